Context: an optimization exercise on an open-source flow, tuned for small area. The choices shown serve that exercise and are no tape-out recipe. Where RTL was checked, it was by simulation tests only, not by an equivalence proof against the original. Runs are listed by start time; runs that overlapped did not see each other's results, and the first one shown may already differ from the original design. The series may have gaps, and a smaller design here may also do less where the tests do not look. For runs 2 to 7 and 9, only the layout was checked, not whether the RTL still works. The clock cells of runs 16 to 20 come from the design's own scripts or RTL, not from TritonCTS. No driver is modelled on the clock port, so clock power and skew are understated where the tree is cut down; a real chip needs a root buffer or a tree.

==> design.v <==
module sdram_master(
input						clk,
input						waitrequest,
input						readdatavalid,
input 		[15:0]	readdata,
input						reset_n,
input 					ready,
output reg				chipselect,				 
output reg 	[1:0]		byteenable,				 
output reg 				done,						 
output reg 				read_n,					 
output reg				write_n,					 
output reg 	[31:0]	address,			 
output reg	[15:0]	writedata,				 
output 		[31:0]	toHexLed					 
);
localparam WAIT_ST = 0;	
localparam READY_ST = 1;	
localparam READ_ST = 2;
localparam MAX_ST = 3; 		
localparam MIN_ST = 4;		
localparam RESET_ST = 5;	
localparam IDLE_ST = 6;	
localparam BASE_ADDR 	 = 32'h0;		
localparam BASE_ADDR_MAX = 32'h14;		
localparam BASE_ADDR_MIN = 32'h16;
localparam MAX_READ_COUNT = 'h9;
localparam MAX_TIMER = 17'd100_000;
reg [2:0] 	State;
reg [2:0]	State_next;
reg [3:0] 	Read_count;
reg [16:0] 	Timer;
reg [15:0]	Maxnum; 
reg [15:0]	Minnum; 
reg [31:0]	address_next; 
assign toHexLed = {Maxnum,Minnum};
always @ (posedge clk) begin
		chipselect 	<= 1'b1;
		byteenable 	<= 2'b11;
end 
always @ (posedge clk) begin
		if (reset_n == 0 || State == RESET_ST) begin
			done 		<= 0;
			read_n	    <= 1'b1;
			write_n 	<= 1'b1;	
		end	
		else begin
			done 		<= (Read_count > MAX_READ_COUNT)	? 1 : 0;
			read_n 	    <= (State == READ_ST)	? 0 : 1'b1;
			write_n 	<= (State == MAX_ST || State == MIN_ST)	? 0 : 1'b1;
		end
end 
always @ (posedge clk) begin
		if (reset_n == 0 || State == RESET_ST) begin
			State 		<= READY_ST;
			Read_count	<= 0;
			Timer 		<= 0;
            Maxnum      <= 0;
            Minnum      <= 16'hFFFF;
			address		<= BASE_ADDR;
			writedata	<= 0;
		end	
		else begin
			State 		<= State_next;
            Timer 		<= (State == WAIT_ST) ? Timer + 17'h1 : 0;
			Read_count	<= (State == READ_ST && readdatavalid) ? Read_count + 4'h1 : Read_count;
            Maxnum      <= (State == READ_ST && readdatavalid && Read_count < 4'hA && readdata > Maxnum) ? readdata : Maxnum;
            Minnum      <= (State == READ_ST && readdatavalid && Read_count < 4'hA && readdata < Minnum) ? readdata : Minnum;
			writedata	<= (State == MAX_ST) ? Maxnum : Minnum;
            address		<= address_next;
		end
end 
always @ (*) begin
	case (State)
	WAIT_ST:	begin   State_next = (Timer > MAX_TIMER) ? READY_ST : WAIT_ST;	end 
    READY_ST: 	begin	State_next = (ready) ? READ_ST : WAIT_ST;	end
	READ_ST:	begin	State_next = (Read_count > MAX_READ_COUNT) ? MAX_ST : READ_ST; end 
	MAX_ST:		begin   State_next = (waitrequest == 0) ? MIN_ST : MAX_ST;		end
	MIN_ST:		begin   State_next = (waitrequest == 0) ? IDLE_ST : MIN_ST;	    end
	IDLE_ST: 	begin	State_next = IDLE_ST;	end
	RESET_ST: 	begin	State_next = WAIT_ST;	end
	default: 	begin	State_next = RESET_ST;	end
	endcase
end 
always @ (*) begin
	case (State)
	READ_ST: 	begin address_next = (waitrequest == 0) ? address + 32'h2 : address; end
	MAX_ST:		begin address_next = BASE_ADDR_MAX; end
	MIN_ST:		begin address_next = BASE_ADDR_MIN; end
	RESET_ST: 	begin address_next = BASE_ADDR; end
	default: 	begin address_next = address; end
	endcase
end 
endmodule
==> run.sh <==
#!/bin/bash
# synth_recipe.tcl (not shown) runs the flow's synth.tcl, then flattens the netlist and writes it again
# the make line also repeats each setting of config.mk as NAME=value (left out here)
make -C /OpenROAD-flow-scripts/flow DESIGN_CONFIG=/design/flow/config.mk WORK_HOME=/design/flow/orfs CLKGATE_MAP_FILE= SYNTH_SCRIPT=/design/flow/synth_recipe.tcl finish
==> config.mk <==
export PLATFORM = sky130hd
export DESIGN_NAME = sdram_master
export DESIGN_NICKNAME = sdram_master
export VERILOG_FILES = /design/flow/design.v
export SDC_FILE = /design/flow/constraint.sdc
export NUM_CORES = 4
export LEC_CHECK = 0
export CAP_MARGIN = 20
export CORE_MARGIN = 2
export CORE_UTILIZATION = 40
export SLEW_MARGIN = 20
==> constraint.sdc <==
create_clock -name core_clock -period 10.0 [get_ports {clk}]
set_input_delay 2.0000 -clock core_clock [delete_from_list [all_inputs] [get_ports {clk}]]
set_output_delay 2.0000 -clock core_clock [all_outputs]
set_load 0.01 [all_outputs]
==> notes.md, run 1 <==
period utilization=0.459; count of final hold-check violations=0; Post-synth EDFFs=0; fin util=0.524; TritonCTS buffer count=9; DRC marker count from the first detailed-route iteration=between 300 and 400; IO Pins=107; sequential-to-total area share from yosys stat=0.384; Primary FF master, synth=dfxtp_1; Max Fclk=between 0.2 and 0.25 GHz; critical path fanouts, max=17; min cycle time layout=4.59 ns; CP Buf/Inv Count=1; placed inst area=6660 sq um; die height=121 microns; Post-Synthesis Cells=687; fin. max-slew vios=0; Port Buffers=102; Max stage delay on crit path=0.70 ns; commonest cells after routing, fill and taps aside=106 x dfxtp_1, 102 x clkdlybuf4s50_1, 68 x nand2_1; startpoint types=input pin; Synth async-reset ratio=0; commonest non-fill, non-tap cell in the layout=dfxtp_1; first-pass GRT wire length=24,100 microns; Hold Crit Class=reg2reg; routed vias/inst=5.42; Final Cell Area=around 7000 sq um; Distinct cells, synth=51; crit path DAT=4.80 ns; antenna viol nets, final=0; chip width=121 microns; Final setup viols=0; Crit path max-delay family=compound AO/OA/AOI/OAI gates; Hold Buf Count CTS=0; clk sinks=106; total of max-cap violations=0; skew final=0.00722 ns; DP Wirelength=roughly 11,000 microns; final estimated routing congestion in global placement=0.819; Layout area overhead=26.6%; Slowest-stage cell, CP=a311o_1; Avg Synthesized Cell Area=between 8 and 9 sq um; synth warn=1; nature of the critical path endpoint=flop; DR WL/cell=15.9 microns; total global-route track usage=0.208; global route overflow=0; CTS tree=yes; Worst-Margin Slew=1.09 ns; initial antenna violation count=0; FF+latch count, synth=about 110; largest net degree at the start of global routing=28; crit path kind=in2reg; length of the first detailed-routing pass in iterations=5; Critical Path, Cell by Cell=clkdlybuf4s50_1, ha_1, nand4_1, nor4_1, a21o_1, a311o_1, o211ai_1; vias after detailed routing=5,164; CTS clk-pin slew, worst paths=about 0.060 ns; Mapped Area=5520 sq um; H-tree levels=3; run status=finished clean; post_cts resized=0; Routed WL=15,100 microns; die area=14,800 sq um; Skew-Pair Late Insertion Delay=0.36 ns; slew margin rel.=0.272; ANT cells=0; clk buf depth=2; final net count=829; initial core utilization=0.414; vias in the first global route=4,795; setup repair bufs after CTS=0; DRC Markers=0; Rows=42; CTS Root Cell=clkbuf_16; Core Region=13,300 sq um; Req. time, crit path=10.21 ns; share of layout cells above drive strength 1=0.0361; Fin Setup TNS=0 ns; RSZ-0062 raised after global routing=no
## tightest hold or removal path, cell delays in order, from the launching register on
cell	delay (ns)
dfxtp_1	0.32
nand2_1	0.06
a21oi_1	0.05
## sequential cells by signal, summed over array words and instances, names as in the netlist
register / count
Timer: 17
Minnum: 16
address: 31
writedata: 16
done: 1
Maxnum: 16
write_n: 1
Read_count: 4
State: 3
read_n: 1
## final timing paths
path | slack, ns | start | depth (start not counted) | to
setup / recovery | 5.41 | readdata[14] | 7 | Maxnum[9]$_SDFFE_PP0P_
hold / removal | 0.48 | Minnum[8]$_SDFFE_PP1P_ | 2 | writedata[8]$_SDFF_PP0_
setup reg to reg | 6.78 | State[2]$_SDFF_PP0_ | 5 | address[28]$_SDFFE_PP0P_
hold reg to reg | 0.48 | Minnum[8]$_SDFFE_PP1P_ | 2 | writedata[8]$_SDFF_PP0_
## through the flow
step           hold slack [ns]  setup slack, ns  cells
2_1_floorplan            0.449             6.12    689
5_1_grt                  0.504             5.21    952
4_1_cts                  0.480             5.44    952
3_3_place_gp             0.464             5.16    936
3_5_place_dp             0.471             5.09    936
6_report                 0.478             5.41    952
## cell usage after synthesis (4+ instances only)
cell type / instances / share of area
a211o_1: 11 / 0.017
nand3_1: 39 / 0.035
and4_1: 5 / 0.0079
xnor2_1: 13 / 0.021
nand2_1: 68 / 0.046
nand3b_1: 7 / 0.0095
dfxtp_1: 106 / 0.38
and3_1: 16 / 0.018
o211ai_1: 17 / 0.023
o21ai_0: 19 / 0.017
or3_1: 11 / 0.012
ha_1: 37 / 0.084
clkbuf_1: 27 / 0.018
o31ai_1: 6 / 0.0082
nor2_1: 54 / 0.037
buf_4: 4 / 0.0054
a21oi_1: 51 / 0.046
nor4_1: 10 / 0.011
nand4_1: 33 / 0.037
nor3_1: 22 / 0.020
or4_1: 8 / 0.011
inv_1: 58 / 0.039
nand2b_1: 5 / 0.0057
xor2_1: 19 / 0.030
## cell families after synthesis
logic type	count (synthesis)	share of synthesized area
buffers and inverters	96	0.0700
other	2	0.00136
DFF	106	0.384
xor gates and xnor gates	32	0.0508
adders and majority gates	37	0.0838
AOI/OAI and AO/OA	122	0.137
muxes	1	0.00181
and+or+nand+nor	291	0.271
## cell type report
cell class | count | area, sq um
Fill cell | 1340 | 6360
Multi-Input combinational cell | 487 | 3030
Sequential cell | 106 | 2120
Timing Repair Buffer | 109 | 1070
Clock buffer | 12 | 256
Tap cell | 176 | 220
Inverter | 58 | 218
Clock inverter | 4 | 73.8
## metal layers
layer,up-vias,track usage,part of all wire
met5,-,0,0
met4,0,0.0884,0.016
met3,15,0.0315,0.045
met2,117,0.312,0.45
met1,2451,0.295,0.49
li1,2581,-,-
Power of run 1 is not shown: the default activity estimate is doubtful for this run.
==> run 2: changes to the inputs <==
==> design.v (replaced) <==
module sdram_master(
input                       clk,
input                       waitrequest,
input                       readdatavalid,
input       [15:0]          readdata,
input                       reset_n,
input                       ready,
output                      chipselect,
output      [1:0]           byteenable,
output reg                  done,
output reg                  read_n,
output reg                  write_n,
output      [31:0]          address,
output reg  [15:0]          writedata,
output      [31:0]          toHexLed
);
reg [1:0]   st;
reg [3:0]   cnt;         
reg [16:0]  tq;          
reg [15:0]  maxnum;
reg [15:0]  minnum;
reg [31:1]  addr;
assign chipselect = 1'b1;
assign byteenable = 2'b11;
assign address    = {addr, 1'b0};
assign toHexLed   = {maxnum, minnum};
wire s_ready = ~done & ~st[1] & ~st[0];
wire s_wait  = ~done & st[0];
wire s_read  = ~done & st[1];
wire s_max   =  done & ~st[1] & ~st[0];
wire s_wr    =  done & ~st[1];             
localparam [16:0] INV  = 17'h0aaaa;        
localparam [16:0] TERM = 17'h151ae;
wire [16:0] t     = tq ^ INV;
wire        fb    = ~(t[16] ^ t[13]);
wire        tdone = (t == TERM);
always @(posedge clk)
    tq <= (s_wait ? {t[15:0], fb} : 17'd0) ^ INV;
wire full = cnt[3] & cnt[1];               
wire take = s_read & readdatavalid & ~full;
wire [4:0] cc;
assign cc[0] = readdatavalid;
genvar i;
generate for (i = 0; i < 4; i = i + 1) begin : g_cnt
    assign cc[i+1] = cc[i] & cnt[i];
end endgenerate
always @(posedge clk)
    cnt <= s_read ? (cnt ^ cc[3:0]) : 4'd0;
always @(posedge clk) begin
    if (!reset_n) begin
        done    <= 1'b0;
        st      <= 2'b00;
        read_n  <= 1'b1;
        write_n <= 1'b1;
    end else begin
        read_n  <= ~s_read;
        write_n <= ~s_wr;
        case ({done, st})
        3'b000:  begin done <= 1'b0; st <= ready ? 2'b10 : 2'b01; end
        3'b001:  begin done <= 1'b0; st <= tdone ? 2'b00 : 2'b01; end
        3'b010:  begin done <= full; st <= full ? 2'b00 : 2'b10; end
        3'b100:  begin done <= 1'b1; st <= waitrequest ? 2'b00 : 2'b01; end
        3'b101:  begin done <= 1'b1; st <= waitrequest ? 2'b01 : 2'b10; end
        default: begin done <= 1'b1; st <= 2'b10; end
        endcase
    end
end
wire [16:0] gmax, lmin;
assign gmax[0] = 1'b0;
assign lmin[0] = 1'b0;
generate for (i = 0; i < 16; i = i + 1) begin : g_cmp
    assign gmax[i+1] = (readdata[i] & ~maxnum[i]) | (readdata[i] & gmax[i]) | (~maxnum[i] & gmax[i]);
    assign lmin[i+1] = (minnum[i] & ~readdata[i]) | (minnum[i] & lmin[i]) | (~readdata[i] & lmin[i]);
end endgenerate
wire upd_max = take & gmax[16];            
wire upd_min = take & lmin[16];            
always @(posedge clk) begin
    if (!reset_n) begin
        maxnum    <= 16'h0000;
        minnum    <= 16'hFFFF;
        writedata <= 16'h0000;
    end else begin
        if (upd_max) maxnum <= readdata;
        if (upd_min) minnum <= readdata;
        writedata <= s_max ? maxnum : minnum;
    end
end
wire [32:1] ac;
assign ac[1] = s_read & ~waitrequest;
generate for (i = 1; i < 32; i = i + 1) begin : g_addr
    assign ac[i+1] = ac[i] & addr[i];
end endgenerate
wire [31:1] ainc = addr ^ ac[31:1];
always @(posedge clk) begin
    if (!reset_n)
        addr <= 31'd0;
    else if (done)
        addr <= {27'd0, 3'b101, ~s_max};
    else
        addr <= ainc;
end
endmodule
==> flow/run.sh (new file) <==
#!/bin/bash
# Standard ORFS layout with: an area-oriented ABC script in synthesis, the smallest
# buffer cell for the port buffers, and a clock tree without dummy loads.
set -euo pipefail
here=$(pwd)
export MY_ABC_SCRIPT=$here/flow/abc.script
export FLOW_SYNTH=$here/synth_recipe.tcl
bash standard.sh \
  SYNTH_SCRIPT=$here/flow/synth.tcl \
  BUFFER_PORTS_ARGS="-buffer_cell sky130_fd_sc_hd__buf_1" \
  CTS_ARGS="-sink_clustering_enable -repair_clock_nets -dont_use_dummy_load -buf_list {sky130_fd_sc_hd__clkbuf_4 sky130_fd_sc_hd__clkbuf_8}" \
  finish > flow.log 2>&1
==> flow/abc.script (new file) <==
strash
ifraig
dc2
strash
dch -f
amap
topo
==> flow/synth.tcl (new file) <==
# The standard flow's synthesis script, with ABC's mapping script replaced by flow/abc.script
# (area-oriented; only the combinational logic is remapped, registers are untouched).
proc abc {args} {
  set i [lsearch $args -script]
  lset args [expr {$i + 1}] $::env(MY_ABC_SCRIPT)
  set j [lsearch $args -D]
  if {$j >= 0} { set args [lreplace $args $j [expr {$j + 1}]] }
  yosys abc {*}$args
}
source $::env(FLOW_SYNTH)
==> standard.sh (new file) <==
#!/bin/bash
# synth_recipe.tcl (not shown) runs the flow's synth.tcl, then flattens the netlist and writes it again
# the make line also repeats each setting of config.mk as NAME=value (left out here)
make -C /OpenROAD-flow-scripts/flow DESIGN_CONFIG=/design/flow/config.mk WORK_HOME=/design/flow/orfs CLKGATE_MAP_FILE= SYNTH_SCRIPT=/design/flow/synth_recipe.tcl "${@:-finish}"
--- a/config.mk
+++ b/config.mk
@@ -7,5 +7,5 @@
 export LEC_CHECK = 0
 export CAP_MARGIN = 20
 export CORE_MARGIN = 2
-export CORE_UTILIZATION = 40
+export CORE_UTILIZATION = 70
 export SLEW_MARGIN = 20
removed: run.sh
==> notes.md, run 2 <==
run status=finished clean; Max Fclk=0.128 GHz (-41%); Distinct cells, synth=30 (-41%); CP Buf/Inv Count=1 (unchanged); chip width=79.1 microns (-35%); DR WL/cell=15.3 microns (-3.4%); Biggest register=addr; initial core utilization=0.722 (+0.308); crit path DAT=8.05 ns (+3.25 ns); FF-to-FF Start=done$_SDFF_PN0_; count of final hold-check violations=0 (unchanged); Hold Buf Count CTS=0 (unchanged); clk buf depth=2 (unchanged); total global-route track usage=0.293 (+0.0855); Worst Setup EP=addr[31]$_SDFF_PP0_; nature of the critical path endpoint=flop; Post-synth EDFFs=0 (unchanged); Skew-Pair Late Insertion Delay=0.36 ns (about the same); DRC marker count from the first detailed-route iteration=296 (-2.3%); vias in the first global route=3,201 (-33%); final estimated routing congestion in global placement=0.845 (+3.2%); Core Region=5470 sq um (-59%); ANT cells=0 (unchanged); final net count=568 (-31%); Mapped Area=3950 sq um (-28%); worst-case reg-to-reg path depth=32 (+27); total of max-cap violations=0 (unchanged); skew final=0.0258 ns (+0.0186 ns); Req. time, crit path=10.23 ns (+0.02 ns); CP Launch Point=waitrequest; largest net degree at the start of global routing=48 (+71%); Slowest-stage cell, CP=a2111oi_0; CP Depth=33 (+26); routed vias/inst=5.96 (+9.9%); Hold Crit Class=reg2reg; Worst-Margin Slew=0.650 ns (-0.438 ns); Avg Synthesized Cell Area=9.93 sq um (+24%); Layout area overhead=16.0%; vias after detailed routing=3,483 (-33%); period utilization=0.782 (+0.322); crit path kind=in2reg; commonest non-fill, non-tap cell in the layout=dfxtp_1; post-synth top area share=0.532 (+0.148); Routed WL=8960 microns (-41%); share of layout cells above drive strength 1=0.0273 (-0.00874); first-pass GRT wire length=14,400 microns (-40%); Post-Synthesis Cells=398 (-42%); commonest cells in the netlist=105 x dfxtp_1, 42 x nor2_1, 40 x clkinv_1, 33 x ha_1, 30 x and3_1; most area-consuming cells after synthesis=dfxtp_1 53%, ha_1 10%, and3_1 4.7%; startpoint types=input pin; met2 usage=0.481 (+0.169); FF+latch count, synth=105 (-0.94%); slew margin rel.=0.564 (+0.291); Max stage delay on crit path=0.33 ns (-0.37 ns); RSZ-0062 raised after global routing=no; commonest cells after routing, fill and taps aside=105 x dfxtp_1, 102 x buf_1, 42 x nor2_1; sequential-to-total area share from yosys stat=0.532 (+0.148); Synth async-reset ratio=0 (unchanged); biggest regs=addr: 31 flops, tq: 17 flops; global routing usage on met3=0.0489 (+0.0174); Crit path max-delay family=adder cells; IO Pins=107 (unchanged); CTS tree=yes; CTS clk-pin slew, worst paths=0.08 ns (+0.02 ns); most used cell, CP=ha_1; Fin Setup TNS=0 ns (unchanged); TritonCTS buffer count=9 (unchanged); antenna viol nets, final=0 (unchanged); post-synth top area cell=dfxtp_1; clk sinks=105 (-0.94%); Port Buffers=102 (unchanged); die height=79.1 microns (-35%); fin cells=584 (-39%); Rows=27 (-36%); fill cell count=362 (-73%); Most Crowded Layer GR=met2; hold_sp=tq[4]$_SDFF_PN0_; die area=6260 sq um (-58%); Final WS setup=2.18 ns (-3.22 ns); max reg flops=31 (unchanged); r2r setup slk=3.29 ns (-3.49 ns); fin. max-slew vios=0 (unchanged); length of the first detailed-routing pass in iterations=4 (-1); Primary FF master, synth=dfxtp_1; placed insts=574 (-39%); post_cts resized=0 (unchanged); CTS Root Cell=clkbuf_8; post-place setup slack=1.77 ns (-3.32 ns); most frequent cell after synthesis=dfxtp_1; Final setup viols=0 (unchanged); synth warn=1 (unchanged); FF-to-FF End=addr[31]$_SDFF_PP0_; DRC Markers=0 (unchanged); met1 GRT Util=0.371 (+0.0756); setup repair bufs after CTS=0 (unchanged); H-tree levels=3 (unchanged); DP Wirelength=6180 microns (-41%); min cycle time layout=7.82 ns (+3.22 ns); initial antenna violation count=0 (unchanged); global route overflow=0 (unchanged); critical path fanouts, max=4 (-13)
[run 2: area by class of cell]
cell class | instances | area, sq um | share of cell area
clock buffer | 9 | 124 | 0.0270
multi-input combinational | 251 | 1680 | 0.366
inverter | 40 | 150 | 0.0328
sequential | 105 | 2100 | 0.459
timing repair buffer | 107 | 440 | 0.0961
tap | 72 | 90.1 | 0.0197
[run 2: how the worst min path moves through the flow]
stage / to / slack (ns) / cells after the start
CTS: tq[5]$_DFF_P_ / 0.39 / 1
floorplan: tq[11]$_DFF_P_ / 0.35 / 1
detailed placement: tq[1]$_DFF_P_ / 0.37 / 1
global placement: tq[7]$_DFF_P_ / 0.36 / 1
finish: tq[5]$_DFF_P_ / 0.38 / 1
global route: tq[5]$_DFF_P_ / 0.40 / 1
[run 2: routing by layer]
layer  routed length, microns  vias up
li1                         -     1679
met1                     3810     1628
met2                     4270      152
met3                      590       24
met4                      283        0
met5                        0        -
[run 2: kinds of logic after synthesis]
kind of cell             Yosys count  share of synthesized area
AO/OA/AOI/OAI                    107                      0.189
AND/OR/NAND/NOR                  107                      0.127
flip-flops                       105                      0.532
buffers and inverters             44                     0.0456
adder cells (fa/ha/maj)           33                      0.104
other                              2                    0.00190
[run 2: metrics by stage]
stage                     hold WS, ns  cell area, sq um   util
after CTS                       0.389              4560  0.832
final                           0.384              4580  0.837
after detailed placement        0.368              4430  0.810
after global routing            0.402              4580  0.837
after floorplan                 0.353              3960      -
after global placement          0.361              4430  0.810
Power of run 2 is not shown: the default activity estimate is doubtful for this run.
==> run 3: changes to the inputs <==
--- a/flow/run.sh
+++ b/flow/run.sh
@@ -8,5 +8,5 @@
 bash standard.sh \
   SYNTH_SCRIPT=$here/flow/synth.tcl \
   BUFFER_PORTS_ARGS="-buffer_cell sky130_fd_sc_hd__buf_1" \
-  CTS_ARGS="-sink_clustering_enable -repair_clock_nets -dont_use_dummy_load -buf_list {sky130_fd_sc_hd__clkbuf_4 sky130_fd_sc_hd__clkbuf_8}" \
+  CTS_ARGS="-sink_clustering_enable -repair_clock_nets -dont_use_dummy_load -sink_clustering_size 25 -buf_list {sky130_fd_sc_hd__clkbuf_8 sky130_fd_sc_hd__clkbuf_16}" \
   finish > flow.log 2>&1
--- a/config.mk
+++ b/config.mk
@@ -8,4 +8,5 @@
 export CAP_MARGIN = 20
 export CORE_MARGIN = 2
 export CORE_UTILIZATION = 70
+export PLACE_DENSITY = 0.8
 export SLEW_MARGIN = 20
==> notes.md, run 3 <==
Req. time, crit path=10.23 ns (about the same); CTS tree=yes; largest net degree at the start of global routing=48 (unchanged); clk sinks=105 (unchanged); initial core utilization=0.722 (unchanged); die height=79.1 microns (unchanged); Distinct cells, synth=30 (unchanged); fraction of synthesized cell area in xor and xnor cells=0 (unchanged); die area=6260 sq um (unchanged); Max Fclk=0.128 GHz (unchanged); H-tree levels=3 (unchanged); simple-gate share of the synthesized area=0.127 (unchanged); skew final=0.0258 ns (unchanged); Synth Area in Adders=0.104 (unchanged); Hold Buf Count CTS=0 (unchanged); Slowest-stage cell, CP=a2111oi_0; length of the first detailed-routing pass in iterations=4 (unchanged); most frequent cell after synthesis=dfxtp_1; period utilization=0.782 (unchanged); clk buf depth=2 (unchanged); crit path kind=in2reg; IO Pins=107 (unchanged); Biggest register=addr; first-pass GRT wire length=14,400 microns (unchanged); final net count=568 (unchanged); post-synth top area cell=dfxtp_1; Final setup viols=0 (unchanged); post-synth top area share=0.532 (unchanged); Skew-Pair Late Insertion Delay=0.36 ns (about the same); most area-consuming cells after synthesis=dfxtp_1 53%, ha_1 10%, and3_1 4.7%; min cycle time layout=7.82 ns (unchanged); worst-case reg-to-reg path depth=32 (unchanged); CTS Root Cell=clkbuf_8; commonest cells in the netlist=105 x dfxtp_1, 42 x nor2_1, 40 x clkinv_1, 33 x ha_1, 30 x and3_1; count of final hold-check violations=0 (unchanged); Compound-Gate Fraction of Synth Area=0.189 (unchanged); share of layout cells above drive strength 1=0.0273 (unchanged); Crit path max-delay family=adder cells; fin cells=584 (unchanged); CTS clk-pin slew, worst paths=0.08 ns (about the same); r2r setup slk=3.29 ns (about the same); post_cts resized=0 (unchanged); critical path fanouts, max=4 (unchanged); DRC marker count from the first detailed-route iteration=296 (unchanged); initial antenna violation count=0 (unchanged); commonest non-fill, non-tap cell in the layout=dfxtp_1; vias after detailed routing=3,483 (unchanged); CP Buf/Inv Count=1 (unchanged); routed vias/inst=5.96 (unchanged); main combinational cell family by area after synthesis=compound AO/OA/AOI/OAI gates; Post-synth EDFFs=0 (unchanged); DR WL/cell=15.3 microns (unchanged); fin. max-slew vios=0 (unchanged); Port Buffers=102 (unchanged); Layout area overhead=16.0% (unchanged); hold endpoint=tq[5]$_DFF_P_; hold path depth=1 (unchanged); vias in the first global route=3,201 (unchanged); total of max-cap violations=0 (unchanged); Fin Setup TNS=0 ns (unchanged); RSZ-0062 raised after global routing=no; slew margin rel.=0.564 (unchanged); Primary FF master, synth=dfxtp_1; Final WS setup=2.18 ns (unchanged); DRC Markers=0 (unchanged); Synth async-reset ratio=0 (unchanged); FF-to-FF Start=done$_SDFF_PN0_; setup repair bufs after CTS=0 (unchanged); synth warn=1 (unchanged); biggest regs=addr: 31 flops, tq: 17 flops; chip width=79.1 microns (unchanged); ANT cells=0 (unchanged); sequential-to-total area share from yosys stat=0.532 (unchanged); Core Region=5470 sq um (unchanged); crit path DAT=8.05 ns (about the same); Max stage delay on crit path=0.33 ns (about the same); Worst-Margin Slew=0.650 ns (unchanged); most used cell, CP=ha_1; Mapped Area=3950 sq um (unchanged); commonest cells after routing, fill and taps aside=105 x dfxtp_1, 102 x buf_1, 42 x nor2_1; Avg Synthesized Cell Area=9.93 sq um (unchanged); DP Wirelength=6180 microns (unchanged); placed insts=574 (unchanged); Routed WL=8960 microns (unchanged); fill cell count=362 (unchanged); Hold Crit Class=reg2reg; total global-route track usage=0.293 (unchanged); Post-Synthesis Cells=398 (unchanged); FF-to-FF End=addr[31]$_SDFF_PP0_; run status=finished clean; global route overflow=0 (unchanged); max reg flops=31 (unchanged); startpoint types=input pin; fraction of synthesized area in multiplexers=0 (unchanged); final estimated routing congestion in global placement=0.845 (unchanged); hold_sp=tq[4]$_SDFF_PN0_; Rows=27 (unchanged); antenna viol nets, final=0 (unchanged); FF+latch count, synth=105 (unchanged); post-place setup slack=1.77 ns (unchanged); TritonCTS buffer count=9 (unchanged); nature of the critical path endpoint=flop
-- run 3: cell counts after synthesis --
No cell type changed its count.
-- run 3: layout make-up --
| class | count | area (sq um) | area share |
|---|---|---|---|
| Tap cell | 72 | 90.1 | 0.0197 |
| Clock buffer | 9 | 124 | 0.0270 |
| Sequential cell | 105 | 2100 | 0.459 |
| Timing Repair Buffer | 107 | 440 | 0.0961 |
| Inverter | 40 | 150 | 0.0328 |
| Multi-Input combinational cell | 251 | 1680 | 0.366 |
-- run 3: how the worst max path moves through the flow --
stage	from	endpoint	slack, ns	depth (start not counted)
floorplan	waitrequest	addr[31]$_SDFF_PP0_	2.39	32
global placement	waitrequest	addr[31]$_SDFF_PP0_	2.04	33
detailed placement	waitrequest	addr[31]$_SDFF_PP0_	1.77	33
CTS	waitrequest	addr[31]$_SDFF_PP0_	2.13	33
global route	waitrequest	addr[31]$_SDFF_PP0_	1.86	33
finish	waitrequest	addr[31]$_SDFF_PP0_	2.18	33
-- run 3: stage by stage --
step	hold slack (ns)	utilization	cell area (sq um)
3_5_place_dp	0.368	0.810	4430
5_1_grt	0.402	0.837	4580
4_1_cts	0.389	0.832	4560
2_1_floorplan	0.353	-	3960
6_report	0.384	0.837	4580
3_3_place_gp	0.361	0.810	4430
-- run 3: per-layer routing --
metal / part of all wire / wire [microns] / global-route usage / vias up
met1: 0.43 / 3810 / 0.371 / 1628
li1: - / - / - / 1679
met4: 0.032 / 283 / 0.155 / 0
met5: 0 / 0 / 0 / -
met2: 0.48 / 4270 / 0.481 / 152
met3: 0.066 / 590 / 0.0489 / 24
-- run 3: logic make-up (layout without fill, tap and decap cells) --
| group | count (synthesis) | after routing |
|---|---|---|
| flip-flops | 105 | 105 |
| other | 2 | 4 |
| AND/OR/NAND/NOR | 107 | 107 |
| adder cells (fa/ha/maj) | 33 | 33 |
| AO/OA/AOI/OAI | 107 | 107 |
| buffers and inverters | 44 | 156 |
Power of run 3 is not shown: the default activity estimate is doubtful for this run.
==> run 4: changes to the inputs <==
==> design.v (replaced) <==
module sdram_master(
input                       clk,
input                       waitrequest,
input                       readdatavalid,
input       [15:0]          readdata,
input                       reset_n,
input                       ready,
output                      chipselect,
output      [1:0]           byteenable,
output                      done,
output reg                  read_n,
output reg                  write_n,
output      [31:0]          address,
output reg  [15:0]          writedata,
output      [31:0]          toHexLed
);
localparam [3:0] RD0 = 4'd0;
localparam [3:0] RD1 = 4'd1;
localparam [3:0] RD2 = 4'd2;
localparam [3:0] RD3 = 4'd3;
localparam [3:0] RD4 = 4'd4;
localparam [3:0] RD5 = 4'd5;
localparam [3:0] RD6 = 4'd6;
localparam [3:0] RD7 = 4'd7;
localparam [3:0] RD8 = 4'd8;
localparam [3:0] RD9 = 4'd9;
localparam [3:0] RD10= 4'd10;
localparam [3:0] RDY = 4'd11;
localparam [3:0] WT  = 4'd12;
localparam [3:0] MX  = 4'd13;
localparam [3:0] MN  = 4'd14;
localparam [3:0] ID  = 4'd15;
reg [3:0]   st;
reg [3:0]   st_n;
reg [15:0]  maxnum;
reg [15:0]  minnum;
reg [31:1]  addr;
wire s_wait = (st == WT);
wire s_read = (st == RD0) | (st == RD1) | (st == RD2) | (st == RD3) | (st == RD4) | (st == RD5) | (st == RD6) | (st == RD7) | (st == RD8) | (st == RD9) | (st == RD10);
wire s_take = (st == RD0) | (st == RD1) | (st == RD2) | (st == RD3) | (st == RD4) | (st == RD5) | (st == RD6) | (st == RD7) | (st == RD8) | (st == RD9);      
wire s_max  = (st == MX);
wire s_wr   = (st == MX) | (st == MN);
assign done = (st == MX) | (st == MN) | (st == ID);
assign chipselect = 1'b1;
assign byteenable = 2'b11;
assign toHexLed   = {maxnum, minnum};
wire tdone = addr[17] & addr[16] & addr[11] & addr[10] & addr[8] & addr[6] & addr[1];
assign address = {addr[31:18], addr[17:1] & {17{~s_wait}}, 1'b0};
always @(*) begin
    case (st)
    RD0: st_n = readdatavalid ? RD1 : RD0;
    RD1: st_n = readdatavalid ? RD2 : RD1;
    RD2: st_n = readdatavalid ? RD3 : RD2;
    RD3: st_n = readdatavalid ? RD4 : RD3;
    RD4: st_n = readdatavalid ? RD5 : RD4;
    RD5: st_n = readdatavalid ? RD6 : RD5;
    RD6: st_n = readdatavalid ? RD7 : RD6;
    RD7: st_n = readdatavalid ? RD8 : RD7;
    RD8: st_n = readdatavalid ? RD9 : RD8;
    RD9: st_n = readdatavalid ? RD10 : RD9;
    RD10: st_n = MX;
    RDY:  st_n = ready ? RD0 : WT;
    WT:   st_n = tdone ? RDY : WT;
    MX:   st_n = waitrequest ? MX : MN;
    MN:   st_n = waitrequest ? MN : ID;
    default: st_n = ID;
    endcase
end
always @(posedge clk) begin
    if (!reset_n) begin
        st      <= RDY;
        read_n  <= 1'b1;
        write_n <= 1'b1;
    end else begin
        st      <= st_n;
        read_n  <= ~s_read;
        write_n <= ~s_wr;
    end
end
genvar i;
wire [16:0] gmax, lmin;
assign gmax[0] = 1'b0;
assign lmin[0] = 1'b0;
generate for (i = 0; i < 16; i = i + 1) begin : g_cmp
    assign gmax[i+1] = (readdata[i] & ~maxnum[i]) | (readdata[i] & gmax[i]) | (~maxnum[i] & gmax[i]);
    assign lmin[i+1] = (minnum[i] & ~readdata[i]) | (minnum[i] & lmin[i]) | (~readdata[i] & lmin[i]);
end endgenerate
wire take    = s_take & readdatavalid;
wire upd_max = take & gmax[16];            
wire upd_min = take & lmin[16];            
always @(posedge clk) begin
    if (!reset_n) begin
        maxnum    <= 16'h0000;
        minnum    <= 16'hFFFF;
        writedata <= 16'h0000;
    end else begin
        if (upd_max) maxnum <= readdata;
        if (upd_min) minnum <= readdata;
        writedata <= s_max ? maxnum : minnum;
    end
end
wire [32:1] ac;
assign ac[1] = (s_read & ~waitrequest) | s_wait;
generate for (i = 1; i < 32; i = i + 1) begin : g_addr
    assign ac[i+1] = ac[i] & addr[i];
end endgenerate
always @(posedge clk) begin
    if (!reset_n || (s_wait && tdone))
        addr <= 31'd0;
    else if (done)
        addr <= {27'd0, 3'b101, ~s_max};
    else
        addr <= addr ^ ac[31:1];
end
endmodule
--- a/flow/run.sh
+++ b/flow/run.sh
@@ -8,5 +8,5 @@
 bash standard.sh \
   SYNTH_SCRIPT=$here/flow/synth.tcl \
   BUFFER_PORTS_ARGS="-buffer_cell sky130_fd_sc_hd__buf_1" \
-  CTS_ARGS="-sink_clustering_enable -repair_clock_nets -dont_use_dummy_load -sink_clustering_size 25 -buf_list {sky130_fd_sc_hd__clkbuf_8 sky130_fd_sc_hd__clkbuf_16}" \
+  CTS_ARGS="-sink_clustering_enable -repair_clock_nets -dont_use_dummy_load -buf_list {sky130_fd_sc_hd__clkbuf_4 sky130_fd_sc_hd__clkbuf_8}" \
   finish > flow.log 2>&1
--- a/config.mk
+++ b/config.mk
@@ -5,8 +5,8 @@
 export SDC_FILE = /design/flow/constraint.sdc
 export NUM_CORES = 4
 export LEC_CHECK = 0
-export CAP_MARGIN = 20
+export CAP_MARGIN = 0
 export CORE_MARGIN = 2
 export CORE_UTILIZATION = 70
-export PLACE_DENSITY = 0.8
-export SLEW_MARGIN = 20
+export GPL_TIMING_DRIVEN = 0
+export SLEW_MARGIN = 0
==> notes.md, run 4 <==
commonest non-fill, non-tap cell in the layout=buf_1; Worst-Margin Slew=1.29 ns (+0.644 ns); Port Buffers=102 (unchanged); clk buf depth=2 (unchanged); nature of the critical path endpoint=flop; Routed WL=8760 microns (-2.2%); post_cts resized=0 (unchanged); total global-route track usage=0.303 (+0.00998); Mapped Area=3700 sq um (-6.2%); Synth async-reset ratio=0 (unchanged); global route overflow=0 (unchanged); die height=76.8 microns (-3.0%); startpoint types=input pin; TritonCTS buffer count=9 (unchanged); vias in the first global route=3,304 (+3.2%); Hold Crit Class=reg2reg; CP Launch Point=waitrequest; final estimated routing congestion in global placement=0.882 (+4.4%); IO Pins=107 (unchanged); total of max-cap violations=0 (unchanged); RSZ-0062 raised after global routing=no; die area=5890 sq um (-5.9%); Fin Setup TNS=0 ns (unchanged); CTS clk-pin slew, worst paths=0.07 ns (about the same); commonest cells in the netlist=85 x dfxtp_1, 51 x clkinv_1, 41 x nor2b_1, 35 x nor2_1, 30 x ha_1; run status=finished clean; first-pass GRT wire length=14,600 microns (+1.5%); most area-consuming cells after synthesis=dfxtp_1 46%, ha_1 10%, nor2b_1 6.9%; clk sinks=85 (-19%); critical path fanouts, max=3 (-1); Final setup viols=0 (unchanged); commonest cells after routing, fill and taps aside=102 x buf_1, 85 x dfxtp_1, 51 x clkinv_1; Max Fclk=0.128 GHz (+0.27%); H-tree levels=3 (unchanged); Slowest-stage cell, CP=ha_1; most used cell, CP=ha_1; Primary FF master, synth=dfxtp_1; Skew-Pair Late Insertion Delay=0.35 ns (about the same); post-synth top area cell=dfxtp_1; FF-to-FF Start=st[1]$_SDFF_PN1_; antenna viol nets, final=0 (unchanged); Final WS setup=2.21 ns (+0.0208 ns); Avg Synthesized Cell Area=9.33 sq um (-6.0%); routed vias/inst=5.83 (-2.3%); Post-synth EDFFs=0 (unchanged); length of the first detailed-routing pass in iterations=5 (+1); FF+latch count, synth=85 (-19%); synth warn=1 (unchanged); initial antenna violation count=0 (unchanged); Max stage delay on crit path=0.27 ns (-0.06 ns); hold_sp=st[3]$_SDFF_PN1_; Layout area overhead=18.1%; count of final hold-check violations=0 (unchanged); min cycle time layout=7.79 ns (-0.0208 ns); skew final=0.0202 ns (-0.00560 ns); Hold Buf Count CTS=0 (unchanged); Distinct cells, synth=29 (-3.3%); initial core utilization=0.725 (+0.00339); post-place setup slack=1.83 ns (+0.0629 ns); sequential-to-total area share from yosys stat=0.459 (-0.0727); Rows=26 (-3.7%); ANT cells=0 (unchanged); fin. max-slew vios=0 (unchanged); Core Region=5110 sq um (-6.7%); largest net degree at the start of global routing=33 (-31%); DR WL/cell=15.0 microns (-2.3%); final net count=568 (unchanged); DRC marker count from the first detailed-route iteration=209 (-29%); DP Wirelength=6410 microns (+3.8%); Post-Synthesis Cells=397 (-0.25%); DRC Markers=0 (unchanged); CTS Root Cell=clkbuf_8; post-synth top area share=0.459 (-0.0727); CTS tree=yes; Crit path max-delay family=adder cells; slew margin rel.=0.137 (-0.426); CP Buf/Inv Count=1 (unchanged); setup repair bufs after CTS=0 (unchanged); period utilization=0.779 (-0.00208); chip width=76.8 microns (-3.0%); Req. time, crit path=10.23 ns (about the same); crit path kind=in2reg; crit path DAT=8.03 ns (-0.02 ns); max reg flops=31 (unchanged); most frequent cell after synthesis=dfxtp_1; share of layout cells above drive strength 1=0.0680 (+0.0406); Biggest register=addr; vias after detailed routing=3,408 (-2.2%)
## run 4: worst reg2reg max path: cells and delay by family (launching register included)
kind	cells	cell delay [ns]
adders and majority gates	30	5.64
AOI/OAI and AO/OA	3	0.57
DFF	1	0.42
buffers and inverters	1	0.16
and+or+nand+nor	1	0.13
## run 4: cells by family after synthesis
group	after synthesis	synth area share
AOI/OAI and AO/OA	114	0.217
adders and majority gates	30	0.101
buffers and inverters	69	0.0881
DFF	85	0.459
other	2	0.00203
and+or+nand+nor	97	0.132
## run 4: path summary, 6_finish.rpt
check,endpoint,slack (ns),depth (start not counted)
max,addr[30]$_SDFF_PP0_,2.21,33
min,st[3]$_SDFF_PN1_,0.46,1
max reg2reg,addr[30]$_SDFF_PP0_,2.99,35
min reg2reg,st[3]$_SDFF_PN1_,0.46,1
## run 4: layout make-up
type                       count  area [sq um]
fill                         300           733
buffer                        18           135
timing repair buffer         107           435
clock buffer                   9           124
sequential                    85          1700
tap                           70          87.6
multi-input combinational    245          1700
inverter                      51           191
## run 4: per-layer routing
layer  wire length, microns  track usage  vias up  part of all wire
met4                    281        0.142        0             0.032
met3                    736       0.0612       27             0.084
met2                   4360        0.542      181              0.50
li1                       -            -     1644                 -
met5                      0            0        -                 0
met1                   3380        0.345     1556              0.39
## run 4: per-stage QoR
step / cells / instance area [sq um] / utilization / hold WS, ns
finish: 585 / 4370 / 0.856 / 0.457
global route: 585 / 4370 / 0.856 / 0.481
CTS: 585 / 4370 / 0.856 / 0.462
detailed placement: 576 / 4250 / 0.832 / 0.452
global placement: 571 / 4180 / 0.819 / 0.442
floorplan: 399 / 3710 / - / 0.428
Power of run 4 is not shown: the default activity estimate is doubtful for this run.
==> run 5: changes to the inputs <==
--- a/flow/run.sh
+++ b/flow/run.sh
@@ -8,5 +8,5 @@
 bash standard.sh \
   SYNTH_SCRIPT=$here/flow/synth.tcl \
   BUFFER_PORTS_ARGS="-buffer_cell sky130_fd_sc_hd__buf_1" \
-  CTS_ARGS="-sink_clustering_enable -repair_clock_nets -dont_use_dummy_load -buf_list {sky130_fd_sc_hd__clkbuf_4 sky130_fd_sc_hd__clkbuf_8}" \
+  CTS_ARGS="-sink_clustering_enable -repair_clock_nets -dont_use_dummy_load -sink_clustering_max_diameter 200 -sink_clustering_size 40 -buf_list {sky130_fd_sc_hd__clkbuf_16}" \
   finish > flow.log 2>&1
--- a/config.mk
+++ b/config.mk
@@ -7,6 +7,6 @@
 export LEC_CHECK = 0
 export CAP_MARGIN = 0
 export CORE_MARGIN = 2
-export CORE_UTILIZATION = 70
+export CORE_UTILIZATION = 80
 export GPL_TIMING_DRIVEN = 0
 export SLEW_MARGIN = 0
==> notes.md, run 5 <==
run status=stopped before the end; Exit stage=global placement (3_3_place_gp); First Err=[ERROR GPL-0301] Utilization 101.194 % exceeds 100%.; chip width=72.1 microns (-6.1%); Avg Synthesized Cell Area=9.33 sq um (unchanged); post-synth top area share=0.459 (unchanged); Rows=24 (-7.7%); post-synth top area cell=dfxtp_1; most frequent cell after synthesis=dfxtp_1; Port Buffers=102 (unchanged); FF+latch count, synth=85 (unchanged); Distinct cells, synth=29 (unchanged); Mapped Area=3700 sq um (unchanged); synth warn=1 (unchanged); commonest cells in the netlist=85 x dfxtp_1, 51 x clkinv_1, 41 x nor2b_1, 35 x nor2_1, 30 x ha_1; Primary FF master, synth=dfxtp_1; most area-consuming cells after synthesis=dfxtp_1 46%, ha_1 10%, nor2b_1 6.9%; initial core utilization=0.839 (+0.114); IO Pins=107 (unchanged); Post-synth EDFFs=0 (unchanged); Synth async-reset ratio=0 (unchanged); sequential-to-total area share from yosys stat=0.459 (unchanged); die height=72.1 microns (-6.1%); Post-Synthesis Cells=397 (unchanged)
-- run 5: cell counts after synthesis --
No cell type changed its count.
-- run 5: kinds of logic after synthesis --
group | after synthesis | synth area share
compound gates | 114 | 0.217
other cells | 2 | 0.00203
fa+ha+maj | 30 | 0.101
simple gates | 97 | 0.132
buf+inv | 69 | 0.0881
flops | 85 | 0.459
==> run 6: changes to the inputs <==
==> flow/run.sh (replaced) <==
#!/bin/bash
# Standard ORFS layout with: an area-oriented ABC script in synthesis, the smallest
# buffer cell for the port buffers, and a clock tree without dummy loads.
set -euo pipefail
here=$(pwd)
export MY_ABC_SCRIPT=$here/flow/abc.script
export FLOW_SYNTH=$here/synth_recipe.tcl
bash standard.sh \
  SYNTH_SCRIPT=$here/flow/synth.tcl REMOVE_ABC_BUFFERS=1 \
  BUFFER_PORTS_ARGS="-buffer_cell sky130_fd_sc_hd__buf_1" \
  CTS_ARGS="-sink_clustering_enable -repair_clock_nets -dont_use_dummy_load -buf_list {sky130_fd_sc_hd__clkbuf_4 sky130_fd_sc_hd__clkbuf_8}" \
  finish > flow.log 2>&1
--- a/config.mk
+++ b/config.mk
@@ -7,6 +7,6 @@
 export LEC_CHECK = 0
 export CAP_MARGIN = 0
 export CORE_MARGIN = 2
-export CORE_UTILIZATION = 80
+export CORE_UTILIZATION = 70
 export GPL_TIMING_DRIVEN = 0
 export SLEW_MARGIN = 0
==> notes.md, run 6 <==
min cycle time layout=around 8 ns; final estimated routing congestion in global placement=0.948; post_cts resized=0; area of the multi-input gates=approximately 1700 sq um; Synth async-reset ratio=0 (unchanged); Core Region=between 5000 and 6000 sq um; clk sinks=85; Port Buffers=102 (unchanged); skew final=between 0.02 and 0.025 ns; setup repair bufs after CTS=0; Skew-Pair Late Insertion Delay=~0.36 ns; commonest cells in the netlist=85 x dfxtp_1, 51 x clkinv_1, 41 x nor2b_1, 35 x nor2_1, 30 x ha_1; total of max-cap violations=0; Primary FF master, synth=dfxtp_1; share of layout cells above drive strength 1=0.0303; FF+latch count, synth=85 (unchanged); simple-gate share of the synthesized area=0.132 (unchanged); fill cell count=around 360; largest net degree at the start of global routing=33; length of the first detailed-routing pass in iterations=5; post-synth top area share=0.459 (unchanged); Routed WL=8370 microns; slew margin rel.=0.141; Max Fclk=0.128 GHz; run status=finished clean; chip width=76.8 microns (+6.5%); post-place setup slack=between 1.5 and 2 ns; total global-route track usage=0.280; Layout area overhead=13.8%; Fin Setup TNS=0 ns; most frequent cell after synthesis=dfxtp_1; Hold Buf Count CTS=0; clk buf depth=2; Synth Area in Adders=0.101 (unchanged); Compound-Gate Fraction of Synth Area=0.217 (unchanged); global route overflow=0; CTS tree=yes; main combinational cell family by area after synthesis=compound AO/OA/AOI/OAI gates; count of final hold-check violations=0; fin. max-slew vios=0; vias after detailed routing=3,309; Worst-Margin Slew=approximately 1.3 ns; DR WL/cell=14.8 microns; Req. time, crit path=between 10 and 15 ns; Max stage delay on crit path=0.27 ns; DRC Markers=0; crit path kind=in2reg; Rows=26 (+8.3%); RSZ-0062 raised after global routing=no; commonest non-fill, non-tap cell in the layout=buf_1; crit path DAT=8.02 ns; critical path fanouts, max=3; routed vias/inst=about 5.9; Post-synth EDFFs=0 (unchanged); most used cell, CP=ha_1; Hold Crit Class=reg2reg; die area=5890 sq um; TritonCTS buffer count=9; period utilization=0.780; ANT cells=0; Biggest register=addr; Final WS setup=between 2 and 2.5 ns; post-synth top area cell=dfxtp_1; fraction of synthesized area in multiplexers=0 (unchanged); initial antenna violation count=0; Distinct cells, synth=29 (unchanged); Post-Synthesis Cells=397 (unchanged); commonest cells after routing, fill and taps aside=102 x buf_1, 85 x dfxtp_1, 51 x clkinv_1; nature of the critical path endpoint=flop; CTS Root Cell=clkbuf_8; CTS clk-pin slew, worst paths=0.08 ns; H-tree levels=3; fraction of synthesized cell area in xor and xnor cells=0 (unchanged); most area-consuming cells after synthesis=dfxtp_1 46%, ha_1 10%, nor2b_1 6.9%; sequential-to-total area share from yosys stat=0.459 (unchanged); synth warn=1 (unchanged); first-pass GRT wire length=~13,000 microns; DP Wirelength=5990 microns; max reg flops=31; DRC marker count from the first detailed-route iteration=roughly 220; hold slack=~0.48 ns; vias in the first global route=3,018; Mapped Area=3700 sq um (unchanged); Avg Synthesized Cell Area=9.33 sq um (unchanged); IO Pins=107 (unchanged); antenna viol nets, final=0; Slowest-stage cell, CP=ha_1; initial core utilization=0.725 (-0.114); final net count=548; FF/Latch Area=between 1500 and 2000 sq um; Final setup viols=0; die height=76.8 microns (+6.5%); startpoint types=input pin
run 6: cell counts after synthesis:
Identical to the previous run, type by type.
run 6: kinds of logic (layout without fill, tap and decap cells):
kind of cell,after synthesis,in the layout
adders and majority gates,30,30
and+or+nand+nor,97,97
other,2,4
AOI/OAI and AO/OA,114,114
DFF,85,85
buffers and inverters,69,165
run 6: cell type report:
| cell class | instances | area share |
|---|---|---|
| inverter | 51 | 0.0454 |
| multi-input combinational | 245 | 0.403 |
| tap | 70 | 0.0208 |
| timing repair buffer | 105 | 0.0979 |
| clock buffer | 9 | 0.0294 |
| sequential | 85 | 0.404 |
run 6: through the flow:
step                instances  area [sq um]   util
floorplan                 381          3580      -
global placement          553          4050  0.793
detailed placement        556          4090  0.801
CTS                       565          4220  0.826
global route              565          4220  0.826
finish                    565          4220  0.826
run 6: worst paths after layout:
| check | start | to | slack, ns | depth (start not counted) |
|---|---|---|---|---|
| hold / removal | st[3]$_SDFF_PN1_ | st[3]$_SDFF_PN1_ | 0.48 | 1 |
| hold reg to reg | st[3]$_SDFF_PN1_ | st[3]$_SDFF_PN1_ | 0.48 | 1 |
| setup reg to reg | st[1]$_SDFF_PN1_ | addr[30]$_SDFF_PP0_ | 2.94 | 35 |
| setup / recovery | waitrequest | addr[30]$_SDFF_PP0_ | 2.20 | 33 |
run 6: worst max-delay path, delay by kind of cell:
kind	cells	cell delay, ns
adders and majority gates	30	5.66
and+or+nand+nor	1	0.13
AOI/OAI and AO/OA	1	0.11
buffers and inverters	1	0.12
run 6: routing by layer:
metal  GRT usage  part of all wire
met2       0.493              0.49
met5           0                 0
met4      0.0909             0.017
met1       0.329              0.41
met3      0.0765             0.079
Power of run 6 is not shown: the default activity estimate is doubtful for this run.
==> run 7: changes to the inputs <==
--- a/flow/run.sh
+++ b/flow/run.sh
@@ -8,5 +8,5 @@
 bash standard.sh \
   SYNTH_SCRIPT=$here/flow/synth.tcl REMOVE_ABC_BUFFERS=1 \
   BUFFER_PORTS_ARGS="-buffer_cell sky130_fd_sc_hd__buf_1" \
-  CTS_ARGS="-sink_clustering_enable -repair_clock_nets -dont_use_dummy_load -buf_list {sky130_fd_sc_hd__clkbuf_4 sky130_fd_sc_hd__clkbuf_8}" \
+  CTS_ARGS="-sink_clustering_enable -repair_clock_nets -dont_use_dummy_load -sink_clustering_max_diameter 200 -sink_clustering_size 40 -buf_list {sky130_fd_sc_hd__clkbuf_16}" \
   finish > flow.log 2>&1
==> notes.md, run 7 <==
H-tree levels=3 (unchanged); share of layout cells above drive strength 1=0.0303 (unchanged); post_cts resized=0 (unchanged); Max stage delay on crit path=0.27 ns (about the same); Crit path max-delay family=adder cells; crit path DAT=8.04 ns (+0.02 ns); commonest cells after routing, fill and taps aside=102 x buf_1, 85 x dfxtp_1, 51 x clkinv_1; CTS Root Cell=clkbuf_16; Met3 Routed Length=717 microns (+9.0%); Hold Buf Count CTS=0 (unchanged); Avg Synthesized Cell Area=9.33 sq um (unchanged); Hold Crit Class=reg2reg; critical path fanouts, max=3 (unchanged); Distinct cells, synth=29 (unchanged); Skew-Pair Late Insertion Delay=0.33 ns (-0.03 ns); most area-consuming cells after synthesis=dfxtp_1 46%, ha_1 10%, nor2b_1 6.9%; max reg flops=31 (unchanged); vias after detailed routing=3,366 (+1.7%); skew final=0.0128 ns (-0.00816 ns); Core Region=5110 sq um (unchanged); FF-to-FF End=addr[30]$_SDFF_PP0_; crit path kind=in2reg; Final setup viols=0 (unchanged); TritonCTS buffer count=9 (unchanged); DRC Markers=0 (unchanged); Mapped Area=3700 sq um (unchanged); fraction of synthesized cell area in xor and xnor cells=0 (unchanged); IO Pins=107 (unchanged); hold_sp=st[3]$_SDFF_PN1_; CTS tree=yes; Biggest register=addr; fraction of synthesized area in multiplexers=0 (unchanged); hold path depth=1 (unchanged); r2r setup slk=2.93 ns (about the same); chip width=76.8 microns (unchanged); ANT cells=0 (unchanged); sequential-to-total area share from yosys stat=0.459 (unchanged); FF-to-FF Start=st[1]$_SDFF_PN1_; DR WL/cell=15.3 microns (+3.2%); clk buf depth=2 (unchanged); synth warn=1 (unchanged); initial antenna violation count=0 (unchanged); simple-gate share of the synthesized area=0.132 (unchanged); fill cell count=339 (-6.1%); wire length on met2=4310 microns (+4.3%); startpoint types=input pin; main combinational cell family by area after synthesis=compound AO/OA/AOI/OAI gates; commonest non-fill, non-tap cell in the layout=buf_1; final estimated routing congestion in global placement=0.948 (unchanged); total global-route track usage=0.288 (+0.00846); largest net degree at the start of global routing=33 (unchanged); Routed WL=8630 microns (+3.2%); run status=finished clean; die height=76.8 microns (unchanged); Post-synth EDFFs=0 (unchanged); CP Buf/Inv Count=1 (unchanged); Slowest-stage cell, CP=ha_1; worst-case reg-to-reg path depth=35 (unchanged); clk sinks=85 (unchanged); CTS clk-pin slew, worst paths=0.06 ns (-0.02 ns); Metal-1 WL=3470 microns (+1.2%); DR top layer=met4; FF+latch count, synth=85 (unchanged); length of the first detailed-routing pass in iterations=5 (unchanged); nature of the critical path endpoint=flop; Post-Synthesis Cells=397 (unchanged); Synth Area in Adders=0.101 (unchanged); vias in the first global route=3,041 (+0.76%); initial core utilization=0.725 (unchanged); global route overflow=0 (unchanged); post-synth top area share=0.459 (unchanged); Max Fclk=0.127 GHz (-0.75%); Layout area overhead=16.5%; antenna viol nets, final=0 (unchanged); Rows=26 (unchanged); total of max-cap violations=0 (unchanged); slew margin rel.=0.143 (+0.00129); post-synth top area cell=dfxtp_1; fin. max-slew vios=0 (unchanged); routed vias/inst=5.96 (+1.7%); Fin Setup TNS=0 ns (unchanged); Worst-Margin Slew=1.29 ns (-0.00193 ns); hold endpoint=st[3]$_SDFF_PN1_; period utilization=0.786 (+0.00586); final net count=548 (unchanged); DP Wirelength=5990 microns (unchanged); RSZ-0062 raised after global routing=no; setup repair bufs after CTS=0 (unchanged); most frequent cell after synthesis=dfxtp_1; Req. time, crit path=10.18 ns (-0.04 ns); first-pass GRT wire length=13,800 microns (+2.5%); Compound-Gate Fraction of Synth Area=0.217 (unchanged); Primary FF master, synth=dfxtp_1; DRC marker count from the first detailed-route iteration=273 (+22%); Synth async-reset ratio=0 (unchanged); count of final hold-check violations=0 (unchanged); Port Buffers=102 (unchanged); min cycle time layout=7.86 ns (+0.0586 ns); die area=5890 sq um (unchanged); commonest cells in the netlist=85 x dfxtp_1, 51 x clkinv_1, 41 x nor2b_1, 35 x nor2_1, 30 x ha_1; most used cell, CP=ha_1
## run 7: worst max-delay path by stage
stage / from / end / slack (ns) / cells past startpoint
global placement: waitrequest / addr[30]$_SDFF_PP0_ / 1.97 / 33
floorplan: waitrequest / addr[30]$_SDFF_PP0_ / 2.43 / 32
finish: waitrequest / addr[30]$_SDFF_PP0_ / 2.14 / 33
global route: waitrequest / addr[30]$_SDFF_PP0_ / 1.96 / 33
detailed placement: waitrequest / addr[30]$_SDFF_PP0_ / 1.81 / 33
CTS: waitrequest / addr[30]$_SDFF_PP0_ / 2.13 / 33
## run 7: cell families after synthesis
group,after synthesis
other,2
and+or+nand+nor,97
AOI/OAI and AO/OA,114
adders and majority gates,30
DFF,85
buffers and inverters,69
## run 7: routing by layer
metal | vias to the layer above | global-route usage
met3 | 17 | 0.0729
met4 | 0 | 0.0927
li1 | 1609 | -
met5 | - | 0
met1 | 1568 | 0.344
met2 | 172 | 0.507
## run 7: per-stage QoR
step | utilization | cell area, sq um | hold slack (ns) | setup WS [ns] | std cells
finish | 0.845 | 4320 | 0.469 | 2.14 | 565
global route | 0.845 | 4320 | 0.493 | 1.96 | 565
CTS | 0.845 | 4320 | 0.463 | 2.13 | 565
detailed placement | 0.801 | 4090 | 0.455 | 1.81 | 556
global placement | 0.793 | 4050 | 0.446 | 1.97 | 553
floorplan | - | 3580 | 0.428 | 2.43 | 381
## run 7: area by class of cell
type                            count  area (sq um)  share of cell area
Tap cell                           70          87.6              0.0203
Inverter                           51           191              0.0443
Multi-Input combinational cell    245          1700               0.394
Clock buffer                        9           225              0.0522
Timing Repair Buffer              105           413              0.0956
Sequential cell                    85          1700               0.394
## run 7: worst reg2reg max path: cells and delay by family, from the launching register on
family	cells	cell delay, ns
flip-flops	1	0.42
adder cells (fa/ha/maj)	30	5.72
AO/OA/AOI/OAI	3	0.55
buffers and inverters	1	0.15
AND/OR/NAND/NOR	1	0.13
Power of run 7 is not shown: the default activity estimate is doubtful for this run.
==> run 8: changes to the inputs <==
--- a/design.v
+++ b/design.v
@@ -34,7 +34,9 @@
 reg [3:0]   st_n;
 reg [15:0]  maxnum;
 reg [15:0]  minnum;
-reg [31:1]  addr;
+reg [31:18] addr_hi;
+reg [17:1]  addr_ln;     
+wire [31:1] addr = {addr_hi, ~addr_ln};
 wire s_wait = (st == WT);
 wire s_read = (st == RD0) | (st == RD1) | (st == RD2) | (st == RD3) | (st == RD4) | (st == RD5) | (st == RD6) | (st == RD7) | (st == RD8) | (st == RD9) | (st == RD10);
 wire s_take = (st == RD0) | (st == RD1) | (st == RD2) | (st == RD3) | (st == RD4) | (st == RD5) | (st == RD6) | (st == RD7) | (st == RD8) | (st == RD9);      
@@ -45,7 +47,7 @@
 assign byteenable = 2'b11;
 assign toHexLed   = {maxnum, minnum};
 wire tdone = addr[17] & addr[16] & addr[11] & addr[10] & addr[8] & addr[6] & addr[1];
-assign address = {addr[31:18], addr[17:1] & {17{~s_wait}}, 1'b0};
+assign address = {addr_hi, ~(addr_ln | {17{s_wait}}), 1'b0};
 always @(*) begin
     case (st)
     RD0: st_n = readdatavalid ? RD1 : RD0;
@@ -88,28 +90,33 @@
 wire take    = s_take & readdatavalid;
 wire upd_max = take & gmax[16];            
 wire upd_min = take & lmin[16];            
+wire mx_new  = upd_max & reset_n;
+wire mx_old  = ~upd_max & reset_n;
+wire mn_new  = ~upd_min | ~reset_n;        
+wire mn_old  = upd_min | ~reset_n;
+wire wd_max  = s_max & reset_n;
+wire wd_min  = ~s_max & reset_n;
 always @(posedge clk) begin
-    if (!reset_n) begin
-        maxnum    <= 16'h0000;
-        minnum    <= 16'hFFFF;
-        writedata <= 16'h0000;
-    end else begin
-        if (upd_max) maxnum <= readdata;
-        if (upd_min) minnum <= readdata;
-        writedata <= s_max ? maxnum : minnum;
-    end
+    maxnum    <= ({16{mx_new}} & readdata) | ({16{mx_old}} & maxnum);
+    minnum    <= ({16{mn_new}} | readdata) & ({16{mn_old}} | minnum);
+    writedata <= ({16{wd_max}} & maxnum) | ({16{wd_min}} & minnum);
 end
 wire [32:1] ac;
 assign ac[1] = (s_read & ~waitrequest) | s_wait;
 generate for (i = 1; i < 32; i = i + 1) begin : g_addr
     assign ac[i+1] = ac[i] & addr[i];
 end endgenerate
+reg [31:1] addr_n;
+always @(*) begin
+    if (!reset_n || (s_wait && tdone))
+        addr_n = 31'd0;
+    else if (done)
+        addr_n = {27'd0, 3'b101, ~s_max};
+    else
+        addr_n = addr ^ ac[31:1];
+end
 always @(posedge clk) begin
-    if (!reset_n || (s_wait && tdone))
-        addr <= 31'd0;
-    else if (done)
-        addr <= {27'd0, 3'b101, ~s_max};
-    else
-        addr <= addr ^ ac[31:1];
+    addr_hi <= addr_n[31:18];
+    addr_ln <= ~addr_n[17:1];
 end
 endmodule
--- a/flow/run.sh
+++ b/flow/run.sh
@@ -8,5 +8,5 @@
 bash standard.sh \
   SYNTH_SCRIPT=$here/flow/synth.tcl REMOVE_ABC_BUFFERS=1 \
   BUFFER_PORTS_ARGS="-buffer_cell sky130_fd_sc_hd__buf_1" \
-  CTS_ARGS="-sink_clustering_enable -repair_clock_nets -dont_use_dummy_load -sink_clustering_max_diameter 200 -sink_clustering_size 40 -buf_list {sky130_fd_sc_hd__clkbuf_16}" \
+  CTS_ARGS="-sink_clustering_enable -repair_clock_nets -dont_use_dummy_load -buf_list {sky130_fd_sc_hd__clkbuf_4 sky130_fd_sc_hd__clkbuf_8}" \
   finish > flow.log 2>&1
==> flow/abc.script (replaced) <==
strash
&get -n
&deepsyn -T 60
&put
strash
dch -f
amap
topo
==> notes.md, run 8 <==
Mapped Area=3460 sq um (-6.7%); FF+latch count, synth=85 (unchanged); RSZ-0062 raised after global routing=no; Port Buffers=102 (unchanged); Routed WL=8070 microns (-6.6%); Final setup viols=0 (unchanged); initial core utilization=0.727 (+0.00146); antenna viol nets, final=0 (unchanged); Biggest register=addr_ln; Synth async-reset ratio=0 (unchanged); post-synth top area cell=dfxtp_1; total global-route track usage=0.298 (+0.00925); Slowest-stage cell, CP=ha_1; nature of the critical path endpoint=flop; Layout area overhead=16.8%; crit path DAT=7.90 ns (-0.14 ns); Core Region=4750 sq um (-6.9%); Post-synth EDFFs=0 (unchanged); max reg flops=17 (-45%); vias in the first global route=2,893 (-4.9%); commonest cells after routing, fill and taps aside=102 x buf_1, 85 x dfxtp_1, 63 x clkinv_1; Max stage delay on crit path=0.26 ns (about the same); CTS clk-pin slew, worst paths=0.08 ns (+0.02 ns); Primary FF master, synth=dfxtp_1; fill cell count=314 (-7.4%); CTS tree=yes; commonest non-fill, non-tap cell in the layout=buf_1; final estimated routing congestion in global placement=0.803 (-15%); Hold Buf Count CTS=0 (unchanged); synth warn=1 (unchanged); most area-consuming cells after synthesis=dfxtp_1 49%, ha_1 11%, clkinv_1 6.8%; fin. max-slew vios=0 (unchanged); ANT cells=0 (unchanged); DRC marker count from the first detailed-route iteration=130 (-52%); H-tree levels=3 (unchanged); FF/Latch Area=1700 sq um (unchanged); first-pass GRT wire length=12,500 microns (-9.3%); DRC Markers=0 (unchanged); count of final hold-check violations=0 (unchanged); length of the first detailed-routing pass in iterations=5 (unchanged); Post-Synthesis Cells=381 (-4.0%); Req. time, crit path=10.23 ns (+0.05 ns); Distinct cells, synth=28 (-3.4%); sequential-to-total area share from yosys stat=0.492 (+0.0331); routed vias/inst=5.62 (-5.6%); Fin Setup TNS=0 ns (unchanged); min cycle time layout=7.67 ns (-0.189 ns); Avg Synthesized Cell Area=9.07 sq um (-2.8%); initial antenna violation count=0 (unchanged); final net count=544 (-0.73%); most frequent cell after synthesis=dfxtp_1; run status=finished clean; TritonCTS buffer count=9 (unchanged); skew final=0.0230 ns (+0.0102 ns); setup repair bufs after CTS=0 (unchanged); critical path fanouts, max=2 (-1); vias after detailed routing=3,138 (-6.8%); DR WL/cell=14.5 microns (-5.4%); hold slack=0.494 ns (+0.0253 ns); startpoint types=input pin; CTS Root Cell=clkbuf_8; total of max-cap violations=0 (unchanged); Hold Crit Class=reg2reg; die height=74.3 microns (-3.2%); crit path kind=in2reg; most used cell, CP=ha_1; post-synth top area share=0.492 (+0.0331); DP Wirelength=5730 microns (-4.4%); clk sinks=85 (unchanged); IO Pins=107 (unchanged); chip width=74.3 microns (-3.2%); slew margin rel.=0.297 (+0.154); fin util=0.849 (+0.00379); post_cts resized=0 (unchanged); Skew-Pair Late Insertion Delay=0.35 ns (+0.02 ns); share of layout cells above drive strength 1=0.0224 (-0.00790); clk buf depth=2 (unchanged); Rows=25 (-3.8%); area of the multi-input gates=1500 sq um (-12%); Worst-Margin Slew=1.05 ns (-0.231 ns); die area=5510 sq um (-6.4%); Max Fclk=0.130 GHz (+2.5%); commonest cells in the netlist=85 x dfxtp_1, 63 x clkinv_1, 36 x nor2_1, 30 x ha_1, 27 x o21ai_0; largest net degree at the start of global routing=29 (-12%); period utilization=0.767 (-0.0189); global route overflow=0 (unchanged)
[run 8: cell count changes after synthesis, moves of 5 or more]
cell	delta
nor2b_1	-28
o221ai_1	-20
a22oi_1	-15
o22a_1	+15
o22ai_1	+15
buf_4	-14
nand2_1	+13
clkinv_1	+12
a221oi_1	-9
nand3_1	+9
o21ai_0	+7
a21oi_1	-5
[run 8: kinds of logic (layout without fill, tap and decap cells)]
| logic type | count (synthesis) | in the layout | share of synthesized area |
|---|---|---|---|
| adders and majority gates | 30 | 30 | 0.109 |
| buffers and inverters | 67 | 175 | 0.0771 |
| DFF | 85 | 85 | 0.492 |
| AOI/OAI and AO/OA | 104 | 104 | 0.199 |
| other | 2 | 4 | 0.00217 |
| and+or+nand+nor | 93 | 93 | 0.121 |
[run 8: layer usage]
layer,vias to the layer above,wire (microns),track usage,part of all wire
met4,0,167,0.143,0.021
met2,128,4220,0.541,0.52
met3,18,572,0.0827,0.071
li1,1549,-,-,-
met1,1443,3110,0.318,0.38
met5,-,0,0,0
[run 8: worst paths after layout]
kind,cells after the start,to,start,slack (ns)
max,33,addr_hi[30]$_SDFF_PP0_,waitrequest,2.33
min,1,addr_hi[31]$_SDFF_PP0_,addr_hi[31]$_SDFF_PP0_,0.49
max reg2reg,36,addr_hi[30]$_SDFF_PP0_,st[0]$_SDFF_PN1_,3.05
min reg2reg,1,addr_hi[31]$_SDFF_PP0_,addr_hi[31]$_SDFF_PP0_,0.49
[run 8: through the flow]
step / worst slack [ns] / area, sq um / cells
3_5_place_dp: 1.97 / 3910 / 549
3_3_place_gp: 2.10 / 3900 / 548
2_1_floorplan: 2.46 / 3430 / 379
6_report: 2.33 / 4040 / 558
5_1_grt: 2.06 / 4040 / 558
4_1_cts: 2.29 / 4040 / 558
[run 8: cell type report]
class / instances / share of cell area
clock buffer: 9 / 0.0307
inverter: 63 / 0.0586
tap: 67 / 0.0208
timing repair buffer: 103 / 0.0967
multi-input combinational: 231 / 0.372
sequential: 85 / 0.421
[run 8: worst max-delay path: cells and delay by family]
family | cells | cell delay, ns
adder cells (fa/ha/maj) | 30 | 5.58
AO/OA/AOI/OAI | 1 | 0.10
buffers and inverters | 1 | 0.08
AND/OR/NAND/NOR | 1 | 0.13
Power of run 8 is not shown: the default activity estimate is doubtful for this run.
==> run 9: changes to the inputs <==
--- a/design.v
+++ b/design.v
@@ -80,15 +80,16 @@
     end
 end
 genvar i;
-wire [16:0] gmax, lmin;
-assign gmax[0] = 1'b0;
-assign lmin[0] = 1'b0;
+wire [15:0] nrd = ~readdata;
+wire [16:0] gemax, lmin;
+assign gemax[0] = 1'b1;                    
+assign lmin[0]  = 1'b0;                    
 generate for (i = 0; i < 16; i = i + 1) begin : g_cmp
-    assign gmax[i+1] = (readdata[i] & ~maxnum[i]) | (readdata[i] & gmax[i]) | (~maxnum[i] & gmax[i]);
-    assign lmin[i+1] = (minnum[i] & ~readdata[i]) | (minnum[i] & lmin[i]) | (~readdata[i] & lmin[i]);
+    assign gemax[i+1] = (maxnum[i] & nrd[i]) | (maxnum[i] & gemax[i]) | (nrd[i] & gemax[i]);
+    assign lmin[i+1]  = (minnum[i] & nrd[i]) | (minnum[i] & lmin[i])  | (nrd[i] & lmin[i]);
 end endgenerate
 wire take    = s_take & readdatavalid;
-wire upd_max = take & gmax[16];            
+wire upd_max = take & ~gemax[16];          
 wire upd_min = take & lmin[16];            
 wire mx_new  = upd_max & reset_n;
 wire mx_old  = ~upd_max & reset_n;
==> flow/run.sh (replaced) <==
#!/bin/bash
# Standard ORFS layout with: an area-oriented ABC script in synthesis (flow/synth.tcl,
# flow/abc.script), the smallest buffer cell for the port buffers, the buffers that
# Yosys/ABC left removed at floorplan, and a clock tree of small buffers where only the
# leaf buffers that need it are upsized (flow/post_cts_size.tcl).
set -euo pipefail
here=$(pwd)
export MY_ABC_SCRIPT=$here/flow/abc.script
export FLOW_SYNTH=$here/synth_recipe.tcl
bash standard.sh \
  SYNTH_SCRIPT=$here/flow/synth.tcl \
  REMOVE_ABC_BUFFERS=1 \
  BUFFER_PORTS_ARGS="-buffer_cell sky130_fd_sc_hd__buf_1" \
  CTS_ARGS="-sink_clustering_enable -repair_clock_nets -dont_use_dummy_load -buf_list {sky130_fd_sc_hd__clkbuf_4}" \
  POST_CTS_TCL=$here/flow/post_cts_size.tcl \
  finish > flow.log 2>&1
==> flow/abc.script (replaced) <==
strash
&get -n
&deepsyn -T 60
&put
strash
dch -f
map -a
topo
==> flow/post_cts_size.tcl (new file) <==
# POST_CTS hook: clock_tree_synthesis runs with small clock buffers only; here any clock
# buffer whose output slew (placement estimate) is above CLK_SLEW_UP ns is swapped for the
# next larger clock buffer, until none is or all are at the largest size allowed.
set cs_sizes {sky130_fd_sc_hd__clkbuf_2 sky130_fd_sc_hd__clkbuf_4 sky130_fd_sc_hd__clkbuf_8 sky130_fd_sc_hd__clkbuf_16}
set cs_limit 0.110
if {[info exists ::env(CLK_SLEW_UP)]} { set cs_limit $::env(CLK_SLEW_UP) }
for {set pass 0} {$pass < 4} {incr pass} {
  estimate_parasitics -placement
  set changed 0
  foreach inst [get_cells *] {
    set ref [get_property $inst ref_name]
    set i [lsearch $cs_sizes $ref]
    if {$i < 0 || $i == [llength $cs_sizes] - 1} { continue }
    # only buffers that drive flip-flops: the limit is on flip-flop clock pins
    set leaf 0
    foreach p [get_pins -of_objects [get_nets -of_objects [get_pins [get_name $inst]/X]]] {
      if {[get_property $p direction] eq "input" && [string match "*/CLK" [get_full_name $p]]} { set leaf 1 }
    }
    if {!$leaf} { continue }
    set s [get_property [get_pins [get_name $inst]/X] slew_max]
    if {$s > $cs_limit} {
      puts "cs: [get_name $inst] $ref slew $s -> [lindex $cs_sizes [expr {$i + 1}]]"
      replace_cell $inst [lindex $cs_sizes [expr {$i + 1}]]
      incr changed
    }
  }
  if {$changed == 0} { break }
  detailed_placement
}
estimate_parasitics -placement
set cs_worst 0
foreach p [get_pins -hierarchical */CLK] {
  set s [get_property $p slew_max]
  if {$s > $cs_worst} { set cs_worst $s }
}
puts "cs: worst flip-flop clock slew (placement estimate) $cs_worst"
==> notes.md, run 9 <==
Biggest register=addr_ln; Final setup viols=0 (unchanged); commonest cells after routing, fill and taps aside=102 x buf_1, 91 x clkinv_1, 85 x dfxtp_1; first-pass GRT wire length=12,000 microns (-4.3%); DRC marker count from the first detailed-route iteration=248 (+91%); fraction of synthesized area in multiplexers=0 (unchanged); fin. max-slew vios=0 (unchanged); most used cell, CP=ha_1; total global-route track usage=0.278 (-0.0194); hold slack=0.484 ns (-0.00945 ns); ANT cells=0 (unchanged); nature of the critical path endpoint=flop; slew margin rel.=0.178 (-0.119); fill cell count=326 (+3.8%); Slowest-stage cell, CP=ha_1; commonest non-fill, non-tap cell in the layout=buf_1; skew final=0.0259 ns (+0.00290 ns); routed vias/inst=5.51 (-2.1%); FF/Latch Area=1700 sq um (unchanged); share of layout cells above drive strength 1=0.0234 (+0.00103); Hold Crit Class=reg2reg; Synth async-reset ratio=0 (unchanged); crit path kind=in2reg; critical path fanouts, max=2 (unchanged); RSZ-0062 raised after global routing=no; FF+latch count, synth=85 (unchanged); most frequent cell after synthesis=clkinv_1; vias in the first global route=2,807 (-3.0%); Fin Setup TNS=0 ns (unchanged); simple-gate share of the synthesized area=0.100 (-0.0209); post-synth top area cell=dfxtp_1; Worst-Margin Slew=1.23 ns (+0.174 ns); chip width=74.2 microns (about the same); most area-consuming cells after synthesis=dfxtp_1 49%, ha_1 11%, clkinv_1 9.9%; total of max-cap violations=0 (unchanged); final net count=565 (+3.9%); Max Fclk=0.130 GHz (about the same); period utilization=0.767 (about the same); IO Pins=107 (unchanged); Req. time, crit path=10.28 ns (+0.05 ns); synth warn=1 (unchanged); DP Wirelength=5460 microns (-4.7%); run status=finished clean; global route overflow=0 (unchanged); die area=5510 sq um (about the same); initial core utilization=0.726 (-0.000789); post-synth top area share=0.493 (+0.000535); Rows=25 (unchanged); Core Region=4750 sq um (unchanged); min cycle time layout=7.67 ns (+0.00311 ns); DR WL/cell=13.1 microns (-9.6%); commonest cells in the netlist=91 x clkinv_1, 85 x dfxtp_1, 48 x o22ai_1, 43 x nor2_1, 33 x nand2_1; Compound-Gate Fraction of Synth Area=0.186 (-0.0128); count of final hold-check violations=0 (unchanged); Post-synth EDFFs=0 (unchanged); crit path DAT=7.95 ns (+0.05 ns); fraction of synthesized cell area in xor and xnor cells=0.00254 (+0.00254); placed inst area=3910 sq um (about the same); Final Cell Area=4000 sq um (-0.96%); Port Buffers=102 (unchanged); vias after detailed routing=3,189 (+1.6%); initial antenna violation count=0 (unchanged); Routed WL=7570 microns (-6.2%); area of the multi-input gates=1390 sq um (-7.3%); final estimated routing congestion in global placement=0.862 (+7.3%); Post-Synthesis Cells=402 (+5.5%); DRC Markers=0 (unchanged); Layout area overhead=15.8%; max reg flops=17 (unchanged); Synth Area in Adders=0.109 (+0.000118); antenna viol nets, final=0 (unchanged); Avg Synthesized Cell Area=8.59 sq um (-5.3%); Skew-Pair Late Insertion Delay=0.41 ns (+0.06 ns); clk sinks=85 (unchanged); largest net degree at the start of global routing=19 (-34%); Distinct cells, synth=21 (-25%); CTS clk-pin slew, worst paths=0.08 ns (about the same); die height=74.2 microns (about the same); sequential-to-total area share from yosys stat=0.493 (+0.000535); length of the first detailed-routing pass in iterations=5 (unchanged); main combinational cell family by area after synthesis=compound AO/OA/AOI/OAI gates; CTS tree=yes; Primary FF master, synth=dfxtp_1; fin util=0.841 (-0.00816); Max stage delay on crit path=0.19 ns (-0.07 ns); startpoint types=input pin; Mapped Area=3450 sq um (-0.11%)
run 9: kinds of logic (layout without fill, tap and decap cells):
family / Yosys count / count (layout)
fa+ha+maj: 30 / 30
flops: 85 / 85
compound gates: 102 / 102
other cells: 2 / 4
simple gates: 87 / 87
xor+xnor: 1 / 1
buf+inv: 95 / 203
run 9: stage by stage:
stage / setup WS, ns / cells
6_report: 2.33 / 579
5_1_grt: 1.94 / 579
3_5_place_dp: 1.88 / 570
3_3_place_gp: 1.98 / 569
2_1_floorplan: 2.38 / 400
run 9: routing by layer:
| metal | track usage | part of all wire |
|---|---|---|
| met5 | 0 | 0 |
| met4 | 0.109 | 0.013 |
| met3 | 0.0637 | 0.085 |
| met2 | 0.474 | 0.48 |
| met1 | 0.344 | 0.42 |
run 9: worst paths after layout:
path	cells past startpoint	slack, ns	endpoint	start
setup / recovery	36	2.33	addr_hi[31]$_SDFF_PP0_	waitrequest
hold / removal	2	0.48	minnum[0]$_DFF_P_	minnum[0]$_DFF_P_
setup reg to reg	37	3.13	addr_hi[31]$_SDFF_PP0_	st[0]$_SDFF_PN1_
hold reg to reg	2	0.48	minnum[0]$_DFF_P_	minnum[0]$_DFF_P_
run 9: layout make-up:
| class | count | area share |
|---|---|---|
| Tap cell | 67 | 0.0210 |
| Multi-Input combinational cell | 224 | 0.348 |
| Timing Repair Buffer | 103 | 0.0986 |
| Inverter | 91 | 0.0854 |
| Sequential cell | 85 | 0.426 |
| Clock buffer | 9 | 0.0216 |
run 9: worst max-delay path, delay by kind of cell:
family | cells | cell delay [ns]
AOI/OAI and AO/OA | 1 | 0.08
xor gates and xnor gates | 1 | 0.17
adders and majority gates | 30 | 5.41
buffers and inverters | 2 | 0.16
and+or+nand+nor | 2 | 0.13
Power of run 9 is not shown: the default activity estimate is doubtful for this run.
==> run 10: changes to the inputs <==
--- a/design.v
+++ b/design.v
@@ -80,16 +80,15 @@
     end
 end
 genvar i;
-wire [15:0] nrd = ~readdata;
-wire [16:0] gemax, lmin;
-assign gemax[0] = 1'b1;                    
-assign lmin[0]  = 1'b0;                    
+wire [16:0] gmax, lmin;
+assign gmax[0] = 1'b0;
+assign lmin[0] = 1'b0;
 generate for (i = 0; i < 16; i = i + 1) begin : g_cmp
-    assign gemax[i+1] = (maxnum[i] & nrd[i]) | (maxnum[i] & gemax[i]) | (nrd[i] & gemax[i]);
-    assign lmin[i+1]  = (minnum[i] & nrd[i]) | (minnum[i] & lmin[i])  | (nrd[i] & lmin[i]);
+    assign gmax[i+1] = (readdata[i] & ~maxnum[i]) | (readdata[i] & gmax[i]) | (~maxnum[i] & gmax[i]);
+    assign lmin[i+1] = (minnum[i] & ~readdata[i]) | (minnum[i] & lmin[i]) | (~readdata[i] & lmin[i]);
 end endgenerate
 wire take    = s_take & readdatavalid;
-wire upd_max = take & ~gemax[16];          
+wire upd_max = take & gmax[16];            
 wire upd_min = take & lmin[16];            
 wire mx_new  = upd_max & reset_n;
 wire mx_old  = ~upd_max & reset_n;
==> notes.md, run 10 <==
Fin Setup TNS=0 ns (unchanged); Worst Setup EP=addr_hi[31]$_SDFF_PP0_; hold slack=0.480 ns (-0.00442 ns); Rows=25 (unchanged); wire length on met2=3860 microns (+5.9%); simple-gate share of the synthesized area=0.0975 (-0.00255); initial antenna violation count=0 (unchanged); post-synth top area share=0.495 (+0.00179); DP Wirelength=5740 microns (+5.1%); startpoint types=input pin; fraction of synthesized area in multiplexers=0 (unchanged); FF+latch count, synth=85 (unchanged); placed insts=566 (-0.70%); hold_sp=minnum[0]$_DFF_P_; final estimated routing congestion in global placement=0.891 (+3.3%); FF/Latch Area=1700 sq um (unchanged); die area=5490 sq um (-0.35%); main combinational cell family by area after synthesis=compound AO/OA/AOI/OAI gates; DR top layer=met4; Skew-Pair Late Insertion Delay=0.41 ns (about the same); DRC marker count from the first detailed-route iteration=198 (-20%); CTS tree=yes; r2r setup slk=3.17 ns (+0.04 ns); FF-to-FF Start=st[0]$_SDFF_PN1_; Worst-Margin Slew=1.29 ns (+0.0630 ns); crit path DAT=7.93 ns (-0.02 ns); Synth async-reset ratio=0 (unchanged); chip width=74.1 microns (-0.18%); Layout area overhead=15.6%; total of max-cap violations=0 (unchanged); period utilization=0.763 (-0.00432); commonest cells in the netlist=92 x clkinv_1, 85 x dfxtp_1, 45 x nor2_1, 44 x o22ai_1, 31 x nand2_1; skew final=0.0309 ns (+0.00499 ns); critical path fanouts, max=2 (unchanged); crit path kind=in2reg; Final setup viols=0 (unchanged); clk sinks=85 (unchanged); nature of the critical path endpoint=flop; Post-synth EDFFs=0 (unchanged); vias after detailed routing=3,191 (+0.063%); length of the first detailed-routing pass in iterations=4 (-1); fraction of synthesized cell area in xor and xnor cells=0.00255 (+0.00000923); global route overflow=0 (unchanged); worst-case reg-to-reg path depth=37 (unchanged); most area-consuming cells after synthesis=dfxtp_1 49%, ha_1 11%, clkinv_1 10%; area of the multi-input gates=1370 sq um (-1.5%); sequential-to-total area share from yosys stat=0.495 (+0.00179); Compound-Gate Fraction of Synth Area=0.185 (-0.00114); DR WL/cell=13.8 microns (+5.4%); post-place setup slack=1.94 ns (+0.0588 ns); commonest cells after routing, fill and taps aside=102 x buf_1, 92 x clkinv_1, 85 x dfxtp_1; vias in the first global route=2,935 (+4.6%); Core Region=4720 sq um (-0.66%); total global-route track usage=0.292 (+0.0139); count of final hold-check violations=0 (unchanged); most used cell, CP=ha_1; initial core utilization=0.728 (+0.00216); Post-Synthesis Cells=399 (-0.75%); final net count=561 (-0.71%); ANT cells=0 (unchanged); largest net degree at the start of global routing=19 (unchanged); Port Buffers=102 (unchanged); slew margin rel.=0.139 (-0.0390); FF-to-FF End=addr_hi[31]$_SDFF_PP0_; fin cells=575 (-0.69%); commonest non-fill, non-tap cell in the layout=buf_1; Req. time, crit path=10.30 ns (+0.02 ns); fill cell count=310 (-4.9%); share of layout cells above drive strength 1=0.0217 (-0.00178); CTS clk-pin slew, worst paths=0.10 ns (+0.02 ns); DRC Markers=0 (unchanged); run status=finished clean; Primary FF master, synth=dfxtp_1; post-synth top area cell=dfxtp_1; most frequent cell after synthesis=clkinv_1; Mapped Area=3440 sq um (-0.36%); max reg flops=17 (unchanged); Biggest register=addr_ln; Slowest-stage cell, CP=ha_1; CP Launch Point=waitrequest; Synth Area in Adders=0.109 (+0.000396); Hold Crit Class=reg2reg; Final WS setup=2.37 ns (+0.0432 ns); min cycle time layout=7.63 ns (-0.0432 ns); antenna viol nets, final=0 (unchanged); fin. max-slew vios=0 (unchanged); RSZ-0062 raised after global routing=no; synth warn=1 (unchanged); Metal-1 WL=3310 microns (+4.1%); Routed WL=7920 microns (+4.6%); Distinct cells, synth=21 (unchanged); IO Pins=107 (unchanged); Max Fclk=0.131 GHz (+0.57%); first-pass GRT wire length=12,300 microns (+3.2%); die height=74.1 microns (-0.18%); Avg Synthesized Cell Area=8.62 sq um (+0.39%); Max stage delay on crit path=0.20 ns (about the same); Met3 Routed Length=544 microns (-16%); routed vias/inst=5.55 (+0.76%)
## run 10: cell count changes after synthesis, moves of 2 or more
cell / before / now
nor2_1: 43 / 45
nand2_1: 33 / 31
o22ai_1: 48 / 44
a211oi_1: 3 / 0
a22oi_1: 22 / 18
o221ai_1: 1 / 6
a21oi_1: 11 / 15
## run 10: per-stage QoR
stage / util / instance area, sq um
final: 0.842 / 3980
after detailed placement: 0.822 / 3880
after global routing: 0.842 / 3980
after global placement: 0.822 / 3880
after floorplan: - / 3420
## run 10: critical path, delay by kind of cell
kind | cells | cell delay, ns
simple gates | 1 | 0.06
xor+xnor | 1 | 0.16
fa+ha+maj | 30 | 5.47
compound gates | 1 | 0.11
buf+inv | 1 | 0.10
## run 10: worst min-delay path by stage
stage	to	slack (ns)	cells after the start
3_5_place_dp	writedata[0]$_DFF_P_	0.47	2
3_3_place_gp	maxnum[0]$_DFF_P_	0.46	2
2_1_floorplan	minnum[15]$_DFF_P_	0.49	2
5_1_grt	writedata[8]$_DFF_P_	0.50	2
6_report	minnum[0]$_DFF_P_	0.48	2
## run 10: layer usage
layer  up-vias  global-route usage
met3        24              0.0637
met4         0               0.170
li1       1559                   -
met2       150               0.505
met5         -                   0
met1      1458               0.332
## run 10: area by class of cell
| class | count | area share |
|---|---|---|
| flip-flops and latches | 85 | 0.428 |
| multi-input cells | 220 | 0.345 |
| repair buffers | 102 | 0.0963 |
| inverters | 92 | 0.0868 |
| clock buffers | 9 | 0.0233 |
| well taps | 67 | 0.0211 |
## run 10: kinds of logic (layout without fill, tap and decap cells)
family	after synthesis	after routing
flip-flops	85	85
AND/OR/NAND/NOR	85	85
buffers and inverters	96	203
AO/OA/AOI/OAI	100	100
XOR/XNOR	1	1
adder cells (fa/ha/maj)	30	30
other	2	4
Power of run 10 is not shown: the default activity estimate is doubtful for this run.
==> run 11: changes to the inputs <==
==> flow/run.sh (replaced) <==
#!/bin/bash
# Standard ORFS layout with: an area-oriented ABC script in synthesis and no separate
# half/full-adder extraction before it (flow/synth.tcl,
# flow/abc.script), the smallest buffer cell for the port buffers, the buffers that
# Yosys/ABC left removed at floorplan, and a clock tree of small buffers where only the
# leaf buffers that need it are upsized (flow/post_cts_size.tcl).
set -euo pipefail
here=$(pwd)
export MY_ABC_SCRIPT=$here/flow/abc.script
export FLOW_SYNTH=$here/synth_recipe.tcl
bash standard.sh \
  SYNTH_SCRIPT=$here/flow/synth.tcl \
  REMOVE_ABC_BUFFERS=1 ADDER_MAP_FILE= \
  BUFFER_PORTS_ARGS="-buffer_cell sky130_fd_sc_hd__buf_1" \
  CTS_ARGS="-sink_clustering_enable -repair_clock_nets -dont_use_dummy_load -buf_list {sky130_fd_sc_hd__clkbuf_4}" \
  POST_CTS_TCL=$here/flow/post_cts_size.tcl \
  finish > flow.log 2>&1
==> flow/abc.script (replaced) <==
strash
&get -n
&deepsyn -T 60
&put
strash
dch -f
amap
topo
==> notes.md, run 11 <==
skew final=0.0355 ns (+0.00455 ns); Layout area overhead=16.0%; CTS clk-pin slew, worst paths=0.08 ns (-0.02 ns); nature of the critical path endpoint=flop; final net count=523 (-6.8%); initial core utilization=0.715 (-0.0131); vias in the first global route=2,938 (+0.10%); share of layout cells above drive strength 1=0.0220 (+0.000346); ANT cells=0 (unchanged); Core Region=4630 sq um (-2.0%); CTS tree=yes; vias after detailed routing=3,216 (+0.78%); total global-route track usage=0.303 (+0.0106); Primary FF master, synth=dfxtp_1; DP Wirelength=5600 microns (-2.4%); Final setup viols=0 (unchanged); commonest cells after routing, fill and taps aside=102 x buf_1, 85 x dfxtp_1, 61 x clkinv_1; length of the first detailed-routing pass in iterations=5 (+1); DR WL/cell=13.8 microns (+0.28%); min cycle time layout=6.62 ns (-1.01 ns); count of final hold-check violations=0 (unchanged); IO Pins=107 (unchanged); crit path DAT=6.90 ns (-1.03 ns); FF+latch count, synth=85 (unchanged); Mapped Area=3310 sq um (-3.7%); Biggest register=addr_ln; initial antenna violation count=0 (unchanged); most frequent cell after synthesis=dfxtp_1; DRC Markers=0 (unchanged); post-place setup slack=3.03 ns (+1.09 ns); Final WS setup=3.38 ns (+1.01 ns); die area=5300 sq um (-3.5%); final estimated routing congestion in global placement=0.904 (+1.5%); clk sinks=85 (unchanged); FF/Latch Area=1700 sq um (unchanged); FF-to-FF Start=st[2]$_SDFF_PN0_; period utilization=0.662 (-0.101); Post-Synthesis Cells=390 (-2.3%); Post-synth EDFFs=0 (unchanged); Req. time, crit path=10.28 ns (-0.02 ns); Routed WL=7650 microns (-3.4%); fill cell count=298 (-3.9%); synth warn=1 (unchanged); Worst-Margin Slew=1.01 ns (-0.282 ns); most area-consuming cells after synthesis=dfxtp_1 51%, clkinv_1 6.9%, nor2_1 6.5%; RSZ-0062 raised after global routing=no; total of max-cap violations=0 (unchanged); fin. max-slew vios=0 (unchanged); largest net degree at the start of global routing=23 (+4); post-synth top area cell=dfxtp_1; Synth async-reset ratio=0 (unchanged); commonest cells in the netlist=85 x dfxtp_1, 61 x clkinv_1, 57 x nor2_1, 28 x o22ai_1, 24 x o21ai_0; area of the multi-input gates=1360 sq um (-0.55%); Distinct cells, synth=29 (+38%); Port Buffers=102 (unchanged); Max Fclk=0.151 GHz (+15%); global route overflow=0 (unchanged); startpoint types=input pin; sequential-to-total area share from yosys stat=0.514 (+0.0193); Fin Setup TNS=0 ns (unchanged); critical path fanouts, max=4 (+2); routed vias/inst=5.81 (+4.6%); CP Launch Point=waitrequest; commonest non-fill, non-tap cell in the layout=buf_1; hold_sp=maxnum[0]$_DFF_P_; post-synth top area share=0.514 (+0.0193); DRC marker count from the first detailed-route iteration=240 (+21%); Skew-Pair Late Insertion Delay=0.43 ns (+0.02 ns); slew margin rel.=0.327 (+0.188); chip width=72.8 microns (-1.8%); die height=72.8 microns (-1.8%); run status=finished clean; Hold Crit Class=reg2reg; Avg Synthesized Cell Area=8.49 sq um (-1.5%); first-pass GRT wire length=12,500 microns (+1.3%); r2r setup slk=4.21 ns (+1.04 ns); max reg flops=17 (unchanged); crit path kind=in2reg; Rows=25 (unchanged); antenna viol nets, final=0 (unchanged)
[run 11: final timing paths]
path	end	depth (start not counted)
max	addr_hi[31]$_SDFF_PP0_	28
min	writedata[0]$_DFF_P_	2
max reg2reg	addr_hi[31]$_SDFF_PP0_	30
min reg2reg	writedata[0]$_DFF_P_	2
[run 11: routing by layer]
metal | share of wire | global-route usage | routed length, microns
met2 | 0.50 | 0.528 | 3840
met3 | 0.071 | 0.0704 | 540
met5 | 0 | 0 | 0
met4 | 0.022 | 0.150 | 168
met1 | 0.41 | 0.346 | 3100
[run 11: final cells by class]
cell class                 count  share of cell area
inverter                      61              0.0596
clock buffer                   9              0.0225
timing repair buffer         103               0.103
sequential                    85               0.443
tap                           54              0.0176
multi-input combinational    242               0.355
[run 11: per-stage QoR]
| step | hold WS, ns | instance area, sq um | util | cells |
|---|---|---|---|---|
| detailed placement | 0.473 | 3750 | 0.811 | 545 |
| finish | 0.483 | 3840 | 0.830 | 554 |
| global route | 0.512 | 3840 | 0.830 | 554 |
| global placement | 0.445 | 3740 | 0.808 | 544 |
| floorplan | 0.454 | 3290 | - | 388 |
[run 11: logic make-up after synthesis]
family,share of synthesized area
other,0.00227
DFF,0.514
AOI/OAI and AO/OA,0.239
and+or+nand+nor,0.166
buffers and inverters,0.0782
[run 11: critical path: stages]
cell and delay [ns]:
buf_1 0.09, a21oi_1 0.18, nand2_1 0.12, nor2_1 0.15, clkinv_1 0.12, nor2_1 0.17, nand2_1 0.12, nor2_1 0.19
nand2_1 0.11, nor2_1 0.17, nand2_1 0.12, nor2_1 0.19, nand2_1 0.13, nor2_1 0.18, nand2_1 0.13, nor2_1 0.17
nand2_1 0.11, or2_0 0.27, nor3_1 0.35, and2_0 0.24, and3_1 0.21, and3_1 0.20, and3_1 0.20, and3_1 0.21
and3_1 0.23, and3_1 0.22, nor2_1 0.06, a211oi_1 0.26
Power of run 11 is not shown: the default activity estimate is doubtful for this run.
==> run 12: changes to the inputs <==
--- a/flow/run.sh
+++ b/flow/run.sh
@@ -10,7 +10,7 @@
 export FLOW_SYNTH=$here/synth_recipe.tcl
 bash standard.sh \
   SYNTH_SCRIPT=$here/flow/synth.tcl \
-  REMOVE_ABC_BUFFERS=1 ADDER_MAP_FILE= \
+  REMOVE_ABC_BUFFERS=1 ADDER_MAP_FILE= SKIP_REPAIR_TIE_FANOUT=1 \
   BUFFER_PORTS_ARGS="-buffer_cell sky130_fd_sc_hd__buf_1" \
   CTS_ARGS="-sink_clustering_enable -repair_clock_nets -dont_use_dummy_load -buf_list {sky130_fd_sc_hd__clkbuf_4}" \
   POST_CTS_TCL=$here/flow/post_cts_size.tcl \
==> notes.md, run 12 <==
worst-case reg-to-reg path depth=30 (unchanged); IO Pins=107 (unchanged); crit path kind=in2reg; initial antenna violation count=0 (unchanged); RSZ-0062 raised after global routing=no; Slowest-stage cell, CP=nor3_1; die area=5300 sq um (unchanged); post-synth top area cell=dfxtp_1; Layout area overhead=15.8%; Biggest register=addr_ln; Core Region=4630 sq um (unchanged); Synth async-reset ratio=0 (unchanged); synth warn=1 (unchanged); final estimated routing congestion in global placement=0.929 (+2.8%); final net count=521 (-0.38%); startpoint types=input pin; CTS tree=yes; fin. max-slew vios=0 (unchanged); Post-synth EDFFs=0 (unchanged); Avg Synthesized Cell Area=8.49 sq um (unchanged); skew final=0.0338 ns (-0.00161 ns); initial core utilization=0.715 (unchanged); Req. time, crit path=10.31 ns (+0.03 ns); commonest cells in the netlist=85 x dfxtp_1, 61 x clkinv_1, 57 x nor2_1, 28 x o22ai_1, 24 x o21ai_0; DR WL/cell=14.2 microns (+2.8%); global route overflow=0 (unchanged); vias after detailed routing=3,218 (+0.062%); Fin Setup TNS=0 ns (unchanged); DP Wirelength=5590 microns (-0.24%); routed vias/inst=5.83 (+0.42%); CP Depth=28 (unchanged); fin util=0.828 (-0.00162); chip width=72.8 microns (unchanged); Final setup viols=0 (unchanged); Hold Crit Class=reg2reg; sequential-to-total area share from yosys stat=0.514 (unchanged); crit path DAT=6.89 ns (about the same); share of layout cells above drive strength 1=0.0221 (+0.0000884); DRC marker count from the first detailed-route iteration=191 (-20%); ANT cells=0 (unchanged); Worst-Margin Slew=1.02 ns (+0.00561 ns); largest net degree at the start of global routing=23 (unchanged); FF-to-FF Start=st[2]$_SDFF_PN0_; area of the multi-input gates=1360 sq um (-0.55%); Rows=25 (unchanged); first-pass GRT wire length=12,400 microns (-0.38%); antenna viol nets, final=0 (unchanged); slew margin rel.=0.323 (-0.00374); total of max-cap violations=0 (unchanged); count of final hold-check violations=0 (unchanged); CP Launch Point=waitrequest; Post-Synthesis Cells=390 (unchanged); fill cell count=313 (+5.0%); Max stage delay on crit path=0.31 ns (-0.04 ns); DRC Markers=0 (unchanged); commonest non-fill, non-tap cell in the layout=buf_1; CTS clk-pin slew, worst paths=0.09 ns (about the same); Crit path max-delay family=simple AND/OR/NAND/NOR gates; run status=finished clean; die height=72.8 microns (unchanged); Mapped Area=3310 sq um (unchanged); period utilization=0.658 (-0.00320); most frequent cell after synthesis=dfxtp_1; max reg flops=17 (unchanged); hold_sp=maxnum[0]$_DFF_P_; Final Cell Area=3830 sq um (-0.20%); clk sinks=85 (unchanged); placed inst area=3750 sq um (-0.20%); Distinct cells, synth=29 (unchanged); length of the first detailed-routing pass in iterations=5 (unchanged); Routed WL=7840 microns (+2.5%); total global-route track usage=0.299 (-0.00338); nature of the critical path endpoint=flop; CP Buf/Inv Count=2 (unchanged); FF/Latch Area=1700 sq um (unchanged); Primary FF master, synth=dfxtp_1; min cycle time layout=6.58 ns (-0.0320 ns); Port Buffers=102 (unchanged); most used cell, CP=nor2_1; vias in the first global route=2,895 (-1.5%); most area-consuming cells after synthesis=dfxtp_1 51%, clkinv_1 6.9%, nor2_1 6.5%; critical path fanouts, max=4 (unchanged); hold path depth=2 (unchanged); post-synth top area share=0.514 (unchanged); Max Fclk=0.152 GHz (+0.49%); FF+latch count, synth=85 (unchanged); Skew-Pair Late Insertion Delay=0.43 ns (about the same); commonest cells after routing, fill and taps aside=102 x buf_1, 85 x dfxtp_1, 61 x clkinv_1
run 12: cell families after synthesis:
group	count (synthesis)	share of synthesized area
other cells	2	0.00227
simple gates	124	0.166
flops	85	0.514
buf+inv	65	0.0782
compound gates	114	0.239
run 12: per-stage QoR:
stage | instances | hold slack, ns | worst slack, ns
3_3_place_gp | 542 | 0.446 | 3.32
6_report | 552 | 0.479 | 3.42
3_5_place_dp | 543 | 0.465 | 3.09
2_1_floorplan | 386 | 0.454 | 3.96
5_1_grt | 552 | 0.496 | 2.87
run 12: metal layers:
layer | global-route usage | vias to the layer above | part of all wire
met1 | 0.341 | 1495 | 0.40
met3 | 0.0746 | 21 | 0.071
met4 | 0.132 | 0 | 0.024
met5 | 0 | - | 0
met2 | 0.528 | 124 | 0.50
li1 | - | 1578 | -
run 12: worst paths after layout:
kind / slack [ns] / to
min reg2reg: 0.48 / writedata[0]$_DFF_P_
max: 3.42 / addr_hi[31]$_SDFF_PP0_
max reg2reg: 4.19 / addr_hi[31]$_SDFF_PP0_
min: 0.48 / writedata[0]$_DFF_P_
run 12: layout make-up:
cell class	count	area share
Sequential cell	85	0.444
Multi-Input combinational cell	240	0.353
Timing Repair Buffer	103	0.103
Inverter	61	0.0597
Clock buffer	9	0.0225
Tap cell	54	0.0176
run 12: tightest hold or removal path: cells and delay by family, from the launching register on:
| kind | cells | cell delay, ns |
|---|---|---|
| flip-flops | 1 | 0.32 |
| AO/OA/AOI/OAI | 1 | 0.07 |
| buffers and inverters | 1 | 0.05 |
Power of run 12 is not shown: the default activity estimate is doubtful for this run.
==> run 13: changes to the inputs <==
==> flow/run.sh (replaced) <==
#!/bin/bash
# Standard ORFS layout with: area-oriented ABC scripts in synthesis, the smallest result
# kept, and no separate half/full-adder extraction before them (flow/synth.tcl,
# flow/abc_s*.script), the smallest buffer cell for the port buffers, the buffers that
# Yosys/ABC left removed at floorplan, and a clock tree of small buffers where only the
# leaf buffers that need it are upsized (flow/post_cts_size.tcl).
set -euo pipefail
here=$(pwd)
export MY_ABC_SCRIPTS="$(ls $here/flow/abc_s*.script | tr '\n' ' ')"
export FLOW_SYNTH=$here/synth_recipe.tcl
bash standard.sh \
  SYNTH_SCRIPT=$here/flow/synth.tcl \
  REMOVE_ABC_BUFFERS=1 ADDER_MAP_FILE= SKIP_REPAIR_TIE_FANOUT=1 \
  BUFFER_PORTS_ARGS="-buffer_cell sky130_fd_sc_hd__buf_1" \
  CTS_ARGS="-sink_clustering_enable -repair_clock_nets -dont_use_dummy_load -buf_list {sky130_fd_sc_hd__clkbuf_4}" \
  POST_CTS_TCL=$here/flow/post_cts_size.tcl \
  finish > flow.log 2>&1
==> flow/abc_s0.script (new file) <==
strash
&get -n
&deepsyn -T 60 -S 0
&put
strash
dch -f
amap
topo
==> flow/abc_s1.script (new file) <==
strash
&get -n
&deepsyn -T 60 -S 1
&put
strash
dch -f
amap
topo
==> flow/abc_s2.script (new file) <==
strash
&get -n
&deepsyn -T 60 -S 2
&put
strash
dch -f
amap
topo
==> flow/abc_s3.script (new file) <==
strash
&get -n
&deepsyn -T 60 -S 3
&put
strash
dch -f
amap
topo
==> flow/abc_s4.script (new file) <==
strash
&get -n
&deepsyn -T 60 -S 4
&put
strash
dch -f
amap
topo
==> flow/synth.tcl (replaced) <==
# The standard flow's synthesis script, with ABC's mapping step replaced: ABC runs once per script
# listed in MY_ABC_SCRIPTS (area-oriented scripts, differing only in the random seed of
# &deepsyn), and the mapping with the smallest cell area is kept. Only the combinational
# logic is remapped; the registers are untouched.
proc abc {args} {
  set i [lsearch $args -script]
  set j [lsearch $args -D]
  if {$j >= 0} { set args [lreplace $args $j [expr {$j + 1}]] }
  set libargs {}
  foreach lib $::env(LIB_FILES) { lappend libargs -liberty $lib }
  yosys design -save my_pre_abc
  set best ""
  set best_area 1e30
  foreach script $::env(MY_ABC_SCRIPTS) {
    yosys design -load my_pre_abc
    lset args [expr {$i + 1}] $script
    yosys abc {*}$args
    yosys opt_clean
    yosys tee -q -o $::env(OBJECTS_DIR)/my_abc_stat.txt stat {*}$libargs
    set f [open $::env(OBJECTS_DIR)/my_abc_stat.txt r]
    set area 1e30
    foreach line [split [read $f] "\n"] {
      if {[regexp {Chip area for module .*: ([0-9.]+)} $line -> a]} { set area $a }
    }
    close $f
    puts "my_abc: $script area $area"
    if {$area < $best_area} {
      set best_area $area
      set best $script
      yosys design -save my_best_abc
    }
  }
  puts "my_abc: kept $best area $best_area"
  yosys design -load my_best_abc
}
source $::env(FLOW_SYNTH)
removed: flow/abc.script
==> notes.md, run 13 <==
CTS clk-pin slew, worst paths=0.11 ns (+0.02 ns); DRC marker count from the first detailed-route iteration=176 (-7.9%); period utilization=0.675 (+0.0163); most used cell, CP=nor2_1; commonest non-fill, non-tap cell in the layout=buf_1; crit path kind=in2reg; commonest cells in the netlist=85 x dfxtp_1, 61 x clkinv_1, 56 x nor2_1, 29 x o22ai_1, 23 x o21ai_0; startpoint types=input pin; Req. time, crit path=10.32 ns (about the same); DP Wirelength=5450 microns (-2.6%); global route overflow=0 (unchanged); die height=72.7 microns (about the same); FF/Latch Area=1700 sq um (unchanged); post-place setup slack=2.98 ns (-0.109 ns); total global-route track usage=0.287 (-0.0121); post-synth top area share=0.514 (about the same); synth warn=1 (unchanged); clk sinks=85 (unchanged); initial core utilization=0.715 (about the same); Layout area overhead=15.7% (about the same); Final WS setup=3.25 ns (-0.163 ns); Biggest register=addr_ln; first-pass GRT wire length=11,700 microns (-5.8%); FF-to-FF Start=st[1]$_SDFF_PN1_; fin. max-slew vios=0 (unchanged); share of layout cells above drive strength 1=0.0222 (+0.000134); Core Region=4630 sq um (unchanged); CTS tree=yes; Hold Crit Class=reg2reg; Post-synth EDFFs=0 (unchanged); run status=finished clean; total of max-cap violations=0 (unchanged); most frequent cell after synthesis=dfxtp_1; Avg Synthesized Cell Area=8.55 sq um (+0.70%); critical path fanouts, max=4 (unchanged); CP Launch Point=waitrequest; min cycle time layout=6.75 ns (+0.163 ns); max reg flops=17 (unchanged); Skew-Pair Late Insertion Delay=0.41 ns (-0.02 ns); Fin Setup TNS=0 ns (unchanged); antenna viol nets, final=0 (unchanged); vias after detailed routing=3,180 (-1.2%); largest net degree at the start of global routing=24 (+4.3%); die area=5290 sq um (about the same); sequential-to-total area share from yosys stat=0.514 (about the same); initial antenna violation count=0 (unchanged); IO Pins=107 (unchanged); Distinct cells, synth=30 (+3.4%); vias in the first global route=2,731 (-5.7%); Final setup viols=0 (unchanged); Max Fclk=0.148 GHz (-2.4%); routed vias/inst=5.79 (-0.64%); skew final=0.0330 ns (-0.000859 ns); Worst-Margin Slew=0.962 ns (-0.0530 ns); most area-consuming cells after synthesis=dfxtp_1 51%, clkinv_1 6.9%, nor2_1 6.4%; ANT cells=0 (unchanged); DRC Markers=0 (unchanged); area of the multi-input gates=1350 sq um (-0.18%); commonest cells after routing, fill and taps aside=102 x buf_1, 85 x dfxtp_1, 61 x clkinv_1; chip width=72.7 microns (about the same); final net count=518 (-0.58%); RSZ-0062 raised after global routing=no; Primary FF master, synth=dfxtp_1; Mapped Area=3310 sq um (about the same); hold_sp=maxnum[0]$_DFF_P_; Max stage delay on crit path=0.34 ns (+0.03 ns); hold slack=0.475 ns (-0.00378 ns); slew margin rel.=0.358 (+0.0353); final estimated routing congestion in global placement=0.875 (-5.8%); nature of the critical path endpoint=flop; count of final hold-check violations=0 (unchanged); post-synth top area cell=dfxtp_1; length of the first detailed-routing pass in iterations=5 (unchanged); Rows=25 (unchanged); Synth async-reset ratio=0 (unchanged); crit path DAT=7.06 ns (+0.17 ns); FF+latch count, synth=85 (unchanged); Port Buffers=102 (unchanged); fin util=0.827 (-0.00135); fill cell count=315 (+0.64%); Slowest-stage cell, CP=nor3_1; DR WL/cell=13.8 microns (-2.8%); Routed WL=7580 microns (-3.3%); Post-Synthesis Cells=387 (-0.77%)
run 13: path summary, 6_finish.rpt:
check / end / slack, ns / cells after the start
setup / recovery: addr_hi[31]$_SDFF_PP0_ / 3.25 / 28
hold / removal: writedata[0]$_DFF_P_ / 0.48 / 2
setup reg to reg: addr_hi[31]$_SDFF_PP0_ / 4.37 / 29
hold reg to reg: writedata[0]$_DFF_P_ / 0.48 / 2
run 13: per-stage QoR:
step | instances | cell area [sq um]
detailed placement | 540 | 3740
global placement | 539 | 3730
finish | 549 | 3830
global route | 549 | 3830
floorplan | 383 | 3280
run 13: logic make-up after synthesis:
logic type,Yosys count,synth area share
AND/OR/NAND/NOR,119,0.161
other,2,0.00227
buffers and inverters,65,0.0783
flip-flops,85,0.514
AO/OA/AOI/OAI,116,0.244
run 13: metal layers:
layer / GRT usage / vias up / wire, microns
met4: 0.130 / 0 / 136
met5: 0 / - / 0
li1: - / 1593 / -
met1: 0.339 / 1433 / 3210
met3: 0.0663 / 14 / 493
met2: 0.496 / 140 / 3740
run 13: critical path: cells and delay by family:
family                 cells  cell delay (ns)
AOI/OAI and AO/OA          2             0.50
and+or+nand+nor           24             4.35
buffers and inverters      2             0.19
run 13: area by class of cell:
| type | count | share of cell area |
|---|---|---|
| Tap cell | 54 | 0.0177 |
| Sequential cell | 85 | 0.445 |
| Inverter | 61 | 0.0598 |
| Clock buffer | 9 | 0.0226 |
| Multi-Input combinational cell | 237 | 0.353 |
| Timing Repair Buffer | 103 | 0.102 |
Power of run 13 is not shown: the default activity estimate is doubtful for this run.
==> run 14: changes to the inputs <==
--- a/config.mk
+++ b/config.mk
@@ -7,6 +7,6 @@
 export LEC_CHECK = 0
 export CAP_MARGIN = 0
 export CORE_MARGIN = 2
-export CORE_UTILIZATION = 70
+export CORE_UTILIZATION = 78
 export GPL_TIMING_DRIVEN = 0
 export SLEW_MARGIN = 0
removed: flow/abc_s0.script
removed: flow/abc_s2.script
removed: flow/abc_s3.script
removed: flow/abc_s4.script
==> notes.md, run 14 <==
most frequent cell after synthesis=dfxtp_1; IO Pins=107 (unchanged); synth warn=1 (unchanged); post-synth top area share=0.514 (unchanged); Port Buffers=102 (unchanged); Synth async-reset ratio=0 (unchanged); run status=stopped before the end; chip width=69.1 microns (-5.0%); die height=69.1 microns (-5.0%); commonest cells in the netlist=85 x dfxtp_1, 61 x clkinv_1, 56 x nor2_1, 29 x o22ai_1, 23 x o21ai_0; Exit stage=global placement (3_3_place_gp); First Err=[ERROR GPL-0301] Utilization 101.842 % exceeds 100%.; Primary FF master, synth=dfxtp_1; Mapped Area=3310 sq um (unchanged); Avg Synthesized Cell Area=8.55 sq um (unchanged); Distinct cells, synth=30 (unchanged); Post-synth EDFFs=0 (unchanged); post-synth top area cell=dfxtp_1; initial core utilization=0.821 (+0.107); FF+latch count, synth=85 (unchanged); sequential-to-total area share from yosys stat=0.514 (unchanged); Post-Synthesis Cells=387 (unchanged); Rows=23 (-8.0%); most area-consuming cells after synthesis=dfxtp_1 51%, clkinv_1 6.9%, nor2_1 6.4%
-- run 14: cell counts after synthesis --
No cell type changed its count.
-- run 14: cells by family after synthesis --
kind of cell,synth area share
AND/OR/NAND/NOR,0.161
other,0.00227
AO/OA/AOI/OAI,0.244
flip-flops,0.514
buffers and inverters,0.0783
==> run 15: changes to the inputs <==
--- a/config.mk
+++ b/config.mk
@@ -7,6 +7,7 @@
 export LEC_CHECK = 0
 export CAP_MARGIN = 0
 export CORE_MARGIN = 2
-export CORE_UTILIZATION = 78
+export CORE_UTILIZATION = 70
 export GPL_TIMING_DRIVEN = 0
+export PLACE_DENSITY = 0.85
 export SLEW_MARGIN = 0
==> notes.md, run 15 <==
post-synth top area cell=dfxtp_1; DRC Markers=0; initial antenna violation count=0; critical path fanouts, max=4; Final Cell Area=3830 sq um; Routed WL=7860 microns; skew final=0.0340 ns; post-place setup slack=between 3 and 4 ns; Distinct cells, synth=30 (unchanged); Avg Synthesized Cell Area=8.55 sq um (unchanged); startpoint types=input pin; Final setup viols=0; Skew-Pair Late Insertion Delay=0.43 ns; Post-synth EDFFs=0 (unchanged); Fin Setup TNS=0 ns; period utilization=0.667; Synth async-reset ratio=0 (unchanged); Mapped Area=3310 sq um (unchanged); placed inst area=~3700 sq um; Core Region=4630 sq um; commonest cells after routing, fill and taps aside=102 x buf_1, 85 x dfxtp_1, 61 x clkinv_1; Primary FF master, synth=dfxtp_1; Post-Synthesis Cells=387 (unchanged); first-pass GRT wire length=12,300 microns; Max Fclk=~0.15 GHz; Slowest-stage cell, CP=nor3_1; Worst-Margin Slew=0.977 ns; ANT cells=0; commonest cells in the netlist=85 x dfxtp_1, 61 x clkinv_1, 56 x nor2_1, 29 x o22ai_1, 23 x o21ai_0; synth warn=1 (unchanged); total global-route track usage=0.296; Biggest register=addr_ln; crit path DAT=6.97 ns; DRC marker count from the first detailed-route iteration=237; nature of the critical path endpoint=flop; die height=72.7 microns (+5.2%); min cycle time layout=6.67 ns; FF+latch count, synth=85 (unchanged); Req. time, crit path=10.30 ns; DR WL/cell=14.3 microns; vias after detailed routing=approximately 3,200; RSZ-0062 raised after global routing=no; most frequent cell after synthesis=dfxtp_1; post-synth top area share=0.514 (unchanged); largest net degree at the start of global routing=24; slew margin rel.=0.349; Hold Crit Class=reg2reg; Final WS setup=3.33 ns; die area=roughly 5300 sq um; routed vias/inst=5.83; total of max-cap violations=0; global route overflow=0; max reg flops=17; commonest non-fill, non-tap cell in the layout=buf_1; length of the first detailed-routing pass in iterations=6; final net count=518; hold slack=roughly 0.49 ns; fin. max-slew vios=0; CTS clk-pin slew, worst paths=approximately 0.1 ns; Layout area overhead=15.7%; Crit path max-delay family=simple AND/OR/NAND/NOR gates; final estimated routing congestion in global placement=roughly 0.90; clk sinks=85; CTS tree=yes; IO Pins=107 (unchanged); most used cell, CP=nor2_1; run status=finished clean; Max stage delay on crit path=0.35 ns; antenna viol nets, final=0; CP Buf/Inv Count=2; DP Wirelength=between 5000 and 6000 microns; vias in the first global route=2,881; Port Buffers=102 (unchanged); count of final hold-check violations=0; crit path kind=in2reg; sequential-to-total area share from yosys stat=0.514 (unchanged); share of layout cells above drive strength 1=0.0222; chip width=72.7 microns (+5.2%); initial core utilization=0.715 (-0.107); most area-consuming cells after synthesis=dfxtp_1 51%, clkinv_1 6.9%, nor2_1 6.4%; Rows=25 (+8.7%)
[run 15: area by class of cell]
cell class / count / area [sq um]
Multi-Input combinational cell: 237 / 1350
Clock buffer: 9 / 86.3
Sequential cell: 85 / 1700
Timing Repair Buffer: 103 / 390
Tap cell: 54 / 67.6
Inverter: 61 / 229
Fill cell: 316 / 802
[run 15: metrics by stage]
step,std cells,utilization
floorplan,383,-
global placement,539,0.805
detailed placement,540,0.808
global route,549,0.827
finish,549,0.827
[run 15: metal layers]
layer,part of all wire,up-vias,global-route usage
met2,0.49,119,0.505
li1,-,1597,-
met4,0.024,0,0.160
met3,0.065,18,0.0622
met1,0.42,1466,0.348
met5,0,-,0
[run 15: worst register-to-register path, delay by kind of cell (launching register included)]
family / cells / cell delay, ns
compound gates: 2 / 0.46
simple gates: 26 / 4.51
flops: 1 / 0.37
buf+inv: 1 / 0.10
[run 15: final timing paths]
check                                  startpoint                endpoint  slack, ns  depth (start not counted)
worst max-delay path                  waitrequest  addr_hi[31]$_SDFF_PP0_       3.33                         28
worst min-delay path            maxnum[0]$_DFF_P_    writedata[0]$_DFF_P_       0.49                          2
worst max register to register   st[1]$_SDFF_PN1_  addr_hi[31]$_SDFF_PP0_       4.45                         29
worst min register to register  maxnum[0]$_DFF_P_    writedata[0]$_DFF_P_       0.49                          2
[run 15: cells by family (layout without fill, tap and decap cells)]
logic type	count (synthesis)	after routing	share of synthesized area
buffers and inverters	65	173	0.0783
AOI/OAI and AO/OA	116	116	0.244
DFF	85	85	0.514
and+or+nand+nor	119	119	0.161
other	2	2	0.00227
Power of run 15 is not shown: the default activity estimate is doubtful for this run.
==> run 16: changes to the inputs <==
==> flow/run.sh (replaced) <==
#!/bin/bash
# Standard ORFS layout with: area-oriented ABC scripts in synthesis, the smallest result
# kept, and no separate half/full-adder extraction before them (flow/synth.tcl,
# flow/abc_s*.script), the smallest buffer cell for the port buffers, the buffers that
# Yosys/ABC left removed at floorplan, and a balanced two-level clock tree of small
# buffers built after CTS in place of its tree (flow/post_cts_manual.tcl, which upsizes
# only the leaf buffers that need it with flow/post_cts_size.tcl).
set -euo pipefail
here=$(pwd)
export MY_ABC_SCRIPTS="$(ls $here/flow/abc_s*.script | tr '\n' ' ')"
export FLOW_SYNTH=$here/synth_recipe.tcl
bash standard.sh \
  SYNTH_SCRIPT=$here/flow/synth.tcl \
  REMOVE_ABC_BUFFERS=1 ADDER_MAP_FILE= SKIP_REPAIR_TIE_FANOUT=1 \
  BUFFER_PORTS_ARGS="-buffer_cell sky130_fd_sc_hd__buf_1" \
  CTS_ARGS="-sink_clustering_enable -repair_clock_nets -dont_use_dummy_load -buf_list {sky130_fd_sc_hd__clkbuf_4}" \
  POST_CTS_TCL=$here/flow/post_cts_manual.tcl \
  finish > flow.log 2>&1
==> flow/post_cts_manual.tcl (new file) <==
# POST_CTS hook: replace the clock tree that clock_tree_synthesis built by a balanced
# two-level tree: the clock port drives one root buffer, the root drives CLK_NLEAF leaf
# buffers, and each leaf drives one group of flip-flops. The groups come from recursive
# bisection of the flip-flop locations (median cuts across the longer side), so they are
# compact and differ in size by at most one. Each leaf sits at its group's centre; a leaf
# whose output slew (placement estimate) is above CLK_SLEW_UP ns is swapped for a larger
# clock buffer.

proc mt_center {inst} {
  set b [$inst getBBox]
  return [list [expr {([$b xMin] + [$b xMax]) / 2.0}] [expr {([$b yMin] + [$b yMax]) / 2.0}]]
}

# items: list of {x y payload}; returns a list of k groups
proc mt_bisect {items k} {
  if {$k <= 1} { return [list $items] }
  set xs [lmap it $items {lindex $it 0}]
  set ys [lmap it $items {lindex $it 1}]
  set dx [expr {[tcl::mathfunc::max {*}$xs] - [tcl::mathfunc::min {*}$xs]}]
  set dy [expr {[tcl::mathfunc::max {*}$ys] - [tcl::mathfunc::min {*}$ys]}]
  set axis [expr {$dx >= $dy ? 0 : 1}]
  set sorted [lsort -real -index $axis $items]
  set k1 [expr {$k / 2}]
  set n1 [expr {int(round([llength $items] * double($k1) / $k))}]
  return [concat [mt_bisect [lrange $sorted 0 [expr {$n1 - 1}]] $k1] \
                 [mt_bisect [lrange $sorted $n1 end] [expr {$k - $k1}]]]
}

proc mt_rebuild_clock_tree {clkname nleaf rootcell leafcell} {
  set block [ord::get_db_block]
  set clknet [$block findNet $clkname]
  set bufs {}
  set nets {}
  set sinks {}
  set todo [list $clknet]
  while {[llength $todo] > 0} {
    set net [lindex $todo 0]
    set todo [lrange $todo 1 end]
    foreach it [$net getITerms] {
      if {[$it isOutputSignal]} { continue }
      set inst [$it getInst]
      set master [$inst getMaster]
      if {[$master isSequential]} {
        lappend sinks $it
      } elseif {[string match "sky130_fd_sc_hd__clkbuf_*" [$master getName]]} {
        lappend bufs $inst
        set onet [[$inst findITerm X] getNet]
        if {$onet ne "NULL" && $onet ne ""} { lappend nets $onet; lappend todo $onet }
      } else {
        error "unexpected cell [$inst getName] ([$master getName]) on the clock network"
      }
    }
  }
  puts "mt: clock network had [llength $bufs] buffers and [llength $sinks] sinks"
  foreach it $sinks { $it disconnect }
  foreach inst $bufs { odb::dbInst_destroy $inst }
  foreach net $nets { odb::dbNet_destroy $net }

  set items {}
  foreach it $sinks {
    set c [mt_center [$it getInst]]
    lappend items [list [lindex $c 0] [lindex $c 1] $it]
  }
  set groups [mt_bisect $items $nleaf]

  # root buffer at the centre of the leaf buffers
  set rmaster [[ord::get_db] findMaster $rootcell]
  set lmaster [[ord::get_db] findMaster $leafcell]
  set root [odb::dbInst_create $block $rmaster "clkbuf_root"]
  set rnet [odb::dbNet_create $block "clknet_root"]
  $rnet setSigType CLOCK
  [$root findITerm A] connect $clknet
  [$root findITerm X] connect $rnet
  set sx 0.0
  set sy 0.0
  set k 0
  foreach g $groups {
    set gx 0.0
    set gy 0.0
    foreach it $g { set gx [expr {$gx + [lindex $it 0]}]; set gy [expr {$gy + [lindex $it 1]}] }
    set gx [expr {$gx / [llength $g]}]
    set gy [expr {$gy / [llength $g]}]
    set inst [odb::dbInst_create $block $lmaster "clkbuf_leaf_$k"]
    set net [odb::dbNet_create $block "clknet_leaf_$k"]
    $net setSigType CLOCK
    [$inst findITerm A] connect $rnet
    [$inst findITerm X] connect $net
    $inst setLocation [expr {int($gx)}] [expr {int($gy)}]
    $inst setPlacementStatus PLACED
    foreach it $g { [lindex $it 2] connect $net }
    puts "mt: clkbuf_leaf_$k drives [llength $g] flip-flops"
    set sx [expr {$sx + $gx}]
    set sy [expr {$sy + $gy}]
    incr k
  }
  $root setLocation [expr {int($sx / $k)}] [expr {int($sy / $k)}]
  $root setPlacementStatus PLACED
}

set mt_nleaf 9
if {[info exists ::env(CLK_NLEAF)]} { set mt_nleaf $::env(CLK_NLEAF) }
mt_rebuild_clock_tree [get_name [get_ports clk]] $mt_nleaf sky130_fd_sc_hd__clkbuf_4 sky130_fd_sc_hd__clkbuf_4
detailed_placement
source [file join [file dirname [info script]] post_cts_size.tcl]
check_placement -verbose
report_clock_skew
--- a/config.mk
+++ b/config.mk
@@ -9,5 +9,4 @@
 export CORE_MARGIN = 2
 export CORE_UTILIZATION = 70
 export GPL_TIMING_DRIVEN = 0
-export PLACE_DENSITY = 0.85
 export SLEW_MARGIN = 0
==> notes.md, run 16 <==
vias after detailed routing=3,199 (-0.031%); Max stage delay on crit path=0.34 ns (about the same); ANT cells=0 (unchanged); share of layout cells above drive strength 1=0.0242 (+0.00197); most area-consuming cells after synthesis=dfxtp_1 51%, clkinv_1 6.9%, nor2_1 6.4%; commonest cells after routing, fill and taps aside=102 x buf_1, 85 x dfxtp_1, 61 x clkinv_1; Post-Synthesis Cells=387 (unchanged); min cycle time layout=6.72 ns (+0.0529 ns); die area=5290 sq um (unchanged); total global-route track usage=0.280 (-0.0166); DRC marker count from the first detailed-route iteration=195 (-18%); worst-case reg-to-reg path depth=29 (unchanged); Worst-Margin Slew=0.951 ns (-0.0261 ns); DP Wirelength=5450 microns (-3.4%); Layout area overhead=15.4%; Metal-1 WL=3210 microns (-2.9%); Slowest-stage cell, CP=nor3_1; IO Pins=107 (unchanged); fin cells=550 (+0.18%); Met3 Routed Length=576 microns (+14%); run status=finished clean; global route overflow=0 (unchanged); crit path DAT=7.03 ns (+0.06 ns); critical path fanouts, max=4 (unchanged); Port Buffers=102 (unchanged); hold path depth=2 (unchanged); Synth async-reset ratio=0 (unchanged); DR WL/cell=13.9 microns (-2.8%); commonest non-fill, non-tap cell in the layout=buf_1; RSZ-0062 raised after global routing=no; Distinct cells, synth=30 (unchanged); FF+latch count, synth=85 (unchanged); slew margin rel.=0.366 (+0.0174); Rows=25 (unchanged); final net count=519 (+0.19%); DRC Markers=0 (unchanged); die height=72.7 microns (unchanged); hold slack=0.483 ns (-0.00313 ns); period utilization=0.672 (+0.00529); Mapped Area=3310 sq um (unchanged); fin. max-slew vios=0 (unchanged); Skew-Pair Late Insertion Delay=0.42 ns (about the same); total of max-cap violations=0 (unchanged); Crit path max-delay family=simple AND/OR/NAND/NOR gates; most used cell, CP=nor2_1; CTS clk-pin slew, worst paths=0.10 ns (about the same); synth warn=1 (unchanged); routed vias/inst=5.82 (-0.21%); most frequent cell after synthesis=dfxtp_1; post-synth top area cell=dfxtp_1; Core Region=4630 sq um (unchanged); clk sinks=85 (unchanged); Routed WL=7650 microns (-2.6%); Hold Crit Class=reg2reg; nature of the critical path endpoint=flop; DR top layer=met4; antenna viol nets, final=0 (unchanged); Biggest register=addr_ln; first-pass GRT wire length=11,900 microns (-3.3%); commonest cells in the netlist=85 x dfxtp_1, 61 x clkinv_1, 56 x nor2_1, 29 x o22ai_1, 23 x o21ai_0; count of final hold-check violations=0 (unchanged); final estimated routing congestion in global placement=0.875 (-2.8%); CP Buf/Inv Count=2 (unchanged); CP Depth=28 (unchanged); startpoint types=input pin; initial core utilization=0.715 (unchanged); wire length on met2=3720 microns (-3.5%); fin util=0.824 (-0.00243); chip width=72.7 microns (unchanged); Post-synth EDFFs=0 (unchanged); max reg flops=17 (unchanged); Fin Setup TNS=0 ns (unchanged); Primary FF master, synth=dfxtp_1; vias in the first global route=2,780 (-3.5%); sequential-to-total area share from yosys stat=0.514 (unchanged); skew final=0.00779 ns (-0.0263 ns); Avg Synthesized Cell Area=8.55 sq um (unchanged); largest net degree at the start of global routing=24 (unchanged); initial antenna violation count=0 (unchanged); placed insts=540 (unchanged); length of the first detailed-routing pass in iterations=5 (-1); Max Fclk=0.149 GHz (-0.79%); Final setup viols=0 (unchanged); post-synth top area share=0.514 (unchanged); Req. time, crit path=10.31 ns (about the same); crit path kind=in2reg
run 16: changes by cell type in the layout (fill, tap and decap cells not counted):
cell	change
clkbuf_8	-3
clkbuf_4	+4
run 16: layer usage:
layer | up-vias | track usage
li1 | 1587 | -
met1 | 1450 | 0.345
met2 | 147 | 0.489
met3 | 15 | 0.0525
met5 | - | 0
met4 | 0 | 0.0988
run 16: layout make-up:
class,instances,area (sq um)
tap,54,67.6
fill,319,813
inverter,61,229
buffer,10,75.1
multi-input combinational,237,1350
timing repair buffer,103,390
sequential,85,1700
run 16: through the flow:
| stage | worst slack (ns) | cell area [sq um] |
|---|---|---|
| final | 3.28 | 3820 |
| after detailed placement | 2.98 | 3740 |
| after floorplan | 3.91 | 3280 |
| after global routing | 2.74 | 3820 |
| after global placement | 3.38 | 3730 |
run 16: tightest hold or removal path, cell delays in order (launching register included):
cell,delay (ns)
dfxtp_1,0.33
clkinv_1,0.04
o21ai_0,0.07
run 16: path summary, 6_finish.rpt:
check	slack [ns]	end	start
worst min-delay path	0.48	st[3]$_SDFF_PN1_	st[3]$_SDFF_PN1_
worst max-delay path	3.28	addr_hi[31]$_SDFF_PP0_	waitrequest
worst min register to register	0.48	st[3]$_SDFF_PN1_	st[3]$_SDFF_PN1_
worst max register to register	4.39	addr_hi[31]$_SDFF_PP0_	st[1]$_SDFF_PN1_
run 16: kinds of logic after synthesis:
kind of cell / Yosys count / synth area share
buffers and inverters: 65 / 0.0783
other: 2 / 0.00227
AND/OR/NAND/NOR: 119 / 0.161
AO/OA/AOI/OAI: 116 / 0.244
flip-flops: 85 / 0.514
Power of run 16 is not shown: the default activity estimate is doubtful for this run.
==> run 17: changes to the inputs <==
--- a/flow/post_cts_manual.tcl
+++ b/flow/post_cts_manual.tcl
@@ -4,7 +4,7 @@
 # bisection of the flip-flop locations (median cuts across the longer side), so they are
 # compact and differ in size by at most one. Each leaf sits at its group's centre; a leaf
 # whose output slew (placement estimate) is above CLK_SLEW_UP ns is swapped for a larger
-# clock buffer.
+# clock buffer. Then cells with slack to spare are downsized (repair_timing -recover_power).
 
 proc mt_center {inst} {
   set b [$inst getBBox]
@@ -102,5 +102,10 @@
 mt_rebuild_clock_tree [get_name [get_ports clk]] $mt_nleaf sky130_fd_sc_hd__clkbuf_4 sky130_fd_sc_hd__clkbuf_4
 detailed_placement
 source [file join [file dirname [info script]] post_cts_size.tcl]
+# downsize cells on paths with slack to spare (the clock period leaves plenty)
+repair_timing -recover_power 100 -verbose
+detailed_placement
 check_placement -verbose
+estimate_parasitics -placement
 report_clock_skew
+report_design_area
==> notes.md, run 17 <==
Core Region=4630 sq um (unchanged); Layout area overhead=15.1%; met2 usage=0.490 (+0.00101); min cycle time layout=6.72 ns (+0.00519 ns); DP Wirelength=5450 microns (unchanged); crit path DAT=7.04 ns (about the same); total of max-cap violations=0 (unchanged); Max Fclk=0.149 GHz (about the same); Port Buffers=102 (unchanged); FF+latch count, synth=85 (unchanged); post-synth top area share=0.514 (unchanged); routed vias/inst=5.78 (-0.59%); nature of the critical path endpoint=flop; initial core utilization=0.715 (unchanged); count of final hold-check violations=0 (unchanged); die height=72.7 microns (unchanged); total global-route track usage=0.280 (+0.000583); startpoint types=input pin; Fin Setup TNS=0 ns (unchanged); post-synth top area cell=dfxtp_1; first-pass GRT wire length=11,900 microns (+0.29%); IO Pins=107 (unchanged); Max stage delay on crit path=0.34 ns (about the same); global routing usage on met3=0.0525 (unchanged); Req. time, crit path=10.31 ns (about the same); length of the first detailed-routing pass in iterations=6 (+1); commonest cells in the netlist=85 x dfxtp_1, 61 x clkinv_1, 56 x nor2_1, 29 x o22ai_1, 23 x o21ai_0; chip width=72.7 microns (unchanged); final net count=519 (unchanged); Hold Crit Class=reg2reg; Final setup viols=0 (unchanged); vias in the first global route=2,774 (-0.22%); run status=finished clean; initial antenna violation count=0 (unchanged); clk sinks=85 (unchanged); antenna viol nets, final=0 (unchanged); hold path depth=2 (unchanged); slew margin rel.=0.368 (+0.00174); die area=5290 sq um (unchanged); Post-Synthesis Cells=387 (unchanged); skew final=0.00991 ns (+0.00212 ns); Distinct cells, synth=30 (unchanged); critical path fanouts, max=4 (unchanged); Rows=25 (unchanged); crit path kind=in2reg; DRC Markers=0 (unchanged); share of layout cells above drive strength 1=0.0202 (-0.00403); commonest cells after routing, fill and taps aside=101 x buf_1, 85 x dfxtp_1, 61 x clkinv_1; most area-consuming cells after synthesis=dfxtp_1 51%, clkinv_1 6.9%, nor2_1 6.4%; RSZ-0062 raised after global routing=no; final estimated routing congestion in global placement=0.875 (unchanged); most used cell, CP=nor2_1; most frequent cell after synthesis=dfxtp_1; Skew-Pair Late Insertion Delay=0.42 ns (about the same); CTS clk-pin slew, worst paths=0.10 ns (about the same); FF-to-FF End=addr_hi[31]$_SDFF_PP0_; Slowest-stage cell, CP=nor3_1; Worst-Margin Slew=0.948 ns (-0.00260 ns); Most Crowded Layer GR=met2; Biggest register=addr_ln; DRC marker count from the first detailed-route iteration=196 (+0.51%); max reg flops=17 (unchanged); DR WL/cell=13.9 microns (-0.37%); Routed WL=7620 microns (-0.37%); global route overflow=0 (unchanged); vias after detailed routing=3,180 (-0.59%); fin. max-slew vios=0 (unchanged); largest net degree at the start of global routing=24 (unchanged); Mapped Area=3310 sq um (unchanged); sequential-to-total area share from yosys stat=0.514 (unchanged); synth warn=1 (unchanged); hold_sp=st[3]$_SDFF_PN1_; Avg Synthesized Cell Area=8.55 sq um (unchanged); Primary FF master, synth=dfxtp_1; met1 GRT Util=0.346 (+0.00177); r2r setup slk=4.39 ns (about the same); period utilization=0.672 (about the same); Post-synth EDFFs=0 (unchanged); ANT cells=0 (unchanged); hold endpoint=st[3]$_SDFF_PN1_; Synth async-reset ratio=0 (unchanged); worst-case reg-to-reg path depth=29 (unchanged); commonest non-fill, non-tap cell in the layout=buf_1; FF-to-FF Start=st[1]$_SDFF_PN1_
## run 17: worst max-delay path by stage
stage | from | to | slack (ns) | depth (start not counted)
2_1_floorplan | waitrequest | addr_hi[31]$_SDFF_PP0_ | 3.91 | 27
3_3_place_gp | waitrequest | addr_hi[31]$_SDFF_PP0_ | 3.38 | 28
3_5_place_dp | waitrequest | addr_hi[31]$_SDFF_PP0_ | 2.98 | 28
5_1_grt | waitrequest | addr_hi[31]$_SDFF_PP0_ | 2.74 | 28
6_report | waitrequest | addr_hi[31]$_SDFF_PP0_ | 3.28 | 28
## run 17: layout make-up
cell class / count / area, sq um
Sequential cell: 85 / 1700
Inverter: 61 / 229
Fill cell: 322 / 822
Buffer: 10 / 75.1
Timing Repair Buffer: 103 / 387
Multi-Input combinational cell: 237 / 1350
Tap cell: 54 / 67.6
## run 17: stage by stage
stage	utilization	setup WS, ns	hold slack, ns	instance area, sq um	std cells
final	0.822	3.28	0.485	3810	550
after global routing	0.822	2.74	0.514	3810	550
after detailed placement	0.808	2.98	0.469	3740	540
after global placement	0.805	3.38	0.447	3730	539
after floorplan	-	3.91	0.451	3280	383
## run 17: cell families after synthesis
family / synth area share
AND/OR/NAND/NOR: 0.161
flip-flops: 0.514
AO/OA/AOI/OAI: 0.244
other: 0.00227
buffers and inverters: 0.0783
## run 17: worst max-delay path, delay by kind of cell
family                 cells  cell delay (ns)
AOI/OAI and AO/OA          2             0.51
buffers and inverters      2             0.18
and+or+nand+nor           24             4.33
## run 17: routing by layer
| metal | up-vias | wire, microns |
|---|---|---|
| met5 | - | 0 |
| met4 | 0 | 147 |
| met3 | 16 | 504 |
| met2 | 130 | 3780 |
| met1 | 1446 | 3190 |
| li1 | 1588 | - |
Power of run 17 is not shown: the default activity estimate is doubtful for this run.
==> run 18: changes to the inputs <==
==> flow/abc_s0.script (new file) <==
strash
&get -n
&deepsyn -T 60 -S 0
&put
strash
dch -f
amap
topo
==> flow/abc_s2.script (new file) <==
strash
&get -n
&deepsyn -T 60 -S 2
&put
strash
dch -f
amap
topo
==> flow/abc_s3.script (new file) <==
strash
&get -n
&deepsyn -T 60 -S 3
&put
strash
dch -f
amap
topo
==> flow/abc_s4.script (new file) <==
strash
&get -n
&deepsyn -T 60 -S 4
&put
strash
dch -f
amap
topo
==> flow/abc_s5.script (new file) <==
strash
&get -n
&deepsyn -T 60 -S 5
&put
strash
dch -f
amap
topo
==> flow/abc_s6.script (new file) <==
strash
&get -n
&deepsyn -T 60 -S 6
&put
strash
dch -f
amap
topo
==> flow/abc_s7.script (new file) <==
strash
&get -n
&deepsyn -T 60 -S 7
&put
strash
dch -f
amap
topo
==> notes.md, run 18 <==
period utilization=0.672 (unchanged); Hold Crit Class=reg2reg; Max Fclk=0.149 GHz (unchanged); Worst-Margin Slew=0.948 ns (unchanged); critical path fanouts, max=4 (unchanged); Biggest register=addr_ln; slew margin rel.=0.368 (unchanged); chip width=72.7 microns (unchanged); synth warn=1 (unchanged); worst-case reg-to-reg path depth=29 (unchanged); run status=finished clean; final estimated routing congestion in global placement=0.875 (unchanged); DP Wirelength=5450 microns (unchanged); commonest cells after routing, fill and taps aside=101 x buf_1, 85 x dfxtp_1, 61 x clkinv_1; Fin Setup TNS=0 ns (unchanged); Max stage delay on crit path=0.34 ns (about the same); hold slack=0.485 ns (unchanged); sequential-to-total area share from yosys stat=0.514 (unchanged); initial core utilization=0.715 (unchanged); DRC marker count from the first detailed-route iteration=196 (unchanged); final net count=519 (unchanged); Slowest-stage cell, CP=nor3_1; crit path kind=in2reg; total of max-cap violations=0 (unchanged); Routed WL=7620 microns (unchanged); most area-consuming cells after synthesis=dfxtp_1 51%, clkinv_1 6.9%, nor2_1 6.4%; routed vias/inst=5.78 (unchanged); Distinct cells, synth=30 (unchanged); skew final=0.00991 ns (unchanged); clk sinks=85 (unchanged); min cycle time layout=6.72 ns (unchanged); DR WL/cell=13.9 microns (unchanged); Post-Synthesis Cells=387 (unchanged); Port Buffers=102 (unchanged); max reg flops=17 (unchanged); Post-synth EDFFs=0 (unchanged); total global-route track usage=0.280 (unchanged); IO Pins=107 (unchanged); commonest non-fill, non-tap cell in the layout=buf_1; most frequent cell after synthesis=dfxtp_1; Core Region=4630 sq um (unchanged); largest net degree at the start of global routing=24 (unchanged); Final Cell Area=3810 sq um (unchanged); CP Launch Point=waitrequest; r2r setup slk=4.39 ns (about the same); Rows=25 (unchanged); Primary FF master, synth=dfxtp_1; vias after detailed routing=3,180 (unchanged); Mapped Area=3310 sq um (unchanged); DRC Markers=0 (unchanged); placed inst area=3740 sq um (unchanged); FF-to-FF End=addr_hi[31]$_SDFF_PP0_; Layout area overhead=15.1% (unchanged); Worst Setup EP=addr_hi[31]$_SDFF_PP0_; crit path DAT=7.04 ns (about the same); Final setup viols=0 (unchanged); FF+latch count, synth=85 (unchanged); share of layout cells above drive strength 1=0.0202 (unchanged); length of the first detailed-routing pass in iterations=6 (unchanged); die area=5290 sq um (unchanged); Synth async-reset ratio=0 (unchanged); most used cell, CP=nor2_1; die height=72.7 microns (unchanged); fill cell count=322 (unchanged); fin util=0.822 (unchanged); Req. time, crit path=10.31 ns (about the same); CTS clk-pin slew, worst paths=0.10 ns (about the same); post-synth top area share=0.514 (unchanged); startpoint types=input pin; ANT cells=0 (unchanged); fin. max-slew vios=0 (unchanged); Avg Synthesized Cell Area=8.55 sq um (unchanged); RSZ-0062 raised after global routing=no; global route overflow=0 (unchanged); FF-to-FF Start=st[1]$_SDFF_PN1_; vias in the first global route=2,774 (unchanged); initial antenna violation count=0 (unchanged); commonest cells in the netlist=85 x dfxtp_1, 61 x clkinv_1, 56 x nor2_1, 29 x o22ai_1, 23 x o21ai_0; antenna viol nets, final=0 (unchanged); Skew-Pair Late Insertion Delay=0.42 ns (about the same); first-pass GRT wire length=11,900 microns (unchanged); post-synth top area cell=dfxtp_1; count of final hold-check violations=0 (unchanged); nature of the critical path endpoint=flop
run 18: cell families (layout without fill, tap and decap cells):
family                 Yosys count  after routing  synth area share
buffers and inverters           65            174            0.0783
other                            2              2           0.00227
AND/OR/NAND/NOR                119            119             0.161
AO/OA/AOI/OAI                  116            116             0.244
flip-flops                      85             85             0.514
run 18: critical path: cells and delay by family:
family	cells	cell delay [ns]
compound gates	2	0.51
simple gates	24	4.33
buf+inv	2	0.18
run 18: final cells by class:
type / instances / area (sq um) / area share
buffer: 10 / 75.1 / 0.0197
inverter: 61 / 229 / 0.0601
tap: 54 / 67.6 / 0.0177
multi-input combinational: 237 / 1350 / 0.354
timing repair buffer: 103 / 387 / 0.102
sequential: 85 / 1700 / 0.447
run 18: routing by layer:
layer | track usage | part of all wire
met1 | 0.346 | 0.42
met2 | 0.490 | 0.50
met3 | 0.0525 | 0.066
met4 | 0.0967 | 0.019
met5 | 0 | 0
run 18: worst min-delay path by stage:
stage                                      start                      to  slack (ns)  cells after the start
after floorplan                 st[3]$_SDFF_PN1_        st[3]$_SDFF_PN1_        0.45                      2
after global placement    addr_hi[31]$_SDFF_PP0_  addr_hi[31]$_SDFF_PP0_        0.45                      1
after detailed placement        st[3]$_SDFF_PN1_        st[3]$_SDFF_PN1_        0.47                      2
after global routing           maxnum[0]$_DFF_P_    writedata[0]$_DFF_P_        0.51                      2
final                           st[3]$_SDFF_PN1_        st[3]$_SDFF_PN1_        0.48                      2
run 18: stage by stage:
step | setup slack (ns) | cells
finish | 3.28 | 550
detailed placement | 2.98 | 540
global placement | 3.38 | 539
global route | 2.74 | 550
floorplan | 3.91 | 383
Power of run 18 is not shown: the default activity estimate is doubtful for this run.
==> run 19: changes to the inputs <==
==> flow/abc_s0h.script (new file) <==
strash
if -K 6
mfs2
strash
&get -n
&deepsyn -T 60 -S 0
&put
strash
dch -f
amap
topo
==> flow/abc_s0m.script (new file) <==
strash
&get -n
&deepsyn -T 60 -S 0
&put
strash
dch -f
amap
topo
mfs3 -ae
topo
==> flow/abc_s1m.script (new file) <==
strash
&get -n
&deepsyn -T 60 -S 1
&put
strash
dch -f
amap
topo
mfs3 -ae
topo
==> flow/abc_s2m.script (new file) <==
strash
&get -n
&deepsyn -T 60 -S 2
&put
strash
dch -f
amap
topo
mfs3 -ae
topo
==> flow/abc_s3h.script (new file) <==
strash
if -K 6
mfs2
strash
&get -n
&deepsyn -T 60 -S 3
&put
strash
dch -f
amap
topo
==> flow/abc_s3m.script (new file) <==
strash
&get -n
&deepsyn -T 60 -S 3
&put
strash
dch -f
amap
topo
mfs3 -ae
topo
==> flow/abc_s4m.script (new file) <==
strash
&get -n
&deepsyn -T 60 -S 4
&put
strash
dch -f
amap
topo
mfs3 -ae
topo
==> flow/abc_s5m.script (new file) <==
strash
&get -n
&deepsyn -T 60 -S 5
&put
strash
dch -f
amap
topo
mfs3 -ae
topo
==> flow/abc_s6m.script (new file) <==
strash
&get -n
&deepsyn -T 60 -S 6
&put
strash
dch -f
amap
topo
mfs3 -ae
topo
==> flow/abc_s7m.script (new file) <==
strash
&get -n
&deepsyn -T 60 -S 7
&put
strash
dch -f
amap
topo
mfs3 -ae
topo
==> notes.md, run 19 <==
run status=finished clean; vias in the first global route=2,783 (+0.32%); count of final hold-check violations=0 (unchanged); fin. max-slew vios=0 (unchanged); initial core utilization=0.741 (+0.0264); Mapped Area=3290 sq um (-0.45%); Synth Area in Adders=0 (unchanged); crit path DAT=6.83 ns (-0.21 ns); CTS clk-pin slew, worst paths=0.10 ns (about the same); final net count=516 (-0.58%); first-pass GRT wire length=12,300 microns (+2.8%); IO Pins=107 (unchanged); sequential-to-total area share from yosys stat=0.517 (+0.00235); RSZ-0062 raised after global routing=no; Port Buffers=102 (unchanged); Skew-Pair Late Insertion Delay=0.43 ns (about the same); min cycle time layout=6.49 ns (-0.238 ns); startpoint types=input pin; post-synth top area cell=dfxtp_1; clk sinks=85 (unchanged); Hold Crit Class=reg2reg; FF-to-FF Start=st[1]$_SDFF_PN1_; main combinational cell family by area after synthesis=compound AO/OA/AOI/OAI gates; Max Fclk=0.154 GHz (+3.7%); Primary FF master, synth=dfxtp_1; share of layout cells above drive strength 1=0.0223 (+0.00215); DRC Markers=0 (unchanged); fraction of synthesized area in multiplexers=0 (unchanged); routed vias/inst=5.85 (+1.1%); simple-gate share of the synthesized area=0.168 (+0.00682); worst-case reg-to-reg path depth=29 (unchanged); slew margin rel.=0.168 (-0.200); ANT cells=0 (unchanged); DR WL/cell=14.2 microns (+2.2%); Final setup viols=0 (unchanged); length of the first detailed-routing pass in iterations=5 (-1); Synth async-reset ratio=0 (unchanged); most area-consuming cells after synthesis=dfxtp_1 52%, clkinv_1 6.3%, nor2_1 6.0%; largest net degree at the start of global routing=24 (unchanged); final estimated routing congestion in global placement=0.930 (+6.3%); Layout area overhead=15.1% (about the same); Distinct cells, synth=33 (+10%); Biggest register=addr_ln; Req. time, crit path=10.35 ns (+0.04 ns); FF+latch count, synth=85 (unchanged); Rows=24 (-4.0%); Compound-Gate Fraction of Synth Area=0.241 (-0.00269); die area=5270 sq um (-0.43%); hold_sp=maxnum[0]$_DFF_P_; chip width=72.6 microns (-0.21%); fill cell count=292 (-9.3%); Routed WL=7720 microns (+1.3%); Worst-Margin Slew=1.25 ns (+0.300 ns); crit path kind=in2reg; die height=72.6 microns (-0.21%); Post-Synthesis Cells=385 (-0.52%); initial antenna violation count=0 (unchanged); critical path fanouts, max=4 (unchanged); DRC marker count from the first detailed-route iteration=184 (-6.1%); global route overflow=0 (unchanged); total of max-cap violations=0 (unchanged); skew final=0.00799 ns (-0.00192 ns); r2r setup slk=4.60 ns (+0.21 ns); period utilization=0.649 (-0.0238); commonest non-fill, non-tap cell in the layout=buf_1; fraction of synthesized cell area in xor and xnor cells=0 (unchanged); DP Wirelength=5610 microns (+3.0%); commonest cells in the netlist=85 x dfxtp_1, 55 x clkinv_1, 53 x nor2_1, 29 x o22ai_1, 24 x o21ai_0; Core Region=4440 sq um (-4.0%); hold endpoint=maxnum[0]$_DFF_P_; max reg flops=17 (unchanged); commonest cells after routing, fill and taps aside=101 x buf_1, 85 x dfxtp_1, 55 x clkinv_1; nature of the critical path endpoint=flop; Fin Setup TNS=0 ns (unchanged); Avg Synthesized Cell Area=8.55 sq um (about the same); FF-to-FF End=addr_hi[31]$_SDFF_PP0_; Post-synth EDFFs=0 (unchanged); most frequent cell after synthesis=dfxtp_1; vias after detailed routing=3,187 (+0.22%); hold path depth=2 (unchanged); total global-route track usage=0.290 (+0.00961); post-synth top area share=0.517 (+0.00235); antenna viol nets, final=0 (unchanged); synth warn=1 (unchanged)
-- run 19: worst max-delay path by stage --
stage | start | end
2_1_floorplan | waitrequest | addr_hi[31]$_SDFF_PP0_
3_3_place_gp | waitrequest | addr_hi[31]$_SDFF_PP0_
3_5_place_dp | waitrequest | addr_hi[31]$_SDFF_PP0_
5_1_grt | waitrequest | addr_hi[31]$_SDFF_PP0_
6_report | waitrequest | addr_hi[31]$_SDFF_PP0_
-- run 19: routing by layer --
layer  GRT usage  vias up  part of all wire
met2       0.512      155              0.50
met4      0.0905        0             0.022
li1            -     1584                 -
met1       0.365     1429              0.41
met5           0        -                 0
met3      0.0442       19             0.074
-- run 19: area by class of cell --
| cell class | instances | area (sq um) | share of cell area |
|---|---|---|---|
| multi-input cells | 241 | 1360 | 0.359 |
| plain buffers | 10 | 75.1 | 0.0198 |
| inverters | 55 | 206 | 0.0545 |
| flip-flops and latches | 85 | 1700 | 0.449 |
| well taps | 52 | 65.1 | 0.0172 |
| repair buffers | 102 | 383 | 0.101 |
-- run 19: worst max-delay path: stages --
cell	delay, ns
buf_1	0.09
o21ai_0	0.24
nand2b_1	0.14
nor2_1	0.15
clkinv_1	0.10
nor2_1	0.19
nand2_1	0.12
nor2_1	0.18
nand2_1	0.12
nor2_1	0.18
nand2_1	0.12
nor2_1	0.19
nand2_1	0.12
nor2_1	0.18
nand2_1	0.13
nor2_1	0.19
nand2_1	0.11
or2_0	0.27
nor2_1	0.23
and2_0	0.22
and3_1	0.21
and3_1	0.19
and3_1	0.21
and3_1	0.21
and3_1	0.22
and3_1	0.23
nor2_1	0.07
a211oi_1	0.20
-- run 19: logic make-up after synthesis --
family / count (synthesis)
and+or+nand+nor: 122
AOI/OAI and AO/OA: 117
other: 2
DFF: 85
buffers and inverters: 59
-- run 19: per-stage QoR --
step                area, sq um  utilization  hold WS [ns]  worst slack (ns)  instances
floorplan                  3260            -         0.448              4.00        381
global placement           3710        0.835         0.447              3.43        535
detailed placement         3720        0.836         0.469              3.15        535
global route               3790        0.853         0.507              2.78        545
finish                     3790        0.853         0.484              3.51        545
Power of run 19 is not shown: the default activity estimate is doubtful for this run.
==> run 20: changes to the inputs <==
==> flow/abc_s18.script (new file) <==
strash
&get -n
&deepsyn -T 60 -S 18
&put
strash
dch -f
amap
topo
==> flow/abc_s18m.script (new file) <==
strash
&get -n
&deepsyn -T 60 -S 18
&put
strash
dch -f
amap
topo
mfs3 -ae
topo
--- a/flow/synth.tcl
+++ b/flow/synth.tcl
@@ -1,7 +1,8 @@
 # The standard flow's synthesis script, with ABC's mapping step replaced: ABC runs once per script
-# listed in MY_ABC_SCRIPTS (area-oriented scripts, differing only in the random seed of
-# &deepsyn), and the mapping with the smallest cell area is kept. Only the combinational
-# logic is remapped; the registers are untouched.
+# listed in MY_ABC_SCRIPTS (area-oriented scripts: &deepsyn with a chosen random seed,
+# then dch and amap, some followed by mfs3 area recovery), and the mapping with the
+# smallest cell area is kept. Only the combinational logic is remapped; the registers
+# are untouched.
 proc abc {args} {
   set i [lsearch $args -script]
   set j [lsearch $args -D]
removed: flow/abc_s0.script
removed: flow/abc_s0h.script
removed: flow/abc_s0m.script
removed: flow/abc_s1.script
removed: flow/abc_s2.script
removed: flow/abc_s2m.script
removed: flow/abc_s3.script
removed: flow/abc_s3h.script
removed: flow/abc_s3m.script
removed: flow/abc_s4.script
removed: flow/abc_s4m.script
removed: flow/abc_s5.script
removed: flow/abc_s5m.script
removed: flow/abc_s6.script
removed: flow/abc_s6m.script
removed: flow/abc_s7.script
removed: flow/abc_s7m.script
==> notes.md, run 20 <==
Avg Synthesized Cell Area=8.55 sq um (unchanged); DR WL/cell=14.2 microns (unchanged); global route overflow=0 (unchanged); post-synth top area share=0.517 (unchanged); RSZ-0062 raised after global routing=no; Met3 Routed Length=574 microns (unchanged); skew final=0.00799 ns (unchanged); final net count=516 (unchanged); FF/Latch Area=1700 sq um (unchanged); Fin Setup TNS=0 ns (unchanged); Worst-Margin Slew=1.25 ns (unchanged); startpoint types=input pin; CP Buf/Inv Count=2 (unchanged); commonest non-fill, non-tap cell in the layout=buf_1; Max stage delay on crit path=0.27 ns (about the same); largest net degree at the start of global routing=24 (unchanged); wire length on met2=3830 microns (unchanged); critical path fanouts, max=4 (unchanged); most area-consuming cells after synthesis=dfxtp_1 52%, clkinv_1 6.3%, nor2_1 6.0%; Metal-1 WL=3150 microns (unchanged); chip width=72.6 microns (unchanged); synth warn=1 (unchanged); initial core utilization=0.741 (unchanged); Final setup viols=0 (unchanged); length of the first detailed-routing pass in iterations=5 (unchanged); count of final hold-check violations=0 (unchanged); total of max-cap violations=0 (unchanged); vias in the first global route=2,783 (unchanged); commonest cells in the netlist=85 x dfxtp_1, 55 x clkinv_1, 53 x nor2_1, 29 x o22ai_1, 24 x o21ai_0; routed vias/inst=5.85 (unchanged); antenna viol nets, final=0 (unchanged); period utilization=0.649 (unchanged); post-synth top area cell=dfxtp_1; fin. max-slew vios=0 (unchanged); most used cell, CP=nor2_1; Primary FF master, synth=dfxtp_1; Layout area overhead=15.1% (unchanged); Rows=24 (unchanged); min cycle time layout=6.49 ns (unchanged); crit path kind=in2reg; Post-synth EDFFs=0 (unchanged); Core Region=4440 sq um (unchanged); Distinct cells, synth=33 (unchanged); final estimated routing congestion in global placement=0.930 (unchanged); Hold Crit Class=reg2reg; DRC marker count from the first detailed-route iteration=184 (unchanged); commonest cells after routing, fill and taps aside=101 x buf_1, 85 x dfxtp_1, 55 x clkinv_1; Biggest register=addr_ln; Routed WL=7720 microns (unchanged); vias after detailed routing=3,187 (unchanged); die height=72.6 microns (unchanged); clk sinks=85 (unchanged); DP Wirelength=5610 microns (unchanged); area of the multi-input gates=1360 sq um (unchanged); crit path DAT=6.83 ns (about the same); Post-Synthesis Cells=385 (unchanged); share of layout cells above drive strength 1=0.0223 (unchanged); die area=5270 sq um (unchanged); nature of the critical path endpoint=flop; total global-route track usage=0.290 (unchanged); Slowest-stage cell, CP=or2_0; IO Pins=107 (unchanged); DR top layer=met4; max reg flops=17 (unchanged); ANT cells=0 (unchanged); sequential-to-total area share from yosys stat=0.517 (unchanged); Mapped Area=3290 sq um (unchanged); run status=finished clean; first-pass GRT wire length=12,300 microns (unchanged); Port Buffers=102 (unchanged); most frequent cell after synthesis=dfxtp_1; Skew-Pair Late Insertion Delay=0.43 ns (about the same); FF+latch count, synth=85 (unchanged); fill cell count=292 (unchanged); slew margin rel.=0.168 (unchanged); Max Fclk=0.154 GHz (unchanged); Crit path max-delay family=simple AND/OR/NAND/NOR gates; Synth async-reset ratio=0 (unchanged); CTS clk-pin slew, worst paths=0.10 ns (about the same); DRC Markers=0 (unchanged); Req. time, crit path=10.35 ns (about the same); initial antenna violation count=0 (unchanged)
[run 20: cell counts in the layout (fill, tap and decap cells not counted)]
Identical to the previous run, type by type.
[run 20: path summary, 6_finish.rpt]
check | startpoint | cells after the start | to | slack [ns]
worst max-delay path | waitrequest | 28 | addr_hi[31]$_SDFF_PP0_ | 3.51
worst max register to register | st[1]$_SDFF_PN1_ | 29 | addr_hi[31]$_SDFF_PP0_ | 4.60
worst min register to register | maxnum[0]$_DFF_P_ | 2 | maxnum[0]$_DFF_P_ | 0.48
worst min-delay path | maxnum[0]$_DFF_P_ | 2 | maxnum[0]$_DFF_P_ | 0.48
[run 20: final cells by class]
class / count / area share
Sequential cell: 85 / 0.449
Buffer: 10 / 0.0198
Inverter: 55 / 0.0545
Timing Repair Buffer: 102 / 0.101
Tap cell: 52 / 0.0172
Multi-Input combinational cell: 241 / 0.359
[run 20: tightest hold or removal path, stage by stage, from the launching register on]
cell      delay, ns
dfxtp_1        0.32
clkinv_1       0.05
o22ai_1        0.07
[run 20: through the flow]
stage	area, sq um	instances	hold WS, ns	utilization	setup slack [ns]
6_report	3790	545	0.484	0.853	3.51
5_1_grt	3790	545	0.507	0.853	2.78
3_5_place_dp	3720	535	0.469	0.836	3.15
3_3_place_gp	3710	535	0.447	0.835	3.43
2_1_floorplan	3260	381	0.448	-	4.00
[run 20: kinds of logic (layout without fill, tap and decap cells)]
kind of cell,after synthesis,after routing,share of synthesized area
compound gates,117,117,0.241
flops,85,85,0.517
buf+inv,59,167,0.0718
simple gates,122,122,0.168
other cells,2,2,0.00228
[run 20: per-layer routing]
layer	track usage	vias to the layer above
li1	-	1584
met2	0.512	155
met5	0	-
met3	0.0442	19
met1	0.365	1429
met4	0.0905	0
Power of run 20 is not shown: the default activity estimate is doubtful for this run.

## port drivers added, routing unchanged
No port has a modelled driver above. Below, the same layouts with a new extraction and two added sets of constraints.
Step 1: set_driving_cell puts a clkbuf_16 on clk and a buf_2 on each other input, an assumption about the parent block.
Step 2 moves the port delays by t, midway between the first and last clock arrival at a register: inputs arrive t later, outputs are due t later. That takes back most of the time a late clock gives input paths.
a / b / c = no drivers / after step 1 / after step 2; a / b = the first two.
| run | t, ns | setup WS [ns] | worst hold slack (ns) |
|---|---|---|---|
| run 1 | 0.396 | 5.406 / 5.418 / 5.022 | 0.478 / 0.478 / 0.478 |
| run 2 | 0.378 | 2.184 / 2.183 / 1.805 | 0.384 / 0.384 / 0.384 |
| run 3 | 0.378 | 2.184 / 2.183 / 1.805 | 0.384 / 0.384 / 0.384 |
| run 4 | 0.370 | 2.205 / 2.211 / 1.841 | 0.457 / 0.457 / 0.457 |
| run 6 | 0.377 | 2.201 / 2.203 / 1.826 | 0.475 / 0.475 / 0.475 |
| run 7 | 0.357 | 2.142 / 2.138 / 1.781 | 0.469 / 0.469 / 0.469 |
| run 8 | 0.367 | 2.331 / 2.334 / 1.966 | 0.494 / 0.494 / 0.494 |
| run 9 | 0.424 | 2.327 / 2.331 / 1.907 | 0.484 / 0.484 / 0.484 |
| run 10 | 0.423 | 2.371 / 2.373 / 1.950 | 0.480 / 0.480 / 0.480 |
| run 11 | 0.435 | 3.383 / 3.387 / 2.951 | 0.483 / 0.483 / 0.483 |
| run 12 | 0.439 | 3.415 / 3.416 / 2.977 | 0.479 / 0.479 / 0.479 |
| run 13 | 0.425 | 3.252 / 3.259 / 2.834 | 0.475 / 0.475 / 0.475 |
| run 15 | 0.436 | 3.334 / 3.339 / 2.903 | 0.487 / 0.487 / 0.487 |
| run 16 | 0.446 | 3.281 / 3.288 / 2.842 | 0.483 / 0.483 / 0.483 |
| run 17 | 0.448 | 3.276 / 3.283 / 2.835 | 0.485 / 0.485 / 0.485 |
| run 18 | 0.448 | 3.276 / 3.283 / 2.835 | 0.485 / 0.485 / 0.485 |
| run 19 | 0.457 | 3.514 / 3.519 / 3.062 | 0.484 / 0.484 / 0.484 |
| run 20 | 0.457 | 3.514 / 3.519 / 3.062 | 0.484 / 0.484 / 0.484 |
After both steps every run listed still meets setup and hold.
